From an optimization exercise on the open Yosys and OpenROAD flow, aimed at small area, a short achievable clock period and few clock cycles; shortcuts taken in it are not production practice.
At most, simulation tests tie the RTL to the original design; equivalence was not proved.
Runs are listed by start time; runs that overlapped did not see each other's results, and the first one shown may already differ from the original design.
The series may have gaps, and a smaller design here may also do less where the tests do not look.
For runs 6, 7 and 16 to 20, only the layout was checked, not whether the RTL still works.

### run.sh
#!/bin/bash
# synth_recipe.tcl (not shown) runs the flow's synth.tcl, then flattens the netlist and writes it again
# the make line also repeats each setting of config.mk as NAME=value (left out here)
make -C /OpenROAD-flow-scripts/flow DESIGN_CONFIG=/design/flow/config.mk WORK_HOME=/design/flow/orfs CLKGATE_MAP_FILE= SYNTH_SCRIPT=/design/flow/synth_recipe.tcl finish
### config.mk
export PLATFORM = sky130hd
export DESIGN_NAME = MDU
export DESIGN_NICKNAME = MDU
export VERILOG_FILES = /design/flow/design.v
export SDC_FILE = /design/flow/constraint.sdc
export NUM_CORES = 4
export LEC_CHECK = 0
export CAP_MARGIN = 20
export CORE_MARGIN = 2
export CORE_UTILIZATION = 40
export SLEW_MARGIN = 20
### constraint.sdc
create_clock -name core_clock -period 100.0 [get_ports {clk}]
set_input_delay 20.0000 -clock core_clock [delete_from_list [all_inputs] [get_ports {clk}]]
set_output_delay 20.0000 -clock core_clock [all_outputs]
set_load 0.01 [all_outputs]
### design.v
module MDU (
	clk, rst_n,
	A, B, Op, C, D,
	ack, req
);
	input clk, rst_n;
	input  [0:32-1] 	A;
    input  [0:32-1] 	B;
    input  [0:3-1]  	Op;
    output [0:32-1] 	C;         
	output [0:4-1]	D;
	input req;
	output ack;
	wire [3-1:0] cnt;
	slowMDU I_slowMDU (
		.clk(clk),
		.rst_n(rst_n),
		.A(A),
		.B(B),
		.C(C),
		.D(D),
		.Op(Op),
		.cnt(cnt),
		.req(req),
		.ack(ack)
	);
endmodule
module slowMDU (
	clk, rst_n, req, ack,
	A, B, Op, C, D, cnt
);
	input						clk, rst_n;
	input						req;
	input  [0:32-1] 	A;
    input  [0:32-1] 	B;
    input  [0:3-1]  	Op;
    output [0:32-1] 	C;         
	output [0:4-1]	D;
	output						ack;
	output [3-1:0] cnt;
	reg [0:32-1] C;
	reg [3-1:0] cnt;
	wire [3-1:0] ini_cnt;
	reg signed [0:32] srcA, srcB;
	reg signed [0:32*2+1] mulC;
	reg signed [0:32] divC;
	reg req_r;
	wire latch;
	assign latch = req;
	always @(posedge clk or negedge rst_n) begin
		if (~rst_n) begin
			srcA <= 0;
			srcB <= 0;
		end
		else if (latch) begin
			case ( Op )
				3'd1: begin
					srcA <= {A[0], A};
					srcB <= {B[0], B};				
				end
				3'd2: begin
					srcA <= {1'b0, A};
					srcB <= {1'b0, B};					
				end
				3'd3: begin
					srcA <= {A[0], A};
					srcB <= {B[0], B};
				end
				3'd4: begin
					srcA <= {A[0], A};
					srcB <= {B[0], B};
				end
				3'd5: begin
					srcA <= {1'b0, A};
					srcB <= {1'b0, B};
				end
				default: begin
					srcA <= 0;
					srcB <= 0;
				end
			endcase
		end
		else begin
			srcA <= srcA;
			srcB <= srcB;
		end
	end  
	reg [0:3-1] Op_r;
	always @(posedge clk or negedge rst_n) begin
		if (~rst_n) begin
			Op_r <= 3'd0;
		end 
		else if (req) begin
			Op_r <= Op;
		end
		else if (cnt == 0) begin
			Op_r <= 3'd0;
		end
	end  
	always @( * ) begin
		case ( Op_r )
			3'd1: begin
				if (cnt == 0) 
					mulC = srcA * srcB;
				else
					mulC = 0;
				divC = 0;
			end	
			3'd2: begin
				if (cnt == 0) 
					mulC = srcA * srcB;
				else
					mulC = 0;
				divC = 0;
			end
			3'd3: begin
				if (cnt == 0) 
					mulC = srcA * srcB;
				else
					mulC = 0;
				divC = 0;
			end
			3'd4: begin
				if (cnt == 0)
					divC = srcA / srcB;
				else
					divC = 0;
				mulC = 0;
			end
			3'd5: begin
				if (cnt == 0)
					divC = srcA / srcB;
				else
					divC = 0;
				mulC = 0;
			end
			default: begin
				divC = 0;
				mulC = 0;
			end
		endcase
	end  
	always @( * ) begin
		case ( Op_r )
			3'd1: begin
				C = mulC[2:32+1];
			end	
			3'd2: begin
				C = mulC[2:32+1];
			end
			3'd3: begin
				C = mulC[32+2:32*2+1];
			end
			3'd4: begin
				C = divC[1:32];
			end
			3'd5: begin
				C = divC[1:32];
			end
			default: begin
				C = 0;
			end
		endcase		
	end  
	always @(posedge clk or negedge rst_n) begin
		if (~rst_n) begin
			cnt <= 0;
		end
		else if (latch) begin
			cnt <= ini_cnt;
		end
		else if (cnt != 0) begin
			cnt <= cnt - 1;
		end
	end  
	assign ini_cnt = 2 - 2;
	assign ack = (cnt == 0);
	always @(posedge clk or negedge rst_n) begin
		if (~rst_n) begin
			req_r <= 0;
		end
		else begin
			req_r <= req;
		end
	end  
	wire LT0, GT0, EQ0;
	wire [0:2] CR0_3;
	wire OV;
	assign OV = 1'b0;
	assign LT0 = ($signed(C) <  0) ? 1'b1 : 1'b0;
	assign GT0 = ($signed(C) >  0) ? 1'b1 : 1'b0;
	assign EQ0 = (C == 0) ? 1'b1 : 1'b0;
	assign CR0_3 = {LT0, GT0, EQ0};
	assign D = {OV, CR0_3};
endmodule
==> results of run 1 <==
stage by stage:
step / worst slack [ps] / setup TNS [ps]
floorplan: 335 / 0
global placement: -3700 / -80210
detailed placement: -3330 / -66400
CTS: 22.3 / 0
global route: -209 / -382
finish: 3120 / 0
placed cells by master (no fill, tap or decap), types with 207 or more instances in the layout:
cell     instances
xnor2_1        321
fa_1          1125
a21o_1         207
nand2_1       1369
nor2_1         853
o21ai_0        336
ha_1           777
a21oi_1        431
inv_1         1278
buf_4          503
per-layer routing:
| layer | global-route usage [%] | up-vias | part of all wire [%] |
|---|---|---|---|
| met4 | 22.1 | 10 | 7.7 |
| li1 | - | 31800 | - |
| met1 | 47.4 | 36700 | 40 |
| met2 | 57.4 | 3882 | 44 |
| met3 | 7.11 | 977 | 8.9 |
| met5 | 0 | - | 0.019 |
tightest hold or removal path, delay by kind of cell (launching register included):
kind,cells,cell delay [ps]
DFF,1,350
and+or+nand+nor,1,80
muxes,1,70
kinds of logic (layout without fill, tap and decap cells):
logic type | after synthesis | count (layout) | share of synthesized area, %
other | 1 | 10 | 0.00513
AO/OA/AOI/OAI | 1935 | 1935 | 17.6
flip-flops | 72 | 72 | 2.46
buffers and inverters | 1721 | 1945 | 8.97
multiplexers | 112 | 112 | 1.67
AND/OR/NAND/NOR | 3162 | 3162 | 19.2
XOR/XNOR | 498 | 498 | 5.96
adder cells (fa/ha/maj) | 1905 | 1905 | 44.1
registers in the layout, indices dropped and copies added (netlist names):
| name | cells |
|---|---|
| I_slowMDU.srcA | 33 |
| I_slowMDU.srcB | 33 |
| I_slowMDU.Op_r | 3 |
| I_slowMDU.cnt | 3 |
how the worst max path moves through the flow:
stage / start / end / slack [ps] / cells past startpoint
after floorplan: I_slowMDU.srcB[32] / D[2] / 340 / 347
after global placement: I_slowMDU.srcB[32] / D[3] / -3700 / 338
after detailed placement: I_slowMDU.srcB[32] / D[3] / -3330 / 336
after CTS: I_slowMDU.srcB[32] / D[3] / 20 / 341
after global routing: I_slowMDU.srcB[32] / D[3] / -210 / 350
final: I_slowMDU.srcA[17] / D[3] / 3120 / 338
cell type report:
type,count,area [sq um]
diodes,9,22.5
clock buffers,10,229
clock inverters,6,43.8
fillers,18400,99800
inverters,1300,4880
multi-input cells,7613,66200
flip-flops and latches,72,1810
well taps,2370,2970
repair buffers,629,5170
repair_timing:
action	4_1_cts	5_1_grt
buffers inserted	14	42
gates resized for setup	58	242
setup endpoints to repair	35	35
pin swaps	6	37
==> run notes, run 1 <==
- In this run the worst hold path is classified as register to register.
- The path with the worst hold slack has its endpoint at I_slowMDU.cnt[2].
- The cell area after placement is a little under 80000 sq um.
- The library cell with the highest instance count after synthesis is nand2_1.
- The worst setup path is launched from a register.
- After the flow finishes, the layout carries non-filler instances totaling roughly 12000.
- The number of buffers added by the clock tree synthesis step is 9.
- Setup violations remaining at the end of the flow were counted as 0.
- Data arrives at the worst endpoint at 76880 ps.
- The most frequent cell on the critical path is buf_4.
- The wire length of the first global-routing pass is around 510 mm.
- After synthesis, the cell types taking the most area are fa_1, ha_1, nand2_1, inv_1, nor2_1.
- The number of flops mapped to enable cells by yosys is 0.
- STA classifies the critical path endpoint as a primary output.
- The post-synthesis register bit count is 72.
- The number of global-route vias before repair is between 70000 and 80000.
- Of the cells placed in the final design, the portion with a size suffix greater than 1 is between 10% and 20%.
- The critical path contains buffers and inverters numbering 41 combined.
- In this run the critical register-to-register path is launched from I_slowMDU.srcA[12].
- The setup path with the least slack is of type register to primary output.
- The worst-skew pair later-pin latency is around 370 ps.
- In this run the remaining antenna-violating nets after routing total 0.
- The root buffer cell is clkbuf_16.
- Global routing used 36.9% of the available tracks across all layers.
- In this run the horizontal extent of the chip is between 400 and 500 um.
- The total overflow left after global routing is 0.
- After routing the design area is about 81000 sq um.
- The category of cells accounting for the largest share of critical-path delay is compound AO/OA/AOI/OAI gates.
- The count of different cell masters after synthesis is 110.
- The number of cells on the worst reg-to-reg path is 3.
- The sequential share of the synthesized area is roughly 2.5%.
- The mapped netlist covers 73100 sq um.
- The starting utilization of the core area is between 40 and 50%.
- The remaining design rule violation count is 0.
- The clock sink count is 72.
- Of all nets on the critical path, the largest fanout is 32.
- The number of placement rows is 156.
- For the worst setup path, the data required time is ~80000 ps.
- The number of antenna violations at the first check in global routing is 18.
- The largest single stage delay on the critical path is a little over 900 ps.
- Measured against its own limit, the worst slew margin works out to ~16%.
- Counting instances, the worst hold path has a depth of 2.
- The worst-case clock buffer depth is 2.
- For this run, asynchronously set or reset flops after synthesis account for between 90% and 100%.
- Max-cap violations in this run came to 0.
- The floorplan core area is 181000 sq um.
- In the synthesized netlist, the cells that appear most often are nand2_1, inv_1, fa_1.
- The pin count of the biggest net entering global routing is 79.
- The worst path needs 96880 ps of the cycle, external delays included.
- The actual slew at the worst max-slew pin is around 1200 ps.
- A synthesized cell averages approximately 7.8 sq um.
- The mean number of vias per cell is 6.11.
- The share of the synthesized area in the top cell type is between 30% and 40%.
- The height of the chip is roughly 430 um.
- The worst clock skew is approximately 6.4 ps.
- The area enclosed by the die boundary is roughly 190000 sq um.
- The endpoint identified for the worst register-to-register timing path is I_slowMDU.srcA[12].
- The run finished with no timing, DRC or antenna violations.
- After the first detailed-routing iteration, the DRC count stood at about 7000.
- The wire length after detailed routing is roughly 350 mm.
- The total vias in the final route is between 70000 and 80000.
- The largest total area in the synthesized netlist belongs to fa_1.
- For this run, the top clock speed supported by timing is between 0.01 and 0.015 GHz.
- The final net count is 11600.
- For this run, the leading register cell type out of synthesis is dfrtp_1.
- The area growth from synthesis to final layout is 11.3%.
- The post-detailed-route wirelength per cell is just under 30 um.
- The worst hold path begins at I_slowMDU.cnt[2].
- The clock-pin transition on the worst setup and hold timing paths is roughly 70 ps.
- Hold timing on the final database bottoms out at a slack of 545 ps.
- The final cell utilization of the core is roughly 45%.
- The count of synthesis-stage warnings from yosys is 1.
- Once placement completed, the tool counted placed cells totaling ~12000.
- The number of slew-limit violations in the final report came to 0.
- Port buffering added 105 buffers.
- Of the available clock period, the critical path in the final layout requires 96.9%.
- The congestion estimate from routability-driven global placement came to approximately 1.1.
- TritonCTS built the clock tree.
- The post-synth net total is around 11000.
- The placed wire-length estimate after detailed placement is around 280 mm.
- For this run, the detailed router's first-pass iteration total came to 6.
- Synthesis handed over a netlist of roughly 9400 instances.
- The final number of hold-violating endpoints came to 0.
- In this run, post-CTS hold repair placed 0 buffers.
- The deepest level of the CTS H-tree is 3.
- The setup check on the worst reg-to-reg path leaves a slack of between 90000 and 100000 ps.
- The slowest stage of the critical path belongs to the cell nor3_1.
- The I/O pin count is 107.
Testbench counts, summed over its fixed seeds: cycles 3,200.
Power of run 1 is not shown: default switching activity piles up to over one toggle a cycle in this logic, so the estimate is an artifact.
==> inputs of run 2 (changes only) <==
==> design.v (replaced) <==
module MDU (
	clk, rst_n,
	A, B, Op, C, D,
	ack, req
);
	input clk, rst_n;
	input  [0:32-1] 	A;
	input  [0:32-1] 	B;
	input  [0:3-1]  	Op;
	output [0:32-1] 	C;
	output [0:4-1]	D;
	input req;
	output ack;
	wire [31:0] a_in  = A;
	wire [31:0] b_in  = B;
	wire [2:0]  op_in = Op;
	reg        busy, prep;
	reg [2:0]  cnt;
	reg        op_div, op_sgn, op_hi, op_u;
	reg        negq, qm1, eq_r;
	reg [31:0] X, Q;
	reg [32:0] R;
	wire last  = (cnt == 3'd0);
	wire dneg  = op_sgn & X[31];
	wire [32:0] x33 = {op_sgn & X[31], X};
	wire [34:0] x1  = {{2{x33[32]}}, x33};
	wire [34:0] x2  = {x33[32], x33, 1'b0};
	wire [7:0] mb = (op_u & last) ? 8'd0 : Q[7:0];
	reg  [32:0] rrow;
	reg  [34:0] opa, opb;
	reg  [35:0] sum;
	reg  [3:0]  qb;
	reg  [7:0]  pl;
	reg         one, two, ng, blo;
	integer i;
	always @(*) begin
		rrow = R;
		qb = 4'd0;
		pl = 8'd0;
		for (i = 0; i < 4; i = i + 1) begin
			if (op_div) begin
				opa = {rrow[32], rrow, Q[31-i]};
				one = 1'b1;
				two = 1'b0;
				ng  = ~(rrow[32] ^ dneg);
			end else begin
				opa = {{2{rrow[32]}}, rrow};
				blo = (i == 0) ? qm1 : mb[2*i-1];
				one = mb[2*i] ^ blo;
				two = (mb[2*i+1] & ~mb[2*i] & ~blo) | (~mb[2*i+1] & mb[2*i] & blo);
				ng  = mb[2*i+1];
			end
			opb = ({35{one}} & x1) | ({35{two}} & x2);
			sum = {opa, 1'b1} + {opb ^ {35{ng}}, ng};
			if (op_div) begin
				rrow = sum[33:1];
				qb[3-i] = ~sum[33];
			end else begin
				rrow = sum[35:3];
				pl[2*i +: 2] = sum[2:1];
			end
		end
	end
	wire [31:0] qdiv   = {Q[27:0], qb};
	wire [31:0] neg_in = prep ? Q : qdiv;
	wire [31:0] neg_o  = -neg_in;
	wire [31:0] absA   = (op_sgn & Q[31]) ? neg_o : Q;
	wire [31:0] T      = dneg ? ~X : X;
	function [2:0] lzb;   
		input [31:0] v;
		begin
			if (|v[31:24])      lzb = 3'd0;
			else if (|v[23:16]) lzb = 3'd1;
			else if (|v[15:8])  lzb = 3'd2;
			else if (|v[7:0])   lzb = 3'd3;
			else                lzb = 3'd4;
		end
	endfunction
	wire [2:0] lza = lzb(absA);
	wire [2:0] lzt = lzb(T);
	wire [3:0] sb_raw = 4'd3 + {1'b0, lza} - {1'b0, lzt};   
	wire [2:0] sb = sb_raw[3] ? 3'd0 : (sb_raw[2:0] > 3'd4 ? 3'd4 : sb_raw[2:0]);
	reg [32:0] r_prep;
	reg [31:0] q_prep;
	always @(*) begin
		case (sb)
			3'd0: begin r_prep = 33'd0;                 q_prep = absA; end
			3'd1: begin r_prep = {25'd0, absA[31:24]};  q_prep = {absA[23:0], 8'd0}; end
			3'd2: begin r_prep = {17'd0, absA[31:16]};  q_prep = {absA[15:0], 16'd0}; end
			3'd3: begin r_prep = {9'd0,  absA[31:8]};   q_prep = {absA[7:0], 24'd0}; end
			default: begin r_prep = {1'b0, absA};       q_prep = 32'd0; end
		endcase
	end
	reg [31:0] q_calc;
	always @(*) begin
		if (prep)
			q_calc = q_prep;
		else if (op_div)
			q_calc = (last & negq) ? neg_o : qdiv;
		else if (last & op_hi)
			q_calc = op_u ? {rrow[23:0], pl} : rrow[31:0];
		else
			q_calc = {pl, Q[31:8]};
	end
	always @(posedge clk) begin
		if (req) begin
			X <= op_in[2] ? b_in : a_in;
			Q <= op_in[2] ? a_in : b_in;
			R <= 33'd0;
			qm1 <= 1'b0;
			op_div <= op_in[2];
			op_sgn <= (op_in == 3'd1) | (op_in == 3'd3) | (op_in == 3'd4);
			op_hi  <= (op_in == 3'd1) | (op_in == 3'd2);
			op_u   <= (op_in == 3'd2);
			cnt    <= (op_in == 3'd2) ? 3'd4 : 3'd3;
		end else begin
			Q <= q_calc;
			R <= prep ? r_prep : rrow;
			qm1 <= Q[7];
			eq_r <= (q_calc == 32'd0);
			if (prep) begin
				negq <= op_sgn & (Q[31] ^ X[31]);
				cnt  <= {(3'd3 - sb[1:0]), 1'b1};
			end else
				cnt <= cnt - 3'd1;
		end
	end
	always @(posedge clk or negedge rst_n) begin
		if (~rst_n) begin
			busy <= 1'b0;
			prep <= 1'b0;
		end else if (req) begin
			busy <= 1'b1;
			prep <= op_in[2];
		end else begin
			prep <= 1'b0;
			if (prep ? (sb == 3'd4) : last)
				busy <= 1'b0;
		end
	end
	assign ack = ~busy;
	assign C = Q;
	assign D = {1'b0, Q[31], ~Q[31] & ~eq_r, eq_r};
endmodule
==> run notes, run 2 <==
- The run finished with no timing, DRC or antenna violations.
- The cell with the biggest individual delay on the critical path is nor3_1.
- The register with the most flip-flops is R.
- After clock tree synthesis, the clock-pin slew on the worst setup and hold paths is ~110 ps.
- The worst clock skew is roughly 35 ps.
- For this configuration, the core starts out at a cell density of between 40 and 50%.
- On the worst path, the slowest cell contributes a delay of ~770 ps.
- Summed over its instances, the top area cell type makes up under 10% of the synthesized netlist area.
- The routed design could run at a clock period as short as between 20000 and 25000 ps.
- The largest registers in the layout are R (33), Q (32), X (32).
- The count of different cell masters after synthesis is 96.
- Setup violations remaining at the end of the flow were counted as 0.
- The maximum achievable frequency is slightly above 0.04 GHz.
- The max capacitance violation total is 0.
- Setup repair after global routing left no endpoint under its margin.
- The overall overflow remaining after global route is 0.
- In this run the worst setup path terminates at eq_r.
- In the detailed route, the total length drawn on met2 is approximately 53 mm.
- The clock sink count is approximately 110.
- The number of flops mapped to enable cells by yosys is 38.
- 107 I/O pins were placed.
- Sequential elements use 11.4% of the synthesized area.
- The detail route stage leaves a number of antenna-violating nets equal to 0.
- The met3 wire length is between 10 and 15 mm.
- Along the worst hold path, the cell count comes to 1.
- In this run the post-CTS setup repair buffer count came out at 0.
- The total vias in the final route is about 26000.
- After detailed routing, the number of vias per cell comes to 6.77.
- In this run the cell area of the synthesized design comes to roughly 22000 sq um.
- The number of antenna violations at the first check in global routing is 4.
- Clock latency on the worst-skew pair, taken at its later pin, is 410 ps.
- The path type of the worst min-delay path is register to register.
- A synthesized cell averages about 7.1 sq um.
- The arrival time of the worst setup path is approximately 24000 ps.
- Across all register-to-register paths, the minimum setup slack is approximately 76000 ps.
- The number of global-route vias before repair came to about 25000.
- In this run the core area contains 86 standard-cell rows.
- For this run, design rule violations remaining after detail routing come to 0.
- Of the available clock period, the critical path in the final layout requires approximately 24%.
- The TritonCTS clock tree is done.
- Input and output buffers added on the ports amount to 105.
- In this run the worst setup path begins at op_div.
- Entering global routing, the biggest net connects 88 pins.
- The worst-case clock buffer depth is 2.
- The most common cell in the synthesized netlist is nand2_1.
- In the layout the commonest cells are nand2_1, a21oi_1, nor2_1.
- In this run, the number of DRC markers left after iteration 0 of detailed routing was between 3000 and 4000.
- The area enclosed by the die boundary is a little under 60000 sq um.
- Summed over all failing endpoints, the final setup total negative slack is 0 ps.
- For this run, the post-layout net count is between 3000 and 4000.
- The proportion of layout cells with a drive suffix above 1 is 9.62%.
- The final number of hold-violating endpoints is 0.
- The highest metal layer carrying signal wires in the routed design is met5.
- By count the netlist is led by nand2_1, a21oi_1, nor2_1.
- The number of buffers added by the clock tree synthesis step is 9.
- The wire length of the first global-routing pass is around 170 mm.
- After synthesis the netlist holds a flip-flop and latch count of roughly 110.
- The gate count of the mapped netlist is approximately 3200.
- The critical register-to-register path endpoint is eq_r.
- Yosys attributes the largest share of cell area to ha_1, xnor2_1, dfxtp_1, a21oi_1, mux2_2.
- The placed wire-length estimate after detailed placement is between 90 and 100 mm.
- The largest fanout on the critical path is 74.
- The startpoint type of the worst setup path is a register.
- The number of slew-limit violations in the final report is 0.
- The post-detailed-route wirelength per cell is 32.0 um.
- The post-cts hold buffer count is 0.
- The actual slew at the worst max-slew pin is between 1000 and 1500 ps.
- The deepest level of the CTS H-tree is 3.
- The number of iterations in the first detailed-routing pass is 8.
- Routability-driven placement finished with a final weighted congestion of between 1 and 1.5.
- The layout filler cell count is between 5000 and 6000.
- The root buffer cell is clkbuf_16.
- After detailed routing, the total wire length is approximately 120 mm.
- The cell type contributing the most total cell area after synthesis is ha_1.
- The number of nets in the synthesized netlist is 3399.
- The flip-flop count of the largest register after layout is 33.
- The worst setup path is of the register to register kind.
- The startpoint of the lowest-slack register-to-register path is op_div.
- The count of synthesis-stage warnings from yosys is 1.
- The post-CTS resize count is 0.
- The die is approximately 240 um wide.
- At the worst endpoint, the required time is between 100000 and 150000 ps.
- The most instantiated flip-flop cell in the synthesis netlist is dfxtp_1.
- The most common library cell in the layout ignoring fill and taps is nand2_1.
- The die is between 200 and 250 um tall.
- The worst setup path is captured at a register.
- The worst pin sits at a relative slew slack of a little over a fifth.
- In this run the standard cell core region covers ~55000 sq um.
- Global routing used around two fifths of the available tracks.
- The number of cells on the worst reg-to-reg path is between 80 and 90.
- The met1 wire length is a little under 50 mm.
- Of all flip-flops after synthesis, the portion carrying an async set or reset was between 1.5 and 2%.
- Compared with the post-synthesis result, the final layout area differs by 9.72%.
[run 2: layout make-up]
cell class                      instances  area [sq um]  share of cell area (%)
Multi-Input combinational cell       2734         18700                    75.7
Sequential cell                       109          2580                    10.4
Timing Repair Buffer                  214          1870                    7.59
Tap cell                              748           936                    3.79
Inverter                               76           288                    1.17
Clock buffer                            9           225                   0.912
Clock inverter                          7          96.3                   0.390
Antenna cell                            2          5.00                  0.0203
[run 2: metrics by stage]
step | setup WS, ps | hold slack, ps | utilization [%] | std cells | instance area [sq um]
6_report | 75880 | 476 | 44.6 | 3899 | 24700
2_1_floorplan | 78400 | 417 | - | 3185 | 22500
3_5_place_dp | 76570 | 452 | 44.0 | 3881 | 24400
4_1_cts | 76520 | 467 | 44.6 | 3897 | 24700
5_1_grt | 74620 | 503 | 44.6 | 3897 | 24700
3_3_place_gp | 76660 | 429 | 44.0 | 3880 | 24300
[run 2: logic make-up (layout without fill, tap and decap cells)]
group           after synthesis  count (layout)  share of synthesized area (%)
other cells                   1               3                         0.0167
fa+ha+maj                   144             144                           8.04
compound gates             1070            1070                           32.1
xor+xnor                    307             307                           12.0
flops                       109             109                           11.4
mux                         171             171                           8.20
simple gates               1041            1041                           22.4
buf+inv                     342             306                           5.86
[run 2: worst min path at each step]
stage,startpoint,to,slack (ps)
CTS,cnt[0],cnt[0],470
global route,cnt[0],cnt[0],500
floorplan,cnt[0],cnt[0],420
global placement,cnt[0],cnt[0],430
finish,cnt[0],cnt[0],480
detailed placement,cnt[0],cnt[0],450
[run 2: critical path, delay by kind of cell, from the launching register on]
kind	cells	cell delay, ps
XOR/XNOR	5	1160
AO/OA/AOI/OAI	32	8320
adder cells (fa/ha/maj)	7	2740
AND/OR/NAND/NOR	34	8620
flip-flops	1	370
buffers and inverters	7	2630
[run 2: per-layer routing]
metal  up-vias  GRT usage (%)
li1      11800              -
met1     12700           51.8
met2      1531           63.7
met3       372           7.72
met4         6           32.4
met5         -              0
Testbench counts for the RTL of run 2, summed over its fixed seeds: cycles 16,078.
Power of run 2 is left out for the same reason.
==> inputs of run 3 (changes only) <==
==> design.v (replaced) <==
module MDU (
	clk, rst_n,
	A, B, Op, C, D,
	ack, req
);
	input clk, rst_n;
	input  [0:32-1] 	A;
	input  [0:32-1] 	B;
	input  [0:3-1]  	Op;
	output [0:32-1] 	C;
	output [0:4-1]	D;
	input req;
	output ack;
	wire [31:0] a_in  = A;
	wire [31:0] b_in  = B;
	wire [2:0]  op_in = Op;
	reg        busy, first, fix;
	reg [2:0]  cnt;
	reg        op_div, op_sgn, op_hi, op_u;
	reg        negq, qm1, eq_r;
	reg [31:0] X, Q;
	reg [32:0] R;
	wire last  = (cnt == 3'd0);
	wire dneg  = op_sgn & X[31];
	wire [32:0] x33 = {op_sgn & X[31], X};
	wire [34:0] x1  = {{2{x33[32]}}, x33};
	wire [34:0] x2  = {x33[32], x33, 1'b0};
	wire [31:0] neg_o  = -Q;
	wire [31:0] absA   = (op_sgn & Q[31]) ? neg_o : Q;
	wire [31:0] T      = dneg ? ~X : X;
	function [2:0] lzb;   
		input [31:0] v;
		begin
			if (|v[31:24])      lzb = 3'd0;
			else if (|v[23:16]) lzb = 3'd1;
			else if (|v[15:8])  lzb = 3'd2;
			else if (|v[7:0])   lzb = 3'd3;
			else                lzb = 3'd4;
		end
	endfunction
	wire [2:0] lza = lzb(absA);
	wire [2:0] lzt = lzb(T);
	wire [3:0] sb_raw = 4'd3 + {1'b0, lza} - {1'b0, lzt};   
	wire [2:0] sb = sb_raw[3] ? 3'd0 : (sb_raw[2:0] > 3'd4 ? 3'd4 : sb_raw[2:0]);
	wire       qzero = first & (sb == 3'd4);
	reg [32:0] r_prep;
	reg [31:0] q_prep;
	always @(*) begin
		case (sb[1:0])
			2'd0: begin r_prep = 33'd0;                 q_prep = absA; end
			2'd1: begin r_prep = {25'd0, absA[31:24]};  q_prep = {absA[23:0], 8'd0}; end
			2'd2: begin r_prep = {17'd0, absA[31:16]};  q_prep = {absA[15:0], 16'd0}; end
			default: begin r_prep = {9'd0, absA[31:8]}; q_prep = {absA[7:0], 24'd0}; end
		endcase
	end
	wire [32:0] r_in = first ? r_prep : R;
	wire [31:0] q_in = first ? q_prep : Q;
	wire [7:0] mb = (op_u & last) ? 8'd0 : Q[7:0];
	reg  [32:0] rrow;
	reg  [34:0] opa, opb;
	reg  [35:0] sum;
	reg  [3:0]  qb;
	reg  [7:0]  pl;
	reg         one, two, ng, blo;
	integer i;
	always @(*) begin
		rrow = r_in;
		qb = 4'd0;
		pl = 8'd0;
		for (i = 0; i < 4; i = i + 1) begin
			if (op_div) begin
				opa = {rrow[32], rrow, q_in[31-i]};
				one = 1'b1;
				two = 1'b0;
				ng  = ~(rrow[32] ^ dneg);
			end else begin
				opa = {{2{rrow[32]}}, rrow};
				blo = (i == 0) ? qm1 : mb[2*i-1];
				one = mb[2*i] ^ blo;
				two = (mb[2*i+1] & ~mb[2*i] & ~blo) | (~mb[2*i+1] & mb[2*i] & blo);
				ng  = mb[2*i+1];
			end
			opb = ({35{one}} & x1) | ({35{two}} & x2);
			sum = {opa, 1'b1} + {opb ^ {35{ng}}, ng};
			if (op_div) begin
				rrow = sum[33:1];
				qb[3-i] = ~sum[33];
			end else begin
				rrow = sum[35:3];
				pl[2*i +: 2] = sum[2:1];
			end
		end
	end
	reg [31:0] q_calc;
	always @(*) begin
		if (op_div) begin
			if (fix)
				q_calc = neg_o;
			else if (qzero)
				q_calc = 32'd0;
			else
				q_calc = {q_in[27:0], qb};
		end else if (last & op_hi)
			q_calc = op_u ? {rrow[23:0], pl} : rrow[31:0];
		else
			q_calc = {pl, Q[31:8]};
	end
	always @(posedge clk) begin
		if (req) begin
			X <= op_in[2] ? b_in : a_in;
			Q <= op_in[2] ? a_in : b_in;
			R <= 33'd0;
			qm1 <= 1'b0;
			op_div <= op_in[2];
			op_sgn <= (op_in == 3'd1) | (op_in == 3'd3) | (op_in == 3'd4);
			op_hi  <= (op_in == 3'd1) | (op_in == 3'd2);
			op_u   <= (op_in == 3'd2);
			cnt    <= (op_in == 3'd2) ? 3'd4 : 3'd3;
		end else begin
			Q <= q_calc;
			R <= rrow;
			qm1 <= Q[7];
			eq_r <= (q_calc == 32'd0);
			if (first) begin
				negq <= op_sgn & (Q[31] ^ X[31]);
				cnt  <= {(2'd3 - sb[1:0]), 1'b0};
			end else
				cnt <= cnt - 3'd1;
		end
	end
	always @(posedge clk or negedge rst_n) begin
		if (~rst_n) begin
			busy  <= 1'b0;
			first <= 1'b0;
			fix   <= 1'b0;
		end else if (req) begin
			busy  <= 1'b1;
			first <= op_in[2];
			fix   <= 1'b0;
		end else begin
			first <= 1'b0;
			fix   <= 1'b0;
			if (first) begin
				if (qzero)
					busy <= 1'b0;
			end else if (fix)
				busy <= 1'b0;
			else if (last) begin
				if (op_div & negq)
					fix <= 1'b1;
				else
					busy <= 1'b0;
			end
		end
	end
	assign ack = ~busy;
	assign C = Q;
	assign D = {1'b0, Q[31], ~Q[31] & ~eq_r, eq_r};
endmodule
==> run notes, run 3 <==
- Summed over all layers, the global routing overflow is 0.
- In this run the count of I/O pins placed on the die edge is roughly 110.
- Counting every net in the synthesized netlist gives slightly above 3000.
- For this run, the number of Yosys warnings is 1.
- The register with the most flip-flops in the layout has 33 of them.
- The largest registers in the layout are R (33), Q (32), X (32).
- The critical path is of the register to primary output type.
- The clock sink count is between 100 and 150.
- Of the total synthesized cell area, the portion taken by AND, OR, NAND and NOR gates is a little under a fifth.
- The startpoint identified for the worst hold timing path is cnt[0].
- Between clock sinks in the finished design, the worst skew comes to roughly 11 ps.
- In this run the number of cells on the critical path is 1.
- At the worst endpoint, the required time is 80000 ps.
- The max capacitance violation total is 0.
- The critical path goes through clkdlybuf4s50_1.
- The mapped netlist covers roughly 21000 sq um.
- Buffers placed on the I/O ports in this run total 105.
- Setup violations remaining at the end of the flow were counted as 0.
- The count of different cell masters after synthesis is 94.
- Counting along the longest clock path gives a buffer depth of 2.
- The root buffer cell is clkbuf_16.
- The gate count of the mapped netlist is between 2000 and 3000.
- Leaving out fill and tap cells, the most frequent cell in the layout is nand2_1.
- Counting instances, the worst hold path has a depth of 1.
- The total vias in the final route is 22900.
- The worst setup path is captured at a primary output.
- The sequential share of the synthesized area is about an eighth.
- The maximum achievable frequency is between 0.04 and 0.05 GHz.
- The number of slew-limit violations in the final report was 0.
- The worst setup path is launched from a register.
- The final worst-path cycle share is around 22%.
- The synthesized design devotes to its leading area cell type 8.78% of total area.
- The pin count of the biggest net entering global routing is between 90 and 100.
- TritonCTS built the clock tree.
- The number of global-route vias before repair came to approximately 22000.
- The largest fanout on the critical path is 16.
- After synthesis, the cell types taking the most area are ha_1, xnor2_1, dfxtp_1, xor2_1, a21oi_1.
- The length in cells of the worst reg-to-reg path is 80.
- The sum of negative setup slack is 0 ps.
- Fill cells in the final layout number 5217.
- The number of antenna violations at the first check in global routing is 0.
- The arrival time of the worst setup path is between 1500 and 2000 ps.
- The actual slew at the worst max-slew pin is about 1100 ps.
- The startpoint identified for the worst register-to-register timing path is Q[0].
- The number of diodes added for antenna fixing is 0.
- After synthesis, the share of cell area in mux cells is 8.71%.
- The starting utilization of the core area is between 40% and 50%.
- The width of the die is 230 um.
- The number of setup buffers added after CTS is 0.
- The flow ran to the end and the layout has no timing, DRC or antenna violations.
- The final number of hold-violating endpoints is 0.
- The floorplan has a little over 80 rows.
- The height of the chip is roughly 230 um.
- The region available for standard cell placement spans a little over 50000 sq um.
- After synthesis, the largest family of logic cells by area is compound AO/OA/AOI/OAI gates.
- The largest stage delay on the critical path is 930 ps.
- The proportion of layout cells with a drive suffix above 1 is about 8.1%.
- In the layout the commonest cells are nand2_1, a21oi_1, xnor2_1.
- Counting flops and latches in the post-synthesis netlist gives 110.
- In the final routed layout, each cell accounts on average for between 20 and 30 um.
- The fraction of the mapped netlist area in compound gates is a little under a third.
- The count of nets left with antenna violations once routing finished came out at 0.
- The area enclosed by the die boundary is 53100 sq um.
- The xor and xnor fraction of the mapped netlist area is 14.8%.
- The register with the most flip-flops in the final layout is R.
- Summed over all layers, the routed wires come to slightly below 100 mm.
- The category of cells accounting for the largest share of critical-path delay is flip-flops.
- The placed wire-length estimate after detailed placement is about 76 mm.
- The deepest level of the CTS H-tree is 3.
- In this run, the number of DRC markers left after iteration 0 of detailed routing was 3022.
- Gates resized during post-CTS repair numbered 0.
- The path type of the worst min-delay path is register to register.
- After Yosys synthesis, full adders, half adders and majority gates account for 8.88% of the synthesized area.
- The synthesized area per cell is around 7.3 sq um.
- The final net count is approximately 3000.
- The share of flip-flops with an asynchronous set or reset is under 10%.
- The area used by sequential logic in the layout is roughly 2600 sq um.
- The remaining design rule violation count is 0.
- In this run the worst setup path begins at Q[5].
- The clock-pin transition on the worst setup and hold timing paths is around 80 ps.
- The all-layer global routing usage is 35.8%.
- The number of buffers added by the clock tree synthesis step is 9.
- The number of iterations in the first detailed-routing pass is 7.
- Relative to the synthesized area, the layout overhead comes to 8.79%.
- After clock tree synthesis, the flow added hold-fix buffers numbering 0.
- The cell type contributing the most total cell area after synthesis is ha_1.
- The first global-routing pass estimated about 140 mm of wire.
- The worst-skew pair later-pin latency is between 300 and 400 ps.
- Counting instances in the post-synthesis netlist gives the leading cell types as nand2_1, a21oi_1, xnor2_1.
- The most instantiated flip-flop cell in the synthesis netlist is dfxtp_1.
- The smallest clock period supported by the final layout is computed as between 20000 and 25000 ps.
- The combined area of the multi-input logic cells is around 17000 sq um.
- Setup repair after global routing left no endpoint under its margin.
- Together, buffers and inverters on the worst path number 1.
- The final weighted congestion in routability-driven placement is 1.02.
- In this run the tightest slew margin relative to its limit is 22.8%.
- The mean number of vias per cell is about 6.6.
- The slowest stage of the critical path belongs to the cell dfxtp_1.
- The library cell with the highest instance count after synthesis is nand2_1.
- Yosys mapped a number of flops with a built-in enable equal to 38.
[run 3: path summary, 6_finish.rpt]
kind	endpoint	slack, ps
max	C[26]	78010
min	cnt[0]	460
max reg2reg	eq_r	78350
min reg2reg	cnt[0]	460
max in group asynchronous	first	79920
min in group asynchronous	busy	19850
[run 3: layout make-up]
type / instances / share of cell area [%]
clock inverter: 6 / 0.191
clock buffer: 10 / 1.03
tap: 672 / 3.77
timing repair buffer: 168 / 6.80
inverter: 56 / 0.953
multi-input combinational: 2418 / 75.6
sequential: 110 / 11.6
[run 3: per-stage QoR]
step / instances / setup slack (ps) / hold WS (ps) / utilization (%) / instance area [sq um]
finish: 3440 / 78010 / 460 / 44.3 / 22300
global route: 3440 / 76960 / 511 / 44.3 / 22300
CTS: 3440 / 78070 / 459 / 44.3 / 22300
detailed placement: 3424 / 78070 / 448 / 43.8 / 22000
global placement: 3424 / 78030 / 442 / 43.8 / 22000
floorplan: 2814 / 78390 / 424 / - / 20500
[run 3: metal layers]
metal	up-vias	track usage (%)	routed length (um)
met5	-	0	0
met4	0	16.8	5320
met3	250	5.67	9640
met2	1447	54.6	41600
met1	10900	49.1	41600
li1	10200	-	-
[run 3: cells by family after synthesis]
logic type | count (synthesis)
multiplexers | 166
flip-flops | 110
buffers and inverters | 286
XOR/XNOR | 344
AO/OA/AOI/OAI | 951
other | 1
AND/OR/NAND/NOR | 811
adder cells (fa/ha/maj) | 145
Testbench counts for the RTL of run 3, summed over its fixed seeds: cycles 15,369.
Power of run 3 is left out for the same reason.
==> inputs of run 4 (changes only) <==
--- a/config.mk
+++ b/config.mk
@@ -8,4 +8,4 @@
 export CAP_MARGIN = 20
 export CORE_MARGIN = 2
-export CORE_UTILIZATION = 40
+export CORE_UTILIZATION = 65
 export SLEW_MARGIN = 20
==> run notes, run 4 <==
- The worst clock skew is 19.7 ps.
- The combined area of the multi-input logic cells is between 15000 and 20000 sq um.
- The most common library cell in the layout ignoring fill and taps is nand2_1.
- The share of the synthesized area in the top cell type is between 8 and 9%.
- The cell type contributing the most total cell area after synthesis is ha_1.
- The starting utilization of the core area is 65.5%.
- In this run the tightest slew margin relative to its limit is roughly 16%.
- The startpoint type of the worst setup path is a register.
- For the pin with the worst max-slew slack, the measured transition is about 1200 ps.
- The final setup violation count is 0.
- The total vias in the final route is approximately 24000.
- The library cells used most frequently in the layout, excluding fill and tap cells, are nand2_1, a21oi_1, xnor2_1.
- In this run the post-CTS setup repair buffer count came out at 0.
- The number of nets handed over by synthesis was just over 3000.
- The path type of the worst min-delay path is register to register.
- In this run the cell area measured after placement is approximately 22000 sq um.
- The number of buffers added by the clock tree synthesis step is 9.
- Of the synthesized area, sequential elements account for roughly an eighth.
- The number of global-route vias before repair came to approximately 22000.
- The mean number of vias per cell is about 7.6.
- Counting I/O delays and the setup requirement, the final critical path takes approximately 23000 ps.
- The gate count of the mapped netlist is 2814.
- The height of the chip is 182 um.
- The post-cts hold buffer count is 0.
- The routed design has about 93 mm of wire.
- For this run, asynchronously set or reset flops after synthesis account for under 10%.
- The run finished with no timing, DRC or antenna violations.
- The finished layout holds about 3200 standard cells, fillers aside.
- The post-detailed-route wirelength per cell is 29.5 um.
- Dividing the synthesized area by the synthesized cell count gives approximately 7.3 sq um.
- The total overflow left after global routing is 0.
- In this run the tool buffered the top-level ports with ~110 buffer cells.
- Data on the critical path arrives at its endpoint at around 23000 ps.
- By area the synthesized netlist is led by ha_1, xnor2_1, dfxtp_1, xor2_1, a21oi_1.
- The number of slew-limit violations in the final report came to 0.
- The register with the most flip-flops is R.
- The proportion of layout cells with a drive suffix above 1 is 7.53%.
- The commonest cells after synthesis are nand2_1, a21oi_1, xnor2_1.
- The finished cells cover between 20000 and 25000 sq um.
- Fill cells in the final layout number ~2600.
- In this design, the stage delay of the slowest critical-path cell is ~1200 ps.
- The capturing element type of the critical path is a register.
- Of the available clock period, the critical path in the final layout requires between 20% and 30%.
- For the worst setup path, the data required time is 100170 ps.
- The all-layer global routing usage is between 50% and 60%.
- The clock-pin transition on the worst setup and hold timing paths is around 80 ps.
- Adding up every negative setup slack in the final design gives 0 ps.
- The deepest level of the CTS H-tree is 3.
- The number of placement rows is 65.
- The cell with the biggest individual delay on the critical path is or4_2.
- The maximum achievable frequency is ~0.043 GHz.
- The post-synthesis register bit count is 110.
- The type of the setup path with the least slack is register to register.
- The largest fanout on the critical path is 35.
- The worst-skew pair later-pin latency is 380 ps.
- The flip-flop count of the largest register after layout is 33.
- Once detailed placement completed, the half-perimeter wirelength came to between 70 and 80 mm.
- The library cell with the highest instance count after synthesis is nand2_1.
- During I/O placement, the number of pins put on the boundary was 107.
- At the end of the flow, the number of nets in the layout was ~3000.
- The placed cell count is between 3000 and 4000.
- The number of antenna violations at the first check in global routing is 5.
- Across the run, the number of max-cap violations was 0.
- In this run, distinct cell masters in the synthesized netlist total 94.
- The post-CTS resize count is 0.
- The final weighted congestion in routability-driven placement is 1.15.
- TritonCTS built the clock tree.
- The tree built by TritonCTS fans out to 110 sinks.
- The total standard cell area after synthesis is 20500 sq um.
- The first detailed-routing pass ran for 9 iterations.
- The floorplan core area is 31300 sq um.
- In the final layout, flip-flops and latches occupy approximately 2600 sq um.
- For this run, the number of Yosys warnings is 1.
- The area enclosed by the die boundary is 33000 sq um.
- Yosys mapped a number of flops with a built-in enable equal to 38.
- The first global-routing pass estimated 137 mm of wire.
- The pin count of the biggest net entering global routing is 80.
- The area growth from synthesis to final layout is 6.64%.
- The final number of hold-violating endpoints is 0.
- In this run, the number of DRC markers left after iteration 0 of detailed routing was roughly 4600.
- The remaining design rule violation count is 0.
- Setup repair after global routing left no endpoint under its margin.
- The largest registers in the layout are R (33), Q (32), X (32).
- The worst-case clock buffer depth is 2.
- In this run the remaining antenna-violating nets after routing total 0.
- The root buffer cell chosen for the clock tree is clkbuf_16.
- Among all flip-flop cells after synthesis, the most frequent one is dfxtp_1.
- The width of the die is 182 um.
## run 4: cell types whose count changed in the layout (fill, tap and decap cells not counted), sizes merged
| cell | change |
|---|---|
| diode | +3 |
| clkbuf | -1 |
| clkinv | +1 |
| buf | -19 |
## run 4: layout make-up
| type | instances | share of cell area (%) |
|---|---|---|
| antenna | 3 | 0.0343 |
| clock buffer | 9 | 1.03 |
| clock inverter | 7 | 0.297 |
| inverter | 56 | 0.972 |
| multi-input combinational | 2418 | 77.2 |
| sequential | 110 | 11.9 |
| tap | 402 | 2.30 |
| timing repair buffer | 149 | 6.31 |
## run 4: metrics by stage
stage                     hold WS [ps]  setup WS (ps)  utilization [%]
after floorplan                    424          78390                -
after global placement             444          78180             68.8
after detailed placement           466          78160             68.8
after CTS                          495          77970             69.8
after global routing               512          76120             69.8
final                              504          76930             69.9
## run 4: layer usage
layer | share of wire (%) | global-route usage (%)
met1 | 34 | 63.7
met2 | 40 | 79.1
met3 | 16 | 21.5
met4 | 10 | 43.6
met5 | 0.029 | 0.148
## run 4: final timing paths
check,from,to,slack (ps),cells after the start
max in group asynchronous,rst_n,first,79910,1
hold / removal,busy,busy,500,2
min in group asynchronous,rst_n,busy,19860,1
setup reg to reg,Q[1],Q[0],76930,73
setup / recovery,Q[1],Q[0],76930,73
hold reg to reg,busy,busy,500,2
## run 4: logic make-up after synthesis
family | synth area share [%]
compound gates | 30.7
buf+inv | 5.31
xor+xnor | 14.8
mux | 8.71
other cells | 0.0183
fa+ha+maj | 8.88
simple gates | 19.0
flops | 12.7
## run 4: critical path, delay by kind of cell (launching register included)
family	cells	cell delay [ps]
xor+xnor	8	1710
buf+inv	6	1620
compound gates	34	9510
fa+ha+maj	8	2570
flops	1	530
mux	1	210
simple gates	16	6640
Power of run 4 is left out for the same reason.
==> inputs of run 5 (changes only) <==
--- a/design.v
+++ b/design.v
@@ -15,8 +15,8 @@
 	wire [31:0] b_in  = B;
 	wire [2:0]  op_in = Op;
-	reg        busy, first, fix;
+	reg        busy, first, fix, negd;
 	reg [2:0]  cnt;
 	reg        op_div, op_sgn, op_hi, op_u;
-	reg        negq, qm1, eq_r;
+	reg        negq, qm1;
 	reg [31:0] X, Q;
 	reg [32:0] R;
@@ -26,6 +26,15 @@
 	wire [34:0] x1  = {{2{x33[32]}}, x33};
 	wire [34:0] x2  = {x33[32], x33, 1'b0};
-	wire [31:0] neg_o  = -Q;
-	wire [31:0] absA   = (op_sgn & Q[31]) ? neg_o : Q;
+	reg  [31:0] neg_o;
+	reg         nc;
+	integer j;
+	always @(*) begin
+		nc = 1'b1;
+		for (j = 0; j < 32; j = j + 1) begin
+			neg_o[j] = ~Q[j] ^ nc;
+			nc = nc & ~Q[j];
+		end
+	end
+	wire        aneg   = first & op_div & op_sgn & Q[31] & ~negd;
 	wire [31:0] T      = dneg ? ~X : X;
 	function [2:0] lzb;   
@@ -39,9 +48,21 @@
 		end
 	endfunction
-	wire [2:0] lza = lzb(absA);
+	function [2:0] skipb;
+		input [2:0] za, zt;
+		begin
+			case ({za, zt})
+				6'o00: skipb = 3'd3; 6'o01: skipb = 3'd2; 6'o02: skipb = 3'd1; 6'o03: skipb = 3'd0; 6'o04: skipb = 3'd0;
+				6'o10: skipb = 3'd4; 6'o11: skipb = 3'd3; 6'o12: skipb = 3'd2; 6'o13: skipb = 3'd1; 6'o14: skipb = 3'd0;
+				6'o20: skipb = 3'd4; 6'o21: skipb = 3'd4; 6'o22: skipb = 3'd3; 6'o23: skipb = 3'd2; 6'o24: skipb = 3'd1;
+				6'o30: skipb = 3'd4; 6'o31: skipb = 3'd4; 6'o32: skipb = 3'd4; 6'o33: skipb = 3'd3; 6'o34: skipb = 3'd2;
+				default: skipb = 3'd4;
+			endcase
+		end
+	endfunction
+	wire [31:0] absA = Q;
+	wire [2:0] lza = lzb(Q);
 	wire [2:0] lzt = lzb(T);
-	wire [3:0] sb_raw = 4'd3 + {1'b0, lza} - {1'b0, lzt};   
-	wire [2:0] sb = sb_raw[3] ? 3'd0 : (sb_raw[2:0] > 3'd4 ? 3'd4 : sb_raw[2:0]);
-	wire       qzero = first & (sb == 3'd4);
+	wire [2:0] sb = skipb(lza, lzt);
+	wire       qzero = first & ~aneg & (sb == 3'd4);
 	reg [32:0] r_prep;
 	reg [31:0] q_prep;
@@ -56,8 +77,36 @@
 	wire [32:0] r_in = first ? r_prep : R;
 	wire [31:0] q_in = first ? q_prep : Q;
+	function [34:0] bkadd;
+		input [34:0] a, b;
+		input        ci;
+		reg [35:0] g, p, G, P;
+		integer k, d;
+		begin
+			g[0] = ci;
+			p[0] = 1'b0;
+			for (k = 1; k < 36; k = k + 1) begin
+				g[k] = a[k-1] & b[k-1];
+				p[k] = a[k-1] ^ b[k-1];
+			end
+			G = g;
+			P = p;
+			for (d = 1; d < 36; d = d * 2)
+				for (k = 2*d-1; k < 36; k = k + 2*d) begin
+					G[k] = G[k] | (P[k] & G[k-d]);
+					P[k] = P[k] & P[k-d];
+				end
+			for (d = 16; d >= 1; d = d / 2)
+				for (k = 3*d-1; k < 36; k = k + 2*d) begin
+					G[k] = G[k] | (P[k] & G[k-d]);
+					P[k] = P[k] & P[k-d];
+				end
+			for (k = 0; k < 35; k = k + 1)
+				bkadd[k] = p[k+1] ^ G[k];
+		end
+	endfunction
 	wire [7:0] mb = (op_u & last) ? 8'd0 : Q[7:0];
 	reg  [32:0] rrow;
 	reg  [34:0] opa, opb;
-	reg  [35:0] sum;
+	reg  [34:0] sum;
 	reg  [3:0]  qb;
 	reg  [7:0]  pl;
@@ -82,11 +131,11 @@
 			end
 			opb = ({35{one}} & x1) | ({35{two}} & x2);
-			sum = {opa, 1'b1} + {opb ^ {35{ng}}, ng};
+			sum = bkadd(opa, opb ^ {35{ng}}, ng);
 			if (op_div) begin
-				rrow = sum[33:1];
-				qb[3-i] = ~sum[33];
+				rrow = sum[32:0];
+				qb[3-i] = ~sum[32];
 			end else begin
-				rrow = sum[35:3];
-				pl[2*i +: 2] = sum[2:1];
+				rrow = sum[34:2];
+				pl[2*i +: 2] = sum[1:0];
 			end
 		end
@@ -95,5 +144,5 @@
 	always @(*) begin
 		if (op_div) begin
-			if (fix)
+			if (fix | aneg)
 				q_calc = neg_o;
 			else if (qzero)
@@ -121,9 +170,9 @@
 			R <= rrow;
 			qm1 <= Q[7];
-			eq_r <= (q_calc == 32'd0);
-			if (first) begin
+			if (first & ~negd)
 				negq <= op_sgn & (Q[31] ^ X[31]);
+			if (first)
 				cnt  <= {(2'd3 - sb[1:0]), 1'b0};
-			end else
+			else
 				cnt <= cnt - 3'd1;
 		end
@@ -134,8 +183,12 @@
 			first <= 1'b0;
 			fix   <= 1'b0;
+			negd  <= 1'b0;
 		end else if (req) begin
 			busy  <= 1'b1;
 			first <= op_in[2];
 			fix   <= 1'b0;
+			negd  <= 1'b0;
+		end else if (aneg) begin
+			negd  <= 1'b1;
 		end else begin
 			first <= 1'b0;
@@ -156,4 +209,5 @@
 	assign ack = ~busy;
 	assign C = Q;
-	assign D = {1'b0, Q[31], ~Q[31] & ~eq_r, eq_r};
+	wire eq = (Q == 32'd0);
+	assign D = {1'b0, Q[31], ~Q[31] & ~eq, eq};
 endmodule
--- a/config.mk
+++ b/config.mk
@@ -8,4 +8,4 @@
 export CAP_MARGIN = 20
 export CORE_MARGIN = 2
-export CORE_UTILIZATION = 65
+export CORE_UTILIZATION = 40
 export SLEW_MARGIN = 20
==> run notes, run 5 <==
- TritonCTS built the clock tree.
- After floorplanning, the core was sized to cover ~44000 sq um.
- The count of synthesis-stage warnings from yosys is 1.
- The total vias in the final route is roughly 18000.
- After detailed routing, the average wire length per cell comes to 24.2 um.
- The die covers between 40000 and 50000 sq um.
- Among cell families on the critical path, the largest total delay comes from compound AO/OA/AOI/OAI gates.
- The synthesized area per cell is slightly below 8 sq um.
- The multiplexer share of the synthesized area is 8.45%.
- Counting flops with a built-in enable in the synthesized netlist gives 38.
- Yosys attributes the largest share of cell area to ha_1, xnor2_1, dfxtp_1, fa_1, edfxtp_1.
- The share of flip-flops with an asynchronous set or reset is roughly 3.6%.
- In this design, the critical path's most frequently occurring cell is xnor2_1.
- Yosys mapped the design onto between 80 and 90 distinct sky130hd cell types.
- The final setup violation count is 0.
- The post-CTS resize count is 0.
- The largest registers in the layout are R (33), Q (32), X (32).
- The worst setup path is captured at a register.
- In this run the count of I/O pins placed on the die edge is ~110.
- The routed design could run at a clock period as short as roughly 24000 ps.
- For this run, the leading register cell type out of synthesis is dfxtp_1.
- OpenSTA, run right after detailed placement, puts the worst setup slack at approximately 76000 ps.
- The maximum achievable frequency is 0.0416 GHz.
- The first routing iteration left between 1500 and 2000 violations.
- After synthesis, the largest family of logic cells by area is compound AO/OA/AOI/OAI gates.
- Setup total negative slack on the finished layout was measured at 0 ps.
- The critical register-to-register path endpoint is Q[30].
- The placed wire-length estimate after detailed placement is 53.4 mm.
- The share of synthesized cell area in and, or, nand and nor gates is about 14%.
- The length in cells of the worst reg-to-reg path is 95.
- Summing the areas of all xor and xnor instances in the mapped netlist gives between 10% and 20% of the synthesized area.
- The gate count of the mapped netlist is around 2300.
- The worst register-to-register path has a setup slack of between 70000 and 80000 ps.
- The worst path meets setup with between 70000 and 80000 ps of slack.
- CTS placed an instance of clkbuf_16 at the clock tree root.
- The final number of hold-violating endpoints is 0.
- The run finished with no timing, DRC or antenna violations.
- Max-cap violations in this run came to 0.
- The register with the most flip-flops in the layout has 33 of them.
- The pin count of the biggest net entering global routing is 97.
- The layout filler cell count is approximately 4500.
- Summing the areas of all compound-gate instances in the mapped netlist gives between 20% and 30% of the synthesized area.
- For the pin with the worst max-slew slack, the measured transition is 1070 ps.
- R holds more flip-flops than any other register.
- The post-cts hold buffer count is 0.
- Data arrives at the worst endpoint at about 24000 ps.
- For hold timing, the worst endpoint is cnt[0].
- Setup repair after global routing left no endpoint under its margin.
- The width of the die is around 220 um.
- The largest stage delay on the critical path is roughly 880 ps.
- Ranked by instance count, the synthesized netlist is headed by nor2_1, xnor2_1, inv_1.
- The clock reaches the later pin of the worst-skew pair after about 390 ps.
- The number of diodes added for antenna fixing is 0.
- The area growth from synthesis to final layout is 9.62%.
- Along the worst path, the maximum fanout reaches 40.
- The mean number of vias per cell is 6.15.
- The final worst-path cycle share is roughly a quarter.
- In the layout the commonest cells are nor2_1, xnor2_1, inv_1.
- Data on the critical path is required at its endpoint by roughly 100000 ps.
- The post-route netlist has under 10% of its cells at a drive strength greater than 1.
- The startpoint type of the worst setup path is a register.
- The path class of the tightest hold or removal check is register to register.
- The count of nets left with antenna violations once routing finished came out at 0.
- The number of global-route vias before repair is between 15000 and 20000.
- The share of the synthesized area in the top cell type is between 10% and 20%.
- The wire length of the first global-routing pass is ~100 mm.
- Once the floorplan was initialized, standard cells occupied 40.7% of the core.
- The remaining design rule violation count is 0.
- The cell with the biggest individual delay on the critical path is nor4_2.
- The critical path is of the register to register type.
- The startpoint of the lowest-slack register-to-register path is X[31].
- The clock sink count is 110.
- Buffers placed on the I/O ports in this run total approximately 110.
- The final weighted congestion in routability-driven placement is 0.991.
- The headroom to the max-slew limit is between 20% and 30%.
- The most common library cell in the layout ignoring fill and taps is nor2_1.
- The worst clock skew is approximately 21 ps.
- Clock-pin slew was measured on the worst setup and hold paths at approximately 90 ps.
- The overall overflow remaining after global route is 0.
- The share of the Yosys chip area taken by registers is approximately 14%.
- Counting buffers and inverters, the worst setup path is between 90 and 100 cells deep.
- Counting instances, the worst hold path has a depth of 2.
- The buffer and inverter count on the worst path is 5.
- The all-layer global routing usage is around 29%.
- In this run the post-CTS setup repair buffer count came out at 0.
- The number of antenna violations at the first check in global routing is 0.
- The library cell with the highest instance count after synthesis is nor2_1.
- The H-tree was split into 3 levels.
- From bottom edge to top edge, the die measures between 200 and 250 um.
- The launch point of the worst hold path is cnt[0].
- The worst-case clock buffer depth is 2.
- The post-synth net total is about 2600.
- The number of iterations in the first detailed-routing pass is 6.
- After synthesis the netlist holds a flip-flop and latch count of 110.
- In this run the core area contains 77 standard-cell rows.
- In this run, CTS created clock tree buffers numbering 9.
- The number of slew-limit violations in the final report is 0.
- The area share of fa/ha/maj cells after synthesis is 19.0%.
- The synthesized design spends more area on one cell type than any other, namely ha_1.
- Wires add up to around 69 mm.
- The final net count is 2573.
- The mapped netlist covers ~18000 sq um.
[run 5: cell count changes after synthesis, moves of 67 or more]
cell / change
fa_1: +67
nand2_1: -118
xor2_1: -106
inv_1: +118
clkbuf_1: -70
a21oi_1: -80
o21ai_0: -76
[run 5: final cells by class]
class | instances | area, sq um | area share (%)
multi-input cells | 1831 | 14100 | 71.4
flip-flops and latches | 110 | 2600 | 13.2
repair buffers | 147 | 1360 | 6.88
well taps | 592 | 741 | 3.75
inverters | 171 | 647 | 3.27
clock buffers | 9 | 225 | 1.14
clock inverters | 7 | 83.8 | 0.424
[run 5: layer usage]
metal,vias to the layer above,routed length [um],GRT usage (%)
met3,161,5140,3.51
met1,8526,30500,40.7
met5,-,0,0
met4,0,3320,12.9
met2,842,30300,45.2
li1,8091,-,-
[run 5: per-stage QoR]
step / util (%) / cell area (sq um) / hold slack [ps] / std cells
global route: 44.6 / 19800 / 584 / 2867
floorplan: - / 18000 / 490 / 2292
detailed placement: 43.9 / 19500 / 523 / 2851
finish: 44.6 / 19800 / 537 / 2867
CTS: 44.6 / 19800 / 542 / 2867
global placement: 43.9 / 19400 / 507 / 2851
[run 5: how the worst max path moves through the flow]
stage / from / end
2_1_floorplan: Q[30] / D[3]
3_3_place_gp: X[31] / Q[30]
3_5_place_dp: X[31] / Q[30]
4_1_cts: X[31] / Q[30]
5_1_grt: X[31] / Q[30]
6_report: X[31] / Q[30]
[run 5: cell families (layout without fill, tap and decap cells)]
group	Yosys count	in the layout
AOI/OAI and AO/OA	684	684
and+or+nand+nor	557	557
buffers and inverters	351	334
adders and majority gates	233	233
xor gates and xnor gates	211	211
muxes	145	145
DFF	110	110
other	1	1
[run 5: worst min-delay path, delay by kind of cell (launching register included)]
family	cells	cell delay, ps
AO/OA/AOI/OAI	1	110
AND/OR/NAND/NOR	1	90
flip-flops	1	320
Testbench counts for the RTL of run 5, summed over its fixed seeds: cycles 15,650.
Power of run 5 is left out for the same reason.
==> inputs of run 6 (changes only) <==
--- a/design.v
+++ b/design.v
@@ -21,5 +21,9 @@
 	reg [31:0] X, Q;
 	reg [32:0] R;
-	wire last  = (cnt == 3'd0);
+	wire last  = ~first & (cnt == 3'd0);
+	wire mj2 = bzr[3] & bzr[2] & ~Q[15] | op_sgn & bor[3] & bor[2] & Q[15];
+	wire mj5 = op_u & Q[31];
+	wire [2:0] mk = mj5 ? 3'd3 : {op_hi, mj2, 1'b0};
+	reg  [2:0] kreg;
 	wire dneg  = op_sgn & X[31];
 	wire [32:0] x33 = {op_sgn & X[31], X};
@@ -37,4 +41,5 @@
 	end
 	wire        aneg   = first & op_div & op_sgn & Q[31] & ~negd;
+	wire        dfirst = first & op_div;
 	wire [31:0] T      = dneg ? ~X : X;
 	function [2:0] lzb;   
@@ -60,9 +65,13 @@
 		end
 	endfunction
+	reg  [3:0] azr, aor, bzr, bor;
+	wire [3:0] alowz = {azr[2] & azr[1] & azr[0], azr[1] & azr[0], azr[0], 1'b1};
+	wire [3:0] az = negd ? ((alowz & azr) | (~alowz & aor)) : azr;
+	wire [3:0] tz = dneg ? bor : bzr;
+	wire [2:0] lza = ~az[3] ? 3'd0 : ~az[2] ? 3'd1 : ~az[1] ? 3'd2 : ~az[0] ? 3'd3 : 3'd4;
+	wire [2:0] lzt = ~tz[3] ? 3'd0 : ~tz[2] ? 3'd1 : ~tz[1] ? 3'd2 : ~tz[0] ? 3'd3 : 3'd4;
 	wire [31:0] absA = Q;
-	wire [2:0] lza = lzb(Q);
-	wire [2:0] lzt = lzb(T);
 	wire [2:0] sb = skipb(lza, lzt);
-	wire       qzero = first & ~aneg & (sb == 3'd4);
+	wire       qzero = dfirst & ~aneg & (sb == 3'd4);
 	reg [32:0] r_prep;
 	reg [31:0] q_prep;
@@ -75,6 +84,6 @@
 		endcase
 	end
-	wire [32:0] r_in = first ? r_prep : R;
-	wire [31:0] q_in = first ? q_prep : Q;
+	wire [32:0] r_in = dfirst ? r_prep : R;
+	wire [31:0] q_in = dfirst ? q_prep : Q;
 	function [34:0] bkadd;
 		input [34:0] a, b;
@@ -105,5 +114,5 @@
 		end
 	endfunction
-	wire [7:0] mb = (op_u & last) ? 8'd0 : Q[7:0];
+	wire [7:0] mb = (op_u & last & ~kreg[2]) ? 8'd0 : Q[7:0];
 	reg  [32:0] rrow;
 	reg  [34:0] opa, opb;
@@ -150,6 +159,12 @@
 			else
 				q_calc = {q_in[27:0], qb};
-		end else if (last & op_hi)
-			q_calc = op_u ? {rrow[23:0], pl} : rrow[31:0];
+		end else if (last)
+			case (kreg)
+				3'd2:    q_calc = {rrow[15:0], pl, Q[31:24]};
+				3'd3:    q_calc = {rrow[23:0], pl};
+				3'd4:    q_calc = rrow[31:0];
+				3'd6:    q_calc = {{16{rrow[32]}}, rrow[31:16]};
+				default: q_calc = {pl, Q[31:8]};
+			endcase
 		else
 			q_calc = {pl, Q[31:8]};
@@ -158,4 +173,10 @@
 		if (req) begin
 			X <= op_in[2] ? b_in : a_in;
+			for (j = 0; j < 4; j = j + 1) begin
+				azr[j] <= (a_in[8*j +: 8] == 8'h00);
+				aor[j] <= (a_in[8*j +: 8] == 8'hff);
+				bzr[j] <= (b_in[8*j +: 8] == 8'h00);
+				bor[j] <= (b_in[8*j +: 8] == 8'hff);
+			end
 			Q <= op_in[2] ? a_in : b_in;
 			R <= 33'd0;
@@ -165,5 +186,4 @@
 			op_hi  <= (op_in == 3'd1) | (op_in == 3'd2);
 			op_u   <= (op_in == 3'd2);
-			cnt    <= (op_in == 3'd2) ? 3'd4 : 3'd3;
 		end else begin
 			Q <= q_calc;
@@ -172,7 +192,8 @@
 			if (first & ~negd)
 				negq <= op_sgn & (Q[31] ^ X[31]);
-			if (first)
-				cnt  <= {(2'd3 - sb[1:0]), 1'b0};
-			else
+			if (first) begin
+				kreg <= mk;
+				cnt  <= op_div ? {(2'd3 - sb[1:0]), 1'b0} : mj2 ? 3'd0 : mj5 ? 3'd3 : 3'd2;
+			end else
 				cnt <= cnt - 3'd1;
 		end
@@ -186,5 +207,5 @@
 		end else if (req) begin
 			busy  <= 1'b1;
-			first <= op_in[2];
+			first <= 1'b1;
 			fix   <= 1'b0;
 			negd  <= 1'b0;
@@ -194,5 +215,5 @@
 			first <= 1'b0;
 			fix   <= 1'b0;
-			if (first) begin
+			if (dfirst) begin
 				if (qzero)
 					busy <= 1'b0;
--- a/config.mk
+++ b/config.mk
@@ -6,6 +6,6 @@
 export NUM_CORES = 4
 export LEC_CHECK = 0
-export CAP_MARGIN = 20
+export CAP_MARGIN = 50
 export CORE_MARGIN = 2
 export CORE_UTILIZATION = 40
-export SLEW_MARGIN = 20
+export SLEW_MARGIN = 75
==> run notes, run 6 <==
- The final critical delay including setup and external delays is about 23000 ps.
- The worst clock skew is 13.3 ps.
- Data on the critical path is required at its endpoint by roughly 80000 ps.
- By startpoint and endpoint, the worst setup path is classified as register to primary output.
- A synthesized cell averages between 7 and 8 sq um.
- The all-layer global routing usage is between 30 and 40%.
- The biggest area contributor in the post-synthesis netlist is ha_1.
- The region available for standard cell placement spans 47500 sq um.
- The library cells used most frequently in the layout, excluding fill and tap cells, are nor2_1, a21oi_1, nand2_1.
- STA classifies the critical path startpoint as a register.
- The final net count is ~2800.
- The first detailed-routing pass ran for 5 iterations.
- Counting every net in the synthesized netlist gives approximately 2800.
- In the post-synthesis netlist, the biggest area contributors are ha_1, edfxtp_1, fa_1, dfxtp_1, xnor2_1.
- The final number of hold-violating endpoints is 0.
- After synthesis, the share of flip-flops with an asynchronous set or reset is ~3.1%.
- The initial utilization of the core area, before any placement, comes to around two fifths.
- The worst hold path begins at negq.
- Counting flops per register, the top entry is R.
- Of the total synthesized cell area, the portion taken by XOR and XNOR cells is 9.53%.
- The worst hold path belongs to the class register to register.
- The number of placement rows is 80.
- The sum of negative setup slack is 0 ps.
- The clock drives 128 sinks.
- The library cell used most frequently in the layout, excluding fill and tap cells, is nor2_1.
- The total vias in the final route is approximately 20000.
- Counting along the longest clock path gives a buffer depth of 2.
- The number of global-route vias before repair was around 20000.
- The layout filler cell count is about 4600.
- In this run the biggest area consumer among cell types represents 10.7% of the synthesized area.
- The worst slack at placement is between 70000 and 80000 ps.
- The sequential share of the synthesized area is between 15 and 20%.
- In the post-synthesis netlist, the cell with the most instances is nor2_1.
- The number of antenna violations at the first check in global routing is 2.
- The register with the most flip-flops in the layout has 33 of them.
- The finished cells cover roughly 23000 sq um.
- After Yosys synthesis, and, or, nand and nor cells account for approximately 15% of the synthesized area.
- The clock tree synthesis step divided the H-tree into 4 levels.
- Synthesis instantiated between 80 and 90 different standard cells from the library.
- The root buffer cell is clkbuf_16.
- Along the worst path, the maximum fanout reaches 5.
- After global routing the overflow that remains totals 0.
- The area share of fa/ha/maj cells after synthesis is 17.8%.
- The die covers around 50000 sq um.
- The proportion of layout cells with a drive suffix above 1 is ~17%.
- The wire-length estimate of the detail-placed layout is a little under 70 mm.
- Compared with the post-synthesis result, the final layout area differs by 21.3%.
- Port buffering added 105 buffers.
- Gates resized during post-CTS repair numbered 0.
- The fraction of the mapped netlist area in compound gates is between 20% and 30%.
- The main combinational cell family by area after synthesis is compound AO/OA/AOI/OAI gates.
- 0 antenna diodes ended up in the layout.
- The post-detailed-route wirelength per cell is around 28 um.
- Ranked by instance count, the synthesized netlist is headed by nor2_1, a21oi_1, nand2_1.
- For this run, the number of Yosys warnings is 1.
- The most used flip-flop cell after synthesis is dfxtp_1.
- The die is between 200 and 250 um wide.
- The post-synthesis register bit count is about 130.
- From bottom edge to top edge, the die measures 223 um.
- Including well taps, the total number of placed cells is just over 3000.
- The wire length after detailed routing is 87.9 mm.
- The clock-pin transition on the worst setup and hold timing paths is 60 ps.
- The final weighted congestion in routability-driven placement is 1.02.
- Buffers added to address setup during post-CTS repair amount to 0.
- TritonCTS built the clock tree.
- The largest registers in the layout are R (33), Q (32), X (32).
- After synthesis, the share of cell area in mux cells is under 10%.
- Setup repair after global routing left no endpoint under its margin.
- The clock reaches the later pin of the worst-skew pair after approximately 450 ps.
- The mean number of vias per cell is 6.41.
- For this run, design rule violations remaining after detail routing come to 0.
- The antenna violation net count after detailed routing is 0.
- The critical path starts at Q[0].
- The synthesized design contains between 50 and 60 enable-type register cells.
- The final critical path takes up 22.6% of the cycle.
- The count of placed standard cells in the final layout, fillers left out is between 3000 and 4000.
- The wire length of the first global-routing pass is approximately 130 mm.
- The pin count of the biggest net entering global routing is between 50 and 60.
- Setup violations remaining at the end of the flow were counted as 0.
- Pin placement for this block handled between 100 and 150 I/O pins.
- Counting every instance in the synthesized netlist gives roughly 2500.
- The number of slew-limit violations in the final report is 0.
- The cell area after placement is around 22000 sq um.
- The first-iteration detailed-routing DRC count is about 2300.
- The startpoint of the lowest-slack register-to-register path is X[31].
- Max-cap violations in this run came to 0.
- The capturing element type of the critical path is a primary output.
- For this design, the CTS-stage hold fixing added 0 buffers.
- The final worst-path setup slack is a little under 80000 ps.
- The flow ran to the end and the layout has no timing, DRC or antenna violations.
- For this run, the top clock speed supported by timing is about 0.044 GHz.
- Buffers inserted during clock tree synthesis total 17.
- The arrival time of the worst setup path is 2630 ps.
- The total standard cell area after synthesis is a little under 20000 sq um.
run 6: cell count changes in the layout (fill, tap and decap cells not counted), sizes merged, moves of 19 or more:
cell    delta
a211oi    -25
xnor2     -32
nand4     +22
mux2i     -23
o211ai    +19
buf       +93
a21oi     +24
o21ai     +23
edfxtp    +21
a22oi     -43
a22o      +36
o22ai     +25
xor2      +30
run 6: cell type report:
class / instances / area, sq um / area share (%)
Clock buffer: 25 / 543 / 2.33
Clock inverter: 7 / 43.8 / 0.188
Inverter: 168 / 643 / 2.76
Multi-Input combinational cell: 1966 / 15800 / 67.9
Sequential cell: 128 / 3220 / 13.8
Tap cell: 615 / 769 / 3.30
Timing Repair Buffer: 247 / 2260 / 9.70
run 6: logic make-up after synthesis:
kind of cell	after synthesis
compound gates	772
simple gates	636
buf+inv	358
fa+ha+maj	233
xor+xnor	209
flops	128
mux	115
other cells	1
run 6: worst max-delay path: stages (launching register included):
cell             delay [ps]
edfxtp_1                460
buf_2                   200
inv_1                   100
ha_1                    210
nor4b_1                 310
nand4_1                 140
nor2_1                  180
clkdlybuf4s50_1         570
run 6: path summary, 6_finish.rpt:
path | depth (start not counted) | endpoint | slack, ps
worst max register to register | 95 | Q[9] | 79070
min in group asynchronous | 1 | first | 19760
max in group asynchronous | 1 | negd | 80040
worst min register to register | 2 | fix | 600
worst max-delay path | 7 | D[3] | 77370
worst min-delay path | 2 | fix | 600
run 6: per-stage QoR:
step	hold WS [ps]	util, %
final	598	49.0
after global routing	615	49.0
after CTS	590	48.4
after detailed placement	579	47.2
after global placement	575	43.6
after floorplan	503	-
run 6: layer usage:
metal	up-vias	part of all wire [%]	track usage, %	routed length (um)
met3	262	8.1	5.49	7100
met4	2	5.7	17.4	4980
met2	1088	45	55.7	39700
li1	9009	-	-	-
met5	-	0.015	0	13
met1	9865	41	45.2	36100
Power of run 6 is left out for the same reason.
==> inputs of run 7 (changes only) <==
--- a/config.mk
+++ b/config.mk
@@ -6,6 +6,6 @@
 export NUM_CORES = 4
 export LEC_CHECK = 0
-export CAP_MARGIN = 50
+export CAP_MARGIN = 20
 export CORE_MARGIN = 2
 export CORE_UTILIZATION = 40
-export SLEW_MARGIN = 75
+export SLEW_MARGIN = 20
==> run notes, run 7 <==
- The overall overflow remaining after global route is 0.
- In the post-synthesis netlist, the biggest area contributors are ha_1, edfxtp_1, fa_1, dfxtp_1, xnor2_1.
- The register with the most flip-flops in the layout has 33 of them.
- The deepest level of the CTS H-tree is 4.
- The most instantiated flip-flop cell in the synthesis netlist is dfxtp_1.
- The number of antenna violations at the first check in global routing is 1.
- The final setup violation count is 0.
- The detail route stage leaves a number of antenna-violating nets equal to 0.
- The number of iterations in the first detailed-routing pass is 6.
- The first-iteration detailed-routing DRC count is around 2300.
- The wire length after detailed routing is ~86 mm.
- The floorplan has 80 rows.
- The synthesized area per cell is 7.84 sq um.
- Routability-driven placement finished with a final weighted congestion of between 1 and 1.5.
- The final critical delay including setup and external delays is about 23000 ps.
- The count of different cell masters after synthesis is a little under 90.
- Prior to clock tree synthesis, the placed netlist has a worst setup slack of just under 80000 ps.
- The total vias in the final route is just under 20000.
- The count of synthesis-stage warnings from yosys is 1.
- The share of the synthesized area in the top cell type is between 10% and 20%.
- The arrival time of the worst setup path is 23320 ps.
- The critical path in this run is classified as register to register.
- The final cell utilization of the core is between 40% and 50%.
- 0 antenna diodes ended up in the layout.
- The tree is rooted in a clkbuf_16.
- In this run the count of I/O pins placed on the die edge is 107.
- Synthesis produced a netlist with a net count of approximately 2800.
- The synthesized design spends more area on one cell type than any other, namely ha_1.
- The proportion of layout cells with a drive suffix above 1 is between 7 and 8%.
- The starting utilization of the core area is approximately two fifths.
- The wire length of the first global-routing pass is between 100 and 150 mm.
- The number of hold buffers added after CTS was 0.
- TritonCTS built the clock tree.
- Compared with the post-synthesis result, the final layout area differs by 10.9%.
- The largest stage delay on the critical path is 980 ps.
- The run finished with no timing, DRC or antenna violations.
- The floorplan step set the die width to 223 um.
- The register with the most flip-flops in the final layout is R.
- The clock sink count is ~130.
- The largest registers in the layout are R (33), Q (32), X (32).
- The commonest cells after synthesis are nor2_1, a21oi_1, nand2_1.
- The tightest min-delay check is of the register to register type.
- At the pin with the least slew margin, the transition time is 1110 ps.
- The cell with the biggest individual delay on the critical path is o311ai_0.
- The number of global-route vias before repair is slightly below 20000.
- The library cell used most frequently in the layout, excluding fill and tap cells, is nor2_1.
- Detailed placement ended at an HPWL of 67.0 mm.
- The share of flip-flops with an asynchronous set or reset is around 3.1%.
- Dividing the detail-routed via count by the number of cells gives 6.42.
- The area enclosed by the die boundary is 49800 sq um.
- The clock reaches the later pin of the worst-skew pair after between 400 and 500 ps.
- Across the run, the number of max-cap violations was 0.
- In the final routed layout, each cell accounts on average for 28.2 um.
- The floorplan core area is around 48000 sq um.
- After technology mapping, the gate count stands at between 2000 and 2500.
- In this run the cell area of the synthesized design comes to between 15000 and 20000 sq um.
- The worst hold slack after final layout is ~600 ps.
- The largest fanout on the critical path is 34.
- In the final design database the tool counted about 2700 nets.
- The final worst-path cycle share is 23.0%.
- The final number of hold-violating endpoints is 0.
- The remaining design rule violation count is 0.
- In this run the tool buffered the top-level ports with roughly 110 buffer cells.
- The headroom to the max-slew limit is approximately a quarter.
- The category of cells accounting for the largest share of critical-path delay is compound AO/OA/AOI/OAI gates.
- For the final database, setup skew stands at around 7.0 ps.
- The internal reg-to-reg setup slack is ~77000 ps.
- Post-CTS timing repair inserted 0 buffers for setup.
- The share of the Yosys chip area taken by registers is 16.5%.
- The most common cell in the synthesized netlist is nor2_1.
- Setup repair after global routing left no endpoint under its margin.
- The layout filler cell count is approximately 4700.
- The all-layer global routing usage is about 34%.
- The number of buffers added by the clock tree synthesis step is 17.
- The number of flops mapped to enable cells by yosys is 59.
- Entering global routing, the biggest net connects 140 pins.
- In the layout the commonest cells are nor2_1, a21oi_1, nand2_1.
- Counting both buffers and inverters, the worst setup path holds a total of 9.
- The post-CTS resize count is 0.
- The capturing element type of the critical path is a register.
- Clock-pin slew was measured on the worst setup and hold paths at ~60 ps.
- Derived from the worst setup path, the maximum achievable clock frequency is around 0.043 GHz.
- The post-synthesis register bit count is 128.
- The required time at the endpoint of the critical path is 100300 ps.
- The number of slew-limit violations in the final report is 0.
- The height of the chip is 223 um.
- The final worst-path setup slack is approximately 77000 ps.
- The sum of negative setup slack is 0 ps.
- The clock passes through at most 2 buffers.
- The startpoint type of the worst setup path is a register.
-- run 7: cells by family after synthesis --
| group | Yosys count | share of synthesized area [%] |
|---|---|---|
| compound gates | 772 | 27.2 |
| xor+xnor | 209 | 9.53 |
| fa+ha+maj | 233 | 17.8 |
| buf+inv | 358 | 7.18 |
| flops | 128 | 16.5 |
| mux | 115 | 6.39 |
| other cells | 1 | 0.0195 |
| simple gates | 636 | 15.4 |
-- run 7: worst register-to-register path: cells and delay by family (launching register included) --
| family | cells | cell delay, ps |
|---|---|---|
| XOR/XNOR | 9 | 1820 |
| AND/OR/NAND/NOR | 13 | 2820 |
| adder cells (fa/ha/maj) | 9 | 3020 |
| flip-flops | 1 | 670 |
| multiplexers | 1 | 290 |
| buffers and inverters | 9 | 2500 |
| AO/OA/AOI/OAI | 43 | 11770 |
-- run 7: worst paths after layout --
| check | depth (start not counted) | from | to |
|---|---|---|---|
| setup / recovery | 84 | X[31] | Q[5] |
| hold / removal | 2 | fix | fix |
| setup reg to reg | 84 | X[31] | Q[5] |
| hold reg to reg | 2 | fix | fix |
| max in group asynchronous | 1 | rst_n | first |
| min in group asynchronous | 1 | rst_n | busy |
-- run 7: area by class of cell --
type / count / area [sq um] / share of cell area [%]
Clock buffer: 22 / 464 / 2.18
Inverter: 168 / 633 / 2.97
Sequential cell: 128 / 3170 / 14.9
Timing Repair Buffer: 148 / 1380 / 6.47
Clock inverter: 10 / 135 / 0.634
Multi-Input combinational cell: 1966 / 14800 / 69.3
Tap cell: 615 / 769 / 3.61
-- run 7: metrics by stage --
step / cells / instance area (sq um)
floorplan: 2452 / 19200
global placement: 3025 / 20700
global route: 3057 / 21300
detailed placement: 3025 / 20700
finish: 3057 / 21300
CTS: 3057 / 21300
-- run 7: per-layer routing --
metal  vias up  global-route usage (%)  share of wire (%)
met1      9523                    43.9                 41
met4         2                    18.4                6.2
met3       262                    6.90                8.7
met5         -                       0              0.017
li1       8797                       -                  -
met2      1055                    54.0                 44
Power of run 7 is left out for the same reason.
==> inputs of run 8 (changes only) <==
--- a/design.v
+++ b/design.v
@@ -68,5 +68,6 @@
 	wire [3:0] alowz = {azr[2] & azr[1] & azr[0], azr[1] & azr[0], azr[0], 1'b1};
 	wire [3:0] az = negd ? ((alowz & azr) | (~alowz & aor)) : azr;
-	wire [3:0] tz = dneg ? bor : bzr;
+	reg  [3:0] tzr;
+	wire [3:0] tz = tzr;
 	wire [2:0] lza = ~az[3] ? 3'd0 : ~az[2] ? 3'd1 : ~az[1] ? 3'd2 : ~az[0] ? 3'd3 : 3'd4;
 	wire [2:0] lzt = ~tz[3] ? 3'd0 : ~tz[2] ? 3'd1 : ~tz[1] ? 3'd2 : ~tz[0] ? 3'd3 : 3'd4;
@@ -86,32 +87,4 @@
 	wire [32:0] r_in = dfirst ? r_prep : R;
 	wire [31:0] q_in = dfirst ? q_prep : Q;
-	function [34:0] bkadd;
-		input [34:0] a, b;
-		input        ci;
-		reg [35:0] g, p, G, P;
-		integer k, d;
-		begin
-			g[0] = ci;
-			p[0] = 1'b0;
-			for (k = 1; k < 36; k = k + 1) begin
-				g[k] = a[k-1] & b[k-1];
-				p[k] = a[k-1] ^ b[k-1];
-			end
-			G = g;
-			P = p;
-			for (d = 1; d < 36; d = d * 2)
-				for (k = 2*d-1; k < 36; k = k + 2*d) begin
-					G[k] = G[k] | (P[k] & G[k-d]);
-					P[k] = P[k] & P[k-d];
-				end
-			for (d = 16; d >= 1; d = d / 2)
-				for (k = 3*d-1; k < 36; k = k + 2*d) begin
-					G[k] = G[k] | (P[k] & G[k-d]);
-					P[k] = P[k] & P[k-d];
-				end
-			for (k = 0; k < 35; k = k + 1)
-				bkadd[k] = p[k+1] ^ G[k];
-		end
-	endfunction
 	wire [7:0] mb = (op_u & last & ~kreg[2]) ? 8'd0 : Q[7:0];
 	reg  [32:0] rrow;
@@ -140,5 +113,5 @@
 			end
 			opb = ({35{one}} & x1) | ({35{two}} & x2);
-			sum = bkadd(opa, opb ^ {35{ng}}, ng);
+			sum = opa + (opb ^ {35{ng}}) + ng;
 			if (op_div) begin
 				rrow = sum[32:0];
@@ -178,4 +151,5 @@
 				bzr[j] <= (b_in[8*j +: 8] == 8'h00);
 				bor[j] <= (b_in[8*j +: 8] == 8'hff);
+				tzr[j] <= (b_in[8*j +: 8] == {8{(op_in == 3'd4) & b_in[31]}});
 			end
 			Q <= op_in[2] ? a_in : b_in;
==> run notes, run 8 <==
- The first global-routing pass estimated 140 mm of wire.
- The worst hold path belongs to the class register to register.
- The starting utilization of the core area is between 40% and 50%.
- Setup repair after global routing left no endpoint under its margin.
- In this run, the number of DRC markers left after iteration 0 of detailed routing was between 2000 and 3000.
- The area growth from synthesis to final layout is 10.5%.
- At the worst endpoint, the arrival time is ~2600 ps.
- The floorplan has 83 rows.
- The H-tree was split into 4 levels.
- The count of buffers added on input and output ports is 105.
- The final net count is between 2000 and 3000.
- The remaining design rule violation count is 0.
- The worst-case clock buffer depth is 2.
- After detailed routing, the average wire length per cell comes to approximately 28 um.
- The launch point of the worst hold path is fix.
- The largest stage delay on the critical path is approximately 600 ps.
- The pin count of the biggest net entering global routing is 99.
- Leaving out fill and tap cells, the most frequent cell in the layout is nand2_1.
- The max capacitance violation total is 0.
- Wire segments on met3 add up to about 8.2 mm in the final route.
- After clock tree synthesis, the flow added hold-fix buffers numbering 0.
- The synthesized design devotes to its leading area cell type 10.3% of total area.
- The number of nets handed over by synthesis was between 2000 and 3000.
- The capturing element type of the critical path is a primary output.
- During I/O placement, the number of pins put on the boundary was around 110.
- In the final layout, the registers with the most flip-flops are R (33), Q (32), X (32).
- For this run, the leading register cell type out of synthesis is dfxtp_1.
- The cell with the biggest individual delay on the critical path is clkdlybuf4s50_1.
- The later pin in the worst-skew pair is clocked with a latency of between 400 and 500 ps.
- The all-layer global routing usage is 34.9%.
- Clock tree synthesis selected as its root buffer the cell clkbuf_16.
- Before antenna repair, the detailed router went through 8 iterations.
- In the layout the commonest cells are nand2_1, a21oi_1, nor2_1.
- The area enclosed by the die boundary is 53300 sq um.
- The startpoint of the lowest-slack register-to-register path is negd.
- The number of slew-limit violations in the final report was 0.
- Post-CTS timing repair inserted 0 buffers for setup.
- The total vias in the final route is approximately 22000.
- Measured against its own limit, the worst slew margin works out to 20.4%.
- The startpoint type of the worst setup path is a register.
- Of all flip-flops after synthesis, the portion carrying an async set or reset was under 10%.
- The detailed router put a total of between 40 and 50 mm of wire on met1.
- The sum of negative setup slack is 0 ps.
- The congestion estimate from routability-driven global placement came to 1.06.
- The flip-flop count of the largest register after layout is 33.
- The proportion of layout cells with a drive suffix above 1 is 8.08%.
- The number of diodes added for antenna fixing is 0.
- The total standard cell area after synthesis is around 21000 sq um.
- The number of flops mapped to enable cells by yosys is 59.
- In this run the horizontal extent of the chip is 231 um.
- The number of global-route vias before repair was ~21000.
- In this run, synthesis produced a sequential element count of about 130.
- For this run, the number of Yosys warnings is 1.
- Of all nets on the critical path, the largest fanout is 7.
- The TritonCTS clock tree is done.
- The region available for standard cell placement spans 51100 sq um.
- The antenna violation net count after detailed routing is 0.
- Ranked by flip-flop count, first place goes to R.
- At the worst endpoint, the required time is 80000 ps.
- The count of different cell masters after synthesis is just over 100.
- The commonest cells after synthesis are nand2_1, a21oi_1, nor2_1.
- The overall overflow remaining after global route is 0.
- Synthesis produced 2740 cells.
- The number of antenna violations at the first check in global routing was 3.
- The flow ran to the end and the layout has no timing, DRC or antenna violations.
- The critical path is of the register to primary output type.
- The actual slew at the worst max-slew pin is between 1000 and 1500 ps.
- Yosys attributes the largest share of cell area to ha_1, edfxtp_1, xnor2_1, dfxtp_1, a21oi_1.
- The clock sink count is ~130.
- The height of the chip is around 230 um.
- The highest layer touched by signal routing is met5.
- The wire length after detailed routing is 95.6 mm.
- Timing would allow up to approximately 0.044 GHz.
- The final critical delay including setup and external delays is ~23000 ps.
- The synthesized area per cell is 7.51 sq um.
- The critical path goes through inv_1, ha_1, nor4b_1, nand4_1, nor2_1, clkdlybuf4s50_1.
- In the finished design, the share of the clock period the worst path needs comes to 22.6%.
- On the final layout, the worst clock skew is 10.2 ps.
- The mean number of vias per cell is ~6.6.
- The number of buffers added by the clock tree synthesis step is 17.
- After clock tree synthesis, the clock-pin slew on the worst setup and hold paths is approximately 70 ps.
- The beginning of the critical path is Q[0].
- The final setup violation count is 0.
- The final number of hold-violating endpoints was 0.
- The total met2 wirelength after detailed routing is around 42 mm.
- The library cell with the highest instance count after synthesis is nand2_1.
- The HPWL after detailed placement is about 75 mm.
- The post-CTS resize count is 0.
- The sequential share of the synthesized area is around 15%.
- The cell type contributing the most total cell area after synthesis is ha_1.
run 8: changes by cell type in the layout (fill, tap and decap cells not counted), sizes merged, moves of 46 or more:
cell   change
a22o      -46
fa        -64
inv       -62
nand2     +76
o21ai     +50
xor2      +48
run 8: final timing paths:
| kind | endpoint | slack [ps] | depth (start not counted) |
|---|---|---|---|
| max reg2reg | Q[14] | 79000 | 61 |
| min | fix | 580 | 2 |
| max in group asynchronous | busy | 79940 | 1 |
| min in group asynchronous | negd | 19820 | 1 |
| min reg2reg | fix | 580 | 2 |
| max | D[3] | 77410 | 6 |
run 8: logic make-up after synthesis:
group                    share of synthesized area [%]
AO/OA/AOI/OAI                                     32.0
XOR/XNOR                                          11.2
adder cells (fa/ha/maj)                           10.7
buffers and inverters                             5.63
flip-flops                                        15.4
multiplexers                                      7.83
other                                           0.0182
AND/OR/NAND/NOR                                   17.2
run 8: through the flow:
step / instances / util [%] / instance area, sq um / hold WS (ps) / worst slack, ps
3_3_place_gp: 3371 / 43.3 / 22100 / 546 / 77320
2_1_floorplan: 2740 / - / 20600 / 450 / 78230
4_1_cts: 3403 / 44.5 / 22700 / 579 / 77440
5_1_grt: 3403 / 44.5 / 22700 / 584 / 77370
3_5_place_dp: 3371 / 43.3 / 22100 / 569 / 77330
6_report: 3403 / 44.5 / 22700 / 579 / 77410
run 8: layer usage:
layer	up-vias	GRT usage, %
li1	10100	-
met1	10800	47.8
met2	1161	54.2
met3	203	5.77
met4	4	14.4
met5	-	0
run 8: worst max-delay path, delay by kind of cell (launching register included):
family	cells	cell delay [ps]
adder cells (fa/ha/maj)	1	190
buffers and inverters	2	790
flip-flops	1	570
AND/OR/NAND/NOR	3	600
run 8: cell type report:
cell class / instances / area, sq um
flip-flops and latches: 128 / 3170
clock inverters: 15 / 194
multi-input cells: 2310 / 16300
well taps: 680 / 851
inverters: 100 / 378
repair buffers: 153 / 1420
fillers: 5240 / 28400
clock buffers: 17 / 425
Testbench counts for the RTL of run 8, summed over its fixed seeds: cycles 14,443.
Power of run 8 is left out for the same reason.
==> inputs of run 9 (changes only) <==
--- a/design.v
+++ b/design.v
@@ -18,5 +18,5 @@
 	reg [2:0]  cnt;
 	reg        op_div, op_sgn, op_hi, op_u;
-	reg        negq, qm1;
+	reg        negq, qm1, eq_r;
 	reg [31:0] X, Q;
 	reg [32:0] R;
@@ -144,5 +144,5 @@
 	end
 	always @(posedge clk) begin
-		if (req) begin
+		if (~busy) begin
 			X <= op_in[2] ? b_in : a_in;
 			for (j = 0; j < 4; j = j + 1) begin
@@ -164,4 +164,5 @@
 			R <= rrow;
 			qm1 <= Q[7];
+			eq_r <= (q_calc == 32'd0);
 			if (first & ~negd)
 				negq <= op_sgn & (Q[31] ^ X[31]);
@@ -173,36 +174,31 @@
 		end
 	end
+	wire done   = ~aneg & (qzero | fix | (last & ~(op_div & negq)));
+	wire busy_n = busy ? ~done : req;
+	reg ack_r;
 	always @(posedge clk or negedge rst_n) begin
 		if (~rst_n) begin
 			busy  <= 1'b0;
+			ack_r <= 1'b1;
 			first <= 1'b0;
 			fix   <= 1'b0;
 			negd  <= 1'b0;
-		end else if (req) begin
-			busy  <= 1'b1;
-			first <= 1'b1;
-			fix   <= 1'b0;
-			negd  <= 1'b0;
-		end else if (aneg) begin
-			negd  <= 1'b1;
 		end else begin
-			first <= 1'b0;
-			fix   <= 1'b0;
-			if (dfirst) begin
-				if (qzero)
-					busy <= 1'b0;
-			end else if (fix)
-				busy <= 1'b0;
-			else if (last) begin
-				if (op_div & negq)
-					fix <= 1'b1;
-				else
-					busy <= 1'b0;
-			end
-		end
-	end
-	assign ack = ~busy;
+			busy  <= busy_n;
+			ack_r <= ~busy_n;
+			if (~busy) begin
+				first <= 1'b1;
+				fix   <= 1'b0;
+				negd  <= 1'b0;
+			end else if (aneg) begin
+				negd  <= 1'b1;
+			end else begin
+				first <= 1'b0;
+				fix   <= ~dfirst & ~fix & last & op_div & negq;
+			end
+		end
+	end
+	assign ack = ack_r;
 	assign C = Q;
-	wire eq = (Q == 32'd0);
-	assign D = {1'b0, Q[31], ~Q[31] & ~eq, eq};
+	assign D = {1'b0, Q[31], ~Q[31] & ~eq_r, eq_r};
 endmodule
==> run notes, run 9 <==
- The TritonCTS clock tree is done.
- Summed over all nets, the half-perimeter wirelength after detailed placement is between 70 and 80 mm.
- The most instantiated flip-flop cell in the synthesis netlist is dfxtp_1.
- Among all stages on the critical path, the largest delay is contributed by dfxtp_1.
- The number of logic stages on the critical path including buffering is 1.
- In the post-synthesis netlist, the biggest area contributors are ha_1, edfxtp_1, dfxtp_1, xnor2_1, a21oi_1.
- The share of flip-flops with an asynchronous set or reset is under 10%.
- The most critical setup path has its startpoint at Q[1].
- The endpoint of the worst setup timing path is C[30].
- The first-iteration detailed-routing DRC count is between 2000 and 3000.
- Setup repair after global routing left no endpoint under its margin.
- In the routed layout, each cell is associated on average with a via count of 6.55.
- In this run the vertical extent of the chip is between 200 and 250 um.
- The final setup violation count is 0.
- The count of nets left with antenna violations once routing finished came out at 0.
- The number of flops mapped to enable cells by yosys is about 60.
- Measured along the x axis, the die boundary spans 233 um.
- The I/O pin count is 107.
- Setup slack on the worst reg-to-reg path comes out at 79880 ps.
- After technology mapping, the gate count stands at 2802.
- The total standard cell area after synthesis is roughly 21000 sq um.
- The cell type contributing the most total cell area after synthesis is ha_1.
- The final net count is 3014.
- In the layout the commonest cells are nand2_1, a21oi_1, nor2_1.
- The number of setup buffers added after CTS is 0.
- Yosys mapped the design onto 109 distinct sky130hd cell types.
- The number of diodes added for antenna fixing is 0.
- For this run, the slowest stage of the critical path takes around 810 ps.
- The actual slew at the worst max-slew pin is 1140 ps.
- The post-detailed-route wirelength per cell is 27.8 um.
- The final critical delay including setup and external delays is between 20000 and 25000 ps.
- The clock tree synthesis step divided the H-tree into 4 levels.
- The number of iterations in the first detailed-routing pass is 8.
- The arrival time of the worst setup path is a little under 2000 ps.
- Derived from the worst setup path, the maximum achievable clock frequency is between 0.04 and 0.05 GHz.
- The area enclosed by the die boundary is 54200 sq um.
- The number of placement rows is between 80 and 90.
- The register with the most flip-flops in the layout has 33 of them.
- After synthesis, the most frequently instantiated cells are nand2_1, a21oi_1, nor2_1.
- The post-CTS resize count is 0.
- Along the worst path, the maximum fanout reaches 12.
- The headroom to the max-slew limit is between 20% and 30%.
- Counting both buffers and inverters, the worst setup path holds a total of 1.
- The number of slew-limit violations in the final report is 0.
- The critical path is of the register to primary output type.
- The largest registers in the layout are R (33), Q (32), X (32).
- The number of antenna violations at the first check in global routing is 2.
- Global routing used 34.7% of the available tracks.
- The max capacitance violation total is 0.
- Counting every net in the synthesized netlist gives 3045.
- The sequential share of the synthesized area is approximately 15%.
- Fill cells in the final layout number about 5300.
- The overall overflow remaining after global route is 0.
- The worst register-to-register path ends at eq_r.
- STA puts the critical path data required time at roughly 80000 ps.
- The worst clock skew is 8.91 ps.
- After clock tree synthesis, the flow added hold-fix buffers numbering 0.
- Yosys instantiated no cell more often than nand2_1.
- The capturing element type of the critical path is a primary output.
- Summed over all layers, the routed wires come to between 90 and 100 mm.
- The run finished with no timing, DRC or antenna violations.
- The sum of negative setup slack is 0 ps.
- The path type of the worst min-delay path is register to register.
- The first global-routing pass estimated approximately 140 mm of wire.
- Relative to the synthesized area, the layout overhead comes to 10.3%.
- The length in cells of the worst reg-to-reg path is approximately 60.
- Of the available clock period, the critical path in the final layout requires a little over a fifth.
- The startpoint identified for the worst register-to-register timing path is tzr[0].
- The clock sink count is 130.
- The number of port buffers is ~110.
- The clock passes through at most 2 buffers.
- The share of the synthesized area in the top cell type is between 10% and 20%.
- The most common library cell in the layout ignoring fill and taps is nand2_1.
- STA classifies the critical path startpoint as a register.
- Counting flops per register, the top entry is R.
- The pin count of the biggest net entering global routing is 156.
- The initial utilization of the core area, before any placement, comes to 40.6%.
- The final number of hold-violating endpoints is 0.
- The proportion of layout cells with a drive suffix above 1 is slightly above 8%.
- Grouping stages by cell kind, the critical path spends the most delay in flip-flops.
- Traced cell by cell, the critical path runs through clkdlybuf4s50_1.
- The post-synthesis register bit count is 130.
- The number of buffers added by the clock tree synthesis step is 17.
- The synthesized area per cell is between 7 and 8 sq um.
- The clock-pin transition on the worst setup and hold timing paths is roughly 70 ps.
- The total vias in the final route is 22700.
- The floorplan core area is between 50000 and 60000 sq um.
- For the worst-skew pair, the clock arrives at the later sink with an insertion delay of ~440 ps.
- In the routed design, unresolved DRC markers number 0.
- The count of synthesis-stage warnings from yosys is 1.
- The number of global-route vias before repair is between 20000 and 25000.
- The final weighted congestion in routability-driven placement is slightly above 1.
- The root buffer cell is clkbuf_16.
## run 9: cell type report
type,instances,area [sq um],area share (%)
Tap cell,680,851,3.69
Timing Repair Buffer,154,1430,6.19
Clock buffer,17,425,1.84
Clock inverter,15,181,0.786
Inverter,100,379,1.64
Sequential cell,130,3220,14.0
Multi-Input combinational cell,2368,16600,71.9
## run 9: how the worst min path moves through the flow
stage	from	to	cells past startpoint
3_3_place_gp	fix	fix	2
5_1_grt	fix	fix	2
6_report	cnt[0]	cnt[0]	1
3_5_place_dp	fix	fix	2
2_1_floorplan	op_hi	kreg[2]	1
4_1_cts	fix	fix	2
## run 9: cells by family (layout without fill, tap and decap cells)
group | after synthesis | count (layout) | synth area share, %
flops | 130 | 130 | 15.4
simple gates | 834 | 834 | 19.1
xor+xnor | 256 | 256 | 10.8
mux | 122 | 122 | 6.32
compound gates | 982 | 982 | 32.3
buf+inv | 304 | 286 | 5.54
fa+ha+maj | 173 | 173 | 10.5
other cells | 1 | 1 | 0.0179
## run 9: per-stage QoR
stage	std cells	hold slack (ps)	cell area (sq um)	util, %	setup slack, ps
floorplan	2802	497	20900	-	78670
global placement	3432	542	22500	43.6	78010
detailed placement	3432	569	22500	43.6	78030
CTS	3464	580	23100	44.8	78100
global route	3464	595	23100	44.8	78070
finish	3464	583	23100	44.8	78070
## run 9: metal layers
layer,track usage [%],vias up,share of wire [%]
met5,0,-,0.016
met4,17.3,2,5.6
met3,5.91,217,8.9
met2,53.2,1162,43
met1,46.9,11000,42
li1,-,10400,-
Testbench counts for the RTL of run 9, summed over its fixed seeds: cycles 14,443.
Power of run 9 is left out for the same reason.
==> inputs of run 10 (changes only) <==
--- a/design.v
+++ b/design.v
@@ -22,5 +22,5 @@
 	reg [32:0] R;
 	wire last  = ~first & (cnt == 3'd0);
-	wire mj2 = bzr[3] & bzr[2] & ~Q[15] | op_sgn & bor[3] & bor[2] & Q[15];
+	wire mj2 = azr[3] & azr[2] & ~Q[15] | op_sgn & aor[3] & aor[2] & Q[15];
 	wire mj5 = op_u & Q[31];
 	wire [2:0] mk = mj5 ? 3'd3 : {op_hi, mj2, 1'b0};
@@ -65,5 +65,5 @@
 		end
 	endfunction
-	reg  [3:0] azr, aor, bzr, bor;
+	reg  [3:0] azr, aor;
 	wire [3:0] alowz = {azr[2] & azr[1] & azr[0], azr[1] & azr[0], azr[0], 1'b1};
 	wire [3:0] az = negd ? ((alowz & azr) | (~alowz & aor)) : azr;
@@ -145,13 +145,11 @@
 	always @(posedge clk) begin
 		if (~busy) begin
-			X <= op_in[2] ? b_in : a_in;
+			X <= b_in;
 			for (j = 0; j < 4; j = j + 1) begin
 				azr[j] <= (a_in[8*j +: 8] == 8'h00);
 				aor[j] <= (a_in[8*j +: 8] == 8'hff);
-				bzr[j] <= (b_in[8*j +: 8] == 8'h00);
-				bor[j] <= (b_in[8*j +: 8] == 8'hff);
 				tzr[j] <= (b_in[8*j +: 8] == {8{(op_in == 3'd4) & b_in[31]}});
 			end
-			Q <= op_in[2] ? a_in : b_in;
+			Q <= a_in;
 			R <= 33'd0;
 			qm1 <= 1'b0;
==> run notes, run 10 <==
- The all-layer global routing usage is between 30% and 40%.
- The worst register-to-register path ends at eq_r.
- Leaving out fill and tap cells, the most frequent cells in the layout are nand2_1, a21oi_1, nor2_1.
- The wire length after detailed routing is slightly below 100 mm.
- The number of placement rows is just over 80.
- The setup path with the least slack is of type register to primary output.
- Global routing finished with a remaining overflow of 0.
- The width of the die is 231 um.
- The number of iterations in the first detailed-routing pass is 8.
- After technology mapping, the gate count stands at approximately 2800.
- The number of flops mapped to enable cells by yosys is 55.
- The cell with the biggest individual delay on the critical path is dfxtp_1.
- The final worst-path cycle share is 22.1%.
- Across the run, the number of max-cap violations was 0.
- The number of diodes added for antenna fixing is 0.
- The most instantiated flip-flop cell in the synthesis netlist is dfxtp_1.
- In this run the worst path has a maximum fanout of 14.
- The flow ran to the end and the layout has no timing, DRC or antenna violations.
- The number of global-route vias before repair came to roughly 22000.
- The buffer and inverter count on the worst path is 1.
- The share of the synthesized area in the top cell type is between 10% and 20%.
- Setup repair after global routing left no endpoint under its margin.
- The worst setup path is launched from a register.
- For this run, the number of Yosys warnings is 1.
- The post-CTS resize count is 0.
- The first global-routing pass estimated approximately 140 mm of wire.
- The count of different cell masters after synthesis is 93.
- Dividing the detail-routed via count by the number of cells gives 6.58.
- The cell type contributing the most total cell area after synthesis is ha_1.
- In this run the number of H-tree levels came out at 4.
- The number of slew-limit violations in the final report is 0.
- The worst-case clock buffer depth is 2.
- The count of buffers added on input and output ports is around 110.
- The floorplan core area is between 50000 and 60000 sq um.
- The post-synthesis register bit count is between 100 and 150.
- The number of cells on the worst reg-to-reg path is between 60 and 70.
- The total standard cell area after synthesis is between 20000 and 25000 sq um.
- The starting utilization of the core area is around 40%.
- Sorting the synthesized cells by area gives the leading types as ha_1, edfxtp_1, dfxtp_1, a21oi_1, xnor2_1.
- CTS placed an instance of clkbuf_16 at the clock tree root.
- For this run, design rule violations remaining after detail routing come to 0.
- At the pin with the least slew margin, the transition time is between 1000 and 1500 ps.
- The placed wire-length estimate after detailed placement is approximately 77 mm.
- For this run, the slowest stage of the critical path takes approximately 940 ps.
- For hold timing, the worst endpoint is kreg[2].
- The clock reaches the later pin of the worst-skew pair after 460 ps.
- The capturing element type of the critical path is a primary output.
- Static timing analysis puts the maximum clock frequency at ~0.045 GHz.
- The detailed router placed roughly 23000 vias in this run.
- The pin count of the biggest net entering global routing is 67.
- The met1 global-route usage is about 45%.
- The startpoint of the lowest-slack register-to-register path is azr[0].
- The final weighted congestion in routability-driven placement is around 1.1.
- In this run, post-CTS hold repair placed 0 buffers.
- The path type of the worst min-delay path is register to register.
- The post-detailed-route wirelength per cell is 28.0 um.
- The sequential share of the synthesized area is approximately 15%.
- Counting the buffers created by CTS gives 17.
- At the worst endpoint, the arrival time is about 2100 ps.
- R holds more flip-flops than any other register.
- The final net count is ~3100.
- The number of antenna violations at the first check in global routing came to 1.
- The first routing iteration left ~2700 violations.
- The number of setup buffers added after CTS is 0.
- After clock tree synthesis, the clock-pin slew on the worst setup and hold paths is 70 ps.
- The share of flip-flops with an asynchronous set or reset is 3.97%.
- The clock drives ~130 sinks.
- After routing, the total negative slack on setup checks comes to 0 ps.
- The proportion of layout cells with a drive suffix above 1 is approximately 6.5%.
- The final critical delay including setup and external delays is approximately 22000 ps.
- Global routing consumed, on the met2 layer, between 50% and 60% of the routing resources.
- The final setup violation count is 0.
- about 110 I/O pins were placed.
- The layer carrying the most global-route usage is met2.
- The largest registers in the layout are R (33), Q (32), X (32).
- From bottom edge to top edge, the die measures ~230 um.
- The critical path goes through clkdlybuf4s50_1.
- Global routing consumed, on the met3 layer, under 10% of the routing resources.
- For the final database, setup skew stands at roughly 22 ps.
- The worst hold path stage count is 1.
- The detail route stage leaves a number of antenna-violating nets equal to 0.
- STA puts the critical path data required time at ~80000 ps.
- Ranked by instance count, the synthesized netlist is headed by nand2_1, a21oi_1, nor2_1.
- The TritonCTS clock tree is done.
- The final number of hold-violating endpoints was 0.
- The internal reg-to-reg setup slack is around 80000 ps.
- The library cell with the highest instance count after synthesis is nand2_1.
- Leaving out fill and tap cells, the most frequent cell in the layout is nand2_1.
- The flip-flop count of the largest register after layout is 33.
- The post-synth net total is slightly above 3000.
- The category of cells accounting for the largest share of critical-path delay is flip-flops.
- The area growth from synthesis to final layout is 10.6%.
- In this run the most critical hold path is launched from op_hi.
- Each instance of the synthesized netlist takes up on average ~7.3 sq um.
- The layout filler cell count is 5368.
- The area enclosed by the die boundary is 53300 sq um.
- The worst pin sits at a relative slew slack of ~27%.
-- run 10: layout make-up --
class	count	area, sq um	share of cell area [%]
multi-input combinational	2402	16300	71.8
sequential	126	3100	13.6
timing repair buffer	162	1480	6.49
tap	680	851	3.74
clock buffer	17	425	1.87
inverter	103	390	1.71
clock inverter	14	183	0.802
-- run 10: how the worst max path moves through the flow --
stage	start	end	slack [ps]	cells past startpoint
after floorplan	Q[31]	D[2]	79160	2
after global placement	Q[31]	C[0]	78440	1
after detailed placement	Q[31]	D[1]	78420	1
after CTS	Q[31]	D[1]	77940	1
after global routing	Q[31]	D[1]	77900	1
final	Q[31]	D[1]	77910	1
-- run 10: through the flow --
stage | hold WS, ps | instance area, sq um | utilization (%) | setup slack (ps) | std cells
2_1_floorplan | 497 | 20600 | - | 79160 | 2837
3_3_place_gp | 514 | 22200 | 43.4 | 78440 | 3473
3_5_place_dp | 549 | 22200 | 43.4 | 78420 | 3473
4_1_cts | 552 | 22800 | 44.6 | 77940 | 3504
5_1_grt | 579 | 22800 | 44.6 | 77900 | 3504
6_report | 547 | 22800 | 44.6 | 77910 | 3504
-- run 10: cells by family after synthesis --
group,count (synthesis),share of synthesized area [%]
compound gates,992,32.3
simple gates,885,20.2
buf+inv,309,5.93
xor+xnor,257,10.9
fa+ha+maj,173,10.7
flops,126,15.0
mux,94,4.92
other cells,1,0.0182
-- run 10: routing by layer --
layer	routed length (um)	up-vias
met2	43600	1252
met5	11	-
met4	6670	2
li1	-	10500
met1	39900	11000
met3	7940	307
Testbench counts for the RTL of run 10, summed over its fixed seeds: cycles 14,449.
Power of run 10 is left out for the same reason.
==> inputs of run 11 (changes only) <==
--- a/config.mk
+++ b/config.mk
@@ -9,3 +9,3 @@
 export CORE_MARGIN = 2
 export CORE_UTILIZATION = 40
-export SLEW_MARGIN = 20
+export SLEW_MARGIN = 50
==> run notes, run 11 <==
- The area enclosed by the die boundary is around 53000 sq um.
- By count the netlist is led by nand2_1, a21oi_1, nor2_1.
- Setup repair after global routing left no endpoint under its margin.
- After legalization and detailed placement, the total HPWL measured 76.7 mm.
- Hold repair after CTS inserted 0 buffers.
- Max-cap violations in this run came to 0.
- The final number of hold-violating endpoints came to 0.
- The synthesized design contains 55 enable-type register cells.
- The floorplan core area is a little over 50000 sq um.
- In the layout the commonest cells are nand2_1, a21oi_1, nor2_1.
- Gates resized during post-CTS repair numbered 0.
- The starting utilization of the core area is 40.3%.
- The synthesized area per cell is 7.26 sq um.
- The mean number of vias per cell is about 6.6.
- The endpoint identified for the worst register-to-register timing path is eq_r.
- The final worst-path cycle share is a little over a fifth.
- The largest registers in the layout are R (33), Q (32), X (32).
- The register with the most flip-flops is R.
- The first-iteration detailed-routing DRC count is roughly 2800.
- On the final layout, the worst clock skew is approximately 25 ps.
- The overall overflow remaining after global route is 0.
- For this design, the sink count on the clock tree is 126.
- Counting flops and latches in the post-synthesis netlist gives ~130.
- The flip-flop count of the largest register after layout is 33.
- The post-detailed-route wirelength per cell is 28.0 um.
- The wire length of the first global-routing pass is approximately 140 mm.
- The most used flip-flop cell after synthesis is dfxtp_1.
- STA classifies the critical path startpoint as a register.
- The most common library cell in the layout ignoring fill and taps is nand2_1.
- The wire length after detailed routing is around 100 mm.
- The startpoint identified for the worst register-to-register timing path is azr[0].
- TritonCTS built the clock tree.
- The path with the worst hold slack has its endpoint at kreg[2].
- The number of setup buffers added after CTS is 0.
- The pin count of the biggest net entering global routing is 67.
- Counting every net in the synthesized netlist gives 3080.
- Setup slack closes at around 80000 ps.
- In this design, the stage delay of the slowest critical-path cell is approximately 800 ps.
- Summed over all failing endpoints, the final setup total negative slack is 0 ps.
- The cell area after placement is between 20000 and 25000 sq um.
- The final critical delay including setup and external delays is 21910 ps.
- The die is approximately 230 um tall.
- The headroom to the max-slew limit is a little under half.
- The worst hold path stage count is 1.
- The min-delay analysis places its worst path in the category register to register.
- The number of logic stages on the critical path including buffering is 1.
- For flop-to-flop paths, the worst setup slack is between 80000 and 90000 ps.
- The number of iterations in the first detailed-routing pass is 9.
- At the worst endpoint, the required time is 80000 ps.
- The netlist uses 93 different library cells.
- Summing all non-filler instances in the final layout gives an area of about 23000 sq um.
- The total vias in the final route is 23200.
- The share of flip-flops with an asynchronous set or reset is around 4%.
- The number of slew-limit violations in the final report is 0.
- The I/O pin count is approximately 110.
- Setup violations remaining at the end of the flow were counted as 0.
- The root buffer cell is clkbuf_16.
- The most common cell in the synthesized netlist is nand2_1.
- The cell type contributing the most total cell area after synthesis is ha_1.
- By startpoint and endpoint, the worst setup path is classified as register to primary output.
- Along the worst path, the maximum fanout reaches 9.
- The count of buffers added on input and output ports is 105.
- The number of global-route vias before repair was roughly 22000.
- The remaining design rule violation count is 0.
- The final weighted congestion in routability-driven placement is between 1 and 1.5.
- The worst register-to-register path has a depth of 64.
- Global routing used between 30 and 40% of the available tracks.
- The maximum achievable frequency is between 0.04 and 0.05 GHz.
- Traced cell by cell, the critical path runs through clkdlybuf4s50_1.
- The number of placement rows is between 80 and 90.
- 0 antenna diodes ended up in the layout.
- The clock-pin transition on the worst setup and hold timing paths is around 70 ps.
- Once detail routing completed, the nets flagged for antenna violations numbered 0.
- The later pin in the worst-skew pair is clocked with a latency of ~470 ps.
- The startpoint identified for the worst hold timing path is op_hi.
- After the last flow step, the layout net total stands at between 3000 and 4000.
- The cell with the biggest individual delay on the critical path is dfxtp_1.
- The run finished with no timing, DRC or antenna violations.
- The post-route netlist has slightly below 7% of its cells at a drive strength greater than 1.
- CTS built an H-tree with a depth of 4.
- The arrival time of the worst setup path is roughly 1900 ps.
- The longest clock path from root to sink contains 2 buffers.
- The number of antenna violations at the first check in global routing is 0.
- The area growth from synthesis to final layout is 10.8%.
- STA classifies the critical path endpoint as a primary output.
- For the pin with the worst max-slew slack, the measured transition is 805 ps.
- Counting the buffers created by CTS gives 17.
- The buffer and inverter count on the worst path is 1.
- The sequential share of the synthesized area is 15.0%.
- The total standard cell area after synthesis is slightly above 20000 sq um.
- Across all hold checks on the routed design, the worst slack comes to 540 ps.
- The category of cells accounting for the largest share of critical-path delay is flip-flops.
- For this run, the number of Yosys warnings is 1.
- The share of the synthesized area in the top cell type is about a tenth.
- The width of the die is approximately 230 um.
- Before CTS, the worst setup slack after placement is between 70000 and 80000 ps.
- The gate count of the mapped netlist is about 2800.
- After synthesis, the cell types taking the most area are ha_1, edfxtp_1, dfxtp_1, a21oi_1, xnor2_1.
[run 11: cell counts after synthesis]
Identical to the previous run, type by type.
[run 11: how the worst max path moves through the flow]
stage | endpoint | startpoint | slack (ps)
6_report | C[29] | Q[2] | 78090
5_1_grt | C[29] | Q[2] | 78110
4_1_cts | C[26] | Q[5] | 78070
3_5_place_dp | tzr[2] | B[11] | 78520
3_3_place_gp | C[0] | Q[31] | 78440
2_1_floorplan | D[2] | Q[31] | 79160
[run 11: logic make-up after synthesis]
logic type               after synthesis  synth area share [%]
AND/OR/NAND/NOR                      885                  20.2
AO/OA/AOI/OAI                        992                  32.3
adder cells (fa/ha/maj)              173                  10.7
multiplexers                          94                  4.92
other                                  1                0.0182
flip-flops                           126                  15.0
buffers and inverters                309                  5.93
XOR/XNOR                             257                  10.9
[run 11: per-layer routing]
metal	up-vias	global-route usage (%)	routed length (um)
met5	-	0	0
met4	0	21.5	6780
met3	331	6.74	8200
met2	1312	58.0	43700
met1	11100	44.9	39600
li1	10400	-	-
[run 11: final cells by class]
type,instances,area [sq um]
Multi-Input combinational cell,2402,16400
Fill cell,5328,28300
Clock inverter,14,159
Tap cell,680,851
Timing Repair Buffer,163,1500
Sequential cell,126,3110
Inverter,103,390
Clock buffer,17,425
[run 11: worst reg2reg max path: cells and delay by family (launching register included)]
kind	cells	cell delay [ps]
and+or+nand+nor	19	5400
buffers and inverters	8	2360
xor gates and xnor gates	6	1890
AOI/OAI and AO/OA	25	7290
DFF	1	560
adders and majority gates	4	1580
muxes	2	630
[run 11: metrics by stage]
stage | cells | utilization, %
after global routing | 3505 | 44.7
after floorplan | 2837 | -
after global placement | 3473 | 43.4
final | 3505 | 44.7
after detailed placement | 3474 | 43.5
after CTS | 3505 | 44.6
Power of run 11 is left out for the same reason.
==> inputs of run 12 (changes only) <==
--- a/design.v
+++ b/design.v
@@ -87,4 +87,32 @@
 	wire [32:0] r_in = dfirst ? r_prep : R;
 	wire [31:0] q_in = dfirst ? q_prep : Q;
+	function [34:0] bkadd;
+		input [34:0] a, b;
+		input        ci;
+		reg [35:0] g, p, G, P;
+		integer k, d;
+		begin
+			g[0] = ci;
+			p[0] = 1'b0;
+			for (k = 1; k < 36; k = k + 1) begin
+				g[k] = a[k-1] & b[k-1];
+				p[k] = a[k-1] ^ b[k-1];
+			end
+			G = g;
+			P = p;
+			for (d = 1; d < 36; d = d * 2)
+				for (k = 2*d-1; k < 36; k = k + 2*d) begin
+					G[k] = G[k] | (P[k] & G[k-d]);
+					P[k] = P[k] & P[k-d];
+				end
+			for (d = 16; d >= 1; d = d / 2)
+				for (k = 3*d-1; k < 36; k = k + 2*d) begin
+					G[k] = G[k] | (P[k] & G[k-d]);
+					P[k] = P[k] & P[k-d];
+				end
+			for (k = 0; k < 35; k = k + 1)
+				bkadd[k] = p[k+1] ^ G[k];
+		end
+	endfunction
 	wire [7:0] mb = (op_u & last & ~kreg[2]) ? 8'd0 : Q[7:0];
 	reg  [32:0] rrow;
@@ -113,5 +141,5 @@
 			end
 			opb = ({35{one}} & x1) | ({35{two}} & x2);
-			sum = opa + (opb ^ {35{ng}}) + ng;
+			sum = bkadd(opa, opb ^ {35{ng}}, ng);
 			if (op_div) begin
 				rrow = sum[32:0];
--- a/config.mk
+++ b/config.mk
@@ -9,3 +9,3 @@
 export CORE_MARGIN = 2
 export CORE_UTILIZATION = 40
-export SLEW_MARGIN = 50
+export SLEW_MARGIN = 20
==> run notes, run 12 <==
- The path type of the worst min-delay path is register to register.
- After synthesis, the share of flip-flops with an asynchronous set or reset is roughly 4%.
- The flow ran to the end and the layout has no timing, DRC or antenna violations.
- The capturing element type of the critical path is a primary output.
- The type of the setup path with the least slack is register to primary output.
- The overall overflow remaining after global route is 0.
- The headroom to the max-slew limit is approximately a fifth.
- By area the synthesized netlist is led by ha_1, edfxtp_1, fa_1, dfxtp_1, xnor2_1.
- After layout, the minimum clock period comes to 22010 ps.
- At the worst endpoint, the required time is about 80000 ps.
- In this run, synthesis inferred 55 flip-flops with an integrated enable.
- The post-cts hold buffer count is 0.
- Traced cell by cell, the critical path runs through clkdlybuf4s50_1.
- Buffers placed on the I/O ports in this run total 105.
- The mean number of vias per cell is about 6.3.
- The number of slew-limit violations in the final report came to 0.
- The number of clock buffers added by TritonCTS is 17.
- The final net count is approximately 2600.
- The die covers 48300 sq um.
- The number of antenna violations at the first check in global routing came to 3.
- The final setup violation count is 0.
- The combined area of the multi-input logic cells is approximately 14000 sq um.
- The antenna violation net count after detailed routing is 0.
- At the placement stage, the worst setup path has a slack of 78060 ps.
- In the synthesized netlist the dominant register cell turns out to be dfxtp_1.
- Synthesis inferred about 130 register bits.
- The number of iterations in the first detailed-routing pass is 6.
- Of the cells placed in the final design, the portion with a size suffix greater than 1 is under 10%.
- The finished cells cover 20700 sq um.
- The number of nets in the synthesized netlist is 2661.
- The flip-flop count of the largest register after layout is 33.
- The largest total area in the synthesized netlist belongs to ha_1.
- After detailed routing, the wire length on met1 is about 32 mm.
- The arrival time of the worst setup path is approximately 2000 ps.
- The worst-case clock buffer depth is 2.
- The width of the die is between 200 and 250 um.
- The tool flagged a number of max-cap violations equal to 0.
- The maximum achievable frequency is 0.0454 GHz.
- The total vias in the final route is 18600.
- The largest stage delay on the critical path is around 870 ps.
- Buffers added to address setup during post-CTS repair amount to 0.
- The clock sink count is approximately 130.
- Summing all flip-flop and latch instances after layout gives around 3100 sq um.
- In the synthesized netlist, the cells that appear most often are nand2_1, nor2_1, ha_1.
- The layout has between 4000 and 5000 filler cells.
- The gate count of the mapped netlist is ~2400.
- The root buffer cell is clkbuf_16.
- The share of the synthesized area in the top cell type is ~11%.
- The first global-routing pass estimated 114 mm of wire.
- Each instance of the synthesized netlist takes up on average 7.89 sq um.
- The cell area after placement is 20100 sq um.
- Clock skew on the completed layout was measured at between 15 and 20 ps.
- At the end of routability-driven placement, the weighted congestion stood at 0.991.
- The buffer and inverter count on the worst path is 1.
- The post-detailed-route wirelength per cell is 25.8 um.
- The number of global-route vias before repair is ~18000.
- TritonCTS built the clock tree.
- For this run, the number of Yosys warnings is 1.
- The post-CTS resize count is 0.
- The register with the most flip-flops is R.
- Broken down by cell family, the worst path's largest delay share belongs to flip-flops.
- The count of different cell masters after synthesis is 91.
- At the pin with the least slew margin, the transition time is 1180 ps.
- The largest fanout on the critical path is 13.
- For this run, the register share of the synthesized area comes to 16.6%.
- The mapped netlist covers around 19000 sq um.
- The floorplan core area is between 40000 and 50000 sq um.
- The deepest level of the CTS H-tree is 4.
- The detailed router finished its first iteration with between 2000 and 2500 violations.
- For this configuration, the core starts out at a cell density of approximately 40%.
- The die is between 200 and 250 um tall.
- The final layout contains routed wiring with a total length of ~76 mm.
- The final worst-path setup slack is 77990 ps.
- STA classifies the critical path startpoint as a register.
- The most common library cell in the layout ignoring fill and taps is nand2_1.
- The clock-pin transition on the worst setup and hold timing paths is approximately 60 ps.
- Setup repair after global routing left no endpoint under its margin.
- The placed wire-length estimate after detailed placement is about 60 mm.
- Across every metal layer, demand over resource in global routing totals between 30% and 40%.
- Of the available clock period, the critical path in the final layout requires between 20 and 25%.
- Entering global routing, the biggest net connects between 100 and 150 pins.
- The area growth from synthesis to final layout is 11.3%.
- The number of placement rows is 79.
- The routed design uses 34.1 mm of met2 wire.
- After routing, the total negative slack on setup checks comes to 0 ps.
- The remaining design rule violation count is 0.
- After detailed routing, no signal wire sits above met4.
- The worst-skew pair later-pin latency is 460 ps.
- The library cell with the highest instance count after synthesis is nand2_1.
- The met3 wire length is about 7 mm.
- On the final layout, the worst hold slack is 597 ps.
- In the final layout, the registers with the most flip-flops are R (33), Q (32), X (32).
- Leaving out fill and tap cells, the most frequent cells in the layout are nand2_1, nor2_1, ha_1.
- The final number of hold-violating endpoints is 0.
- The I/O pin count is ~110.
- The slowest stage of the critical path is the dfxtp_1 cell.
run 12: cell families (layout without fill, tap and decap cells):
kind of cell	after synthesis	count (layout)	share of synthesized area [%]
flops	126	126	16.6
compound gates	756	756	27.9
xor+xnor	210	210	9.88
fa+ha+maj	233	233	18.4
buf+inv	343	336	7.13
simple gates	608	608	15.4
other cells	1	2	0.0201
mux	81	81	4.65
run 12: through the flow:
step	std cells	util, %
after floorplan	2358	-
after global placement	2926	43.4
after detailed placement	2926	43.4
after CTS	2958	44.8
after global routing	2958	44.8
final	2959	44.8
run 12: path summary, 6_finish.rpt:
check | slack, ps | start | cells past startpoint | end
worst max-delay path | 77990 | Q[3] | 1 | C[28]
worst min-delay path | 600 | negq | 2 | fix
worst max register to register | 78500 | tzr[0] | 88 | eq_r
worst min register to register | 600 | negq | 2 | fix
max in group asynchronous | 79970 | rst_n | 1 | ack_r
min in group asynchronous | 19770 | rst_n | 1 | busy
run 12: layout make-up:
cell class	instances	share of cell area, %
Multi-Input combinational cell	1889	68.9
Sequential cell	126	15.0
Timing Repair Buffer	140	6.40
Tap cell	607	3.67
Inverter	164	3.00
Clock buffer	20	2.21
Clock inverter	12	0.864
Antenna cell	1	0.0121
run 12: routing by layer:
metal | vias to the layer above | global-route usage [%]
li1 | 8474 | -
met1 | 8983 | 41.0
met2 | 919 | 49.1
met3 | 209 | 8.32
met4 | 0 | 14.1
met5 | - | 0
Testbench counts for the RTL of run 12, summed over its fixed seeds: cycles 14,449.
Power of run 12 is left out for the same reason.
==> inputs of run 13 (changes only) <==
--- a/config.mk
+++ b/config.mk
@@ -9,3 +9,3 @@
 export CORE_MARGIN = 2
 export CORE_UTILIZATION = 40
-export SLEW_MARGIN = 20
+export SLEW_MARGIN = 50
==> run notes, run 13 <==
- The worst-case clock buffer depth is 2.
- Traced cell by cell, the critical path runs through clkdlybuf4s50_1.
- The proportion of layout cells with a drive suffix above 1 is under 10%.
- The max capacitance violation total is 0.
- Setup repair after global routing left no endpoint under its margin.
- The actual slew at the worst max-slew pin is 802 ps.
- At the placement stage, the worst setup path has a slack of ~78000 ps.
- The first-iteration detailed-routing DRC count is approximately 2200.
- The routed design could run at a clock period as short as about 22000 ps.
- For this run, design rule violations remaining after detail routing come to 0.
- The number of global-route vias before repair came to around 18000.
- Counting cells, the worst reg-to-reg path comes to 86.
- The share of the Yosys chip area taken by registers is between 15 and 20%.
- The final net count is around 2600.
- The kind of cell with the highest combined delay along the critical path is flip-flops.
- Ranked by flip-flop count, first place goes to R.
- The number of antenna violations at the first check in global routing came to 2.
- The number of logic stages on the critical path including buffering is 1.
- After clock tree synthesis, the clock-pin slew on the worst setup and hold paths is roughly 60 ps.
- The post-detailed-route wirelength per cell is ~26 um.
- The count of synthesis-stage warnings from yosys is 1.
- After filler insertion, the fill cell instance count of the layout stands at 4641.
- The final setup violation count is 0.
- The area growth from synthesis to layout is 11.9%.
- The synthesized area per cell is slightly below 8 sq um.
- The clock drives between 100 and 150 sinks.
- The deepest level of the CTS H-tree is 4.
- The largest registers in the layout are R (33), Q (32), X (32).
- Setup total negative slack on the finished layout was measured at 0 ps.
- The cell with the biggest individual delay on the critical path is dfxtp_1.
- For this block, the routed nets add up to 76.4 mm of wire.
- The placed wire-length estimate after detailed placement is between 50 and 60 mm.
- The post-CTS resize count is 0.
- The headroom to the max-slew limit is 46.0%.
- Summed over all layers, the global routing overflow is 0.
- The floorplan core area is about 46000 sq um.
- For this run, the slowest stage of the critical path takes between 800 and 900 ps.
- The startpoint type of the worst setup path is a register.
- The root buffer cell is clkbuf_16.
- The congestion estimate from routability-driven global placement came to 0.991.
- The most used flip-flop cell after synthesis is dfxtp_1.
- In this run the biggest area consumer among cell types represents between 10% and 20% of the synthesized area.
- The worst-skew pair later-pin latency is 450 ps.
- The register with the most flip-flops in the layout has 33 of them.
- Entering global routing, the biggest net connects between 100 and 150 pins.
- The critical path in this run is classified as register to primary output.
- The I/O pin count is 107.
- The post-synthesis register bit count is 126.
- For this run, global-route usage on met3 was measured as under 10%.
- The library cell with the highest instance count after synthesis is nand2_1.
- STA classifies the critical path endpoint as a primary output.
- Along the worst hold path, the cell count comes to 2.
- The flow ran to the end and the layout has no timing, DRC or antenna violations.
- The number of nets handed over by synthesis was between 2000 and 3000.
- The most common library cell in the layout ignoring fill and taps is nand2_1.
- Across all setup checks in the final design, the least slack found is between 70000 and 80000 ps.
- The height of the chip is 220 um.
- The final worst-path cycle share is between 20 and 25%.
- Counting flops with an async set or reset pin after synthesis yields a share of roughly 4%.
- The layer flagged by global routing as most heavily used is met2.
- The number of buffers added by the clock tree synthesis step is 17.
- Cells fill a little under half of the core in the end.
- In this run the tool buffered the top-level ports with ~110 buffer cells.
- Sorting the synthesized cells by area gives the leading types as ha_1, edfxtp_1, fa_1, dfxtp_1, xnor2_1.
- The starting utilization of the core area is approximately two fifths.
- In this run, post-CTS hold repair placed 0 buffers.
- The pre-antenna-repair detailed-routing pass consisted of 5 iterations.
- The largest fanout on the critical path is 12.
- The final number of hold-violating endpoints is 0.
- The cell count after synthesis came out at 2358.
- For the worst setup path, the data arrival time is 1970 ps.
- The area enclosed by the die boundary is between 40000 and 50000 sq um.
- The number of placement rows is 79.
- After synthesis, the netlist uses 91 different library cells.
- TritonCTS built the clock tree.
- 0 antenna diodes ended up in the layout.
- The number of flops mapped to enable cells by yosys is 55.
- The detail route stage leaves a number of antenna-violating nets equal to 0.
- Clock skew on the completed layout was measured at 12.5 ps.
- The min-delay analysis places its worst path in the category register to register.
- Post-CTS timing repair inserted 0 buffers for setup.
- The total standard cell area after synthesis is 18600 sq um.
- The met2 usage in global routing is roughly half.
- In this run the horizontal extent of the chip is 220 um.
- The number of slew-limit violations in the final report is 0.
- Across every metal layer, demand over resource in global routing totals 31.5%.
- Counting both buffers and inverters, the worst setup path holds a total of 1.
- The total vias in the final route is 18700.
- The maximum achievable frequency is 0.0455 GHz.
- The wire length of the first global-routing pass is between 100 and 150 mm.
- The top cell types in the final layout, fill and taps aside, are nand2_1, nor2_1, ha_1.
- The cell type contributing the most total cell area after synthesis is ha_1.
- STA puts the critical path data required time at ~80000 ps.
- The commonest cells after synthesis are nand2_1, nor2_1, ha_1.
- The met1 global-route usage is a little over two fifths.
- The mean number of vias per cell is approximately 6.3.
- Final hold analysis gives a worst-case slack of around 600 ps.
[run 13: cell counts after synthesis]
No cell type changed its count.
[run 13: path summary, 6_finish.rpt]
path                              from    end  slack, ps
worst max register to register  tzr[0]   eq_r      78620
max in group asynchronous        rst_n  ack_r      79980
min in group asynchronous        rst_n    fix      19770
worst min-delay path              negq    fix        600
worst max-delay path              Q[1]  C[30]      78030
worst min register to register    negq    fix        600
[run 13: area by class of cell]
class | count | area [sq um] | area share [%]
Clock inverter | 12 | 148 | 0.709
Timing Repair Buffer | 142 | 1360 | 6.52
Clock buffer | 20 | 489 | 2.35
Inverter | 164 | 622 | 2.99
Sequential cell | 126 | 3100 | 14.9
Multi-Input combinational cell | 1889 | 14300 | 68.9
Tap cell | 607 | 759 | 3.65
[run 13: metal layers]
layer / vias to the layer above / share of wire (%)
li1: 8483 / -
met1: 9092 / 43
met2: 914 / 45
met3: 171 / 8.4
met4: 0 / 4.1
met5: - / 0
[run 13: cell families (layout without fill, tap and decap cells)]
family          after synthesis  count (layout)  share of synthesized area [%]
compound gates              756             756                           27.9
simple gates                608             608                           15.4
buf+inv                     343             338                           7.13
fa+ha+maj                   233             233                           18.4
xor+xnor                    210             210                           9.88
flops                       126             126                           16.6
mux                          81              81                           4.65
other cells                   1               1                         0.0201
[run 13: worst min-delay path: stages, from the launching register on]
cell      delay [ps]
edfxtp_1         390
nand4_1          100
a21oi_1           60
[run 13: metrics by stage]
stage               area, sq um  std cells
detailed placement        20200       2927
floorplan                 18600       2358
finish                    20800       2960
CTS                       20800       2959
global placement          20100       2926
global route              20800       2960
Power of run 13 is left out for the same reason.
==> inputs of run 14 (changes only) <==
==> flow/run.sh (new file) <==
#!/bin/bash
set -euo pipefail
bash standard.sh SETUP_SLACK_MARGIN=78.5 finish > standard.log 2>&1
==> standard.sh (new file) <==
#!/bin/bash
# synth_recipe.tcl (not shown) runs the flow's synth.tcl, then flattens the netlist and writes it again
# the make line also repeats each setting of config.mk as NAME=value (left out here)
make -C /OpenROAD-flow-scripts/flow DESIGN_CONFIG=/design/flow/config.mk WORK_HOME=/design/flow/orfs CLKGATE_MAP_FILE= SYNTH_SCRIPT=/design/flow/synth_recipe.tcl "${@:-finish}"
--- a/config.mk
+++ b/config.mk
@@ -9,3 +9,3 @@
 export CORE_MARGIN = 2
 export CORE_UTILIZATION = 40
-export SLEW_MARGIN = 50
+export SLEW_MARGIN = 20
removed: run.sh
==> run notes, run 14 <==
- The worst register-to-register path ends at eq_r.
- The floorplan core area is around 46000 sq um.
- The headroom to the max-slew limit is 26.6%.
- The number of antenna violations at the first check in global routing is 2.
- The combined area of the multi-input logic cells is 14300 sq um.
- After layout, the minimum clock period comes to about 22000 ps.
- For this run, the number of Yosys warnings is 1.
- The library cell used most frequently in the layout, excluding fill and tap cells, is nand2_1.
- Broken down by cell family, the worst path's largest delay share belongs to buffers and inverters.
- Routability-driven placement finished with a final weighted congestion of ~1.
- The length in cells of the worst reg-to-reg path is a little under 90.
- The layout filler cell count is ~4600.
- The repair_antennas step left the layout with diodes totalling 0.
- In the post-synthesis netlist, the cell with the most instances is nand2_1.
- By area the synthesized netlist is led by ha_1, edfxtp_1, fa_1, dfxtp_1, xnor2_1.
- The required time at the endpoint of the critical path is 80000 ps.
- The register with the most flip-flops in the layout has 33 of them.
- Compared with the post-synthesis result, the final layout area differs by 12.7%.
- TritonCTS created 17 clock buffers.
- The maximum achievable frequency is around 0.047 GHz.
- Max-cap violations in this run came to 0.
- The placed wire-length estimate after detailed placement is 59.1 mm.
- For this run, the total global-route usage over all layers was measured as 31.7%.
- After synthesis, flip-flops and latches occupy approximately 17% of the total area.
- The placed cell count is about 2900.
- The final worst-path cycle share is between 20% and 30%.
- The largest total area in the synthesized netlist belongs to ha_1.
- In this run the clock root is driven by a clkbuf_16.
- The share of the synthesized area in the top cell type is 11.1%.
- After floorplanning, the core was divided into 79 placement rows.
- The gate count of the mapped netlist is ~2400.
- The largest single stage delay on the critical path is just under 600 ps.
- The deepest level of the CTS H-tree is 4.
- The post-synthesis register bit count is about 130.
- The area enclosed by the die boundary is ~48000 sq um.
- In this run, post-CTS hold repair placed 0 buffers.
- Of the cells placed in the final design, the portion with a size suffix greater than 1 is around 8.1%.
- The clock-pin transition on the worst setup and hold timing paths is approximately 60 ps.
- The final setup violation count is 0.
- The antenna violation net count after detailed routing is 0.
- The final cell utilization of the core is 45.4%.
- The first-iteration detailed-routing DRC count is 2062.
- Clock latency on the worst-skew pair, taken at its later pin, is about 460 ps.
- On the critical path, the stage with the largest delay is an instance of clkdlybuf4s50_1.
- Across the whole layout, storage elements account for about 3200 sq um.
- The starting utilization of the core area is slightly above 40%.
- The mapped netlist covers 18600 sq um.
- The buffer and inverter count on the worst path is 1.
- The number of port buffers is around 110.
- The synthesized area per cell is roughly 7.9 sq um.
- The library cells used most frequently in the layout, excluding fill and tap cells, are nand2_1, nor2_1, ha_1.
- Counting instances, the worst hold path has a depth of 2.
- In the final routed layout, each cell accounts on average for approximately 26 um.
- The startpoint type of the worst setup path is a register.
- The signal on the critical path passes through clkdlybuf4s50_1.
- Setup total negative slack on the finished layout was measured at 0 ps.
- Yosys mapped a number of flops with a built-in enable equal to 55.
- The path class of the tightest hold or removal check is register to register.
- The net count of the finished layout is around 2700.
- Using the TritonRoute via totals, the vias-per-cell ratio works out to 6.32.
- Entering global routing, the biggest net connects 138 pins.
- In this run the register-to-register setup slack is 79820 ps.
- The TritonCTS clock tree is done.
- The number of slew-limit violations in the final report was 0.
- The count of different cell masters after synthesis is approximately 90.
- Summed over all layers, the global routing overflow is 0.
- The run finished with no timing, DRC or antenna violations.
- At the pin with the least slew margin, the transition time is about 1100 ps.
- The startpoint of the lowest-slack register-to-register path is tzr[0].
- The number of global-route vias before repair came to 18300.
- Counting flops with an async set or reset pin after synthesis yields a share of 3.97%.
- The final number of hold-violating endpoints is 0.
- The critical path starts at Q[28].
- The die is between 200 and 250 um wide.
- The total vias in the final route is between 15000 and 20000.
- The I/O pin count is 107.
- The first global-routing pass estimated roughly 110 mm of wire.
- The number of iterations in the first detailed-routing pass is 6.
- On the final layout, the worst clock skew is roughly 16 ps.
- The routed design has approximately 77 mm of wire.
- The most instantiated flip-flop cell in the synthesis netlist is dfxtp_1.
- By startpoint and endpoint, the worst setup path is classified as register to primary output.
- The count of placed standard cells in the final layout, fillers left out is about 3000.
- The worst-case clock buffer depth is 2.
- The arrival time of the worst setup path is 1500 ps.
- The launch point of the worst hold path is negq.
- The die is 220 um tall.
- The remaining design rule violation count is 0.
- When the netlist entered floorplanning its net count stood at 2661.
- The largest fanout on the critical path is 4.
- The clock drives 126 sinks.
- Setup repair after global routing could not meet its margin everywhere.
- The endpoint of the worst hold path is fix.
- The register with the most flip-flops is R.
- The largest registers in the layout are R (33), Q (32), X (32).
- The worst setup path is captured at a primary output.
- The worst hold slack after final layout is between 500 and 600 ps.
- After synthesis, the most frequently instantiated cells are nand2_1, nor2_1, ha_1.
[run 14: cell counts after synthesis]
Identical to the previous run, type by type.
[run 14: logic make-up after synthesis]
kind of cell / synth area share, %
fa+ha+maj: 18.4
flops: 16.6
compound gates: 27.9
buf+inv: 7.13
other cells: 0.0201
mux: 4.65
xor+xnor: 9.88
simple gates: 15.4
[run 14: how the worst max path moves through the flow]
stage          endpoint  slack (ps)  cells after the start
2_1_floorplan      D[2]       79170                      2
3_3_place_gp     tzr[2]       78060                      4
3_5_place_dp     tzr[2]       78060                      4
4_1_cts           C[26]       78470                      1
5_1_grt            eq_r       78470                     89
6_report           C[3]       78500                      1
[run 14: final cells by class]
type | instances | share of cell area (%)
multi-input cells | 1889 | 68.4
flip-flops and latches | 126 | 15.2
repair buffers | 151 | 6.80
well taps | 607 | 3.62
inverters | 164 | 2.96
clock buffers | 20 | 2.18
clock inverters | 12 | 0.853
[run 14: tightest hold or removal path: cells and delay by family (launching register included)]
kind            cells  cell delay, ps
simple gates        1             100
flops               1             390
compound gates      1              60
[run 14: metrics by stage]
step / worst slack, ps / area [sq um]
floorplan: 79170 / 18600
global placement: 78060 / 20100
detailed placement: 78060 / 20100
CTS: 78470 / 20800
global route: 78470 / 21000
finish: 78500 / 21000
[run 14: what timing repair did]
action / 4_1_cts / 5_1_grt
setup endpoints to repair: 34 / 42
buffers inserted: 3 / 8
pin swaps: 0 / 2
resized for setup: 59 / 25
[run 14: per-layer routing]
layer	GRT usage (%)	share of wire [%]	up-vias
li1	-	-	8496
met1	41.1	41	9105
met2	49.2	45	943
met3	8.39	9.4	215
met4	14.3	4.4	0
met5	0	0	-
Power of run 14 is left out for the same reason.
==> inputs of run 15 (changes only) <==
==> flow/run.sh (replaced) <==
#!/bin/bash
set -euo pipefail
bash standard.sh SETUP_SLACK_MARGIN=79.0 finish > standard.log 2>&1
==> run notes, run 15 <==
- After synthesis, the largest area contributor takes up ~11% of total cell area.
- Row generation in the floorplan step produced 79 rows.
- The register with the most flip-flops in the layout has 33 of them.
- The post-synth net total is about 2700.
- The critical register-to-register path endpoint is eq_r.
- The pin count of the biggest net entering global routing is between 100 and 150.
- The deepest level of the CTS H-tree is 4.
- The number of global-route vias before repair is 18400.
- Max-cap violations in this run came to 0.
- After synthesis, the most frequently instantiated cells are nand2_1, nor2_1, ha_1.
- TritonCTS built the clock tree.
- For this run, the number of Yosys warnings is 1.
- The library cell with the highest instance count after synthesis is nand2_1.
- The worst setup path is launched from a register.
- The worst pin sits at a relative slew slack of roughly 23%.
- Clock-pin slew was measured on the worst setup and hold paths at 60 ps.
- The most common library cell in the layout ignoring fill and taps is nand2_1.
- For the worst flop-to-flop path, the logic depth is 89.
- For this run, the leading register cell type out of synthesis is dfxtp_1.
- The final number of hold-violating endpoints was 0.
- The number of slew-limit violations in the final report was 0.
- For this configuration, the core starts out at a cell density of 40.2%.
- The tree is rooted in a clkbuf_16.
- The register with the most flip-flops in the final layout is R.
- For the final routed database, the setup TNS stands at 0 ps.
- Measured along the x axis, the die boundary spans between 200 and 250 um.
- After synthesis, the mean cell area works out to between 7 and 8 sq um.
- The maximum achievable frequency is about 0.047 GHz.
- Across all register-to-register paths, the minimum setup slack is 79900 ps.
- The worst clock skew is around 17 ps.
- The worst hold path stage count is 2.
- The launch point of the worst hold path is negq.
- The startpoint of the lowest-slack register-to-register path is tzr[0].
- Ranked by total cell area, the synthesized netlist is headed by ha_1, edfxtp_1, fa_1, dfxtp_1, xnor2_1.
- The final weighted congestion in routability-driven placement is approximately 1.
- Counting every instance in the synthesized netlist gives 2358.
- The all-layer global routing usage is a little under a third.
- The path type of the worst min-delay path is register to register.
- The worst setup path is captured at a primary output.
- After detailed routing, the average wire length per cell comes to ~26 um.
- The clock sink count is between 100 and 150.
- The wire length after detailed routing is a little under 80 mm.
- Setup repair after global routing could not meet its margin everywhere.
- The count of buffers added on input and output ports is between 100 and 150.
- The wire length of the first global-routing pass is roughly 110 mm.
- Counting flops with a built-in enable in the synthesized netlist gives 55.
- The largest single stage delay on the critical path is about 460 ps.
- The most frequent cell on the critical path is buf_6.
- The mean number of vias per cell is approximately 6.3.
- The flow ran to the end and the layout has no timing, DRC or antenna violations.
- Counting flops and latches in the post-synthesis netlist gives 126.
- For hold timing, the worst endpoint is fix.
- The first-iteration detailed-routing DRC count is around 2200.
- From bottom edge to top edge, the die measures between 200 and 250 um.
- The smallest clock period supported by the final layout is computed as between 20000 and 25000 ps.
- The number of antenna violations at the first check in global routing is 3.
- For the worst-skew pair, the clock arrives at the later sink with an insertion delay of 460 ps.
- The worst setup path is of the register to primary output kind.
- The detailed router placed between 15000 and 20000 vias in this run.
- The worst-case clock buffer depth is 2.
- Setup violations remaining at the end of the flow were counted as 0.
- The cell with the biggest individual delay on the critical path is edfxtp_1.
- between 100 and 150 I/O pins were placed.
- From synthesis to final layout, the design area changed by 13.6%.
- The largest registers in the layout are R (33), Q (32), X (32).
- The post-route netlist has about 11% of its cells at a drive strength greater than 1.
- The count of nets left with antenna violations once routing finished came out at 0.
- The cell type contributing the most total cell area after synthesis is ha_1.
- STA puts the critical path data required time at about 80000 ps.
- The number of buffers added by the clock tree synthesis step is 17.
- The total standard cell area after synthesis is 18600 sq um.
- The largest fanout on the critical path is 2.
- After legalization and detailed placement, the total HPWL measured 59.1 mm.
- The floorplan core area is roughly 46000 sq um.
- The remaining design rule violation count is 0.
- The worst path uses a little over a fifth of the clock period.
- The number of iterations in the first detailed-routing pass is 5.
- The overall overflow remaining after global route is 0.
- The area enclosed by the die boundary is approximately 48000 sq um.
- The final net count is 2680.
- The arrival time of the worst setup path is 1240 ps.
- For the pin with the worst max-slew slack, the measured transition is roughly 1100 ps.
- Of all flip-flops after synthesis, the portion carrying an async set or reset was under 10%.
- The signal on the critical path passes through buf_6, nor2_4, buf_6.
- The share of the Yosys chip area taken by registers is around 17%.
- The number of different library cells used by synthesis comes to between 90 and 100.
- In the layout the commonest cells are nand2_1, nor2_1, ha_1.
## run 15: cell count changes in the layout (fill, tap and decap cells not counted), moves of 2 or more
| cell | previous run | this run |
|---|---|---|
| buf_2 | 0 | 30 |
| buf_4 | 42 | 70 |
| buf_6 | 1 | 6 |
| clkdlybuf4s50_1 | 99 | 66 |
| dfxtp_1 | 36 | 34 |
| dfxtp_2 | 6 | 2 |
| dfxtp_4 | 24 | 30 |
| dlygate4sd2_1 | 4 | 2 |
| nor2_1 | 182 | 178 |
| nor2_4 | 0 | 3 |
## run 15: final cells by class
| cell class | count | area, sq um |
|---|---|---|
| Clock inverter | 12 | 179 |
| Timing Repair Buffer | 179 | 1490 |
| Multi-Input combinational cell | 1889 | 14400 |
| Sequential cell | 126 | 3220 |
| Fill cell | 4618 | 25100 |
| Inverter | 164 | 622 |
| Clock buffer | 20 | 457 |
| Tap cell | 607 | 759 |
| Antenna cell | 1 | 2.50 |
## run 15: layer usage
| metal | vias to the layer above | track usage [%] | wire [um] |
|---|---|---|---|
| met5 | - | 0 | 0 |
| met4 | 0 | 14.2 | 3250 |
| met3 | 200 | 8.60 | 7350 |
| met2 | 923 | 49.6 | 34800 |
| met1 | 9173 | 41.0 | 31800 |
| li1 | 8559 | - | - |
## run 15: per-stage QoR
step | instance area (sq um) | utilization [%] | instances | hold WS, ps | worst slack, ps
floorplan | 18600 | - | 2358 | 497 | 79170
global placement | 20100 | 43.4 | 2926 | 584 | 78060
detailed placement | 20100 | 43.4 | 2926 | 583 | 78060
CTS | 21000 | 45.4 | 2993 | 603 | 78730
global route | 21100 | 45.7 | 2997 | 628 | 78650
finish | 21200 | 45.7 | 2998 | 593 | 78760
## run 15: logic make-up (layout without fill, tap and decap cells)
group                    count (synthesis)  in the layout  synth area share, %
buffers and inverters                  343            375                 7.13
multiplexers                            81             81                 4.65
AO/OA/AOI/OAI                          756            756                 27.9
other                                    1              2               0.0201
flip-flops                             126            126                 16.6
adder cells (fa/ha/maj)                233            233                 18.4
XOR/XNOR                               210            210                 9.88
AND/OR/NAND/NOR                        608            608                 15.4
## run 15: worst max-delay path by stage
stage	depth (start not counted)	to	startpoint	slack, ps
after floorplan	2	D[2]	Q[31]	79170
after global placement	4	tzr[2]	Op[2]	78060
after detailed placement	4	tzr[2]	Op[2]	78060
after CTS	3	D[2]	eq_r	78730
after global routing	89	eq_r	tzr[0]	78650
final	3	D[2]	eq_r	78760
## run 15: worst max-delay path: cells and delay by family, from the launching register on
family                 cells  cell delay, ps
AND/OR/NAND/NOR            1              70
buffers and inverters      2             260
flip-flops                 1             460
## run 15: repair_timing
| action | 4_1_cts | 5_1_grt |
|---|---|---|
| gates cloned | 0 | 0 |
| resized for setup | 220 | 34 |
| hold buffers | 0 | 0 |
| pin swaps | 2 | 2 |
| setup endpoints to repair | 43 | 46 |
| buffers inserted | 35 | 4 |
Power of run 15 is left out for the same reason.
==> inputs of run 16 (changes only) <==
--- a/design.v
+++ b/design.v
@@ -18,5 +18,6 @@
 	reg [2:0]  cnt;
 	reg        op_div, op_sgn, op_hi, op_u;
-	reg        negq, qm1, eq_r;
+	reg        negq, qm1;
+	reg        lt_r, gt_r, eq_r;   
 	reg [31:0] X, Q;
 	reg [32:0] R;
@@ -68,6 +69,6 @@
 	wire [3:0] alowz = {azr[2] & azr[1] & azr[0], azr[1] & azr[0], azr[0], 1'b1};
 	wire [3:0] az = negd ? ((alowz & azr) | (~alowz & aor)) : azr;
-	reg  [3:0] tzr;
-	wire [3:0] tz = tzr;
+	reg  [3:0] bzr, bor;
+	wire [3:0] tz = dneg ? bor : bzr;
 	wire [2:0] lza = ~az[3] ? 3'd0 : ~az[2] ? 3'd1 : ~az[1] ? 3'd2 : ~az[0] ? 3'd3 : 3'd4;
 	wire [2:0] lzt = ~tz[3] ? 3'd0 : ~tz[2] ? 3'd1 : ~tz[1] ? 3'd2 : ~tz[0] ? 3'd3 : 3'd4;
@@ -177,5 +178,6 @@
 				azr[j] <= (a_in[8*j +: 8] == 8'h00);
 				aor[j] <= (a_in[8*j +: 8] == 8'hff);
-				tzr[j] <= (b_in[8*j +: 8] == {8{(op_in == 3'd4) & b_in[31]}});
+				bzr[j] <= (b_in[8*j +: 8] == 8'h00);
+				bor[j] <= (b_in[8*j +: 8] == 8'hff);
 			end
 			Q <= a_in;
@@ -190,5 +192,4 @@
 			R <= rrow;
 			qm1 <= Q[7];
-			eq_r <= (q_calc == 32'd0);
 			if (first & ~negd)
 				negq <= op_sgn & (Q[31] ^ X[31]);
@@ -227,4 +228,10 @@
 	assign ack = ack_r;
 	assign C = Q;
-	assign D = {1'b0, Q[31], ~Q[31] & ~eq_r, eq_r};
+	wire qc_zero = (q_calc == 32'd0);
+	always @(posedge clk) begin
+		lt_r <= q_calc[31];
+		gt_r <= ~q_calc[31] & ~qc_zero;
+		eq_r <= qc_zero;
+	end
+	assign D = {1'b0, lt_r, gt_r, eq_r};
 endmodule
==> run notes, run 16 <==
- The final setup violation count is 0.
- The deepest level of the CTS H-tree is 4.
- The pin count of the biggest net entering global routing is 71.
- The final weighted congestion in routability-driven placement is roughly 1.0.
- The placed wire-length estimate after detailed placement is around 60 mm.
- The final net count is between 2000 and 3000.
- The floorplan step set the die height to about 220 um.
- After global routing the overflow that remains totals 0.
- In the routed design, unresolved DRC markers number 0.
- For the finished layout, the period the worst path requires is 21070 ps.
- The type of the setup path with the least slack is register to primary output.
- Clock tree synthesis found a total of between 100 and 150 sinks.
- Counting flops with a built-in enable in the synthesized netlist gives 58.
- The most used flip-flop cell after synthesis is dfxtp_1.
- The wire length of the first global-routing pass is 118 mm.
- The number of slew-limit violations in the final report is 0.
- The headroom to the max-slew limit is around 25%.
- Dividing the detail-routed via count by the number of cells gives 6.34.
- After synthesis, the largest area contributor takes up roughly 11% of total cell area.
- The area enclosed by the die boundary is roughly 49000 sq um.
- Data on the critical path is required at its endpoint by ~80000 ps.
- The worst-skew pair later-pin latency is approximately 450 ps.
- The kind of cell with the highest combined delay along the critical path is flip-flops.
- More flip-flops sit in one register than any other, and that register is R.
- The root buffer cell is clkbuf_16.
- Counting both buffers and inverters, the worst setup path holds a total of 1.
- The worst hold path belongs to the class register to register.
- The sequential share of the synthesized area is roughly 17%.
- The count of different cell masters after synthesis is 102.
- The startpoint type of the worst setup path is a register.
- The capturing element type of the critical path is a primary output.
- Setup repair after global routing could not meet its margin everywhere.
- The all-layer global routing usage is 31.6%.
- The final design area excluding fillers is about 22000 sq um.
- The number of buffers added by the clock tree synthesis step is 17.
- For this run, the number of Yosys warnings is 1.
- TritonCTS built the clock tree.
- Port buffering added between 100 and 150 buffers.
- The cell count after synthesis came out at between 2000 and 2500.
- The wire length after detailed routing is ~81 mm.
- The mapped netlist covers ~19000 sq um.
- Yosys attributes the largest share of cell area to ha_1, edfxtp_1, dfxtp_1, fa_1, xnor2_1.
- For this design, the CTS-stage hold fixing added 0 buffers.
- The proportion of layout cells with a drive suffix above 1 is roughly 14%.
- The total vias in the final route is slightly below 20000.
- The maximum achievable frequency is approximately 0.047 GHz.
- The width of the die is between 200 and 250 um.
- Leaving out fill and tap cells, the most frequent cell in the layout is nor2_1.
- The synthesized area per cell is approximately 7.9 sq um.
- Across the run, the number of max-cap violations was 0.
- After clock tree synthesis, the clock-pin slew on the worst setup and hold paths is approximately 70 ps.
- The I/O pin count is around 110.
- The slowest stage of the critical path belongs to the cell dfstp_2.
- The largest registers in the layout are R (33), Q (32), X (32).
- The actual slew at the worst max-slew pin is between 1000 and 1500 ps.
- The share of flip-flops with an asynchronous set or reset is between 3 and 4%.
- The register with the most flip-flops in the layout has 33 of them.
- The floorplan core area is between 40000 and 50000 sq um.
- The worst clock skew is approximately 13 ps.
- STA puts the critical path data arrival time at between 1000 and 1500 ps.
- The post-detailed-route wirelength per cell is between 20 and 30 um.
- The area growth from synthesis to final layout is 16.5%.
- The cell area after placement is 20400 sq um.
- The number of iterations in the first detailed-routing pass is 9.
- The library cell with the highest instance count after synthesis is nor2_1.
- The post-synth net total is around 2700.
- The flow ran to the end and the layout has no timing, DRC or antenna violations.
- Along the worst path, the maximum fanout reaches 1.
- The final critical path takes up around a fifth of the cycle.
- The number of global-route vias before repair is between 15000 and 20000.
- The final number of hold-violating endpoints came to 0.
- Traced cell by cell, the critical path runs through buf_6.
- In the final timing run, aggregate negative setup slack is 0 ps.
- The number of antenna violations at the first check in global routing came to 0.
- The worst-case clock buffer depth is 2.
- The largest stage delay on the critical path is about 530 ps.
- The largest total area in the synthesized netlist belongs to ha_1.
- In this run, synthesis produced a sequential element count of 132.
- In the layout the commonest cells are nor2_1, nand2_1, inv_1.
- The antenna violation net count after detailed routing is 0.
- After floorplanning, the core was divided into 79 placement rows.
- Once the floorplan was initialized, standard cells occupied roughly two fifths of the core.
- The first-iteration detailed-routing DRC count is about 2300.
- Sorting the synthesized cells by how often they occur yields nor2_1, nand2_1, inv_1.
run 16: cell count changes in the layout (fill, tap and decap cells not counted), moves of 13 or more:
cell | before | now
buf_4 | 70 | 109
nor2_1 | 178 | 208
nand2_1 | 198 | 175
a21o_1 | 82 | 65
a22oi_1 | 106 | 91
a21oi_1 | 146 | 159
run 16: logic make-up after synthesis:
family / count (synthesis) / synth area share, %
AND/OR/NAND/NOR: 651 / 16.5
AO/OA/AOI/OAI: 737 / 27.0
flip-flops: 132 / 17.2
buffers and inverters: 352 / 7.33
other: 1 / 0.0198
adder cells (fa/ha/maj): 233 / 18.1
XOR/XNOR: 209 / 9.71
multiplexers: 76 / 4.18
run 16: layout make-up:
class / instances / area (sq um)
Fill cell: 4666 / 24600
Multi-Input combinational cell: 1908 / 14700
Sequential cell: 132 / 3360
Timing Repair Buffer: 229 / 2010
Tap cell: 607 / 759
Inverter: 170 / 641
Clock buffer: 18 / 450
Clock inverter: 14 / 138
Antenna cell: 1 / 2.50
run 16: routing by layer:
metal,vias to the layer above,global-route usage [%],part of all wire [%],wire length (um)
li1,8755,-,-,-
met1,9536,42.9,43,34600
met2,1044,49.9,44,35500
met3,193,6.31,9.6,7790
met4,0,11.4,3.6,2900
met5,-,0,0,0
run 16: worst paths after layout:
| kind | start | end | slack (ps) | cells after the start |
|---|---|---|---|---|
| worst max-delay path | ack_r | ack | 78930 | 1 |
| worst min-delay path | op_hi | kreg[2] | 530 | 1 |
| worst max register to register | X[31] | eq_r | 79920 | 96 |
| worst min register to register | op_hi | kreg[2] | 530 | 1 |
| max in group asynchronous | rst_n | ack_r | 79940 | 1 |
| min in group asynchronous | rst_n | busy | 19790 | 1 |
run 16: repair_timing:
action / 4_1_cts / 5_1_grt
gates resized for setup: 246 / 44
pin swaps: 4 / 27
endpoints found under the setup margin: 88 / 39
buffers inserted: 38 / 37
cloned: 2 / 4
run 16: through the flow:
stage	std cells	utilization [%]	hold WS (ps)	setup slack (ps)
after global routing	3078	47.3	547	78910
final	3079	47.3	530	78930
after global placement	2965	43.7	510	76850
after CTS	3037	46.1	537	78920
after floorplan	2391	-	497	79260
after detailed placement	2965	43.8	515	76480
Power of run 16 is left out for the same reason.
==> inputs of run 17 (changes only) <==
--- a/design.v
+++ b/design.v
@@ -23,5 +23,5 @@
 	reg [32:0] R;
 	wire last  = ~first & (cnt == 3'd0);
-	wire mj2 = azr[3] & azr[2] & ~Q[15] | op_sgn & aor[3] & aor[2] & Q[15];
+	wire mj2 = az[3] & az[2] & ~Q[15] | op_sgn & ao[3] & ao[2] & Q[15];
 	wire mj5 = op_u & Q[31];
 	wire [2:0] mk = mj5 ? 3'd3 : {op_hi, mj2, 1'b0};
@@ -66,9 +66,11 @@
 		end
 	endfunction
-	reg  [3:0] azr, aor;
-	wire [3:0] alowz = {azr[2] & azr[1] & azr[0], azr[1] & azr[0], azr[0], 1'b1};
-	wire [3:0] az = negd ? ((alowz & azr) | (~alowz & aor)) : azr;
-	reg  [3:0] bzr, bor;
-	wire [3:0] tz = dneg ? bor : bzr;
+	wire [3:0] az, tz, ao;
+	genvar gb;
+	generate for (gb = 0; gb < 4; gb = gb + 1) begin : g_bz
+		assign az[gb] = (Q[8*gb +: 8] == 8'h00);
+		assign ao[gb] = (Q[8*gb +: 8] == 8'hff);
+		assign tz[gb] = (X[8*gb +: 8] == {8{dneg}});
+	end endgenerate
 	wire [2:0] lza = ~az[3] ? 3'd0 : ~az[2] ? 3'd1 : ~az[1] ? 3'd2 : ~az[0] ? 3'd3 : 3'd4;
 	wire [2:0] lzt = ~tz[3] ? 3'd0 : ~tz[2] ? 3'd1 : ~tz[1] ? 3'd2 : ~tz[0] ? 3'd3 : 3'd4;
@@ -175,10 +177,4 @@
 		if (~busy) begin
 			X <= b_in;
-			for (j = 0; j < 4; j = j + 1) begin
-				azr[j] <= (a_in[8*j +: 8] == 8'h00);
-				aor[j] <= (a_in[8*j +: 8] == 8'hff);
-				bzr[j] <= (b_in[8*j +: 8] == 8'h00);
-				bor[j] <= (b_in[8*j +: 8] == 8'hff);
-			end
 			Q <= a_in;
 			R <= 33'd0;
==> run notes, run 17 <==
- The cell with the biggest individual delay on the critical path is dfstp_2.
- In this run the core area contains 78 standard-cell rows.
- The root buffer cell chosen for the clock tree is clkbuf_16.
- In the layout the commonest cells are nand2_1, nor2_1, buf_4.
- The startpoint type of the worst setup path is a register.
- Across all hold checks on the routed design, the worst slack comes to between 500 and 600 ps.
- The most instantiated flip-flop cell in the synthesis netlist is dfxtp_1.
- In the routed design, unresolved DRC markers number 0.
- The worst-case clock buffer depth is 2.
- In this run the remaining antenna-violating nets after routing total 0.
- The type of the setup path with the least slack is register to primary output.
- The wire length after detailed routing is between 80 and 90 mm.
- After the first detailed-routing iteration, the DRC count stood at about 2200.
- The final setup violation count is 0.
- For the worst-skew pair, the clock arrives at the later sink with an insertion delay of approximately 500 ps.
- For the final database, setup skew stands at between 15 and 20 ps.
- The register with the most flip-flops is R.
- The headroom to the max-slew limit is between 10% and 20%.
- The share of flip-flops with an asynchronous set or reset is ~4.3%.
- The all-layer global routing usage is 35.0%.
- The synthesized netlist contains 94 unique library cells.
- The most common library cell in the layout ignoring fill and taps is nand2_1.
- The deepest level of the CTS H-tree is 4.
- The largest stage delay on the critical path is ~530 ps.
- The maximum achievable frequency is about 0.047 GHz.
- The flow ran to the end and the layout has no timing, DRC or antenna violations.
- The startpoint identified for the worst register-to-register timing path is X[24].
- The placed wire-length estimate after detailed placement is ~62 mm.
- Entering global routing, the biggest net connects roughly 130 pins.
- The count of cells in the finished layout, fillers not included, comes to about 3100.
- The height of the chip is 218 um.
- The count of synthesis-stage warnings from yosys is 1.
- The wire length of the first global-routing pass is between 100 and 150 mm.
- The number of buffers and inverters on the critical path is 1.
- At the end of the flow, the number of nets in the layout was approximately 2800.
- The path type of the worst min-delay path is register to register.
- The final number of hold-violating endpoints is 0.
- After clock tree synthesis, the clock-pin slew on the worst setup and hold paths is about 60 ps.
- Hold repair after CTS inserted 0 buffers.
- The final critical delay including setup and external delays is 21130 ps.
- The number of global-route vias before repair was 18900.
- The post-synth net total is 2650.
- The number of slew-limit violations in the final report was 0.
- The sequential share of the synthesized area is between 10% and 20%.
- The layout has ~4400 filler cells.
- Cells with a size suffix above 1 make up ~18% of the layout.
- The area share of fa/ha/maj cells after synthesis is 18.8%.
- The die covers 47400 sq um.
- The beginning of the critical path is ack_r.
- The number of flops mapped to enable cells by yosys is between 40 and 50.
- The length in cells of the worst reg-to-reg path is 100.
- Summing the areas of all and, or, nand and nor instances in the mapped netlist gives between 10% and 20% of the synthesized area.
- The width of the die is roughly 220 um.
- The final worst-path cycle share is about a fifth.
- The largest registers in the layout are R (33), Q (32), X (32).
- Traced cell by cell, the critical path runs through buf_6.
- The core region is 45200 sq um.
- The top cell type by area accounts for between 10% and 20% of the synthesized area.
- After global routing the overflow that remains totals 0.
- The starting utilization of the core area is 40.4%.
- The endpoint of the worst hold path is kreg[2].
- The largest fanout on the critical path is 1.
- The mean number of vias per cell is about 6.3.
- The critical register-to-register path endpoint is gt_r.
- The max capacitance violation total is 0.
- The placed cell count is 2915.
- The number of antenna violations at the first check in global routing was 4.
- The library cell with the highest instance count after synthesis is nand2_1.
- The worst hold path stage count is 1.
- Routability-driven placement finished with a final weighted congestion of approximately 1.0.
- The area growth from synthesis to layout is 21.3%.
- For flop-to-flop paths, the worst setup slack is approximately 80000 ps.
- Data on the critical path is required at its endpoint by roughly 80000 ps.
- The worst setup path is captured at a primary output.
- The startpoint identified for the worst hold timing path is op_hi.
- Synthesis produced a netlist whose cell count is ~2300.
- The main combinational cell family by area after synthesis is compound AO/OA/AOI/OAI gates.
- Detailed routing inserted a total of just under 20000 vias.
- Multiplexer cells account for between 3 and 4% of the synthesized area.
- Summing the areas of all compound-gate instances in the mapped netlist gives ~28% of the synthesized area.
- After detailed routing, the average wire length per cell comes to about 27 um.
- STA puts the critical path data arrival time at approximately 1100 ps.
- Pin placement for this block handled 107 I/O pins.
- Grouping stages by cell kind, the critical path spends the most delay in flip-flops.
- Setup repair after global routing could not meet its margin everywhere.
- The sum of negative setup slack is 0 ps.
- The number of port buffers is ~110.
- The xor and xnor fraction of the mapped netlist area is between 10% and 20%.
- The tree built by TritonCTS fans out to between 100 and 150 sinks.
- TritonCTS built the clock tree.
- Summed over all instances, the cell type with the most area after synthesis is ha_1.
- The post-synthesis register bit count is between 100 and 150.
- The synthesized netlist occupies a cell area of 18300 sq um.
- By area the synthesized netlist is led by ha_1, dfxtp_1, fa_1, xnor2_1, edfxtp_1.
- Buffers inserted during clock tree synthesis total 17.
- At the pin with the least slew margin, the transition time is 1200 ps.
- After synthesis, the most frequently instantiated cells are nand2_1, nor2_1, a21oi_1.
- The flip-flop count of the largest register after layout is 33.
- The number of iterations in the first detailed-routing pass is 6.
- A synthesized cell averages 7.78 sq um.
## run 17: changes by cell type in the layout (fill, tap and decap cells not counted), sizes merged, moves of 15 or more
cell / delta
nor2: -28
edfxtp: -15
nand2: +20
a21oi: +22
or4: -18
buf: +77
## run 17: what timing repair did
item / CTS / global route
pin swaps: 8 / 21
gates cloned: 3 / 1
setup buffers: 92 / 53
endpoints found under the setup margin: 102 / 56
resized for setup: 282 / 64
## run 17: final cells by class
class | instances | area [sq um] | share of cell area, %
clock buffer | 20 | 468 | 2.11
sequential | 117 | 2890 | 13.0
tap | 600 | 751 | 3.39
clock inverter | 12 | 88.8 | 0.401
timing repair buffer | 302 | 2700 | 12.2
antenna | 2 | 5.00 | 0.0226
inverter | 162 | 616 | 2.78
multi-input combinational | 1883 | 14600 | 66.1
## run 17: stage by stage
| stage | worst slack [ps] | utilization [%] | area (sq um) |
|---|---|---|---|
| 6_report | 78870 | 49.0 | 22200 |
| 4_1_cts | 78840 | 47.4 | 21400 |
| 3_5_place_dp | 75380 | 43.7 | 19800 |
| 2_1_floorplan | 79440 | - | 18300 |
| 3_3_place_gp | 75830 | 43.7 | 19800 |
| 5_1_grt | 78840 | 49.0 | 22100 |
## run 17: per-layer routing
layer	vias up	routed length (um)	GRT usage, %
li1	8692	-	-
met1	9399	33200	42.9
met2	1056	36700	54.2
met3	308	7620	9.54
met4	0	6270	21.8
met5	-	0	0
## run 17: worst max-delay path by stage
stage	end	cells past startpoint
floorplan	op_sgn	1
global placement	gt_r	99
detailed placement	gt_r	99
CTS	ack	1
global route	ack	1
finish	ack	1
## run 17: kinds of logic (layout without fill, tap and decap cells)
group,count (synthesis),count (layout)
xor gates and xnor gates,214,214
and+or+nand+nor,604,606
other,1,3
muxes,68,68
buffers and inverters,349,496
DFF,117,117
AOI/OAI and AO/OA,761,761
adders and majority gates,233,233
Power of run 17 is left out for the same reason.
==> inputs of run 18 (changes only) <==
==> flow/run.sh (replaced) <==
#!/bin/bash
set -euo pipefail
bash standard.sh SETUP_SLACK_MARGIN=78.0 finish > standard.log 2>&1
==> run notes, run 18 <==
- Among all stages on the critical path, the largest delay is contributed by dfxtp_1.
- The critical path is of the register to primary output type.
- The critical path goes through clkdlybuf4s50_1.
- The number of slew-limit violations in the final report is 0.
- In the post-synthesis netlist, the biggest area contributors are ha_1, dfxtp_1, fa_1, xnor2_1, edfxtp_1.
- The H-tree was split into 4 levels.
- The placed wire-length estimate after detailed placement is 61.7 mm.
- The routed layout has 19300 vias.
- The first routing iteration left ~2100 violations.
- The number of global-route vias before repair is ~18000.
- The share of flip-flops with an asynchronous set or reset is around 4.3%.
- The final weighted congestion in routability-driven placement is roughly 1.0.
- Of the cells placed in the final design, the portion with a size suffix greater than 1 is between 10 and 15%.
- In the final layout, the registers with the most flip-flops are R (33), Q (32), X (32).
- The area growth from synthesis to final layout is 17.7%.
- The number of clock buffers added by TritonCTS is 17.
- The max capacitance violation total is 0.
- The clock net in this run drives a total of 117 sinks.
- The pin count of the biggest net entering global routing is 133.
- The remaining design rule violation count is 0.
- Using the TritonRoute via totals, the vias-per-cell ratio works out to ~6.3.
- The post-detailed-route wirelength per cell is 26.8 um.
- The area enclosed by the die boundary is roughly 47000 sq um.
- The sum of negative setup slack is 0 ps.
- TritonCTS built the clock tree.
- In this design, the stage delay of the slowest critical-path cell is 750 ps.
- The worst clock skew is between 15 and 20 ps.
- For this run, the number of Yosys warnings is 1.
- The number of antenna violations at the first check in global routing came to 2.
- Data on the critical path is required at its endpoint by approximately 80000 ps.
- The I/O pin count is roughly 110.
- The worst register-to-register path has a setup slack of between 70000 and 80000 ps.
- The sequential share of the synthesized area is between 10% and 20%.
- The floorplan core area is 45200 sq um.
- The root buffer cell chosen for the clock tree is clkbuf_16.
- In this run the biggest area consumer among cell types represents 11.3% of the synthesized area.
- The worst setup path is launched from a register.
- The cell area that synthesis handed to floorplanning was 18300 sq um.
- The number of iterations in the first detailed-routing pass is 6.
- Among cell families on the critical path, the largest total delay comes from flip-flops.
- The top cell types in the final layout, fill and taps aside, are nand2_1, nor2_1, a21oi_1.
- Headroom to the max-slew limit came out at roughly a fifth.
- The wire length of the first global-routing pass is 119 mm.
- The width of the die is about 220 um.
- The antenna violation net count after detailed routing is 0.
- The final setup violation count is 0.
- The final net count is roughly 2700.
- The layout has 4467 filler cells.
- The flip-flop count of the largest register after layout is 33.
- In the global route stage, overall resource usage came out at roughly a third.
- The starting utilization of the core area is 40.4%.
- Row generation in the floorplan step produced 78 rows.
- The final number of hold-violating endpoints is 0.
- Setup repair after global routing left no endpoint under its margin.
- The post-synth net total is approximately 2700.
- The synthesized design contains 43 enable-type register cells.
- The most instantiated flip-flop cell in the synthesis netlist is dfxtp_1.
- In this run the deepest clock path goes through 2 buffers.
- The clock-pin transition on the worst setup and hold timing paths is 60 ps.
- The most common library cell in the layout ignoring fill and taps is nand2_1.
- Dividing the final minimum period by the clock period gives between 20% and 30%.
- Yosys instantiated no cell more often than nand2_1.
- Synthesis produced ~2300 cells.
- The count of different cell masters after synthesis is between 90 and 100.
- The cell type contributing the most total cell area after synthesis is ha_1.
- The min-delay analysis places its worst path in the category register to register.
- After layout, the minimum clock period comes to 21900 ps.
- The synthesized area per cell is between 7 and 8 sq um.
- At the pin with the least slew margin, the transition time is 1180 ps.
- The arrival time of the worst setup path is approximately 1900 ps.
- The number of port buffers is ~110.
- The worst-skew pair later-pin latency is 500 ps.
- The wire length after detailed routing is between 80 and 90 mm.
- The number of antenna diodes in the final layout is 0.
- Based on the critical path, the design can be clocked at up to ~0.046 GHz.
- The post-synthesis register bit count is between 100 and 150.
- STA classifies the critical path endpoint as a primary output.
- The overall overflow remaining after global route is 0.
- The run finished with no timing, DRC or antenna violations.
- The number of buffers and inverters on the critical path is 1.
- The post-cts hold buffer count is 0.
- Counting instances in the post-synthesis netlist gives the leading cell types as nand2_1, nor2_1, a21oi_1.
- The floorplan step set the die height to 218 um.
- Across all hold checks on the routed design, the worst slack comes to 526 ps.
- More flip-flops sit in one register than any other, and that register is R.
- Of all nets on the critical path, the largest fanout is 9.
run 18: cell types whose count changed in the layout (fill, tap and decap cells not counted), sizes merged:
cell | before | now
buf | 231 | 151
nor2 | 187 | 188
bufbuf | 1 | 0
clkbuf | 21 | 22
diode | 2 | 0
clkdlybuf4s50 | 69 | 105
run 18: area by class of cell:
class / count / area, sq um / share of cell area, %
inverters: 162 / 616 / 2.86
repair buffers: 258 / 2310 / 10.7
flip-flops and latches: 117 / 2800 / 13.0
well taps: 600 / 751 / 3.49
multi-input cells: 1884 / 14500 / 67.3
clock buffers: 20 / 468 / 2.18
clock inverters: 12 / 88.8 / 0.413
run 18: path summary, 6_finish.rpt:
check,from,to,cells after the start
setup / recovery,Q[17],C[14],1
hold / removal,op_hi,kreg[2],1
setup reg to reg,X[26],gt_r,99
hold reg to reg,op_hi,kreg[2],1
max in group asynchronous,rst_n,ack_r,1
min in group asynchronous,rst_n,first,1
run 18: kinds of logic after synthesis:
family                   Yosys count  share of synthesized area [%]
adder cells (fa/ha/maj)          233                           18.8
XOR/XNOR                         214                           10.3
multiplexers                      68                           3.89
buffers and inverters            349                           7.58
other                              1                         0.0205
AO/OA/AOI/OAI                    761                           28.4
flip-flops                       117                           15.3
AND/OR/NAND/NOR                  604                           15.7
run 18: through the flow:
| stage | std cells | util, % | worst slack [ps] | cell area, sq um |
|---|---|---|---|---|
| 2_1_floorplan | 2347 | - | 79440 | 18300 |
| 3_3_place_gp | 2915 | 43.7 | 75830 | 19800 |
| 3_5_place_dp | 2915 | 43.7 | 75380 | 19800 |
| 4_1_cts | 2956 | 45.5 | 78060 | 20500 |
| 5_1_grt | 3053 | 47.6 | 77890 | 21500 |
| 6_report | 3053 | 47.6 | 78100 | 21500 |
run 18: what timing repair did:
| item | CTS | global route |
|---|---|---|
| resized for setup | 31 | 34 |
| setup buffers | 8 | 93 |
| endpoints found under the hold margin | 0 | 0 |
| setup endpoints to repair | 50 | 33 |
| gates cloned | 1 | 4 |
| pin swaps | 1 | 8 |
run 18: routing by layer:
layer / track usage [%] / wire (um) / share of wire [%] / up-vias
met2: 52.0 / 36000 / 44 / 1072
met1: 42.0 / 32300 / 39 / 9309
met4: 21.1 / 5830 / 7.1 / 2
li1: - / - / - / 8620
met3: 8.69 / 7770 / 9.5 / 280
met5: 0.104 / 15 / 0.018 / -
Power of run 18 is left out for the same reason.
==> inputs of run 19 (changes only) <==
==> flow/run.sh (replaced) <==
#!/bin/bash
set -euo pipefail
bash standard.sh SETUP_SLACK_MARGIN=78.5 finish > standard.log 2>&1
==> run notes, run 19 <==
- The flow ran to the end and the layout has no timing, DRC or antenna violations.
- From synthesis to final layout, the design area changed by 19.0%.
- On the worst path, the slowest cell contributes a delay of around 560 ps.
- The number of iterations in the first detailed-routing pass is 6.
- TritonCTS created 17 clock buffers.
- Across every metal layer, demand over resource in global routing totals 34.0%.
- No sink is reached through more buffers than the 2 on the longest clock path.
- In this run the critical register-to-register path is captured at gt_r.
- The met3 wire length is between 7 and 8 mm.
- The startpoint identified for the worst hold timing path is op_hi.
- After detailed routing, the total wire length is around 80 mm.
- The commonest cells after synthesis are nand2_1, nor2_1, a21oi_1.
- The cell with the biggest individual delay on the critical path is clkdlybuf4s50_1.
- The synthesized design contains roughly 120 register bits.
- The path type of the worst min-delay path is register to register.
- Along the worst hold path, the cell count comes to 1.
- The headroom to the max-slew limit is 25.9%.
- Each instance of the synthesized netlist takes up on average between 7 and 8 sq um.
- The final weighted congestion in routability-driven placement is about 1.0.
- The largest registers in the layout are R (33), Q (32), X (32).
- The first-iteration detailed-routing DRC count is between 2000 and 2500.
- The final net count is about 2800.
- After synthesis, flip-flops and latches occupy between 10% and 20% of the total area.
- The total met2 wirelength after detailed routing is around 36 mm.
- When the netlist entered floorplanning its net count stood at 2650.
- The pin count of the biggest net entering global routing is between 100 and 150.
- In this run the number of cells on the critical path is 1.
- The share of the synthesized area in the top cell type is 11.3%.
- In this run the remaining antenna-violating nets after routing total 0.
- The count of synthesis-stage warnings from yosys is 1.
- The maximum achievable frequency is around 0.047 GHz.
- The gate count of the mapped netlist is 2347.
- The top cell types in the final layout, fill and taps aside, are nand2_1, nor2_1, a21oi_1.
- The worst-skew pair later-pin latency is around 500 ps.
- The clock-pin transition on the worst setup and hold timing paths is ~60 ps.
- The register with the most flip-flops in the final layout is R.
- The number of antenna violations at the first check in global routing is 1.
- CTS built an H-tree with a depth of 4.
- The cell area that synthesis handed to floorplanning was approximately 18000 sq um.
- The final worst-path cycle share is 21.5%.
- The TritonCTS clock tree is done.
- The total vias in the final route is 19400.
- Setup violations remaining at the end of the flow were counted as 0.
- The starting utilization of the core area is just over 40%.
- Leaving out fill and tap cells, the most frequent cell in the layout is nand2_1.
- ha_1 takes more of the synthesized area than any other cell.
- The proportion of layout cells with a drive suffix above 1 is about 14%.
- Traced cell by cell, the critical path runs through clkdlybuf4s50_1.
- Dividing the detail-routed wire length by the instance count gives about 27 um.
- The most instantiated flip-flop cell in the synthesis netlist is dfxtp_1.
- The largest fanout on the critical path is 7.
- Port buffering added roughly 110 buffers.
- 107 I/O pins were placed.
- STA classifies the critical path startpoint as a register.
- At the pin with the least slew margin, the transition time is roughly 1100 ps.
- The startpoint of the lowest-slack register-to-register path is X[28].
- The width of the die is 218 um.
- The clock period could shrink to between 20000 and 25000 ps.
- The number of global-route vias before repair is 18400.
- For this run, asynchronously set or reset flops after synthesis account for 4.27%.
- In this run, post-CTS hold repair placed 0 buffers.
- By instance count, the leading cell after synthesis is nand2_1.
- The internal reg-to-reg setup slack is ~79000 ps.
- The number of diodes added for antenna fixing is 0.
- The remaining design rule violation count is 0.
- The floorplan core area is about 45000 sq um.
- The required time at the endpoint of the critical path is approximately 80000 ps.
- The clock sink count is between 100 and 150.
- The overall overflow remaining after global route is 0.
- The flip-flop count of the largest register after layout is 33.
- CTS placed an instance of clkbuf_16 at the clock tree root.
- Setup repair after global routing left no endpoint under its margin.
- On the critical path the largest part of the delay comes from buffers and inverters.
- The worst setup path is captured at a primary output.
- The endpoint of the worst hold path is kreg[2].
- Measured in cells, the most critical reg-to-reg path has a length of between 100 and 150.
- From bottom edge to top edge, the die measures 218 um.
- The type of the setup path with the least slack is register to primary output.
- The die covers about 47000 sq um.
- The mean number of vias per cell is 6.34.
- The first global-routing pass estimated ~120 mm of wire.
- Max-cap violations in this run came to 0.
- The placed wire-length estimate after detailed placement is approximately 62 mm.
- The number of slew-limit violations in the final report is 0.
- The final number of hold-violating endpoints is 0.
- The worst clock skew is roughly 17 ps.
- Data on the critical path arrives at its endpoint at ~1500 ps.
- The beginning of the critical path is Q[11].
- The count of different cell masters after synthesis is 94.
- The number of flops mapped to enable cells by yosys is 43.
- The sum of negative setup slack is 0 ps.
- The highest layer used for signal routing is met5.
- The number of buffers and inverters on the critical path is 1.
- After synthesis, the cell types taking the most area are ha_1, dfxtp_1, fa_1, xnor2_1, edfxtp_1.
- The number of placement rows is 78.
- For this block, wires on met1 add up to 32.8 mm.
[run 19: cell count changes in the layout (fill, tap and decap cells not counted), moves of 2 or more]
cell             delta
dfxtp_1            -20
a221oi_2            +4
clkdlybuf4s50_1    -22
buf_4               -7
dlygate4sd2_1      +20
dlymetal6s2s_1      +2
buf_8               +2
buf_6              +12
dfxtp_2             +7
dfxtp_4            +13
a221oi_1            -4
[run 19: cells by family after synthesis]
logic type,after synthesis,share of synthesized area [%]
AOI/OAI and AO/OA,761,28.4
and+or+nand+nor,604,15.7
buffers and inverters,349,7.58
adders and majority gates,233,18.8
xor gates and xnor gates,214,10.3
DFF,117,15.3
muxes,68,3.89
other,1,0.0205
[run 19: layout make-up]
cell class,count,area (sq um)
Fill cell,4454,23500
Timing Repair Buffer,265,2400
Clock buffer,20,468
Inverter,162,616
Clock inverter,12,88.8
Tap cell,600,751
Multi-Input combinational cell,1884,14500
Sequential cell,117,2860
[run 19: repair_timing]
action | 4_1_cts | 5_1_grt
buffers inserted | 20 | 88
endpoints found under the setup margin | 92 | 38
gates cloned | 1 | 4
pin swaps | 1 | 14
gates resized for setup | 105 | 48
[run 19: layer usage]
layer / track usage [%] / vias up
met5: 0 / -
met4: 21.0 / 2
met3: 8.37 / 291
met2: 52.5 / 1066
met1: 42.4 / 9407
li1: - / 8632
[run 19: worst max path at each step]
| stage | endpoint |
|---|---|
| 2_1_floorplan | op_sgn |
| 3_3_place_gp | gt_r |
| 3_5_place_dp | gt_r |
| 4_1_cts | gt_r |
| 5_1_grt | gt_r |
| 6_report | C[20] |
[run 19: per-stage QoR]
step | hold slack (ps) | std cells | utilization, % | cell area, sq um | worst slack (ps)
final | 526 | 3060 | 48.1 | 21700 | 78530
after CTS | 527 | 2968 | 46.0 | 20800 | 78480
after detailed placement | 513 | 2915 | 43.7 | 19800 | 75380
after global routing | 540 | 3060 | 48.1 | 21700 | 78410
after floorplan | 486 | 2347 | - | 18300 | 79440
after global placement | 500 | 2915 | 43.7 | 19800 | 75830
[run 19: worst register-to-register path: cells and delay by family, from the launching register on]
kind | cells | cell delay [ps]
AO/OA/AOI/OAI | 51 | 9610
XOR/XNOR | 10 | 1850
adder cells (fa/ha/maj) | 9 | 3080
buffers and inverters | 5 | 880
flip-flops | 1 | 520
multiplexers | 2 | 510
AND/OR/NAND/NOR | 24 | 4120
Power of run 19 is left out for the same reason.
==> inputs of run 20 (changes only) <==
--- a/design.v
+++ b/design.v
@@ -18,10 +18,9 @@
 	reg [2:0]  cnt;
 	reg        op_div, op_sgn, op_hi, op_u;
-	reg        negq, qm1;
-	reg        lt_r, gt_r, eq_r;   
+	reg        negq, qm1, eq_r;
 	reg [31:0] X, Q;
 	reg [32:0] R;
 	wire last  = ~first & (cnt == 3'd0);
-	wire mj2 = az[3] & az[2] & ~Q[15] | op_sgn & ao[3] & ao[2] & Q[15];
+	wire mj2 = azr[3] & azr[2] & ~Q[15] | op_sgn & aor[3] & aor[2] & Q[15];
 	wire mj5 = op_u & Q[31];
 	wire [2:0] mk = mj5 ? 3'd3 : {op_hi, mj2, 1'b0};
@@ -66,11 +65,9 @@
 		end
 	endfunction
-	wire [3:0] az, tz, ao;
-	genvar gb;
-	generate for (gb = 0; gb < 4; gb = gb + 1) begin : g_bz
-		assign az[gb] = (Q[8*gb +: 8] == 8'h00);
-		assign ao[gb] = (Q[8*gb +: 8] == 8'hff);
-		assign tz[gb] = (X[8*gb +: 8] == {8{dneg}});
-	end endgenerate
+	reg  [3:0] azr, aor;
+	wire [3:0] alowz = {azr[2] & azr[1] & azr[0], azr[1] & azr[0], azr[0], 1'b1};
+	wire [3:0] az = negd ? ((alowz & azr) | (~alowz & aor)) : azr;
+	reg  [3:0] tzr;
+	wire [3:0] tz = tzr;
 	wire [2:0] lza = ~az[3] ? 3'd0 : ~az[2] ? 3'd1 : ~az[1] ? 3'd2 : ~az[0] ? 3'd3 : 3'd4;
 	wire [2:0] lzt = ~tz[3] ? 3'd0 : ~tz[2] ? 3'd1 : ~tz[1] ? 3'd2 : ~tz[0] ? 3'd3 : 3'd4;
@@ -144,5 +141,8 @@
 			end
 			opb = ({35{one}} & x1) | ({35{two}} & x2);
-			sum = bkadd(opa, opb ^ {35{ng}}, ng);
+			if (i >= 2)
+				sum = bkadd(opa, opb ^ {35{ng}}, ng);
+			else
+				sum = opa + (opb ^ {35{ng}}) + ng;
 			if (op_div) begin
 				rrow = sum[32:0];
@@ -177,4 +177,9 @@
 		if (~busy) begin
 			X <= b_in;
+			for (j = 0; j < 4; j = j + 1) begin
+				azr[j] <= (a_in[8*j +: 8] == 8'h00);
+				aor[j] <= (a_in[8*j +: 8] == 8'hff);
+				tzr[j] <= (b_in[8*j +: 8] == {8{(op_in == 3'd4) & b_in[31]}});
+			end
 			Q <= a_in;
 			R <= 33'd0;
@@ -188,4 +193,5 @@
 			R <= rrow;
 			qm1 <= Q[7];
+			eq_r <= (q_calc == 32'd0);
 			if (first & ~negd)
 				negq <= op_sgn & (Q[31] ^ X[31]);
@@ -224,10 +230,4 @@
 	assign ack = ack_r;
 	assign C = Q;
-	wire qc_zero = (q_calc == 32'd0);
-	always @(posedge clk) begin
-		lt_r <= q_calc[31];
-		gt_r <= ~q_calc[31] & ~qc_zero;
-		eq_r <= qc_zero;
-	end
-	assign D = {1'b0, lt_r, gt_r, eq_r};
+	assign D = {1'b0, Q[31], ~Q[31] & ~eq_r, eq_r};
 endmodule
==> flow/run.sh (replaced) <==
#!/bin/bash
set -euo pipefail
bash standard.sh SETUP_SLACK_MARGIN=79.0 finish > standard.log 2>&1
==> run notes, run 20 <==
- Dividing the detail-routed via count by the number of cells gives ~6.4.
- The remaining design rule violation count is 0.
- The worst register-to-register path ends at eq_r.
- The first-iteration detailed-routing DRC count is 2285.
- For this configuration, the core starts out at a cell density of between 40% and 50%.
- The gate count of the mapped netlist is 2500.
- Walking the worst path, the cells encountered are nor2_1, buf_2.
- Setup repair after global routing could not meet its margin everywhere.
- The post-synthesis register bit count is 126.
- The clock-pin transition on the worst setup and hold timing paths is 60 ps.
- The die covers 49400 sq um.
- Together, buffers and inverters on the worst path number 1.
- Across the run, the number of max-cap violations was 0.
- Setup violations remaining at the end of the flow were counted as 0.
- The final net count is roughly 2800.
- The floorplan core area is approximately 47000 sq um.
- The library cell with the highest instance count after synthesis is nor2_1.
- The sequential share of the synthesized area is between 10% and 20%.
- R holds more flip-flops than any other register.
- The area growth from synthesis to final layout is 11.2%.
- STA classifies the critical path endpoint as a primary output.
- The worst pin sits at a relative slew slack of between 30 and 40%.
- The clock arrives with between 20 and 30 ps of skew.
- The wire length after detailed routing is between 70 and 80 mm.
- The H-tree was split into 4 levels.
- The category of cells accounting for the largest share of critical-path delay is flip-flops.
- The antenna violation net count after detailed routing is 0.
- The critical path runs through a total of 2 cells.
- For this run, the number of Yosys warnings is 1.
- Along the worst path, the maximum fanout reaches 2.
- The initialized floorplan defines 79 standard-cell rows.
- The count of different cell masters after synthesis is 94.
- 0 antenna diodes ended up in the layout.
- The wire length of the first global-routing pass is 117 mm.
- Dividing the synthesized area by the synthesized cell count gives roughly 7.6 sq um.
- The worst-case clock buffer depth is 2.
- In this run the most critical hold path is launched from op_hi.
- The internal reg-to-reg setup slack is about 79000 ps.
- The number of antenna violations at the first check in global routing is 0.
- In the layout the commonest cells are nand2_1, nor2_1, a21oi_1.
- The I/O pin count is about 110.
- The height of the chip is between 200 and 250 um.
- In this run the critical register-to-register path is launched from tzr[2].
- At the pin with the least slew margin, the transition time is around 1000 ps.
- The number of cells on the worst reg-to-reg path is 76.
- The number of global-route vias before repair was about 19000.
- The synthesized netlist occupies a cell area of approximately 19000 sq um.
- Sorting the synthesized cells by how often they occur yields nor2_1, nand2_1, a21oi_1.
- The synthesized design spends more area on one cell type than any other, namely ha_1.
- The number of buffers added by the clock tree synthesis step is 17.
- Leaving out fill and tap cells, the most frequent cell in the layout is nand2_1.
- The TritonCTS clock tree is done.
- The flow ran to the end and the layout has no timing, DRC or antenna violations.
- The type of the setup path with the least slack is register to primary output.
- In the global route stage, overall resource usage came out at 30.9%.
- The largest stage delay on the critical path is 390 ps.
- In the finished design, the share of the clock period the worst path needs comes to a little over a fifth.
- The number of nets in the synthesized netlist is between 2000 and 3000.
- The number of port buffers is between 100 and 150.
- The routed layout has 19900 vias.
- The arrival time of the worst setup path is between 1000 and 1500 ps.
- For this design, the slowest cell found on the critical path is edfxtp_1.
- The layout filler cell count is 4729.
- The clock sink count is around 130.
- In the post-synthesis netlist, the biggest area contributors are ha_1, edfxtp_1, dfxtp_1, xnor2_1, a21oi_1.
- The flip-flop count of the largest register after layout is 33.
- The min-delay analysis places its worst path in the category register to register.
- The largest registers in the layout are R (33), Q (32), X (32).
- The final number of hold-violating endpoints came to 0.
- In the final routed layout, each cell accounts on average for ~25 um.
- Entering global routing, the biggest net connects between 70 and 80 pins.
- The worst-skew pair later-pin latency is between 400 and 500 ps.
- The final weighted congestion in routability-driven placement is 0.985.
- The proportion of layout cells with a drive suffix above 1 is 10.9%.
- The number of slew-limit violations in the final report came to 0.
- The share of the synthesized area in the top cell type is 11.0%.
- The final critical delay including setup and external delays is 21080 ps.
- The startpoint type of the worst setup path is a register.
- The number of flops mapped to enable cells by yosys is 55.
- The sum of negative setup slack is 0 ps.
- The HPWL after detailed placement is between 60 and 70 mm.
- CTS placed an instance of clkbuf_16 at the clock tree root.
- Of all flip-flops after synthesis, the portion carrying an async set or reset was under 10%.
- Summed over all layers, the global routing overflow is 0.
- Hold is met by between 500 and 600 ps.
- The most instantiated flip-flop cell in the synthesis netlist is dfxtp_1.
- The maximum achievable frequency is around 0.047 GHz.
- The post-cts hold buffer count is 0.
- The die is approximately 220 um wide.
- The number of iterations in the first detailed-routing pass is 8.
- The worst hold path stage count is 1.
- For hold timing, the worst endpoint is kreg[2].
- The required time at the endpoint of the critical path is 80000 ps.
==> run 20: area by class of cell <==
cell class | count | area, sq um | share of cell area, %
Timing Repair Buffer | 171 | 1380 | 6.49
Inverter | 131 | 494 | 2.33
Clock buffer | 17 | 425 | 2.01
Multi-Input combinational cell | 2058 | 14800 | 69.8
Tap cell | 607 | 759 | 3.58
Clock inverter | 15 | 138 | 0.649
Sequential cell | 126 | 3220 | 15.2
==> run 20: how the worst max path moves through the flow <==
stage / from / to
final: eq_r / D[2]
after global routing: eq_r / D[2]
after detailed placement: Q[31] / D[1]
after floorplan: Q[31] / D[2]
after global placement: Op[2] / tzr[3]
after CTS: eq_r / D[2]
==> run 20: metal layers <==
layer	track usage [%]	vias to the layer above	part of all wire, %	wire length (um)
met5	0	-	0	0
met4	10.2	0	3.0	2310
met3	6.15	132	9.5	7420
met2	47.3	1044	43	34000
met1	43.3	9632	44	34500
li1	-	9128	-	-
==> run 20: kinds of logic (layout without fill, tap and decap cells) <==
group / count (synthesis) / after routing / synth area share, %
AOI/OAI and AO/OA: 854 / 854 / 30.4
and+or+nand+nor: 682 / 682 / 16.6
buffers and inverters: 316 / 334 / 6.51
xor gates and xnor gates: 237 / 237 / 10.9
adders and majority gates: 203 / 203 / 14.7
DFF: 126 / 126 / 16.3
muxes: 81 / 81 / 4.57
other: 1 / 1 / 0.0197
==> run 20: what timing repair did <==
action,4_1_cts,5_1_grt
endpoints found under the hold margin,0,0
resized for setup,209,9
endpoints found under the setup margin,38,20
pin swaps,0,1
setup buffers,27,1
==> run 20: through the flow <==
step                setup WS, ps  utilization (%)  instances  area [sq um]
finish                     78920             45.4       3125         21200
global route               78850             45.4       3125         21200
CTS                        78910             45.3       3124         21200
detailed placement         78480             43.7       3065         20400
global placement           78470             43.7       3065         20400
floorplan                  79130                -       2500         19100
==> run 20: worst reg2reg max path, delay by kind of cell (launching register included) <==
family / cells / cell delay, ps
AND/OR/NAND/NOR: 27 / 6090
XOR/XNOR: 6 / 1870
AO/OA/AOI/OAI: 30 / 7850
multiplexers: 1 / 270
buffers and inverters: 5 / 930
flip-flops: 1 / 490
adder cells (fa/ha/maj): 7 / 2760
Power of run 20 is left out for the same reason.
==> inputs of run 21 (changes only) <==
--- a/design.v
+++ b/design.v
@@ -141,8 +141,5 @@
 			end
 			opb = ({35{one}} & x1) | ({35{two}} & x2);
-			if (i >= 2)
-				sum = bkadd(opa, opb ^ {35{ng}}, ng);
-			else
-				sum = opa + (opb ^ {35{ng}}) + ng;
+			sum = bkadd(opa, opb ^ {35{ng}}, ng);
 			if (op_div) begin
 				rrow = sum[32:0];
==> flow/run.sh (replaced) <==
#!/bin/bash
set -euo pipefail
bash standard.sh SETUP_SLACK_MARGIN=79.3 finish > standard.log 2>&1
--- a/config.mk
+++ b/config.mk
@@ -8,4 +8,4 @@
 export CAP_MARGIN = 20
 export CORE_MARGIN = 2
-export CORE_UTILIZATION = 40
+export CORE_UTILIZATION = 50
 export SLEW_MARGIN = 20
==> run notes, run 21 <==
- The final critical delay including setup and external delays is 21180 ps.
- The worst-case clock buffer depth is 2.
- The count of different cell masters after synthesis is slightly above 90.
- The all-layer global routing usage is between 30% and 40%.
- The pin count of the biggest net entering global routing is 86.
- STA classifies the critical path startpoint as a register.
- Relative to the synthesized area, the layout overhead comes to 14.3%.
- The final worst-path cycle share is between 20% and 30%.
- The total vias in the final route is 19100.
- The overall overflow remaining after global route is 0.
- The library cell with the highest instance count after synthesis is nand2_1.
- Setup repair after global routing could not meet its margin everywhere.
- The synthesized design devotes to its leading area cell type between 10 and 15% of total area.
- Walking the worst path, the cells encountered are nor2_1, buf_2.
- The most used flip-flop cell after synthesis is dfxtp_1.
- The max capacitance violation total is 0.
- The largest stage delay on the critical path is approximately 500 ps.
- The placed wire-length estimate after detailed placement is roughly 58 mm.
- The actual slew at the worst max-slew pin is 1150 ps.
- Leaving out fill and tap cells, the most frequent cell in the layout is nand2_1.
- Along the worst hold path, the cell count comes to 1.
- For this block, the initial DRC count from the detailed router was between 1500 and 2000.
- The number of iterations in the first detailed-routing pass is 8.
- The maximum achievable frequency is approximately 0.047 GHz.
- The worst-skew pair later-pin latency is ~440 ps.
- Buffers placed on the I/O ports in this run total 105.
- The type of the setup path with the least slack is register to primary output.
- For this run, design rule violations remaining after detail routing come to 0.
- The arrival time of the worst setup path is roughly 1200 ps.
- The antenna violation net count after detailed routing is 0.
- The library cells used most frequently in the layout, excluding fill and tap cells, are nand2_1, nor2_1, ha_1.
- The initial utilization of the core area, before any placement, comes to 50.8%.
- The tree built by TritonCTS fans out to approximately 130 sinks.
- The sequential share of the synthesized area is between 15 and 20%.
- The die is 197 um wide.
- By count the netlist is led by nand2_1, nor2_1, ha_1.
- The wire length of the first global-routing pass is 115 mm.
- The proportion of layout cells with a drive suffix above 1 is 12.4%.
- The height of the chip is around 200 um.
- The number of buffers added by the clock tree synthesis step is 17.
- Headroom to the max-slew limit came out at 22.4%.
- TritonCTS built the clock tree.
- The deepest level of the CTS H-tree is 4.
- Between clock sinks in the finished design, the worst skew comes to 10.4 ps.
- The kind of cell with the highest combined delay along the critical path is flip-flops.
- The final net count is 2688.
- between 100 and 150 I/O pins were placed.
- Of all flip-flops after synthesis, the portion carrying an async set or reset was under 10%.
- The buffer and inverter count on the worst path is 1.
- The slowest stage of the critical path belongs to the cell edfxtp_1.
- After detailed routing, the average wire length per cell comes to around 27 um.
- The flow ran to the end and the layout has no timing, DRC or antenna violations.
- The synthesized area per cell is roughly 7.9 sq um.
- The cell type contributing the most total cell area after synthesis is ha_1.
- After clock tree synthesis, the clock-pin slew on the worst setup and hold paths is ~70 ps.
- The number of nets handed over by synthesis was 2661.
- The register with the most flip-flops is R.
- The floorplan core area is around 37000 sq um.
- The capturing element type of the critical path is a primary output.
- By area the synthesized netlist is led by ha_1, edfxtp_1, fa_1, dfxtp_1, xnor2_1.
- Yosys mapped a number of flops with a built-in enable equal to 55.
- For this block, the routed nets add up to 76.6 mm of wire.
- The root buffer cell is clkbuf_16.
- The final weighted congestion in routability-driven placement is ~1.1.
- The number of global-route vias before repair is roughly 18000.
- The tightest min-delay check is of the register to register type.
- The gate count of the mapped netlist is roughly 2400.
- The number of placement rows is 70.
- The sum of negative setup slack is 0 ps.
- The post-cts hold buffer count is 0.
- The final setup violation count is 0.
- The count of synthesis-stage warnings from yosys is 1.
- The synthesized netlist occupies a cell area of between 15000 and 20000 sq um.
- The largest registers in the layout are R (33), Q (32), X (32).
- The number of slew-limit violations in the final report came to 0.
- The number of logic stages on the critical path including buffering is 2.
- The final number of hold-violating endpoints is 0.
- The required time at the endpoint of the critical path is 80000 ps.
- The register with the most flip-flops in the layout has 33 of them.
- Dividing the detail-routed via count by the number of cells gives 6.66.
- The largest fanout on the critical path is 2.
- The die covers about 39000 sq um.
- The post-synthesis register bit count is approximately 130.
- Counting cells, the worst reg-to-reg path comes to between 80 and 90.
- The number of antenna violations at the first check in global routing is 1.
-- run 21: worst paths after layout --
kind	start	end	slack, ps
setup / recovery	eq_r	D[2]	78820
hold / removal	op_hi	kreg[2]	550
setup reg to reg	azr[0]	eq_r	79770
hold reg to reg	op_hi	kreg[2]	550
max in group asynchronous	rst_n	ack_r	79960
min in group asynchronous	rst_n	fix	19790
-- run 21: logic make-up after synthesis --
group           Yosys count  synth area share (%)
fa+ha+maj               233                  18.4
mux                      81                  4.65
xor+xnor                210                  9.88
buf+inv                 343                  7.13
compound gates          756                  27.9
flops                   126                  16.6
other cells               1                0.0201
simple gates            608                  15.4
-- run 21: worst reg2reg max path, delay by kind of cell, from the launching register on --
family / cells / cell delay, ps
fa+ha+maj: 8 / 2910
compound gates: 39 / 9520
xor+xnor: 9 / 1730
flops: 1 / 530
simple gates: 24 / 4600
buf+inv: 4 / 780
-- run 21: stage by stage --
step                area, sq um  utilization, %  hold slack, ps  worst slack [ps]  cells
detailed placement        20000            54.5             540             77700   2793
finish                    21300            58.1             549             78820   2867
CTS                       21100            57.8             555             78800   2864
global route              21300            58.1             575             78790   2866
floorplan                 18600               -             497             79260   2358
global placement          19900            54.5             541             77210   2792
-- run 21: per-layer routing --
layer,GRT usage (%),up-vias,wire (um)
met2,62.5,1077,34000
met1,51.8,9209,31400
met4,19.6,2,4510
met3,6.06,223,6730
li1,-,8576,-
met5,0,-,10
-- run 21: cell type report --
type	count	area, sq um
clock inverter	8	80.1
antenna	1	2.50
clock buffer	24	514
sequential	126	3220
inverter	164	622
timing repair buffer	187	1680
multi-input combinational	1889	14600
tap	468	586
fill	3477	15300
-- run 21: repair_timing --
action | in CTS | in global routing
setup endpoints to repair | 72 | 75
setup buffers | 39 | 2
pin swaps | 31 | 6
resized for setup | 359 | 30
Testbench counts for the RTL of run 21, summed over its fixed seeds: cycles 14,449.
Power of run 21 is left out for the same reason.
==> inputs of run 22 (changes only) <==
==> flow/run.sh (replaced) <==
#!/bin/bash
set -euo pipefail
bash standard.sh SETUP_SLACK_MARGIN=79.0 finish > standard.log 2>&1
--- a/config.mk
+++ b/config.mk
@@ -8,4 +8,4 @@
 export CAP_MARGIN = 20
 export CORE_MARGIN = 2
-export CORE_UTILIZATION = 50
+export CORE_UTILIZATION = 60
 export SLEW_MARGIN = 20
==> run notes, run 22 <==
- The total standard cell area after synthesis is around 19000 sq um.
- The number of slew-limit violations in the final report came to 0.
- The I/O pin count is between 100 and 150.
- Before antenna repair, the detailed router went through 7 iterations.
- The sum of negative setup slack is 0 ps.
- The wire length of the first global-routing pass is 116 mm.
- The final worst-path cycle share is 21.2%.
- The run finished with no timing, DRC or antenna violations.
- The worst setup path is captured at a primary output.
- The final number of hold-violating endpoints is 0.
- The largest fanout on the critical path is 2.
- CTS built an H-tree with a depth of 4.
- The required time at the endpoint of the critical path is roughly 80000 ps.
- After technology mapping, the gate count stands at roughly 2400.
- The most used flip-flop cell after synthesis is dfxtp_1.
- The post-synthesis register bit count is 126.
- The cell type contributing the most total cell area after synthesis is ha_1.
- The count of different cell masters after synthesis is roughly 90.
- The register with the most flip-flops is R.
- The floorplan core area is between 30000 and 40000 sq um.
- The number of global-route vias before repair was between 15000 and 20000.
- The flip-flop count of the largest register after layout is 33.
- The final setup violation count is 0.
- In this run the clock root is driven by a clkbuf_16.
- The number of flops mapped to enable cells by yosys is 55.
- For this run, design rule violations remaining after detail routing come to 0.
- The area growth from synthesis to layout is 11.7%.
- The clock sink count is approximately 130.
- The all-layer global routing usage is between 40% and 50%.
- The height of the chip is ~180 um.
- The final critical delay including setup and external delays is approximately 21000 ps.
- The clock reaches the later pin of the worst-skew pair after roughly 450 ps.
- The share of flip-flops with an asynchronous set or reset is under 10%.
- The width of the die is approximately 180 um.
- The post-synth net total is around 2700.
- The worst hold slack after final layout is 556 ps.
- The number of antenna violations at the first check in global routing is 1.
- The combined area of the multi-input logic cells is 14400 sq um.
- The placed cell count is roughly 2700.
- The critical path is of the register to primary output type.
- By instance count, the leading cell after synthesis is nand2_1.
- The max capacitance violation total is 0.
- The worst slack at placement is about 78000 ps.
- The share of the Yosys chip area taken by registers is between 10% and 20%.
- The post-cts hold buffer count is 0.
- At the end of routability-driven placement, the weighted congestion stood at ~1.1.
- The die covers between 30000 and 40000 sq um.
- Row generation in the floorplan step produced between 60 and 70 rows.
- By area the synthesized netlist is led by ha_1, edfxtp_1, fa_1, dfxtp_1, xnor2_1.
- Port buffering added roughly 110 buffers.
- TritonCTS built the clock tree.
- Entering global routing, the biggest net connects about 160 pins.
- The most common library cell in the layout ignoring fill and taps is nand2_1.
- For this run, the number of Yosys warnings is 1.
- At the pin with the least slew margin, the transition time is roughly 1100 ps.
- The final net count is 2679.
- The synthesized design devotes to its leading area cell type 11.1% of total area.
- In the final routed layout, each cell accounts on average for 27.8 um.
- Registers take roughly 3200 sq um.
- The starting utilization of the core area is 60.9%.
- The library cells used most frequently in the layout, excluding fill and tap cells, are nand2_1, nor2_1, ha_1.
- The commonest cells after synthesis are nand2_1, nor2_1, ha_1.
- After legalization and detailed placement, the total HPWL measured between 50 and 60 mm.
- The mean number of vias per cell is just over 7.
- The headroom to the max-slew limit is between 20% and 30%.
- The startpoint type of the worst setup path is a register.
- The finished layout holds 2785 standard cells, fillers aside.
- The wire length after detailed routing is around 77 mm.
- The antenna violation net count after detailed routing is 0.
- The first-iteration detailed-routing DRC count is 3116.
- The path type of the worst min-delay path is register to register.
- Each instance of the synthesized netlist takes up on average 7.89 sq um.
- Timing would allow up to approximately 0.047 GHz.
- Summed over all layers, the global routing overflow is 0.
- The clock-pin transition on the worst setup and hold timing paths is 70 ps.
- In the final layout, the registers with the most flip-flops are R (33), Q (32), X (32).
- The layout filler cell count is between 2000 and 3000.
- The proportion of layout cells with a drive suffix above 1 is between 10% and 20%.
- The total vias in the final route is 20000.
- The number of buffers added by the clock tree synthesis step is 17.
- The repair_antennas step left the layout with diodes totalling 0.
- For the final database, setup skew stands at approximately 18 ps.
- Across all setup checks in the final design, the least slack found is around 80000 ps.
- In this run the deepest clock path goes through 2 buffers.
- The arrival time of the worst setup path is 1160 ps.
- Setup repair after global routing could not meet its margin everywhere.
==> run 22: cell types whose count changed in the layout (fill, tap and decap cells not counted), moves of 10 or more <==
cell,previous run,this run
buf_2,3,34
buf_4,76,66
buf_6,38,4
clkdlybuf4s50_1,4,66
dlygate4sd2_1,56,3
==> run 22: worst paths after layout <==
kind | cells after the start | slack (ps) | startpoint | endpoint
hold / removal | 1 | 560 | op_hi | kreg[2]
max in group asynchronous | 1 | 79970 | rst_n | ack_r
hold reg to reg | 1 | 560 | op_hi | kreg[2]
setup / recovery | 2 | 78840 | eq_r | D[2]
setup reg to reg | 85 | 79720 | first | eq_r
min in group asynchronous | 1 | 19770 | rst_n | negd
==> run 22: per-stage QoR <==
stage / instance area, sq um / utilization [%]
after floorplan: 18600 / -
after detailed placement: 19800 / 64.8
after global placement: 19800 / 64.8
after global routing: 20800 / 67.9
after CTS: 20600 / 67.5
final: 20800 / 67.9
==> run 22: area by class of cell <==
type                            instances  share of cell area (%)
Timing Repair Buffer                  178                    7.04
Inverter                              164                    2.99
Tap cell                              396                    2.38
Clock buffer                           18                    2.06
Multi-Input combinational cell       1889                    69.4
Sequential cell                       126                    15.5
Clock inverter                         14                   0.650
==> run 22: repair_timing <==
item,in CTS,in global routing
setup endpoints to repair,42,38
endpoints found under the hold margin,0,0
pin swaps,2,3
setup buffers,35,1
resized for setup,223,31
==> run 22: cells by family after synthesis <==
| kind of cell | count (synthesis) | synth area share (%) |
|---|---|---|
| other | 1 | 0.0201 |
| muxes | 81 | 4.65 |
| xor gates and xnor gates | 210 | 9.88 |
| AOI/OAI and AO/OA | 756 | 27.9 |
| adders and majority gates | 233 | 18.4 |
| DFF | 126 | 16.6 |
| and+or+nand+nor | 608 | 15.4 |
| buffers and inverters | 343 | 7.13 |
==> run 22: per-layer routing <==
layer	global-route usage (%)	vias to the layer above	part of all wire, %
met5	0	-	0.017
met4	24.6	2	6.3
met3	16.7	372	15
met2	69.0	1601	41
met1	59.2	9408	38
li1	-	8575	-
==> run 22: critical path: stages (launching register included) <==
cell	delay [ps]
edfxtp_1	480
nor2_4	120
buf_6	110
Power of run 22 is left out for the same reason.
==> inputs of run 23 (changes only) <==
--- a/config.mk
+++ b/config.mk
@@ -8,4 +8,4 @@
 export CAP_MARGIN = 20
 export CORE_MARGIN = 2
-export CORE_UTILIZATION = 60
+export CORE_UTILIZATION = 50
 export SLEW_MARGIN = 20
==> run notes, run 23 <==
- The length in cells of the worst reg-to-reg path is between 90 and 100.
- The total vias in the final route is 18900.
- The final critical delay including setup and external delays is 21170 ps.
- The floorplan core area is between 30000 and 40000 sq um.
- The worst-case clock buffer depth is 2.
- For this run, the number of Yosys warnings is 1.
- The most used flip-flop cell after synthesis is dfxtp_1.
- The final weighted congestion in routability-driven placement is roughly 1.0.
- The share of the Yosys chip area taken by registers is 16.6%.
- The gate count of the mapped netlist is 2358.
- The maximum achievable frequency is ~0.047 GHz.
- Across the routed clock network, the largest skew measured is just over 10 ps.
- The flow ran to the end and the layout has no timing, DRC or antenna violations.
- Sorting the synthesized cells by area gives the leading types as ha_1, edfxtp_1, fa_1, dfxtp_1, xnor2_1.
- The height of the chip is about 200 um.
- STA classifies the critical path endpoint as a primary output.
- The proportion of layout cells with a drive suffix above 1 is 11.5%.
- For the pin with the worst max-slew slack, the measured transition is about 1200 ps.
- The critical register-to-register path endpoint is eq_r.
- The detail route stage leaves a number of antenna-violating nets equal to 0.
- Buffers inserted to repair hold after CTS numbered 0.
- In this run the critical register-to-register path is launched from tzr[0].
- The area growth from synthesis to final layout is 12.4%.
- At the end of the flow, the number of nets in the layout was roughly 2700.
- The cell area that synthesis handed to floorplanning was between 15000 and 20000 sq um.
- In the synthesized netlist the async set-or-reset flop fraction comes to under 10%.
- For the worst setup path, the data required time is 80000 ps.
- The worst setup path is launched from a register.
- The final layout contains routed wiring with a total length of about 75 mm.
- The largest registers in the layout are R (33), Q (32), X (32).
- Summed over all layers, the global routing overflow is 0.
- After the first detailed-routing iteration, the DRC count stood at around 1800.
- The register with the most flip-flops in the final layout is R.
- The sum of negative setup slack is 0 ps.
- The floorplan step defined a die boundary enclosing slightly below 40000 sq um.
- The final setup violation count is 0.
- The internal reg-to-reg setup slack is 79710 ps.
- The count of different cell masters after synthesis is roughly 90.
- The worst setup path is of the register to primary output kind.
- The critical path starts at eq_r.
- The library cell with the highest instance count after synthesis is nand2_1.
- The remaining design rule violation count is 0.
- The number of antenna violations at the first check in global routing is 1.
- The die is around 200 um wide.
- The flip-flop count of the largest register after layout is 33.
- The final worst-path cycle share is a little over a fifth.
- The post-detailed-route wirelength per cell is around 26 um.
- Clock tree synthesis found a total of between 100 and 150 sinks.
- The number of buffers added by the clock tree synthesis step is 17.
- In this run, synthesis inferred 55 flip-flops with an integrated enable.
- Setup repair after global routing could not meet its margin everywhere.
- The final number of hold-violating endpoints is 0.
- The deepest level of the CTS H-tree is 4.
- The clock-pin transition on the worst setup and hold timing paths is around 70 ps.
- Once the floorplan was initialized, standard cells occupied 50.8% of the core.
- The headroom to the max-slew limit is 19.5%.
- 0 antenna diodes ended up in the layout.
- CTS placed an instance of clkbuf_16 at the clock tree root.
- The arrival time of the worst setup path is 1170 ps.
- In this run, synthesis produced a sequential element count of 126.
- The path type of the worst min-delay path is register to register.
- Entering global routing, the biggest net connects 74 pins.
- The largest fanout on the critical path is 2.
- The first global-routing pass estimated about 110 mm of wire.
- The max capacitance violation total is 0.
- The clock reaches the later pin of the worst-skew pair after between 400 and 500 ps.
- In the routed layout, each cell is associated on average with a via count of around 6.6.
- The number of global-route vias before repair is around 19000.
- The layout filler cell count is about 3500.
- The most critical setup path has its endpoint at D[2].
- The I/O pin count is 107.
- The placed wire-length estimate after detailed placement is about 57 mm.
- The TritonCTS clock tree is done.
- The synthesized area per cell is approximately 7.9 sq um.
- The cell type contributing the most total cell area after synthesis is ha_1.
- By count the netlist is led by nand2_1, nor2_1, ha_1.
- Global routing used 38.6% of the available tracks across all layers.
- Leaving out fill and tap cells, the most frequent cells in the layout are nand2_1, nor2_1, ha_1.
- The number of slew-limit violations in the final report is 0.
- Of the post-synthesis cell area, the dominant cell type holds approximately 11%.
- The most common library cell in the layout ignoring fill and taps is nand2_1.
- For this run, the detailed router's first-pass iteration total came to 7.
- The post-synth net total is 2661.
- The number of placement rows is 70.
- The worst hold path stage count is 1.
- The number of port buffers is roughly 110.
## run 23: final cells by class
class	instances	area (sq um)	share of cell area, %
clock buffer	19	443	2.12
multi-input combinational	1889	14400	69.0
sequential	126	3220	15.4
clock inverter	13	140	0.670
tap	468	586	2.80
inverter	164	622	2.97
timing repair buffer	182	1480	7.05
## run 23: repair_timing
action                     in CTS  in global routing
setup endpoints to repair      54                 37
gates cloned                    0                  0
buffers inserted               37                  2
pin swaps                       9                  3
gates resized for setup       246                 23
## run 23: cell families after synthesis
group / share of synthesized area, %
flops: 16.6
xor+xnor: 9.88
compound gates: 27.9
other cells: 0.0201
buf+inv: 7.13
fa+ha+maj: 18.4
mux: 4.65
simple gates: 15.4
## run 23: worst max-delay path, stage by stage (launching register included)
cell and delay, ps:
edfxtp_1 490, nor2_2 110, buf_2 130
## run 23: stage by stage
stage / instances / cell area (sq um) / util (%) / hold slack, ps / setup slack (ps)
3_5_place_dp: 2790 / 19900 / 54.4 / 536 / 77350
5_1_grt: 2861 / 20900 / 57.2 / 565 / 78790
4_1_cts: 2859 / 20800 / 56.9 / 551 / 78820
2_1_floorplan: 2358 / 18600 / - / 497 / 79170
6_report: 2861 / 20900 / 57.2 / 542 / 78830
3_3_place_gp: 2790 / 19900 / 54.4 / 541 / 76930
## run 23: how the worst min path moves through the flow
stage / from / slack [ps] / end
2_1_floorplan: op_hi / 500 / kreg[2]
3_3_place_gp: op_hi / 540 / kreg[2]
3_5_place_dp: op_hi / 540 / kreg[2]
4_1_cts: op_hi / 550 / kreg[2]
5_1_grt: op_hi / 560 / kreg[2]
6_report: op_hi / 540 / kreg[2]
## run 23: layer usage
layer | global-route usage, % | wire length (um)
met1 | 50.0 | 30700
met2 | 60.7 | 33000
met3 | 6.79 | 6130
met4 | 21.8 | 4710
met5 | 0 | 12
Power of run 23 is left out for the same reason.

[port drivers added, routing unchanged]
Ports are ideal in the flow. The routed layouts listed here were re-timed in OpenROAD.
Step 1: set_driving_cell puts a clkbuf_16 on clk and a buf_2 on each other input, an assumption about the parent block.
Step 2 times the ports against the registers' clock, not the clock port: input delays grow and output delays shrink by t, the midpoint of the rising clock arrivals with the driver on.
a / b / c = ideal ports / drivers / drivers and shift; a / b = the first two.
run	t (ns)	slack for setup (ns)	latest minus earliest clock arrival (ns)
run 1	0.423	3.125 / 3.067 / 3.490	0.011 / 0.010
run 2	0.440	75.877 / 75.877 / 75.877	0.035 / 0.034
run 3	0.423	78.005 / 77.955 / 78.020	0.012 / 0.011
run 4	0.418	76.933 / 76.933 / 76.933	0.019 / 0.019
run 5	0.425	75.987 / 75.986 / 75.986	0.021 / 0.022
run 6	0.491	77.374 / 77.327 / 77.465	0.013 / 0.013
run 7	0.493	76.975 / 76.975 / 76.851	0.007 / 0.007
run 8	0.491	77.407 / 77.354 / 77.258	0.010 / 0.011
run 9	0.484	78.069 / 78.018 / 78.027	0.009 / 0.009
run 10	0.505	77.908 / 77.856 / 78.361	0.022 / 0.022
run 11	0.504	78.086 / 78.035 / 78.387	0.026 / 0.026
run 12	0.508	77.986 / 77.930 / 78.192	0.019 / 0.019
run 13	0.502	78.030 / 77.975 / 78.208	0.013 / 0.013
run 14	0.509	78.499 / 78.442 / 78.309	0.016 / 0.016
run 15	0.508	78.763 / 78.706 / 78.561	0.017 / 0.017
run 16	0.502	78.930 / 78.874 / 78.517	0.013 / 0.014
run 17	0.552	78.873 / 78.812 / 78.821	0.018 / 0.019
run 18	0.552	78.103 / 78.043 / 78.595	0.017 / 0.017
run 19	0.550	78.528 / 78.468 / 78.815	0.016 / 0.017
run 20	0.504	78.917 / 78.866 / 78.614	0.026 / 0.027
run 21	0.483	78.822 / 78.770 / 78.772	0.011 / 0.011
run 22	0.498	78.841 / 78.787 / 78.551	0.018 / 0.018
run 23	0.494	78.827 / 78.774 / 78.502	0.010 / 0.010
After both steps every run listed still meets setup and hold. For run 16, which loses most, drivers alone change the setup slack by -0.056 ns; drivers and shift together by -0.413 ns.
